This is an optimization exercise on Yosys and OpenROAD, whose aim is small area, not a production implementation. Where RTL was checked, it was by simulation tests only, not by an equivalence proof against the original. Order is by start time. A run may have started before the one above it ended, and the first run may already hold edits. Not every run is shown, and edits may drop behaviour that the tests do not exercise. Only the layout flow was run in runs 2 to 6 and 10; the RTL was not checked for function there.

### design.v
`timescale 1ns / 1ps
module input_2_fp32 #(
    parameter DATA_WIDTH = 32,
    parameter ASCENDING = 1
) (
    input clk, rst, i_valid,
    input [DATA_WIDTH-1 : 0] x_0, x_1,
    output reg [DATA_WIDTH-1 : 0] y_0, y_1,
    output reg o_valid
);
wire flag_0, flag_1;
wire [7 : 0] exp_0, exp_1;
wire [22 : 0] frac_0, frac_1;
reg result;
wire exp_0_l_exp_1, exp_0_e_exp_1;
wire frac_0_l_frac_1, frac_0_e_frac_1;
assign {flag_0, exp_0, frac_0} = x_0;
assign {flag_1, exp_1, frac_1} = x_1;
assign exp_0_l_exp_1   = exp_0 < exp_1;
assign exp_0_e_exp_1   = exp_0 == exp_1;
assign frac_0_l_frac_1 = frac_0 < frac_1;
assign frac_0_e_frac_1 = frac_0 == frac_1;
always @(*) begin
    if(!exp_0_e_exp_1)
        result = exp_0_l_exp_1 ? 0: 1;
    else if(!frac_0_e_frac_1)
        result = frac_0_l_frac_1 ? 0: 1;
    else
        result = flag_0 & ~flag_1;   
end
always @(posedge clk or negedge rst) begin
    if (!rst) begin
        y_0 <= 0;
        y_1 <= 0;
        o_valid <= 0;
    end
    else begin
        if (ASCENDING) begin
            if (!result) begin
                y_0 <= x_0;
                y_1 <= x_1;
            end
            else begin
                y_0 <= x_1;
                y_1 <= x_0;
            end
        end
        else begin
            if (result) begin
                y_0 <= x_0;
                y_1 <= x_1;
            end
            else begin
                y_0 <= x_1;
                y_1 <= x_0;
            end
        end
        o_valid <= i_valid;
    end
end
endmodule
`timescale 1ns / 1ps
module bitonic_sorting_recursion_submodule #
(
    parameter LOG_INPUT_NUM = 4,  
    parameter DATA_WIDTH = 32,
    parameter ASCENDING = 1
)
(
    input clk, rst, i_valid,
    input [DATA_WIDTH*(2**LOG_INPUT_NUM)-1 : 0] x,
    output [DATA_WIDTH*(2**LOG_INPUT_NUM)-1 : 0] y,
    output o_valid
);
if (LOG_INPUT_NUM > 1) begin
    wire [DATA_WIDTH*(2**LOG_INPUT_NUM)-1 : 0] stage0_rslt;
    wire stage0_valid;
    genvar i;
    for ( i = 0; i < (2**(LOG_INPUT_NUM-1)); i = i + 1) begin: stage0
        input_2_fp32 #
        (
            .DATA_WIDTH(DATA_WIDTH),
            .ASCENDING(ASCENDING)
        )
        input_2_stage0
        (
            .clk(clk),
            .rst(rst),
            .i_valid(i_valid),
            .x_0(x[DATA_WIDTH*(i+1)-1:DATA_WIDTH*i]),
            .x_1(x[DATA_WIDTH*(i+1+(2**(LOG_INPUT_NUM-1)))-1:DATA_WIDTH*(i+(2**(LOG_INPUT_NUM-1)))]),
            .y_0(stage0_rslt[DATA_WIDTH*(i+1)-1:DATA_WIDTH*i]),
            .y_1(stage0_rslt[DATA_WIDTH*(i+1+(2**(LOG_INPUT_NUM-1)))-1:DATA_WIDTH*(i+(2**(LOG_INPUT_NUM-1)))]),
            .o_valid(stage0_valid)
        );
    end
    bitonic_sorting_recursion_submodule #
    (
        .LOG_INPUT_NUM(LOG_INPUT_NUM-1),
        .DATA_WIDTH(DATA_WIDTH),
        .ASCENDING(ASCENDING)
    )
    inst_stage1_0 
    (
        .clk(clk),
        .rst(rst),
        .i_valid(stage0_valid),
        .x(stage0_rslt[DATA_WIDTH*(2**(LOG_INPUT_NUM-1))-1:0]),
        .y(y[DATA_WIDTH*(2**(LOG_INPUT_NUM-1))-1:0]),
        .o_valid(o_valid)
    );
    bitonic_sorting_recursion_submodule #
    (
        .LOG_INPUT_NUM(LOG_INPUT_NUM-1),
        .DATA_WIDTH(DATA_WIDTH),
        .ASCENDING(ASCENDING)
    )
    inst_stage1_1 
    (
        .clk(clk),
        .rst(rst),
        .i_valid(stage0_valid),
        .x(stage0_rslt[DATA_WIDTH*(2**LOG_INPUT_NUM)-1:DATA_WIDTH*(2**(LOG_INPUT_NUM-1))]),
        .y(y[DATA_WIDTH*(2**LOG_INPUT_NUM)-1:DATA_WIDTH*(2**(LOG_INPUT_NUM-1))]),
        .o_valid()
    );
end else if (LOG_INPUT_NUM == 1) begin
    input_2_fp32 #
    (
        .DATA_WIDTH(DATA_WIDTH),
        .ASCENDING(ASCENDING)
    )
    input_2_stage0_1 
    (
        .clk(clk),
        .rst(rst),
        .i_valid(i_valid),
        .x_0(x[DATA_WIDTH-1:0]),
        .x_1(x[DATA_WIDTH*2-1:DATA_WIDTH]),
        .y_0(y[DATA_WIDTH-1:0]),
        .y_1(y[DATA_WIDTH*2-1:DATA_WIDTH]),
        .o_valid(o_valid)
    );
end
endmodule
`timescale 1ns / 1ps
module bitonic_sorting_recursion #
(
    parameter LOG_INPUT_NUM = 4,  
    parameter DATA_WIDTH = 32,
    parameter ASCENDING = 1
)
(
    input clk, rst, i_valid,
    input [DATA_WIDTH*(2**LOG_INPUT_NUM)-1 : 0] x,
    output [DATA_WIDTH*(2**LOG_INPUT_NUM)-1 : 0] y,
    output o_valid
);
if (LOG_INPUT_NUM > 1) begin
    wire [DATA_WIDTH*(2**LOG_INPUT_NUM)-1 : 0] stage0_rslt;
    wire stage0_valid;
    bitonic_sorting_recursion #
    (
        .LOG_INPUT_NUM(LOG_INPUT_NUM-1),
        .DATA_WIDTH(DATA_WIDTH),
        .ASCENDING(ASCENDING)
    )
    inst_stage0_0 
    (
        .clk(clk),
        .rst(rst),
        .i_valid(i_valid),
        .x(x[DATA_WIDTH*(2**(LOG_INPUT_NUM-1))-1:0]),
        .y(stage0_rslt[DATA_WIDTH*(2**(LOG_INPUT_NUM-1))-1:0]),  
        .o_valid(stage0_valid)
    );
    bitonic_sorting_recursion #
    (
        .LOG_INPUT_NUM(LOG_INPUT_NUM-1),
        .DATA_WIDTH(DATA_WIDTH),
        .ASCENDING(1-ASCENDING)
    )
    inst_stage0_1 
    (
        .clk(clk),
        .rst(rst),
        .i_valid(i_valid),
        .x(x[DATA_WIDTH*(2**LOG_INPUT_NUM)-1:DATA_WIDTH*(2**(LOG_INPUT_NUM-1))]),
        .y(stage0_rslt[DATA_WIDTH*(2**LOG_INPUT_NUM)-1:DATA_WIDTH*(2**(LOG_INPUT_NUM-1))]),  
        .o_valid()
    );
    bitonic_sorting_recursion_submodule #
    (
        .LOG_INPUT_NUM(LOG_INPUT_NUM),
        .DATA_WIDTH(DATA_WIDTH),
        .ASCENDING(ASCENDING)
    )
    inst_stage1 
    (
        .clk(clk),
        .rst(rst),
        .i_valid(stage0_valid),
        .x(stage0_rslt),
        .y(y),
        .o_valid(o_valid)
    );
end else if (LOG_INPUT_NUM == 1) begin
    input_2_fp32 #   
    (
        .DATA_WIDTH(DATA_WIDTH),
        .ASCENDING(ASCENDING)
    )
    input_2_stage0_1 
    (
        .clk(clk),
        .rst(rst),
        .i_valid(i_valid),
        .x_0(x[DATA_WIDTH-1:0]),
        .x_1(x[DATA_WIDTH*2-1:DATA_WIDTH]),
        .y_0(y[DATA_WIDTH-1:0]),
        .y_1(y[DATA_WIDTH*2-1:DATA_WIDTH]),
        .o_valid(o_valid)
    );
end
endmodule
`timescale 1ns / 1ps
module sort16_top (
    input          clk,
    input          rst,
    input          i_valid,
    input  [511:0] x,
    output [511:0] y,
    output         o_valid
);
bitonic_sorting_recursion #
(
    .LOG_INPUT_NUM(4),
    .DATA_WIDTH(32),
    .ASCENDING(1)
)
sorter
(
    .clk(clk),
    .rst(rst),
    .i_valid(i_valid),
    .x(x),
    .y(y),
    .o_valid(o_valid)
);
endmodule
### run.sh
#!/bin/bash
# synth_recipe.tcl (not shown) runs the flow's synth.tcl, then flattens the netlist and writes it again
# the make line also repeats each setting of config.mk as NAME=value (left out here)
make -C /OpenROAD-flow-scripts/flow DESIGN_CONFIG=/design/flow/config.mk WORK_HOME=/design/flow/orfs CLKGATE_MAP_FILE= SYNTH_SCRIPT=/design/flow/synth_recipe.tcl finish
### config.mk
export PLATFORM = sky130hd
export DESIGN_NAME = sort16_top
export DESIGN_NICKNAME = sort16_top
export VERILOG_FILES = /design/flow/design.v
export SDC_FILE = /design/flow/constraint.sdc
export NUM_CORES = 8
export LEC_CHECK = 0
export CAP_MARGIN = 20
export CORE_MARGIN = 2
export CORE_UTILIZATION = 45
export SLEW_MARGIN = 20
### constraint.sdc
create_clock -name core_clock -period 5.0 [get_ports {clk}]
set_input_delay 1.0000 -clock core_clock [delete_from_list [all_inputs] [get_ports {clk}]]
set_output_delay 1.0000 -clock core_clock [all_outputs]
set_load 0.01 [all_outputs]
==> results of run 1 <==
## logic make-up (layout without fill, tap and decap cells)
group,Yosys count,count (layout)
flip-flops,5130,5130
AND/OR/NAND/NOR,4367,4367
multiplexers,3843,3843
AO/OA/AOI/OAI,3471,3471
buffers and inverters,3442,4971
adder cells (fa/ha/maj),2480,2480
other,0,216
## layout by cell type, fill, tap and decap left out, drive strengths merged, types with 27 or more instances in the layout
cell / instances
a2111oi: 54
a211o: 48
a211oi: 108
a21o: 238
a21oi: 985
a221o: 720
a31oi: 40
and2: 384
and3: 81
buf: 331
bufinv: 67
clkbuf: 777
clkdlybuf4s50: 1026
clkinv: 110
clkinvlp: 29
dfrtp: 5130
diode: 216
ha: 2480
inv: 2630
mux2: 3840
nand2: 1908
nand2b: 124
nand3: 187
nand4: 565
nor2: 470
nor2b: 154
nor3: 253
nor4: 67
o2111ai: 76
o211ai: 591
o21a: 27
o21ai: 450
or2: 32
or3: 29
or4: 46
## worst max-delay path by stage
stage	startpoint	endpoint
after floorplan	x[110]	register
after global placement	x[180]	register
after detailed placement	x[180]	register
after CTS	register	register
after global routing	register	register
final	register	register
## cell usage after synthesis (14+ instances only)
cell       instances  area [um^2]
a2111oi_0         54          473
a211o_1           48          420
a211oi_1         102          766
a21o_1           238         1790
a21oi_1          985         4930
a221o_1          720         7210
a31oi_1           40          250
and2_1           383         2400
and3_1            81          507
and4_1            21          184
buf_1             14         52.6
buf_2             66          330
clkbuf_1         759         2850
dfrtp_1         5130       128000
ha_1            2480        31000
inv_1           2591         9730
mux2_2          3720        41900
mux2_4           120         1800
nand2_1         1908         7160
nand2b_1         124          776
nand3_1          187          936
nand3b_1          24          180
nand4_1          565         3530
nor2_1           470         1760
nor2b_1          154          963
nor3_1           253         1270
nor4_1            67          419
o2111ai_1         76          666
o211ai_1         591         4440
o21a_1            27          203
o21ai_0          431         2160
o21ai_1           19         95.1
o21bai_1          18          135
o221ai_1          16          140
o31ai_1           16          120
or2_2             30          188
or3_1             29          181
or4_1             44          330
## what timing repair did
item / in CTS / in global routing
gates resized for setup: 0 / 0
setup buffers: 0 / 0
hold buffers: 1 / 0
hold endpoints to repair: 99 / 0
## metrics by stage
stage           util  hold WS [ps]  worst slack, ps
3_3_place_gp   0.488           334              653
3_5_place_dp   0.488           335              706
2_1_floorplan      -           331             1310
6_report       0.523           325              951
5_1_grt        0.523           302              864
4_1_cts        0.522           265             1050
## final cells by class
cell class              count  area share
clock buffers             777      0.0537
flip-flops and latches   5130       0.423
inverters                2591      0.0320
well taps                7755      0.0320
repair buffers           1358      0.0452
clock inverters           245      0.0113
diodes                    216     0.00178
multi-input cells       14200       0.401
## layer usage
metal / up-vias / GRT usage / routed length, um
li1: 82800 / - / -
met4: 48 / 0.188 / 66800
met5: - / 0 / 302
met1: 94500 / 0.441 / 415000
met2: 6981 / 0.486 / 423000
met3: 1853 / 0.0580 / 66400
==> flow_metrics.env, run 1 <==
export IMPL_core_mm2=0.581
export IMPL_cts_buffer_depth=4
export IMPL_grt_first_pass_wirelength_um=1360000
export IMPL_n_fill_cell=50100
export IMPL_dp_hpwl_um=792000
export IMPL_wl_per_cell_um=30.1
export IMPL_path_class="reg2reg"
export IMPL_synthFlopType="dfrtp_1"
export IMPL_grt_total_usage=0.324
export IMPL_path_cells="ha_1 -> nand4_1 -> nor4_1 -> nand2_1 -> a2111oi_0 -> buf_4 -> o21ai_0 -> o21ai_4 -> buf_12 -> mux2_2"
export IMPL_syn_nets=25700
export IMPL_critPathMaxStageDelay_ps=670
export IMPL_synth_edff_count=0
export IMPL_postRouteAntennaNets=0
export IMPL_setup_violations_final=0
export IMPL_crit_slowest_cell="nor4_1"
export IMPL_ys_warn_count=8
export IMPL_fin_skew_ps=57.2
export IMPL_critPathBufInv=2
export IMPL_routed_wl_um=972000
export IMPL_cts_sinks=5130
export IMPL_ioPinCount=1028
export IMPL_tns_ps=0
export IMPL_nets=26800
export IMPL_cts_buffers=571
export IMPL_grt_pass1_vias=179000
export IMPL_multi_input_area_mm2=0.122
export IMPL_synthCells=22700
export IMPL_required_ps=6000
export IMPL_drv_slew=0
export IMPL_rsz0062_at_grt="false"
export IMPL_root_buffer="clkbuf_16"
export IMPL_min_path_type="in2reg"
export IMPL_die_area_mm2=0.588
export IMPL_io_buffers=1027
export IMPL_yosysSeqAreaShare=0.490
export IMPL_cp_start_kind="register"
export IMPL_holdPathStages=1
export IMPL_crit_family="simple AND/OR/NAND/NOR gates"
export IMPL_hold_start="i_valid"
export IMPL_reg2reg_depth=10
export IMPL_dieHeight_um=767
export IMPL_placed_area_mm2=0.283
export IMPL_die_w_um=767
export IMPL_antenna_found_initial=193
export IMPL_synthAdderAreaFrac=0.118
export IMPL_min_period_over_period=0.810
export IMPL_remaining_drc_errors=0
export IMPL_drt_vias_per_instance=5.78
export IMPL_yosysUniqueCellTypes=67
export IMPL_place_inst=31000
export IMPL_fin_area_mm2=0.304
export IMPL_reg2reg_slack_ps=950
export IMPL_syn_area_mm2=0.262
export IMPL_synth_compound_area_frac=0.0940
export IMPL_drt_iter0_drc=17200
export IMPL_cts_htree_levels=6
export IMPL_clk_pin_slew_ps=60
export IMPL_outcome="finished clean"
export IMPL_cts_tree="built"
export IMPL_grt_overflow=0
export IMPL_cp_num_cells=10
export IMPL_firstDrtPassIters=9
export IMPL_initial_utilization=0.451
export IMPL_postSynthAreaPerCell_um2=11.5
export IMPL_crit_fanout=36
export IMPL_timing_fmax_mhz=247
export IMPL_yosys_area_share_xor_xnor=0
export IMPL_synth_simple_area_share=0.0803
export IMPL_min_period_ps=4050
export IMPL_slew_headroom=0.150
export IMPL_grt_max_degree=191
export IMPL_worstPathArrival_ps=5050
export IMPL_maxCapViolCount=0
export IMPL_insertion_delay_ps=1150
export IMPL_layout_drive_gt1_share=0.218
export IMPL_fin_cells=32200
export IMPL_synthMuxAreaShare=0.167
export IMPL_fp_row_count=280
export IMPL_synth_top_family_by_area="multiplexers"
export IMPL_area_delta_synth_final_pct=15.9
export IMPL_vias=186000
export IMPL_regArea_mm2=0.128
export IMPL_worst_pin_slew_ps=1270
export IMPL_ys_async_sr_fraction=1.00
export IMPL_ys_ff_latch=5130
export IMPL_gp_congestion=1.07
export IMPL_cp_end_kind="register"
export IMPL_hold_viol=0
Power of run 1 is not shown: the default activity estimate is doubtful for this run.
==> run 2, diff against run 1 <==
==> design.v (replaced) <==
`timescale 1ns / 1ps
module cas32 (
    input  [31:0] a, b,
    output [31:0] lo, hi
);
wire [31:0] ka = {a[30:0], a[31]};
wire [31:0] kb = {b[30:0], b[31]};
wire [31:0] g0 = ka & ~kb;
wire [31:0] p0 = ka | ~kb;
wire [15:0] g1, p1; wire [7:0] g2, p2; wire [3:0] g3, p3; wire [1:0] g4, p4;
genvar i;
for (i = 0; i < 16; i = i + 1) begin : l1
    assign g1[i] = g0[2*i+1] | p0[2*i+1] & g0[2*i];
    assign p1[i] = p0[2*i+1] & p0[2*i];
end
for (i = 0; i < 8; i = i + 1) begin : l2
    assign g2[i] = g1[2*i+1] | p1[2*i+1] & g1[2*i];
    assign p2[i] = p1[2*i+1] & p1[2*i];
end
for (i = 0; i < 4; i = i + 1) begin : l3
    assign g3[i] = g2[2*i+1] | p2[2*i+1] & g2[2*i];
    assign p3[i] = p2[2*i+1] & p2[2*i];
end
for (i = 0; i < 2; i = i + 1) begin : l4
    assign g4[i] = g3[2*i+1] | p3[2*i+1] & g3[2*i];
    assign p4[i] = p3[2*i+1] & p3[2*i];
end
wire sw = g4[1] | p4[1] & g4[0];
assign lo = sw ? b : a;
assign hi = sw ? a : b;
endmodule
`timescale 1ns / 1ps
module sort16_top (
    input          clk,
    input          rst,
    input          i_valid,
    input  [511:0] x,
    output [511:0] y,
    output         o_valid
);
reg [3:0] vld;
always @(posedge clk or negedge rst)
    if (!rst) vld <= 0;
    else vld <= {vld[2:0], i_valid};
assign o_valid = vld[3];
wire [31:0] c1_0_13_lo, c1_0_13_hi;
cas32 c1_0_13 (.a(x[31:0]), .b(x[447:416]), .lo(c1_0_13_lo), .hi(c1_0_13_hi));
wire [31:0] c1_1_12_lo, c1_1_12_hi;
cas32 c1_1_12 (.a(x[63:32]), .b(x[415:384]), .lo(c1_1_12_lo), .hi(c1_1_12_hi));
wire [31:0] c1_2_15_lo, c1_2_15_hi;
cas32 c1_2_15 (.a(x[95:64]), .b(x[511:480]), .lo(c1_2_15_lo), .hi(c1_2_15_hi));
wire [31:0] c1_3_14_lo, c1_3_14_hi;
cas32 c1_3_14 (.a(x[127:96]), .b(x[479:448]), .lo(c1_3_14_lo), .hi(c1_3_14_hi));
wire [31:0] c1_4_8_lo, c1_4_8_hi;
cas32 c1_4_8 (.a(x[159:128]), .b(x[287:256]), .lo(c1_4_8_lo), .hi(c1_4_8_hi));
wire [31:0] c1_5_6_lo, c1_5_6_hi;
cas32 c1_5_6 (.a(x[191:160]), .b(x[223:192]), .lo(c1_5_6_lo), .hi(c1_5_6_hi));
wire [31:0] c1_7_11_lo, c1_7_11_hi;
cas32 c1_7_11 (.a(x[255:224]), .b(x[383:352]), .lo(c1_7_11_lo), .hi(c1_7_11_hi));
wire [31:0] c1_9_10_lo, c1_9_10_hi;
cas32 c1_9_10 (.a(x[319:288]), .b(x[351:320]), .lo(c1_9_10_lo), .hi(c1_9_10_hi));
wire [31:0] c2_0_5_lo, c2_0_5_hi;
cas32 c2_0_5 (.a(c1_0_13_lo), .b(c1_5_6_lo), .lo(c2_0_5_lo), .hi(c2_0_5_hi));
wire [31:0] c2_1_7_lo, c2_1_7_hi;
cas32 c2_1_7 (.a(c1_1_12_lo), .b(c1_7_11_lo), .lo(c2_1_7_lo), .hi(c2_1_7_hi));
wire [31:0] c2_2_9_lo, c2_2_9_hi;
cas32 c2_2_9 (.a(c1_2_15_lo), .b(c1_9_10_lo), .lo(c2_2_9_lo), .hi(c2_2_9_hi));
wire [31:0] c2_3_4_lo, c2_3_4_hi;
cas32 c2_3_4 (.a(c1_3_14_lo), .b(c1_4_8_lo), .lo(c2_3_4_lo), .hi(c2_3_4_hi));
wire [31:0] c2_6_13_lo, c2_6_13_hi;
cas32 c2_6_13 (.a(c1_5_6_hi), .b(c1_0_13_hi), .lo(c2_6_13_lo), .hi(c2_6_13_hi));
wire [31:0] c2_8_14_lo, c2_8_14_hi;
cas32 c2_8_14 (.a(c1_4_8_hi), .b(c1_3_14_hi), .lo(c2_8_14_lo), .hi(c2_8_14_hi));
wire [31:0] c2_10_15_lo, c2_10_15_hi;
cas32 c2_10_15 (.a(c1_9_10_hi), .b(c1_2_15_hi), .lo(c2_10_15_lo), .hi(c2_10_15_hi));
wire [31:0] c2_11_12_lo, c2_11_12_hi;
cas32 c2_11_12 (.a(c1_7_11_hi), .b(c1_1_12_hi), .lo(c2_11_12_lo), .hi(c2_11_12_hi));
reg [31:0] r2_0, r2_1, r2_2, r2_3, r2_4, r2_5, r2_6, r2_7, r2_8, r2_9, r2_10, r2_11, r2_12, r2_13, r2_14, r2_15;
always @(posedge clk) begin
    r2_0 <= c2_0_5_lo;
    r2_1 <= c2_1_7_lo;
    r2_2 <= c2_2_9_lo;
    r2_3 <= c2_3_4_lo;
    r2_4 <= c2_3_4_hi;
    r2_5 <= c2_0_5_hi;
    r2_6 <= c2_6_13_lo;
    r2_7 <= c2_1_7_hi;
    r2_8 <= c2_8_14_lo;
    r2_9 <= c2_2_9_hi;
    r2_10 <= c2_10_15_lo;
    r2_11 <= c2_11_12_lo;
    r2_12 <= c2_11_12_hi;
    r2_13 <= c2_6_13_hi;
    r2_14 <= c2_8_14_hi;
    r2_15 <= c2_10_15_hi;
end
wire [31:0] c3_0_1_lo, c3_0_1_hi;
cas32 c3_0_1 (.a(r2_0), .b(r2_1), .lo(c3_0_1_lo), .hi(c3_0_1_hi));
wire [31:0] c3_2_3_lo, c3_2_3_hi;
cas32 c3_2_3 (.a(r2_2), .b(r2_3), .lo(c3_2_3_lo), .hi(c3_2_3_hi));
wire [31:0] c3_4_5_lo, c3_4_5_hi;
cas32 c3_4_5 (.a(r2_4), .b(r2_5), .lo(c3_4_5_lo), .hi(c3_4_5_hi));
wire [31:0] c3_6_8_lo, c3_6_8_hi;
cas32 c3_6_8 (.a(r2_6), .b(r2_8), .lo(c3_6_8_lo), .hi(c3_6_8_hi));
wire [31:0] c3_7_9_lo, c3_7_9_hi;
cas32 c3_7_9 (.a(r2_7), .b(r2_9), .lo(c3_7_9_lo), .hi(c3_7_9_hi));
wire [31:0] c3_10_11_lo, c3_10_11_hi;
cas32 c3_10_11 (.a(r2_10), .b(r2_11), .lo(c3_10_11_lo), .hi(c3_10_11_hi));
wire [31:0] c3_12_13_lo, c3_12_13_hi;
cas32 c3_12_13 (.a(r2_12), .b(r2_13), .lo(c3_12_13_lo), .hi(c3_12_13_hi));
wire [31:0] c3_14_15_lo, c3_14_15_hi;
cas32 c3_14_15 (.a(r2_14), .b(r2_15), .lo(c3_14_15_lo), .hi(c3_14_15_hi));
wire [31:0] c4_0_2_lo, c4_0_2_hi;
cas32 c4_0_2 (.a(c3_0_1_lo), .b(c3_2_3_lo), .lo(c4_0_2_lo), .hi(c4_0_2_hi));
wire [31:0] c4_1_3_lo, c4_1_3_hi;
cas32 c4_1_3 (.a(c3_0_1_hi), .b(c3_2_3_hi), .lo(c4_1_3_lo), .hi(c4_1_3_hi));
wire [31:0] c4_4_10_lo, c4_4_10_hi;
cas32 c4_4_10 (.a(c3_4_5_lo), .b(c3_10_11_lo), .lo(c4_4_10_lo), .hi(c4_4_10_hi));
wire [31:0] c4_5_11_lo, c4_5_11_hi;
cas32 c4_5_11 (.a(c3_4_5_hi), .b(c3_10_11_hi), .lo(c4_5_11_lo), .hi(c4_5_11_hi));
wire [31:0] c4_6_7_lo, c4_6_7_hi;
cas32 c4_6_7 (.a(c3_6_8_lo), .b(c3_7_9_lo), .lo(c4_6_7_lo), .hi(c4_6_7_hi));
wire [31:0] c4_8_9_lo, c4_8_9_hi;
cas32 c4_8_9 (.a(c3_6_8_hi), .b(c3_7_9_hi), .lo(c4_8_9_lo), .hi(c4_8_9_hi));
wire [31:0] c4_12_14_lo, c4_12_14_hi;
cas32 c4_12_14 (.a(c3_12_13_lo), .b(c3_14_15_lo), .lo(c4_12_14_lo), .hi(c4_12_14_hi));
wire [31:0] c4_13_15_lo, c4_13_15_hi;
cas32 c4_13_15 (.a(c3_12_13_hi), .b(c3_14_15_hi), .lo(c4_13_15_lo), .hi(c4_13_15_hi));
reg [31:0] r4_0, r4_1, r4_2, r4_3, r4_4, r4_5, r4_6, r4_7, r4_8, r4_9, r4_10, r4_11, r4_12, r4_13, r4_14, r4_15;
always @(posedge clk) begin
    r4_0 <= c4_0_2_lo;
    r4_1 <= c4_1_3_lo;
    r4_2 <= c4_0_2_hi;
    r4_3 <= c4_1_3_hi;
    r4_4 <= c4_4_10_lo;
    r4_5 <= c4_5_11_lo;
    r4_6 <= c4_6_7_lo;
    r4_7 <= c4_6_7_hi;
    r4_8 <= c4_8_9_lo;
    r4_9 <= c4_8_9_hi;
    r4_10 <= c4_4_10_hi;
    r4_11 <= c4_5_11_hi;
    r4_12 <= c4_12_14_lo;
    r4_13 <= c4_13_15_lo;
    r4_14 <= c4_12_14_hi;
    r4_15 <= c4_13_15_hi;
end
wire [31:0] c5_1_2_lo, c5_1_2_hi;
cas32 c5_1_2 (.a(r4_1), .b(r4_2), .lo(c5_1_2_lo), .hi(c5_1_2_hi));
wire [31:0] c5_3_12_lo, c5_3_12_hi;
cas32 c5_3_12 (.a(r4_3), .b(r4_12), .lo(c5_3_12_lo), .hi(c5_3_12_hi));
wire [31:0] c5_4_6_lo, c5_4_6_hi;
cas32 c5_4_6 (.a(r4_4), .b(r4_6), .lo(c5_4_6_lo), .hi(c5_4_6_hi));
wire [31:0] c5_5_7_lo, c5_5_7_hi;
cas32 c5_5_7 (.a(r4_5), .b(r4_7), .lo(c5_5_7_lo), .hi(c5_5_7_hi));
wire [31:0] c5_8_10_lo, c5_8_10_hi;
cas32 c5_8_10 (.a(r4_8), .b(r4_10), .lo(c5_8_10_lo), .hi(c5_8_10_hi));
wire [31:0] c5_9_11_lo, c5_9_11_hi;
cas32 c5_9_11 (.a(r4_9), .b(r4_11), .lo(c5_9_11_lo), .hi(c5_9_11_hi));
wire [31:0] c5_13_14_lo, c5_13_14_hi;
cas32 c5_13_14 (.a(r4_13), .b(r4_14), .lo(c5_13_14_lo), .hi(c5_13_14_hi));
wire [31:0] c6_1_4_lo, c6_1_4_hi;
cas32 c6_1_4 (.a(c5_1_2_lo), .b(c5_4_6_lo), .lo(c6_1_4_lo), .hi(c6_1_4_hi));
wire [31:0] c6_2_6_lo, c6_2_6_hi;
cas32 c6_2_6 (.a(c5_1_2_hi), .b(c5_4_6_hi), .lo(c6_2_6_lo), .hi(c6_2_6_hi));
wire [31:0] c6_5_8_lo, c6_5_8_hi;
cas32 c6_5_8 (.a(c5_5_7_lo), .b(c5_8_10_lo), .lo(c6_5_8_lo), .hi(c6_5_8_hi));
wire [31:0] c6_7_10_lo, c6_7_10_hi;
cas32 c6_7_10 (.a(c5_5_7_hi), .b(c5_8_10_hi), .lo(c6_7_10_lo), .hi(c6_7_10_hi));
wire [31:0] c6_9_13_lo, c6_9_13_hi;
cas32 c6_9_13 (.a(c5_9_11_lo), .b(c5_13_14_lo), .lo(c6_9_13_lo), .hi(c6_9_13_hi));
wire [31:0] c6_11_14_lo, c6_11_14_hi;
cas32 c6_11_14 (.a(c5_9_11_hi), .b(c5_13_14_hi), .lo(c6_11_14_lo), .hi(c6_11_14_hi));
reg [31:0] r6_0, r6_1, r6_2, r6_3, r6_4, r6_5, r6_6, r6_7, r6_8, r6_9, r6_10, r6_11, r6_12, r6_13, r6_14, r6_15;
always @(posedge clk) begin
    r6_0 <= r4_0;
    r6_1 <= c6_1_4_lo;
    r6_2 <= c6_2_6_lo;
    r6_3 <= c5_3_12_lo;
    r6_4 <= c6_1_4_hi;
    r6_5 <= c6_5_8_lo;
    r6_6 <= c6_2_6_hi;
    r6_7 <= c6_7_10_lo;
    r6_8 <= c6_5_8_hi;
    r6_9 <= c6_9_13_lo;
    r6_10 <= c6_7_10_hi;
    r6_11 <= c6_11_14_lo;
    r6_12 <= c5_3_12_hi;
    r6_13 <= c6_9_13_hi;
    r6_14 <= c6_11_14_hi;
    r6_15 <= r4_15;
end
wire [31:0] c7_2_4_lo, c7_2_4_hi;
cas32 c7_2_4 (.a(r6_2), .b(r6_4), .lo(c7_2_4_lo), .hi(c7_2_4_hi));
wire [31:0] c7_3_6_lo, c7_3_6_hi;
cas32 c7_3_6 (.a(r6_3), .b(r6_6), .lo(c7_3_6_lo), .hi(c7_3_6_hi));
wire [31:0] c7_9_12_lo, c7_9_12_hi;
cas32 c7_9_12 (.a(r6_9), .b(r6_12), .lo(c7_9_12_lo), .hi(c7_9_12_hi));
wire [31:0] c7_11_13_lo, c7_11_13_hi;
cas32 c7_11_13 (.a(r6_11), .b(r6_13), .lo(c7_11_13_lo), .hi(c7_11_13_hi));
wire [31:0] c8_3_5_lo, c8_3_5_hi;
cas32 c8_3_5 (.a(c7_3_6_lo), .b(r6_5), .lo(c8_3_5_lo), .hi(c8_3_5_hi));
wire [31:0] c8_6_8_lo, c8_6_8_hi;
cas32 c8_6_8 (.a(c7_3_6_hi), .b(r6_8), .lo(c8_6_8_lo), .hi(c8_6_8_hi));
wire [31:0] c8_7_9_lo, c8_7_9_hi;
cas32 c8_7_9 (.a(r6_7), .b(c7_9_12_lo), .lo(c8_7_9_lo), .hi(c8_7_9_hi));
wire [31:0] c8_10_12_lo, c8_10_12_hi;
cas32 c8_10_12 (.a(r6_10), .b(c7_9_12_hi), .lo(c8_10_12_lo), .hi(c8_10_12_hi));
reg [31:0] r8_0, r8_1, r8_2, r8_3, r8_4, r8_5, r8_6, r8_7, r8_8, r8_9, r8_10, r8_11, r8_12, r8_13, r8_14, r8_15;
always @(posedge clk) begin
    r8_0 <= r6_0;
    r8_1 <= r6_1;
    r8_2 <= c7_2_4_lo;
    r8_3 <= c8_3_5_lo;
    r8_4 <= c7_2_4_hi;
    r8_5 <= c8_3_5_hi;
    r8_6 <= c8_6_8_lo;
    r8_7 <= c8_7_9_lo;
    r8_8 <= c8_6_8_hi;
    r8_9 <= c8_7_9_hi;
    r8_10 <= c8_10_12_lo;
    r8_11 <= c7_11_13_lo;
    r8_12 <= c8_10_12_hi;
    r8_13 <= c7_11_13_hi;
    r8_14 <= r6_14;
    r8_15 <= r6_15;
end
wire [31:0] c9_3_4_lo, c9_3_4_hi;
cas32 c9_3_4 (.a(r8_3), .b(r8_4), .lo(c9_3_4_lo), .hi(c9_3_4_hi));
wire [31:0] c9_5_6_lo, c9_5_6_hi;
cas32 c9_5_6 (.a(r8_5), .b(r8_6), .lo(c9_5_6_lo), .hi(c9_5_6_hi));
wire [31:0] c9_7_8_lo, c9_7_8_hi;
cas32 c9_7_8 (.a(r8_7), .b(r8_8), .lo(c9_7_8_lo), .hi(c9_7_8_hi));
wire [31:0] c9_9_10_lo, c9_9_10_hi;
cas32 c9_9_10 (.a(r8_9), .b(r8_10), .lo(c9_9_10_lo), .hi(c9_9_10_hi));
wire [31:0] c9_11_12_lo, c9_11_12_hi;
cas32 c9_11_12 (.a(r8_11), .b(r8_12), .lo(c9_11_12_lo), .hi(c9_11_12_hi));
wire [31:0] c10_6_7_lo, c10_6_7_hi;
cas32 c10_6_7 (.a(c9_5_6_hi), .b(c9_7_8_lo), .lo(c10_6_7_lo), .hi(c10_6_7_hi));
wire [31:0] c10_8_9_lo, c10_8_9_hi;
cas32 c10_8_9 (.a(c9_7_8_hi), .b(c9_9_10_lo), .lo(c10_8_9_lo), .hi(c10_8_9_hi));
assign y = {r8_15, r8_14, r8_13, c9_11_12_hi, c9_11_12_lo, c9_9_10_hi, c10_8_9_hi, c10_8_9_lo, c10_6_7_hi, c10_6_7_lo, c9_5_6_lo, c9_3_4_hi, c9_3_4_lo, r8_2, r8_1, r8_0};
endmodule
==> run 2 against run 1 <==
Net effect: the layout now fails its checks (max-capacitance violations, max-slew violations, negative setup slack); global-route usage rose by 15 points; critical path depth grew 14; clock skew grew 110 ps; final cell count decreased by 29%; largest cell class is now multi-input gates; clock-buffer cell count down 502; wire length down 27%; sequential cell count shrank 3078; core utilization rose by 16 points; worst hold slack worse by 86 ps.
==> flow_metrics.env, run 2 <==
export IMPL_outcome="failed layout checks"
export IMPL_violatedChecks="max-capacitance violations, max-slew violations, negative setup slack"
export IMPL_vias=138000
export IMPL_cts_htree_levels=4
export IMPL_root_buffer="clkbuf_16"
export IMPL_netlist_top_cells_count="mux2i_1 (2,446), dfxtp_1 (2,048), inv_1 (1,296)"
export IMPL_cp_end_kind="output pin"
export IMPL_required_ps=4000
export IMPL_nets=19500
export IMPL_maxCapViolCount=1
export IMPL_min_period_over_period=1.32
export IMPL_layout_drive_gt1_share=0.334
export IMPL_firstDrtPassIters=10
export IMPL_fin_skew_ps=164
export IMPL_grt_total_usage=0.471
export IMPL_hold_viol=0
export IMPL_worst_pin_slew_ps=1590
export IMPL_synth_top_cell_area_share=0.334
export IMPL_fin_area_mm2=0.184
export IMPL_ys_top_cells_by_area="dfxtp_1 (33%), mux2i_1 (20%), a21oi_1 (4.3%)"
export IMPL_wl_per_cell_um=31.1
export IMPL_area_delta_synth_final_pct=50.1
export IMPL_synthFlopType="dfxtp_1"
export IMPL_crit_fanout=7
export IMPL_yosysMostFrequentCell="mux2i_1"
export IMPL_synth_top_cell_by_area="dfxtp_1"
export IMPL_dieHeight_um=526
export IMPL_ys_async_sr_fraction=0.00195
export IMPL_postSynthAreaPerCell_um2=8.81
export IMPL_gp_congestion=1.19
export IMPL_hold_start="r6_15[29]"
export IMPL_synth_edff_count=0
export IMPL_cts_hold_fix_buffers=0
export IMPL_setup_violations_final=707
export IMPL_worst_slack_ps=-1600
export IMPL_routed_wl_um=710000
export IMPL_insertion_delay_ps=1000
export IMPL_critPathLaunch="r8_5[6]"
export IMPL_path_cells="nor2b_4 -> maj3_2 -> a211oi_2 -> a2111oi_2 -> nor2_1 -> o41ai_4 -> buf_4 -> buf_6 -> mux2i_2 -> a22oi_1 -> o211ai_1 -> buf_4 -> a2111oi_4 -> o2111ai_1 -> a21oi_1 -> o211ai_1 -> buf_4 -> buf_12 -> buf_12 -> buf_8 -> buf_6 -> mux2i_1 -> buf_4 -> buf_6"
export IMPL_drt_iter0_drc=18200
export IMPL_grt_overflow=0
export IMPL_rr_startpoint="r2_1[17]"
export IMPL_worstPathArrival_ps=5600
export IMPL_fin_cells=22800
export IMPL_ioPinCount=1028
export IMPL_cts_buffer_depth=4
export IMPL_initial_utilization=0.453
export IMPL_placed_area_mm2=0.168
export IMPL_syn_nets=14400
export IMPL_slew_headroom=-0.0628
export IMPL_die_w_um=526
export IMPL_holdPathStages=0
export IMPL_timing_fmax_mhz=152
export IMPL_antenna_found_initial=96
export IMPL_clk_pin_slew_ps=70
export IMPL_cts_sinks=2052
export IMPL_drt_vias_per_instance=6.04
export IMPL_grt_pass1_vias=125000
export IMPL_place_inst=22000
export IMPL_grt_max_degree=70
export IMPL_n_fill_cell=21500
export IMPL_hold_slack_ps=240
export IMPL_rsz0062_at_grt="true"
export IMPL_cp_start_kind="register"
export IMPL_io_buffers=1027
export IMPL_cts_buffers=217
export IMPL_cts_tree="built"
export IMPL_path_class="reg2out"
export IMPL_reg2reg_depth=25
export IMPL_die_area_mm2=0.277
export IMPL_drv_slew=3
export IMPL_crit_slowest_cell="mux2i_2"
export IMPL_yosysSeqAreaShare=0.335
export IMPL_critPathMostFrequentCell="buf_4"
export IMPL_ys_ff_latch=2052
export IMPL_min_path_type="reg2reg"
export IMPL_remaining_drc_errors=0
export IMPL_ys_warn_count=1
export IMPL_layout_common_cells="buf_4 (4,021), mux2i_1 (2,194), dfxtp_1 (1,966), inv_1 (1,283), a21oi_1 (1,004)"
export IMPL_synthCells=13900
export IMPL_grt_first_pass_wirelength_um=932000
export IMPL_syn_area_mm2=0.123
export IMPL_postRouteAntennaNets=0
export IMPL_core_mm2=0.271
export IMPL_post_route_util=0.680
export IMPL_critPathMaxStageDelay_ps=590
export IMPL_yosysUniqueCellTypes=111
export IMPL_fp_row_count=191
export IMPL_mostFrequentLayoutCell="buf_4"
export IMPL_dp_hpwl_um=586000
export IMPL_min_period_ps=6600
## run 2: final cells by class
type	instances	area [um^2]	area share
well taps	3570	4470	0.0242
diodes	52	130	0.000706
clock inverters	121	1620	0.00882
repair buffers	5502	47700	0.259
flip-flops and latches	2052	41200	0.224
inverters	1299	4880	0.0265
clock buffers	275	6010	0.0326
multi-input cells	9949	78200	0.425
## run 2: worst max-delay path: cells and delay by family, from the launching register on
kind | cells | cell delay [ps]
flops | 1 | 370
mux | 2 | 810
fa+ha+maj | 1 | 200
buf+inv | 10 | 1410
compound gates | 9 | 1590
simple gates | 2 | 280
## run 2: path summary, 6_finish.rpt
| path | endpoint | slack [ps] |
|---|---|---|
| max reg2reg | r4_2[8] | -400 |
| min | r8_15[29] | 240 |
| min in group asynchronous | vld[3] | 300 |
| max in group asynchronous | vld[0] | 4520 |
| min reg2reg | r8_15[29] | 240 |
| max | y[235] | -1600 |
## run 2: per-layer routing
metal | routed length, um | vias up | part of all wire | track usage
met5 | 366 | - | 0.00052 | 0
met4 | 76900 | 46 | 0.11 | 0.405
met3 | 75900 | 2523 | 0.11 | 0.110
met2 | 294000 | 8946 | 0.41 | 0.704
met1 | 264000 | 65600 | 0.37 | 0.568
li1 | - | 60900 | - | -
## run 2: per-stage QoR
stage | TNS, ps | worst slack, ps
2_1_floorplan | -27.7 | -3.77
3_3_place_gp | -799120 | -1470
3_5_place_dp | -835630 | -1530
4_1_cts | -531200 | -1610
5_1_grt | -543480 | -1740
6_report | -409330 | -1600
## run 2: kinds of logic after synthesis
group / synth area share
flops: 0.335
compound gates: 0.194
mux: 0.252
buf+inv: 0.0693
simple gates: 0.110
fa+ha+maj: 0.0395
## run 2: timing repair
item	CTS	global route
resized for setup	1138	1329
pin swaps	54	227
setup endpoints to repair	1310	1894
cloned	19	65
endpoints found under the hold margin	0	0
setup buffers	77	236
Power of run 2 is not shown: default switching activity piles up to over one toggle a cycle in this logic, so the estimate is an artifact.
==> run 3, diff against run 2 <==
--- a/design.v
+++ b/design.v
@@ -38,11 +38,11 @@
     output [511:0] y,
     output         o_valid
 );
-reg [3:0] vld;
+reg [2:0] vld;
 always @(posedge clk or negedge rst)
     if (!rst) vld <= 0;
-    else vld <= {vld[2:0], i_valid};
-assign o_valid = vld[3];
+    else vld <= {vld[1:0], i_valid};
+assign o_valid = vld[2];
 wire [31:0] c1_0_13_lo, c1_0_13_hi;
 cas32 c1_0_13 (.a(x[31:0]), .b(x[447:416]), .lo(c1_0_13_lo), .hi(c1_0_13_hi));
 wire [31:0] c1_1_12_lo, c1_1_12_hi;
@@ -126,90 +126,71 @@
 cas32 c4_12_14 (.a(c3_12_13_lo), .b(c3_14_15_lo), .lo(c4_12_14_lo), .hi(c4_12_14_hi));
 wire [31:0] c4_13_15_lo, c4_13_15_hi;
 cas32 c4_13_15 (.a(c3_12_13_hi), .b(c3_14_15_hi), .lo(c4_13_15_lo), .hi(c4_13_15_hi));
-reg [31:0] r4_0, r4_1, r4_2, r4_3, r4_4, r4_5, r4_6, r4_7, r4_8, r4_9, r4_10, r4_11, r4_12, r4_13, r4_14, r4_15;
+wire [31:0] c5_1_2_lo, c5_1_2_hi;
+cas32 c5_1_2 (.a(c4_1_3_lo), .b(c4_0_2_hi), .lo(c5_1_2_lo), .hi(c5_1_2_hi));
+wire [31:0] c5_3_12_lo, c5_3_12_hi;
+cas32 c5_3_12 (.a(c4_1_3_hi), .b(c4_12_14_lo), .lo(c5_3_12_lo), .hi(c5_3_12_hi));
+wire [31:0] c5_4_6_lo, c5_4_6_hi;
+cas32 c5_4_6 (.a(c4_4_10_lo), .b(c4_6_7_lo), .lo(c5_4_6_lo), .hi(c5_4_6_hi));
+wire [31:0] c5_5_7_lo, c5_5_7_hi;
+cas32 c5_5_7 (.a(c4_5_11_lo), .b(c4_6_7_hi), .lo(c5_5_7_lo), .hi(c5_5_7_hi));
+wire [31:0] c5_8_10_lo, c5_8_10_hi;
+cas32 c5_8_10 (.a(c4_8_9_lo), .b(c4_4_10_hi), .lo(c5_8_10_lo), .hi(c5_8_10_hi));
+wire [31:0] c5_9_11_lo, c5_9_11_hi;
+cas32 c5_9_11 (.a(c4_8_9_hi), .b(c4_5_11_hi), .lo(c5_9_11_lo), .hi(c5_9_11_hi));
+wire [31:0] c5_13_14_lo, c5_13_14_hi;
+cas32 c5_13_14 (.a(c4_13_15_lo), .b(c4_12_14_hi), .lo(c5_13_14_lo), .hi(c5_13_14_hi));
+reg [31:0] r5_0, r5_1, r5_2, r5_3, r5_4, r5_5, r5_6, r5_7, r5_8, r5_9, r5_10, r5_11, r5_12, r5_13, r5_14, r5_15;
 always @(posedge clk) begin
-    r4_0 <= c4_0_2_lo;
-    r4_1 <= c4_1_3_lo;
-    r4_2 <= c4_0_2_hi;
-    r4_3 <= c4_1_3_hi;
-    r4_4 <= c4_4_10_lo;
-    r4_5 <= c4_5_11_lo;
-    r4_6 <= c4_6_7_lo;
-    r4_7 <= c4_6_7_hi;
-    r4_8 <= c4_8_9_lo;
-    r4_9 <= c4_8_9_hi;
-    r4_10 <= c4_4_10_hi;
-    r4_11 <= c4_5_11_hi;
-    r4_12 <= c4_12_14_lo;
-    r4_13 <= c4_13_15_lo;
-    r4_14 <= c4_12_14_hi;
-    r4_15 <= c4_13_15_hi;
-end
-wire [31:0] c5_1_2_lo, c5_1_2_hi;
-cas32 c5_1_2 (.a(r4_1), .b(r4_2), .lo(c5_1_2_lo), .hi(c5_1_2_hi));
-wire [31:0] c5_3_12_lo, c5_3_12_hi;
-cas32 c5_3_12 (.a(r4_3), .b(r4_12), .lo(c5_3_12_lo), .hi(c5_3_12_hi));
-wire [31:0] c5_4_6_lo, c5_4_6_hi;
-cas32 c5_4_6 (.a(r4_4), .b(r4_6), .lo(c5_4_6_lo), .hi(c5_4_6_hi));
-wire [31:0] c5_5_7_lo, c5_5_7_hi;
-cas32 c5_5_7 (.a(r4_5), .b(r4_7), .lo(c5_5_7_lo), .hi(c5_5_7_hi));
-wire [31:0] c5_8_10_lo, c5_8_10_hi;
-cas32 c5_8_10 (.a(r4_8), .b(r4_10), .lo(c5_8_10_lo), .hi(c5_8_10_hi));
-wire [31:0] c5_9_11_lo, c5_9_11_hi;
-cas32 c5_9_11 (.a(r4_9), .b(r4_11), .lo(c5_9_11_lo), .hi(c5_9_11_hi));
-wire [31:0] c5_13_14_lo, c5_13_14_hi;
-cas32 c5_13_14 (.a(r4_13), .b(r4_14), .lo(c5_13_14_lo), .hi(c5_13_14_hi));
+    r5_0 <= c4_0_2_lo;
+    r5_1 <= c5_1_2_lo;
+    r5_2 <= c5_1_2_hi;
+    r5_3 <= c5_3_12_lo;
+    r5_4 <= c5_4_6_lo;
+    r5_5 <= c5_5_7_lo;
+    r5_6 <= c5_4_6_hi;
+    r5_7 <= c5_5_7_hi;
+    r5_8 <= c5_8_10_lo;
+    r5_9 <= c5_9_11_lo;
+    r5_10 <= c5_8_10_hi;
+    r5_11 <= c5_9_11_hi;
+    r5_12 <= c5_3_12_hi;
+    r5_13 <= c5_13_14_lo;
+    r5_14 <= c5_13_14_hi;
+    r5_15 <= c4_13_15_hi;
+end
 wire [31:0] c6_1_4_lo, c6_1_4_hi;
-cas32 c6_1_4 (.a(c5_1_2_lo), .b(c5_4_6_lo), .lo(c6_1_4_lo), .hi(c6_1_4_hi));
+cas32 c6_1_4 (.a(r5_1), .b(r5_4), .lo(c6_1_4_lo), .hi(c6_1_4_hi));
 wire [31:0] c6_2_6_lo, c6_2_6_hi;
-cas32 c6_2_6 (.a(c5_1_2_hi), .b(c5_4_6_hi), .lo(c6_2_6_lo), .hi(c6_2_6_hi));
+cas32 c6_2_6 (.a(r5_2), .b(r5_6), .lo(c6_2_6_lo), .hi(c6_2_6_hi));
 wire [31:0] c6_5_8_lo, c6_5_8_hi;
-cas32 c6_5_8 (.a(c5_5_7_lo), .b(c5_8_10_lo), .lo(c6_5_8_lo), .hi(c6_5_8_hi));
+cas32 c6_5_8 (.a(r5_5), .b(r5_8), .lo(c6_5_8_lo), .hi(c6_5_8_hi));
 wire [31:0] c6_7_10_lo, c6_7_10_hi;
-cas32 c6_7_10 (.a(c5_5_7_hi), .b(c5_8_10_hi), .lo(c6_7_10_lo), .hi(c6_7_10_hi));
+cas32 c6_7_10 (.a(r5_7), .b(r5_10), .lo(c6_7_10_lo), .hi(c6_7_10_hi));
 wire [31:0] c6_9_13_lo, c6_9_13_hi;
-cas32 c6_9_13 (.a(c5_9_11_lo), .b(c5_13_14_lo), .lo(c6_9_13_lo), .hi(c6_9_13_hi));
+cas32 c6_9_13 (.a(r5_9), .b(r5_13), .lo(c6_9_13_lo), .hi(c6_9_13_hi));
 wire [31:0] c6_11_14_lo, c6_11_14_hi;
-cas32 c6_11_14 (.a(c5_9_11_hi), .b(c5_13_14_hi), .lo(c6_11_14_lo), .hi(c6_11_14_hi));
-reg [31:0] r6_0, r6_1, r6_2, r6_3, r6_4, r6_5, r6_6, r6_7, r6_8, r6_9, r6_10, r6_11, r6_12, r6_13, r6_14, r6_15;
-always @(posedge clk) begin
-    r6_0 <= r4_0;
-    r6_1 <= c6_1_4_lo;
-    r6_2 <= c6_2_6_lo;
-    r6_3 <= c5_3_12_lo;
-    r6_4 <= c6_1_4_hi;
-    r6_5 <= c6_5_8_lo;
-    r6_6 <= c6_2_6_hi;
-    r6_7 <= c6_7_10_lo;
-    r6_8 <= c6_5_8_hi;
-    r6_9 <= c6_9_13_lo;
-    r6_10 <= c6_7_10_hi;
-    r6_11 <= c6_11_14_lo;
-    r6_12 <= c5_3_12_hi;
-    r6_13 <= c6_9_13_hi;
-    r6_14 <= c6_11_14_hi;
-    r6_15 <= r4_15;
-end
+cas32 c6_11_14 (.a(r5_11), .b(r5_14), .lo(c6_11_14_lo), .hi(c6_11_14_hi));
 wire [31:0] c7_2_4_lo, c7_2_4_hi;
-cas32 c7_2_4 (.a(r6_2), .b(r6_4), .lo(c7_2_4_lo), .hi(c7_2_4_hi));
+cas32 c7_2_4 (.a(c6_2_6_lo), .b(c6_1_4_hi), .lo(c7_2_4_lo), .hi(c7_2_4_hi));
 wire [31:0] c7_3_6_lo, c7_3_6_hi;
-cas32 c7_3_6 (.a(r6_3), .b(r6_6), .lo(c7_3_6_lo), .hi(c7_3_6_hi));
+cas32 c7_3_6 (.a(r5_3), .b(c6_2_6_hi), .lo(c7_3_6_lo), .hi(c7_3_6_hi));
 wire [31:0] c7_9_12_lo, c7_9_12_hi;
-cas32 c7_9_12 (.a(r6_9), .b(r6_12), .lo(c7_9_12_lo), .hi(c7_9_12_hi));
+cas32 c7_9_12 (.a(c6_9_13_lo), .b(r5_12), .lo(c7_9_12_lo), .hi(c7_9_12_hi));
 wire [31:0] c7_11_13_lo, c7_11_13_hi;
-cas32 c7_11_13 (.a(r6_11), .b(r6_13), .lo(c7_11_13_lo), .hi(c7_11_13_hi));
+cas32 c7_11_13 (.a(c6_11_14_lo), .b(c6_9_13_hi), .lo(c7_11_13_lo), .hi(c7_11_13_hi));
 wire [31:0] c8_3_5_lo, c8_3_5_hi;
-cas32 c8_3_5 (.a(c7_3_6_lo), .b(r6_5), .lo(c8_3_5_lo), .hi(c8_3_5_hi));
+cas32 c8_3_5 (.a(c7_3_6_lo), .b(c6_5_8_lo), .lo(c8_3_5_lo), .hi(c8_3_5_hi));
 wire [31:0] c8_6_8_lo, c8_6_8_hi;
-cas32 c8_6_8 (.a(c7_3_6_hi), .b(r6_8), .lo(c8_6_8_lo), .hi(c8_6_8_hi));
+cas32 c8_6_8 (.a(c7_3_6_hi), .b(c6_5_8_hi), .lo(c8_6_8_lo), .hi(c8_6_8_hi));
 wire [31:0] c8_7_9_lo, c8_7_9_hi;
-cas32 c8_7_9 (.a(r6_7), .b(c7_9_12_lo), .lo(c8_7_9_lo), .hi(c8_7_9_hi));
+cas32 c8_7_9 (.a(c6_7_10_lo), .b(c7_9_12_lo), .lo(c8_7_9_lo), .hi(c8_7_9_hi));
 wire [31:0] c8_10_12_lo, c8_10_12_hi;
-cas32 c8_10_12 (.a(r6_10), .b(c7_9_12_hi), .lo(c8_10_12_lo), .hi(c8_10_12_hi));
+cas32 c8_10_12 (.a(c6_7_10_hi), .b(c7_9_12_hi), .lo(c8_10_12_lo), .hi(c8_10_12_hi));
 reg [31:0] r8_0, r8_1, r8_2, r8_3, r8_4, r8_5, r8_6, r8_7, r8_8, r8_9, r8_10, r8_11, r8_12, r8_13, r8_14, r8_15;
 always @(posedge clk) begin
-    r8_0 <= r6_0;
-    r8_1 <= r6_1;
+    r8_0 <= r5_0;
+    r8_1 <= c6_1_4_lo;
     r8_2 <= c7_2_4_lo;
     r8_3 <= c8_3_5_lo;
     r8_4 <= c7_2_4_hi;
@@ -222,8 +203,8 @@
     r8_11 <= c7_11_13_lo;
     r8_12 <= c8_10_12_hi;
     r8_13 <= c7_11_13_hi;
-    r8_14 <= r6_14;
-    r8_15 <= r6_15;
+    r8_14 <= c6_11_14_hi;
+    r8_15 <= r5_15;
 end
 wire [31:0] c9_3_4_lo, c9_3_4_hi;
 cas32 c9_3_4 (.a(r8_3), .b(r8_4), .lo(c9_3_4_lo), .hi(c9_3_4_hi));
--- a/config.mk
+++ b/config.mk
@@ -5,6 +5,7 @@
 export SDC_FILE = /design/flow/constraint.sdc
 export NUM_CORES = 8
 export LEC_CHECK = 0
+export ABC_AREA = 1
 export CAP_MARGIN = 20
 export CORE_MARGIN = 2
 export CORE_UTILIZATION = 45
==> run 3 against run 2 <==
Net effect: the layout fails its checks (negative setup slack); final cell count grew 22%; worst setup slack gained 1100 ps; worst hold slack gained 68 ps; register-to-register slack is essentially flat; clock skew shrank 79 ps; sequential share of layout area shrank 3.0 points; sequential cell count shrank 513; core utilization shrank 5.9 points; synthesized area shrank 5.3%; die area shrank 5.2%; via count grew 11%; first-iteration DRC count grew 17%; critical path type unchanged; highest routed layer unchanged.
==> flow_metrics.env, run 3 <==
export IMPL_yosysUniqueCellTypes=59
export IMPL_setup_violations_final=690
export IMPL_grt_overflow=0
export IMPL_cts_htree_levels=4
export IMPL_critPathLaunch="r8_5[21]"
export IMPL_initial_utilization=0.453
export IMPL_worst_slack_ps=-513
export IMPL_slew_headroom=0.236
export IMPL_cp_start_kind="register"
export IMPL_grt_first_pass_wirelength_um=891000
export IMPL_remaining_drc_errors=0
export IMPL_hold_viol=0
export IMPL_holdPathStages=0
export IMPL_worstPathArrival_ps=4510
export IMPL_dieHeight_um=512
export IMPL_synth_top_cell_area_share=0.274
export IMPL_syn_nets=21800
export IMPL_worst_pin_slew_ps=1130
export IMPL_ys_ff_latch=1539
export IMPL_yosysMostFrequentCell="nand2_1"
export IMPL_syn_area_mm2=0.116
export IMPL_synth_top_cell_by_area="nand2_1"
export IMPL_cts_buffers=161
export IMPL_path_class="reg2out"
export IMPL_nets=24900
export IMPL_ys_warn_count=1
export IMPL_cp_end_kind="output pin"
export IMPL_netlist_top_cells_count="nand2_1 (8,490), inv_1 (2,812), nand3_1 (2,392)"
export IMPL_reg2reg_depth=35
export IMPL_fp_row_count=186
export IMPL_clk_pin_slew_ps=80
export IMPL_core_mm2=0.257
export IMPL_die_w_um=512
export IMPL_timing_fmax_mhz=181
export IMPL_mostFrequentLayoutCell="nand2_1"
export IMPL_pre_cts_slack_ps=-421
export IMPL_antenna_found_initial=50
export IMPL_layout_common_cells="nand2_1 (8,315), inv_1 (2,796), buf_4 (2,442), nand3_1 (2,373), o21ai_0 (1,631)"
export IMPL_synthCells=21300
export IMPL_postSynthAreaPerCell_um2=5.45
export IMPL_synth_edff_count=0
export IMPL_drt_iter0_drc=21300
export IMPL_grt_total_usage=0.463
export IMPL_hold_end="r8_15[6]"
export IMPL_ys_top_cells_by_area="nand2_1 (27%), dfxtp_1 (26%), nand3_1 (10%)"
export IMPL_wl_per_cell_um=23.0
export IMPL_dp_hpwl_um=545000
export IMPL_cts_buffer_depth=3
export IMPL_tns_ps=-135630
export IMPL_reg2reg_slack_ps=-400
export IMPL_root_buffer="clkbuf_16"
export IMPL_drv_slew=0
export IMPL_required_ps=4000
export IMPL_vias=153000
export IMPL_r2r_end="r5_10[25]"
export IMPL_layout_drive_gt1_share=0.163
export IMPL_maxCapViolCount=0
export IMPL_outcome="failed layout checks"
export IMPL_min_period_ps=5510
export IMPL_drt_vias_per_instance=5.50
export IMPL_die_area_mm2=0.263
export IMPL_rr_startpoint="r2_6[30]"
export IMPL_area_delta_synth_final_pct=37.1
export IMPL_min_path_type="reg2reg"
export IMPL_io_buffers=1027
export IMPL_synthFlopType="dfxtp_1"
export IMPL_grt_pass1_vias=131000
export IMPL_cts_sinks=1539
export IMPL_postRouteAntennaNets=0
export IMPL_ioPinCount=1028
export IMPL_rsz0062_at_grt="true"
export IMPL_hold_start="r5_15[6]"
export IMPL_grt_max_degree=122
export IMPL_yosysSeqAreaShare=0.265
export IMPL_ys_async_sr_fraction=0.00195
export IMPL_crit_fanout=13
export IMPL_fin_skew_ps=85.0
export IMPL_violatedChecks="negative setup slack"
export IMPL_cts_tree="built"
export IMPL_insertion_delay_ps=900
export IMPL_gp_congestion=1.12
export IMPL_routed_wl_um=643000
export IMPL_min_period_over_period=1.10
export IMPL_firstDrtPassIters=11
run 3: final cells by class:
class                           instances  area, um^2
Antenna cell                           28        70.1
Clock buffer                          201        4390
Clock inverter                         98        1330
Fill cell                           24600       97500
Inverter                             2894       10900
Multi-Input combinational cell      15900       71900
Sequential cell                      1539       31000
Tap cell                             3384        4230
Timing Repair Buffer                 3848       35700
run 3: worst max-delay path by stage:
stage          cells past startpoint     end  slack (ps)
6_report                          26  y[228]        -510
5_1_grt                           26  y[202]        -690
4_1_cts                           25  y[256]        -580
3_5_place_dp                      20  y[267]        -420
3_3_place_gp                      20  y[267]        -360
2_1_floorplan                     23  y[193]         510
run 3: cell families after synthesis:
| family | synth area share |
|---|---|
| AOI/OAI and AO/OA | 0.166 |
| buffers and inverters | 0.135 |
| DFF | 0.265 |
| and+or+nand+nor | 0.434 |
run 3: metal layers:
metal  GRT usage  part of all wire  up-vias
li1            -                 -    73600
met1       0.562              0.37    68600
met2       0.697              0.41     9273
met3      0.0905              0.11     1965
met4       0.410              0.11       20
met5           0           0.00018        -
run 3: repair_timing:
action                                  in CTS  in global routing
resized for setup                          448                837
buffers inserted                            15                 82
hold endpoints to repair                     0                  0
cloned                                      13                 37
pin swaps                                   18                102
hold buffers                                 0                  0
endpoints found under the setup margin     720                962
run 3: metrics by stage:
stage / util / instances / hold WS (ps) / cell area (um^2)
floorplan: - / 21300 / 310 / 116000
global placement: 0.583 / 27400 / 311 / 150000
detailed placement: 0.583 / 27400 / 312 / 150000
CTS: 0.609 / 27800 / 277 / 157000
global route: 0.621 / 27900 / 331 / 159000
finish: 0.621 / 27900 / 307 / 159000
run 3: critical path: stages, from the launching register on:
cell and delay, ps:
dfxtp_1 360, inv_1 80, nand2_1 70, o221ai_2 110, a21oi_2 200, o2111ai_2 160, o211ai_1 230, a21oi_2 100
nand2_4 160, buf_4 150, clkbuf_16 150, buf_4 130, nand2_1 70, o21ai_2 140, nand2_1 130, nand3b_1 110
o211ai_1 80, a21oi_1 190, nand2_1 90, nand2_2 120, nand2_4 90, buf_6 140, buf_12 130, clkbuf_16 150
nand2_2 70, nand2_2 70, buf_6 120
Power of run 3 is left out for the same reason.
==> run 4, diff against run 3 <==
==> flow/run.sh (new file) <==
#!/bin/bash
# Standard ORFS layout, with two changes: the data pins are placed in bit-slice
# order (flow/io.tcl, run just before pin placement), and ports are buffered with
# the smallest buffer instead of a delay cell.
set -euo pipefail
here=$(pwd)
bash standard.sh \
  "PRE_IO_PLACEMENT_TCL=$here/flow/io.tcl" \
  "BUFFER_PORTS_ARGS=-buffer_cell sky130_fd_sc_hd__buf_1" \
  finish > "$here/standard_flow.log" 2>&1
==> flow/io.tcl (new file) <==
# Bit-slice pin order: inputs on the left edge and outputs on the right edge,
# bit k of all 16 values next to each other.
set xs {}
set ys {}
for {set k 0} {$k < 32} {incr k} {
  for {set i 0} {$i < 16} {incr i} {
    set b [expr {32 * $i + $k}]
    lappend xs "x\[$b\]"
    lappend ys "y\[$b\]"
  }
}
set_io_pin_constraint -pin_names $xs -region left:* -group -order
set_io_pin_constraint -pin_names $ys -region right:* -group -order
==> standard.sh (new file) <==
#!/bin/bash
# synth_recipe.tcl (not shown) runs the flow's synth.tcl, then flattens the netlist and writes it again
# the make line also repeats each setting of config.mk as NAME=value (left out here)
make -C /OpenROAD-flow-scripts/flow DESIGN_CONFIG=/design/flow/config.mk WORK_HOME=/design/flow/orfs CLKGATE_MAP_FILE= SYNTH_SCRIPT=/design/flow/synth_recipe.tcl "${@:-finish}"
removed: run.sh
==> run 4 against run 3 <==
Net effect: the run now fails in I/O pin placement; synthesized cell count unchanged; synthesized area unchanged.
==> flow_metrics.env, run 4 <==
export IMPL_yosysMostFrequentCell="nand2_1"
export IMPL_synthCells=21300
export IMPL_syn_nets=21800
export IMPL_failed_stage="I/O pin placement"
export IMPL_ys_warn_count=1
export IMPL_fp_row_count=186
export IMPL_outcome="aborted with a tool error"
export IMPL_synth_edff_count=0
export IMPL_synth_top_cell_by_area="nand2_1"
export IMPL_dieHeight_um=512
export IMPL_syn_area_mm2=0.116
export IMPL_synth_top_cell_area_share=0.274
export IMPL_toolErrorMsg="[ERROR PPL-0111] 2 constraint(s) does not have available slots for the pins."
export IMPL_initial_utilization=0.453
export IMPL_netlist_top_cells_count="nand2_1 (8,490), inv_1 (2,812), nand3_1 (2,392)"
export IMPL_postSynthAreaPerCell_um2=5.45
export IMPL_die_w_um=512
export IMPL_ys_ff_latch=1539
export IMPL_yosysUniqueCellTypes=59
export IMPL_ys_async_sr_fraction=0.00195
export IMPL_yosysSeqAreaShare=0.265
export IMPL_ys_top_cells_by_area="nand2_1 (27%), dfxtp_1 (26%), nand3_1 (10%)"
export IMPL_synthFlopType="dfxtp_1"
[run 4: cell counts after synthesis]
Identical to the previous run, type by type.
[run 4: kinds of logic after synthesis]
kind of cell,count (synthesis),synth area share
AND/OR/NAND/NOR,12400,0.434
buffers and inverters,3887,0.135
AO/OA/AOI/OAI,3477,0.166
flip-flops,1539,0.265
==> run 5, diff against run 4 <==
==> design.v (replaced) <==
`timescale 1ns / 1ps
module cas32 (
    input  [31:0] a, b,
    output [31:0] lo, hi
);
wire [31:0] ka = {a[30:0], a[31]};
wire [31:0] kb = {b[30:0], b[31]};
wire [31:0] g0 = ka & ~kb;
wire [31:0] p0 = ka | ~kb;
wire [15:0] g1, p1; wire [7:0] g2, p2; wire [3:0] g3, p3; wire [1:0] g4, p4;
genvar i;
for (i = 0; i < 16; i = i + 1) begin : l1
    assign g1[i] = g0[2*i+1] | p0[2*i+1] & g0[2*i];
    assign p1[i] = p0[2*i+1] & p0[2*i];
end
for (i = 0; i < 8; i = i + 1) begin : l2
    assign g2[i] = g1[2*i+1] | p1[2*i+1] & g1[2*i];
    assign p2[i] = p1[2*i+1] & p1[2*i];
end
for (i = 0; i < 4; i = i + 1) begin : l3
    assign g3[i] = g2[2*i+1] | p2[2*i+1] & g2[2*i];
    assign p3[i] = p2[2*i+1] & p2[2*i];
end
for (i = 0; i < 2; i = i + 1) begin : l4
    assign g4[i] = g3[2*i+1] | p3[2*i+1] & g3[2*i];
    assign p4[i] = p3[2*i+1] & p3[2*i];
end
wire sw = g4[1] | p4[1] & g4[0];
assign lo = sw ? b : a;
assign hi = sw ? a : b;
endmodule
`timescale 1ns / 1ps
module sort16_top (
    input          clk,
    input          rst,
    input          i_valid,
    input  [511:0] x,
    output [511:0] y,
    output         o_valid
);
reg [2:0] vld;
always @(posedge clk or negedge rst)
    if (!rst) vld <= 0;
    else vld <= {vld[1:0], i_valid};
assign o_valid = vld[2];
wire [31:0] c1_0_13_lo, c1_0_13_hi;
cas32 c1_0_13 (.a(x[31:0]), .b(x[447:416]), .lo(c1_0_13_lo), .hi(c1_0_13_hi));
wire [31:0] c1_1_12_lo, c1_1_12_hi;
cas32 c1_1_12 (.a(x[63:32]), .b(x[415:384]), .lo(c1_1_12_lo), .hi(c1_1_12_hi));
wire [31:0] c1_2_15_lo, c1_2_15_hi;
cas32 c1_2_15 (.a(x[95:64]), .b(x[511:480]), .lo(c1_2_15_lo), .hi(c1_2_15_hi));
wire [31:0] c1_3_14_lo, c1_3_14_hi;
cas32 c1_3_14 (.a(x[127:96]), .b(x[479:448]), .lo(c1_3_14_lo), .hi(c1_3_14_hi));
wire [31:0] c1_4_8_lo, c1_4_8_hi;
cas32 c1_4_8 (.a(x[159:128]), .b(x[287:256]), .lo(c1_4_8_lo), .hi(c1_4_8_hi));
wire [31:0] c1_5_6_lo, c1_5_6_hi;
cas32 c1_5_6 (.a(x[191:160]), .b(x[223:192]), .lo(c1_5_6_lo), .hi(c1_5_6_hi));
wire [31:0] c1_7_11_lo, c1_7_11_hi;
cas32 c1_7_11 (.a(x[255:224]), .b(x[383:352]), .lo(c1_7_11_lo), .hi(c1_7_11_hi));
wire [31:0] c1_9_10_lo, c1_9_10_hi;
cas32 c1_9_10 (.a(x[319:288]), .b(x[351:320]), .lo(c1_9_10_lo), .hi(c1_9_10_hi));
wire [31:0] c2_0_5_lo, c2_0_5_hi;
cas32 c2_0_5 (.a(c1_0_13_lo), .b(c1_5_6_lo), .lo(c2_0_5_lo), .hi(c2_0_5_hi));
wire [31:0] c2_1_7_lo, c2_1_7_hi;
cas32 c2_1_7 (.a(c1_1_12_lo), .b(c1_7_11_lo), .lo(c2_1_7_lo), .hi(c2_1_7_hi));
wire [31:0] c2_2_9_lo, c2_2_9_hi;
cas32 c2_2_9 (.a(c1_2_15_lo), .b(c1_9_10_lo), .lo(c2_2_9_lo), .hi(c2_2_9_hi));
wire [31:0] c2_3_4_lo, c2_3_4_hi;
cas32 c2_3_4 (.a(c1_3_14_lo), .b(c1_4_8_lo), .lo(c2_3_4_lo), .hi(c2_3_4_hi));
wire [31:0] c2_6_13_lo, c2_6_13_hi;
cas32 c2_6_13 (.a(c1_5_6_hi), .b(c1_0_13_hi), .lo(c2_6_13_lo), .hi(c2_6_13_hi));
wire [31:0] c2_8_14_lo, c2_8_14_hi;
cas32 c2_8_14 (.a(c1_4_8_hi), .b(c1_3_14_hi), .lo(c2_8_14_lo), .hi(c2_8_14_hi));
wire [31:0] c2_10_15_lo, c2_10_15_hi;
cas32 c2_10_15 (.a(c1_9_10_hi), .b(c1_2_15_hi), .lo(c2_10_15_lo), .hi(c2_10_15_hi));
wire [31:0] c2_11_12_lo, c2_11_12_hi;
cas32 c2_11_12 (.a(c1_7_11_hi), .b(c1_1_12_hi), .lo(c2_11_12_lo), .hi(c2_11_12_hi));
wire [31:0] c3_0_1_lo, c3_0_1_hi;
cas32 c3_0_1 (.a(c2_0_5_lo), .b(c2_1_7_lo), .lo(c3_0_1_lo), .hi(c3_0_1_hi));
wire [31:0] c3_2_3_lo, c3_2_3_hi;
cas32 c3_2_3 (.a(c2_2_9_lo), .b(c2_3_4_lo), .lo(c3_2_3_lo), .hi(c3_2_3_hi));
wire [31:0] c3_4_5_lo, c3_4_5_hi;
cas32 c3_4_5 (.a(c2_3_4_hi), .b(c2_0_5_hi), .lo(c3_4_5_lo), .hi(c3_4_5_hi));
wire [31:0] c3_6_8_lo, c3_6_8_hi;
cas32 c3_6_8 (.a(c2_6_13_lo), .b(c2_8_14_lo), .lo(c3_6_8_lo), .hi(c3_6_8_hi));
wire [31:0] c3_7_9_lo, c3_7_9_hi;
cas32 c3_7_9 (.a(c2_1_7_hi), .b(c2_2_9_hi), .lo(c3_7_9_lo), .hi(c3_7_9_hi));
wire [31:0] c3_10_11_lo, c3_10_11_hi;
cas32 c3_10_11 (.a(c2_10_15_lo), .b(c2_11_12_lo), .lo(c3_10_11_lo), .hi(c3_10_11_hi));
wire [31:0] c3_12_13_lo, c3_12_13_hi;
cas32 c3_12_13 (.a(c2_11_12_hi), .b(c2_6_13_hi), .lo(c3_12_13_lo), .hi(c3_12_13_hi));
wire [31:0] c3_14_15_lo, c3_14_15_hi;
cas32 c3_14_15 (.a(c2_8_14_hi), .b(c2_10_15_hi), .lo(c3_14_15_lo), .hi(c3_14_15_hi));
reg [31:0] r3_0, r3_1, r3_2, r3_3, r3_4, r3_5, r3_6, r3_7, r3_8, r3_9, r3_10, r3_11, r3_12, r3_13, r3_14, r3_15;
always @(posedge clk) begin
    r3_0 <= c3_0_1_lo;
    r3_1 <= c3_0_1_hi;
    r3_2 <= c3_2_3_lo;
    r3_3 <= c3_2_3_hi;
    r3_4 <= c3_4_5_lo;
    r3_5 <= c3_4_5_hi;
    r3_6 <= c3_6_8_lo;
    r3_7 <= c3_7_9_lo;
    r3_8 <= c3_6_8_hi;
    r3_9 <= c3_7_9_hi;
    r3_10 <= c3_10_11_lo;
    r3_11 <= c3_10_11_hi;
    r3_12 <= c3_12_13_lo;
    r3_13 <= c3_12_13_hi;
    r3_14 <= c3_14_15_lo;
    r3_15 <= c3_14_15_hi;
end
wire [31:0] c4_0_2_lo, c4_0_2_hi;
cas32 c4_0_2 (.a(r3_0), .b(r3_2), .lo(c4_0_2_lo), .hi(c4_0_2_hi));
wire [31:0] c4_1_3_lo, c4_1_3_hi;
cas32 c4_1_3 (.a(r3_1), .b(r3_3), .lo(c4_1_3_lo), .hi(c4_1_3_hi));
wire [31:0] c4_4_10_lo, c4_4_10_hi;
cas32 c4_4_10 (.a(r3_4), .b(r3_10), .lo(c4_4_10_lo), .hi(c4_4_10_hi));
wire [31:0] c4_5_11_lo, c4_5_11_hi;
cas32 c4_5_11 (.a(r3_5), .b(r3_11), .lo(c4_5_11_lo), .hi(c4_5_11_hi));
wire [31:0] c4_6_7_lo, c4_6_7_hi;
cas32 c4_6_7 (.a(r3_6), .b(r3_7), .lo(c4_6_7_lo), .hi(c4_6_7_hi));
wire [31:0] c4_8_9_lo, c4_8_9_hi;
cas32 c4_8_9 (.a(r3_8), .b(r3_9), .lo(c4_8_9_lo), .hi(c4_8_9_hi));
wire [31:0] c4_12_14_lo, c4_12_14_hi;
cas32 c4_12_14 (.a(r3_12), .b(r3_14), .lo(c4_12_14_lo), .hi(c4_12_14_hi));
wire [31:0] c4_13_15_lo, c4_13_15_hi;
cas32 c4_13_15 (.a(r3_13), .b(r3_15), .lo(c4_13_15_lo), .hi(c4_13_15_hi));
wire [31:0] c5_1_2_lo, c5_1_2_hi;
cas32 c5_1_2 (.a(c4_1_3_lo), .b(c4_0_2_hi), .lo(c5_1_2_lo), .hi(c5_1_2_hi));
wire [31:0] c5_3_12_lo, c5_3_12_hi;
cas32 c5_3_12 (.a(c4_1_3_hi), .b(c4_12_14_lo), .lo(c5_3_12_lo), .hi(c5_3_12_hi));
wire [31:0] c5_4_6_lo, c5_4_6_hi;
cas32 c5_4_6 (.a(c4_4_10_lo), .b(c4_6_7_lo), .lo(c5_4_6_lo), .hi(c5_4_6_hi));
wire [31:0] c5_5_7_lo, c5_5_7_hi;
cas32 c5_5_7 (.a(c4_5_11_lo), .b(c4_6_7_hi), .lo(c5_5_7_lo), .hi(c5_5_7_hi));
wire [31:0] c5_8_10_lo, c5_8_10_hi;
cas32 c5_8_10 (.a(c4_8_9_lo), .b(c4_4_10_hi), .lo(c5_8_10_lo), .hi(c5_8_10_hi));
wire [31:0] c5_9_11_lo, c5_9_11_hi;
cas32 c5_9_11 (.a(c4_8_9_hi), .b(c4_5_11_hi), .lo(c5_9_11_lo), .hi(c5_9_11_hi));
wire [31:0] c5_13_14_lo, c5_13_14_hi;
cas32 c5_13_14 (.a(c4_13_15_lo), .b(c4_12_14_hi), .lo(c5_13_14_lo), .hi(c5_13_14_hi));
wire [31:0] c6_1_4_lo, c6_1_4_hi;
cas32 c6_1_4 (.a(c5_1_2_lo), .b(c5_4_6_lo), .lo(c6_1_4_lo), .hi(c6_1_4_hi));
wire [31:0] c6_2_6_lo, c6_2_6_hi;
cas32 c6_2_6 (.a(c5_1_2_hi), .b(c5_4_6_hi), .lo(c6_2_6_lo), .hi(c6_2_6_hi));
wire [31:0] c6_5_8_lo, c6_5_8_hi;
cas32 c6_5_8 (.a(c5_5_7_lo), .b(c5_8_10_lo), .lo(c6_5_8_lo), .hi(c6_5_8_hi));
wire [31:0] c6_7_10_lo, c6_7_10_hi;
cas32 c6_7_10 (.a(c5_5_7_hi), .b(c5_8_10_hi), .lo(c6_7_10_lo), .hi(c6_7_10_hi));
wire [31:0] c6_9_13_lo, c6_9_13_hi;
cas32 c6_9_13 (.a(c5_9_11_lo), .b(c5_13_14_lo), .lo(c6_9_13_lo), .hi(c6_9_13_hi));
wire [31:0] c6_11_14_lo, c6_11_14_hi;
cas32 c6_11_14 (.a(c5_9_11_hi), .b(c5_13_14_hi), .lo(c6_11_14_lo), .hi(c6_11_14_hi));
reg [31:0] r6_0, r6_1, r6_2, r6_3, r6_4, r6_5, r6_6, r6_7, r6_8, r6_9, r6_10, r6_11, r6_12, r6_13, r6_14, r6_15;
always @(posedge clk) begin
    r6_0 <= c4_0_2_lo;
    r6_1 <= c6_1_4_lo;
    r6_2 <= c6_2_6_lo;
    r6_3 <= c5_3_12_lo;
    r6_4 <= c6_1_4_hi;
    r6_5 <= c6_5_8_lo;
    r6_6 <= c6_2_6_hi;
    r6_7 <= c6_7_10_lo;
    r6_8 <= c6_5_8_hi;
    r6_9 <= c6_9_13_lo;
    r6_10 <= c6_7_10_hi;
    r6_11 <= c6_11_14_lo;
    r6_12 <= c5_3_12_hi;
    r6_13 <= c6_9_13_hi;
    r6_14 <= c6_11_14_hi;
    r6_15 <= c4_13_15_hi;
end
wire [31:0] c7_2_4_lo, c7_2_4_hi;
cas32 c7_2_4 (.a(r6_2), .b(r6_4), .lo(c7_2_4_lo), .hi(c7_2_4_hi));
wire [31:0] c7_3_6_lo, c7_3_6_hi;
cas32 c7_3_6 (.a(r6_3), .b(r6_6), .lo(c7_3_6_lo), .hi(c7_3_6_hi));
wire [31:0] c7_9_12_lo, c7_9_12_hi;
cas32 c7_9_12 (.a(r6_9), .b(r6_12), .lo(c7_9_12_lo), .hi(c7_9_12_hi));
wire [31:0] c7_11_13_lo, c7_11_13_hi;
cas32 c7_11_13 (.a(r6_11), .b(r6_13), .lo(c7_11_13_lo), .hi(c7_11_13_hi));
wire [31:0] c8_3_5_lo, c8_3_5_hi;
cas32 c8_3_5 (.a(c7_3_6_lo), .b(r6_5), .lo(c8_3_5_lo), .hi(c8_3_5_hi));
wire [31:0] c8_6_8_lo, c8_6_8_hi;
cas32 c8_6_8 (.a(c7_3_6_hi), .b(r6_8), .lo(c8_6_8_lo), .hi(c8_6_8_hi));
wire [31:0] c8_7_9_lo, c8_7_9_hi;
cas32 c8_7_9 (.a(r6_7), .b(c7_9_12_lo), .lo(c8_7_9_lo), .hi(c8_7_9_hi));
wire [31:0] c8_10_12_lo, c8_10_12_hi;
cas32 c8_10_12 (.a(r6_10), .b(c7_9_12_hi), .lo(c8_10_12_lo), .hi(c8_10_12_hi));
wire [31:0] c9_3_4_lo, c9_3_4_hi;
cas32 c9_3_4 (.a(c8_3_5_lo), .b(c7_2_4_hi), .lo(c9_3_4_lo), .hi(c9_3_4_hi));
wire [31:0] c9_5_6_lo, c9_5_6_hi;
cas32 c9_5_6 (.a(c8_3_5_hi), .b(c8_6_8_lo), .lo(c9_5_6_lo), .hi(c9_5_6_hi));
wire [31:0] c9_7_8_lo, c9_7_8_hi;
cas32 c9_7_8 (.a(c8_7_9_lo), .b(c8_6_8_hi), .lo(c9_7_8_lo), .hi(c9_7_8_hi));
wire [31:0] c9_9_10_lo, c9_9_10_hi;
cas32 c9_9_10 (.a(c8_7_9_hi), .b(c8_10_12_lo), .lo(c9_9_10_lo), .hi(c9_9_10_hi));
wire [31:0] c9_11_12_lo, c9_11_12_hi;
cas32 c9_11_12 (.a(c7_11_13_lo), .b(c8_10_12_hi), .lo(c9_11_12_lo), .hi(c9_11_12_hi));
reg [31:0] r9_0, r9_1, r9_2, r9_3, r9_4, r9_5, r9_6, r9_7, r9_8, r9_9, r9_10, r9_11, r9_12, r9_13, r9_14, r9_15;
always @(posedge clk) begin
    r9_0 <= r6_0;
    r9_1 <= r6_1;
    r9_2 <= c7_2_4_lo;
    r9_3 <= c9_3_4_lo;
    r9_4 <= c9_3_4_hi;
    r9_5 <= c9_5_6_lo;
    r9_6 <= c9_5_6_hi;
    r9_7 <= c9_7_8_lo;
    r9_8 <= c9_7_8_hi;
    r9_9 <= c9_9_10_lo;
    r9_10 <= c9_9_10_hi;
    r9_11 <= c9_11_12_lo;
    r9_12 <= c9_11_12_hi;
    r9_13 <= c7_11_13_hi;
    r9_14 <= r6_14;
    r9_15 <= r6_15;
end
wire [31:0] c10_6_7_lo, c10_6_7_hi;
cas32 c10_6_7 (.a(r9_6), .b(r9_7), .lo(c10_6_7_lo), .hi(c10_6_7_hi));
wire [31:0] c10_8_9_lo, c10_8_9_hi;
cas32 c10_8_9 (.a(r9_8), .b(r9_9), .lo(c10_8_9_lo), .hi(c10_8_9_hi));
assign y = {r9_15, r9_14, r9_13, r9_12, r9_11, r9_10, c10_8_9_hi, c10_8_9_lo, c10_6_7_hi, c10_6_7_lo, r9_5, r9_4, r9_3, r9_2, r9_1, r9_0};
endmodule
--- a/flow/run.sh
+++ b/flow/run.sh
@@ -6,5 +6,6 @@
 here=$(pwd)
 bash standard.sh \
   "PRE_IO_PLACEMENT_TCL=$here/flow/io.tcl" \
+  "PLACE_PINS_ARGS=-min_distance 1 -min_distance_in_tracks" \
   "BUFFER_PORTS_ARGS=-buffer_cell sky130_fd_sc_hd__buf_1" \
   finish > "$here/standard_flow.log" 2>&1
--- a/config.mk
+++ b/config.mk
@@ -9,4 +9,5 @@
 export CAP_MARGIN = 20
 export CORE_MARGIN = 2
 export CORE_UTILIZATION = 45
+export GPL_TIMING_DRIVEN = 0
 export SLEW_MARGIN = 20
==> run 5 against run 4 <==
Net effect: the run fails in global routing; synthesized cell count grew 5.5%; synthesized area grew 3.4%.
==> flow_metrics.env, run 5 <==
export IMPL_dp_hpwl_um=754000
export IMPL_yosysMostFrequentCell="nand2_1"
export IMPL_initial_utilization=0.453
export IMPL_outcome="aborted with a tool error"
export IMPL_grt_overflow=2637
export IMPL_yosysSeqAreaShare=0.256
export IMPL_grt_max_degree=18
export IMPL_syn_nets=23000
export IMPL_postSynthAreaPerCell_um2=5.34
export IMPL_failed_stage="global routing"
export IMPL_root_buffer="clkbuf_16"
export IMPL_grt_first_pass_wirelength_um=1560000
export IMPL_cts_sinks=1539
export IMPL_cts_htree_levels=4
export IMPL_synth_compound_area_frac=0.137
export IMPL_synthFlopType="dfxtp_1"
export IMPL_toolErrorMsg="[ERROR GRT-0116] Global routing finished with congestion. Check the congestion regions in the DRC Viewer."
export IMPL_yosysUniqueCellTypes=52
export IMPL_synth_top_cell_area_share=0.303
export IMPL_yosys_area_share_xor_xnor=0
export IMPL_synth_edff_count=0
export IMPL_synth_simple_area_share=0.467
export IMPL_cts_buffers=156
export IMPL_fp_row_count=189
export IMPL_synth_top_family_by_area="simple AND/OR/NAND/NOR gates"
export IMPL_synthAdderAreaFrac=0
export IMPL_grt_pass1_vias=166000
export IMPL_die_w_um=521
export IMPL_ys_top_cells_by_area="nand2_1 (30%), dfxtp_1 (26%), nand3_1 (9.6%)"
export IMPL_syn_area_mm2=0.120
export IMPL_io_buffers=1027
export IMPL_ioPinCount=1028
export IMPL_cts_buffer_depth=4
export IMPL_netlist_top_cells_count="nand2_1 (9,705), inv_1 (2,809), nand3_1 (2,316)"
export IMPL_gp_congestion=1.48
export IMPL_synthCells=22500
export IMPL_ys_async_sr_fraction=0.00195
export IMPL_dieHeight_um=521
export IMPL_ys_ff_latch=1539
export IMPL_grt_total_usage=0.779
export IMPL_synth_top_cell_by_area="nand2_1"
export IMPL_ys_warn_count=1
export IMPL_synthMuxAreaShare=0
-- run 5: changes by cell type after synthesis, moves of 76 or more --
cell and delta:
clkbuf_1 -332, nor2_1 +339, nand2_1 +1215, o22ai_1 -138
o21ai_1 +582, a21oi_1 -229, nand3_1 -76, buf_2 +269
buf_4 +78, o21a_1 -105, o21ai_0 -300
-- run 5: how the worst min path moves through the flow --
stage	to	slack, ps	depth (start not counted)
after global placement	r9_0[31]	310	0
after floorplan	r9_0[0]	310	0
after detailed placement	r9_0[20]	310	0
after CTS	vld[0]	230	1
-- run 5: logic make-up after synthesis --
group                  count (synthesis)
flip-flops                          1539
buffers and inverters               3959
AO/OA/AOI/OAI                       3099
AND/OR/NAND/NOR                    13900
-- run 5: layer usage --
metal / global-route usage / GRT overflow
met5: 0.204 / 0
met4: 0.710 / 882
met3: 0.656 / 12
met2: 0.915 / 1738
met1: 0.817 / 5
-- run 5: what timing repair did --
action	in CTS
endpoints found under the setup margin	1404
hold buffers	1
endpoints found under the hold margin	3
gates resized for setup	1655
buffers inserted	63
pin swaps	46
cloned	3
-- run 5: through the flow --
step / cell area (um^2) / instances / TNS (ps) / worst slack (ps) / utilization
after CTS: 141000 / 27500 / -205730 / -374 / 0.530
after detailed placement: 130000 / 27200 / -2104650 / -3660 / 0.490
after global placement: 128000 / 27100 / -2629280 / -5120 / 0.484
after floorplan: 120000 / 22500 / 0 / 511 / -
==> run 6, diff against run 5 <==
==> run.sh (new file) <==
#!/bin/bash
# synth_recipe.tcl (not shown) runs the flow's synth.tcl, then flattens the netlist and writes it again
# the make line also repeats each setting of config.mk as NAME=value (left out here)
make -C /OpenROAD-flow-scripts/flow DESIGN_CONFIG=/design/flow/config.mk WORK_HOME=/design/flow/orfs CLKGATE_MAP_FILE= SYNTH_SCRIPT=/design/flow/synth_recipe.tcl finish
--- a/config.mk
+++ b/config.mk
@@ -8,6 +8,7 @@
 export ABC_AREA = 1
 export CAP_MARGIN = 20
 export CORE_MARGIN = 2
-export CORE_UTILIZATION = 45
+export CORE_UTILIZATION = 60
 export GPL_TIMING_DRIVEN = 0
+export PLACE_DENSITY = 0.75
 export SLEW_MARGIN = 20
removed: flow/run.sh
removed: flow/io.tcl
removed: standard.sh
==> run 6 against run 5 <==
Net effect: the flow again stops in global routing; synthesized area unchanged; synthesized cell count is the same.
==> flow_metrics.env, run 6 <==
export IMPL_ys_ff_latch=1539
export IMPL_root_buffer="clkbuf_16"
export IMPL_grt_total_usage=0.706
export IMPL_synthCells=22500
export IMPL_syn_area_mm2=0.120
export IMPL_ys_top_cells_by_area="nand2_1 (30%), dfxtp_1 (26%), nand3_1 (9.6%)"
export IMPL_synthFlopType="dfxtp_1"
export IMPL_ys_async_sr_fraction=0.00195
export IMPL_initial_utilization=0.603
export IMPL_ys_warn_count=1
export IMPL_cts_htree_levels=4
export IMPL_yosysSeqAreaShare=0.256
export IMPL_cts_buffer_depth=3
export IMPL_worstEndpointType="register input"
export IMPL_syn_nets=23000
export IMPL_synth_edff_count=0
export IMPL_outcome="aborted with a tool error"
export IMPL_synth_top_cell_by_area="nand2_1"
export IMPL_postSynthAreaPerCell_um2=5.34
export IMPL_postGrtWorstEndpoint="r9_8[6]$_DFF_P_/D"
export IMPL_ioPinCount=1028
export IMPL_cts_buffers=151
export IMPL_io_buffers=1027
export IMPL_yosysUniqueCellTypes=52
export IMPL_die_w_um=452
export IMPL_failed_stage="global routing"
export IMPL_grt_overflow=13
export IMPL_dieHeight_um=452
export IMPL_cts_sinks=1539
export IMPL_gp_congestion=1.35
export IMPL_fp_row_count=164
export IMPL_dp_hpwl_um=531000
export IMPL_toolErrorMsg="[ERROR GRT-0232] Routing congestion too high. Check the congestion heatmap in the GUI."
export IMPL_grt_max_degree=18
export IMPL_yosysMostFrequentCell="nand2_1"
export IMPL_netlist_top_cells_count="nand2_1 (9,705), inv_1 (2,809), nand3_1 (2,316)"
export IMPL_synth_top_cell_area_share=0.303
[run 6: cell counts after synthesis]
Identical to the previous run, type by type.
[run 6: repair_timing]
| action | in CTS |
|---|---|
| resized for setup | 1305 |
| pin swaps | 24 |
| setup buffers | 27 |
| endpoints found under the hold margin | 0 |
| setup endpoints to repair | 1400 |
| hold buffers | 0 |
[run 6: layer usage]
| layer | global-route usage | GRT overflow |
|---|---|---|
| met1 | 0.715 | 0 |
| met2 | 0.890 | 8 |
| met3 | 0.515 | 1 |
| met4 | 0.702 | 4 |
| met5 | 0.225 | 0 |
[run 6: metrics by stage]
| step | TNS (ps) | hold slack [ps] | setup WS (ps) | std cells | instance area (um^2) |
|---|---|---|---|---|---|
| after floorplan | 0 | 310 | 511 | 22500 | 120000 |
| after global placement | -1310450 | 311 | -2670 | 26200 | 134000 |
| after detailed placement | -1279740 | 312 | -2440 | 26200 | 134000 |
| after CTS | -171350 | 315 | -290 | 26500 | 143000 |
[run 6: worst min path at each step]
| stage | end | start |
|---|---|---|
| 3_5_place_dp | r9_15[13] | r6_15[13] |
| 4_1_cts | r9_0[15] | r6_0[15] |
| 2_1_floorplan | r9_0[0] | r6_0[0] |
| 3_3_place_gp | r9_1[0] | r6_1[0] |
[run 6: cell families after synthesis]
| kind of cell | Yosys count | share of synthesized area |
|---|---|---|
| and+or+nand+nor | 13900 | 0.467 |
| buffers and inverters | 3959 | 0.140 |
| AOI/OAI and AO/OA | 3099 | 0.137 |
| DFF | 1539 | 0.256 |
==> run 7, diff against run 6 <==
==> design.v (replaced) <==
`timescale 1ns / 1ps
module cas32 (
    input  [31:0] a, b,
    output [31:0] lo, hi
);
wire [31:0] ka = {a[30:0], a[31]};
wire [31:0] kb = {b[30:0], b[31]};
wire [31:0] g0 = ka & ~kb;
wire [31:0] p0 = ka | ~kb;
wire [15:0] g1, p1; wire [7:0] g2, p2; wire [3:0] g3, p3; wire [1:0] g4, p4;
genvar i;
for (i = 0; i < 16; i = i + 1) begin : l1
    assign g1[i] = g0[2*i+1] | p0[2*i+1] & g0[2*i];
    assign p1[i] = p0[2*i+1] & p0[2*i];
end
for (i = 0; i < 8; i = i + 1) begin : l2
    assign g2[i] = g1[2*i+1] | p1[2*i+1] & g1[2*i];
    assign p2[i] = p1[2*i+1] & p1[2*i];
end
for (i = 0; i < 4; i = i + 1) begin : l3
    assign g3[i] = g2[2*i+1] | p2[2*i+1] & g2[2*i];
    assign p3[i] = p2[2*i+1] & p2[2*i];
end
for (i = 0; i < 2; i = i + 1) begin : l4
    assign g4[i] = g3[2*i+1] | p3[2*i+1] & g3[2*i];
    assign p4[i] = p3[2*i+1] & p3[2*i];
end
wire sw = g4[1] | p4[1] & g4[0];
assign lo = sw ? b : a;
assign hi = sw ? a : b;
endmodule
`timescale 1ns / 1ps
module sort16_top (
    input          clk,
    input          rst,
    input          i_valid,
    input  [511:0] x,
    output [511:0] y,
    output         o_valid
);
reg [4:0] vld;
always @(posedge clk or negedge rst)
    if (!rst) vld <= 0;
    else vld <= {vld[3:0], i_valid};
assign o_valid = vld[4];
wire [31:0] c1_0_13_lo, c1_0_13_hi;
cas32 c1_0_13 (.a(x[31:0]), .b(x[447:416]), .lo(c1_0_13_lo), .hi(c1_0_13_hi));
wire [31:0] c1_1_12_lo, c1_1_12_hi;
cas32 c1_1_12 (.a(x[63:32]), .b(x[415:384]), .lo(c1_1_12_lo), .hi(c1_1_12_hi));
wire [31:0] c1_2_15_lo, c1_2_15_hi;
cas32 c1_2_15 (.a(x[95:64]), .b(x[511:480]), .lo(c1_2_15_lo), .hi(c1_2_15_hi));
wire [31:0] c1_3_14_lo, c1_3_14_hi;
cas32 c1_3_14 (.a(x[127:96]), .b(x[479:448]), .lo(c1_3_14_lo), .hi(c1_3_14_hi));
wire [31:0] c1_4_8_lo, c1_4_8_hi;
cas32 c1_4_8 (.a(x[159:128]), .b(x[287:256]), .lo(c1_4_8_lo), .hi(c1_4_8_hi));
wire [31:0] c1_5_6_lo, c1_5_6_hi;
cas32 c1_5_6 (.a(x[191:160]), .b(x[223:192]), .lo(c1_5_6_lo), .hi(c1_5_6_hi));
wire [31:0] c1_7_11_lo, c1_7_11_hi;
cas32 c1_7_11 (.a(x[255:224]), .b(x[383:352]), .lo(c1_7_11_lo), .hi(c1_7_11_hi));
wire [31:0] c1_9_10_lo, c1_9_10_hi;
cas32 c1_9_10 (.a(x[319:288]), .b(x[351:320]), .lo(c1_9_10_lo), .hi(c1_9_10_hi));
wire [31:0] c2_0_5_lo, c2_0_5_hi;
cas32 c2_0_5 (.a(c1_0_13_lo), .b(c1_5_6_lo), .lo(c2_0_5_lo), .hi(c2_0_5_hi));
wire [31:0] c2_1_7_lo, c2_1_7_hi;
cas32 c2_1_7 (.a(c1_1_12_lo), .b(c1_7_11_lo), .lo(c2_1_7_lo), .hi(c2_1_7_hi));
wire [31:0] c2_2_9_lo, c2_2_9_hi;
cas32 c2_2_9 (.a(c1_2_15_lo), .b(c1_9_10_lo), .lo(c2_2_9_lo), .hi(c2_2_9_hi));
wire [31:0] c2_3_4_lo, c2_3_4_hi;
cas32 c2_3_4 (.a(c1_3_14_lo), .b(c1_4_8_lo), .lo(c2_3_4_lo), .hi(c2_3_4_hi));
wire [31:0] c2_6_13_lo, c2_6_13_hi;
cas32 c2_6_13 (.a(c1_5_6_hi), .b(c1_0_13_hi), .lo(c2_6_13_lo), .hi(c2_6_13_hi));
wire [31:0] c2_8_14_lo, c2_8_14_hi;
cas32 c2_8_14 (.a(c1_4_8_hi), .b(c1_3_14_hi), .lo(c2_8_14_lo), .hi(c2_8_14_hi));
wire [31:0] c2_10_15_lo, c2_10_15_hi;
cas32 c2_10_15 (.a(c1_9_10_hi), .b(c1_2_15_hi), .lo(c2_10_15_lo), .hi(c2_10_15_hi));
wire [31:0] c2_11_12_lo, c2_11_12_hi;
cas32 c2_11_12 (.a(c1_7_11_hi), .b(c1_1_12_hi), .lo(c2_11_12_lo), .hi(c2_11_12_hi));
reg [31:0] r2_0, r2_1, r2_2, r2_3, r2_4, r2_5, r2_6, r2_7, r2_8, r2_9, r2_10, r2_11, r2_12, r2_13, r2_14, r2_15;
always @(posedge clk) begin
    r2_0 <= c2_0_5_lo;
    r2_1 <= c2_1_7_lo;
    r2_2 <= c2_2_9_lo;
    r2_3 <= c2_3_4_lo;
    r2_4 <= c2_3_4_hi;
    r2_5 <= c2_0_5_hi;
    r2_6 <= c2_6_13_lo;
    r2_7 <= c2_1_7_hi;
    r2_8 <= c2_8_14_lo;
    r2_9 <= c2_2_9_hi;
    r2_10 <= c2_10_15_lo;
    r2_11 <= c2_11_12_lo;
    r2_12 <= c2_11_12_hi;
    r2_13 <= c2_6_13_hi;
    r2_14 <= c2_8_14_hi;
    r2_15 <= c2_10_15_hi;
end
wire [31:0] c3_0_1_lo, c3_0_1_hi;
cas32 c3_0_1 (.a(r2_0), .b(r2_1), .lo(c3_0_1_lo), .hi(c3_0_1_hi));
wire [31:0] c3_2_3_lo, c3_2_3_hi;
cas32 c3_2_3 (.a(r2_2), .b(r2_3), .lo(c3_2_3_lo), .hi(c3_2_3_hi));
wire [31:0] c3_4_5_lo, c3_4_5_hi;
cas32 c3_4_5 (.a(r2_4), .b(r2_5), .lo(c3_4_5_lo), .hi(c3_4_5_hi));
wire [31:0] c3_6_8_lo, c3_6_8_hi;
cas32 c3_6_8 (.a(r2_6), .b(r2_8), .lo(c3_6_8_lo), .hi(c3_6_8_hi));
wire [31:0] c3_7_9_lo, c3_7_9_hi;
cas32 c3_7_9 (.a(r2_7), .b(r2_9), .lo(c3_7_9_lo), .hi(c3_7_9_hi));
wire [31:0] c3_10_11_lo, c3_10_11_hi;
cas32 c3_10_11 (.a(r2_10), .b(r2_11), .lo(c3_10_11_lo), .hi(c3_10_11_hi));
wire [31:0] c3_12_13_lo, c3_12_13_hi;
cas32 c3_12_13 (.a(r2_12), .b(r2_13), .lo(c3_12_13_lo), .hi(c3_12_13_hi));
wire [31:0] c3_14_15_lo, c3_14_15_hi;
cas32 c3_14_15 (.a(r2_14), .b(r2_15), .lo(c3_14_15_lo), .hi(c3_14_15_hi));
wire [31:0] c4_0_2_lo, c4_0_2_hi;
cas32 c4_0_2 (.a(c3_0_1_lo), .b(c3_2_3_lo), .lo(c4_0_2_lo), .hi(c4_0_2_hi));
wire [31:0] c4_1_3_lo, c4_1_3_hi;
cas32 c4_1_3 (.a(c3_0_1_hi), .b(c3_2_3_hi), .lo(c4_1_3_lo), .hi(c4_1_3_hi));
wire [31:0] c4_4_10_lo, c4_4_10_hi;
cas32 c4_4_10 (.a(c3_4_5_lo), .b(c3_10_11_lo), .lo(c4_4_10_lo), .hi(c4_4_10_hi));
wire [31:0] c4_5_11_lo, c4_5_11_hi;
cas32 c4_5_11 (.a(c3_4_5_hi), .b(c3_10_11_hi), .lo(c4_5_11_lo), .hi(c4_5_11_hi));
wire [31:0] c4_6_7_lo, c4_6_7_hi;
cas32 c4_6_7 (.a(c3_6_8_lo), .b(c3_7_9_lo), .lo(c4_6_7_lo), .hi(c4_6_7_hi));
wire [31:0] c4_8_9_lo, c4_8_9_hi;
cas32 c4_8_9 (.a(c3_6_8_hi), .b(c3_7_9_hi), .lo(c4_8_9_lo), .hi(c4_8_9_hi));
wire [31:0] c4_12_14_lo, c4_12_14_hi;
cas32 c4_12_14 (.a(c3_12_13_lo), .b(c3_14_15_lo), .lo(c4_12_14_lo), .hi(c4_12_14_hi));
wire [31:0] c4_13_15_lo, c4_13_15_hi;
cas32 c4_13_15 (.a(c3_12_13_hi), .b(c3_14_15_hi), .lo(c4_13_15_lo), .hi(c4_13_15_hi));
reg [31:0] r4_0, r4_1, r4_2, r4_3, r4_4, r4_5, r4_6, r4_7, r4_8, r4_9, r4_10, r4_11, r4_12, r4_13, r4_14, r4_15;
always @(posedge clk) begin
    r4_0 <= c4_0_2_lo;
    r4_1 <= c4_1_3_lo;
    r4_2 <= c4_0_2_hi;
    r4_3 <= c4_1_3_hi;
    r4_4 <= c4_4_10_lo;
    r4_5 <= c4_5_11_lo;
    r4_6 <= c4_6_7_lo;
    r4_7 <= c4_6_7_hi;
    r4_8 <= c4_8_9_lo;
    r4_9 <= c4_8_9_hi;
    r4_10 <= c4_4_10_hi;
    r4_11 <= c4_5_11_hi;
    r4_12 <= c4_12_14_lo;
    r4_13 <= c4_13_15_lo;
    r4_14 <= c4_12_14_hi;
    r4_15 <= c4_13_15_hi;
end
wire [31:0] c5_1_2_lo, c5_1_2_hi;
cas32 c5_1_2 (.a(r4_1), .b(r4_2), .lo(c5_1_2_lo), .hi(c5_1_2_hi));
wire [31:0] c5_3_12_lo, c5_3_12_hi;
cas32 c5_3_12 (.a(r4_3), .b(r4_12), .lo(c5_3_12_lo), .hi(c5_3_12_hi));
wire [31:0] c5_4_6_lo, c5_4_6_hi;
cas32 c5_4_6 (.a(r4_4), .b(r4_6), .lo(c5_4_6_lo), .hi(c5_4_6_hi));
wire [31:0] c5_5_7_lo, c5_5_7_hi;
cas32 c5_5_7 (.a(r4_5), .b(r4_7), .lo(c5_5_7_lo), .hi(c5_5_7_hi));
wire [31:0] c5_8_10_lo, c5_8_10_hi;
cas32 c5_8_10 (.a(r4_8), .b(r4_10), .lo(c5_8_10_lo), .hi(c5_8_10_hi));
wire [31:0] c5_9_11_lo, c5_9_11_hi;
cas32 c5_9_11 (.a(r4_9), .b(r4_11), .lo(c5_9_11_lo), .hi(c5_9_11_hi));
wire [31:0] c5_13_14_lo, c5_13_14_hi;
cas32 c5_13_14 (.a(r4_13), .b(r4_14), .lo(c5_13_14_lo), .hi(c5_13_14_hi));
wire [31:0] c6_1_4_lo, c6_1_4_hi;
cas32 c6_1_4 (.a(c5_1_2_lo), .b(c5_4_6_lo), .lo(c6_1_4_lo), .hi(c6_1_4_hi));
wire [31:0] c6_2_6_lo, c6_2_6_hi;
cas32 c6_2_6 (.a(c5_1_2_hi), .b(c5_4_6_hi), .lo(c6_2_6_lo), .hi(c6_2_6_hi));
wire [31:0] c6_5_8_lo, c6_5_8_hi;
cas32 c6_5_8 (.a(c5_5_7_lo), .b(c5_8_10_lo), .lo(c6_5_8_lo), .hi(c6_5_8_hi));
wire [31:0] c6_7_10_lo, c6_7_10_hi;
cas32 c6_7_10 (.a(c5_5_7_hi), .b(c5_8_10_hi), .lo(c6_7_10_lo), .hi(c6_7_10_hi));
wire [31:0] c6_9_13_lo, c6_9_13_hi;
cas32 c6_9_13 (.a(c5_9_11_lo), .b(c5_13_14_lo), .lo(c6_9_13_lo), .hi(c6_9_13_hi));
wire [31:0] c6_11_14_lo, c6_11_14_hi;
cas32 c6_11_14 (.a(c5_9_11_hi), .b(c5_13_14_hi), .lo(c6_11_14_lo), .hi(c6_11_14_hi));
reg [31:0] r6_0, r6_1, r6_2, r6_3, r6_4, r6_5, r6_6, r6_7, r6_8, r6_9, r6_10, r6_11, r6_12, r6_13, r6_14, r6_15;
always @(posedge clk) begin
    r6_0 <= r4_0;
    r6_1 <= c6_1_4_lo;
    r6_2 <= c6_2_6_lo;
    r6_3 <= c5_3_12_lo;
    r6_4 <= c6_1_4_hi;
    r6_5 <= c6_5_8_lo;
    r6_6 <= c6_2_6_hi;
    r6_7 <= c6_7_10_lo;
    r6_8 <= c6_5_8_hi;
    r6_9 <= c6_9_13_lo;
    r6_10 <= c6_7_10_hi;
    r6_11 <= c6_11_14_lo;
    r6_12 <= c5_3_12_hi;
    r6_13 <= c6_9_13_hi;
    r6_14 <= c6_11_14_hi;
    r6_15 <= r4_15;
end
wire [31:0] c7_2_4_lo, c7_2_4_hi;
cas32 c7_2_4 (.a(r6_2), .b(r6_4), .lo(c7_2_4_lo), .hi(c7_2_4_hi));
wire [31:0] c7_3_6_lo, c7_3_6_hi;
cas32 c7_3_6 (.a(r6_3), .b(r6_6), .lo(c7_3_6_lo), .hi(c7_3_6_hi));
wire [31:0] c7_9_12_lo, c7_9_12_hi;
cas32 c7_9_12 (.a(r6_9), .b(r6_12), .lo(c7_9_12_lo), .hi(c7_9_12_hi));
wire [31:0] c7_11_13_lo, c7_11_13_hi;
cas32 c7_11_13 (.a(r6_11), .b(r6_13), .lo(c7_11_13_lo), .hi(c7_11_13_hi));
wire [31:0] c8_3_5_lo, c8_3_5_hi;
cas32 c8_3_5 (.a(c7_3_6_lo), .b(r6_5), .lo(c8_3_5_lo), .hi(c8_3_5_hi));
wire [31:0] c8_6_8_lo, c8_6_8_hi;
cas32 c8_6_8 (.a(c7_3_6_hi), .b(r6_8), .lo(c8_6_8_lo), .hi(c8_6_8_hi));
wire [31:0] c8_7_9_lo, c8_7_9_hi;
cas32 c8_7_9 (.a(r6_7), .b(c7_9_12_lo), .lo(c8_7_9_lo), .hi(c8_7_9_hi));
wire [31:0] c8_10_12_lo, c8_10_12_hi;
cas32 c8_10_12 (.a(r6_10), .b(c7_9_12_hi), .lo(c8_10_12_lo), .hi(c8_10_12_hi));
reg [31:0] r8_0, r8_1, r8_2, r8_3, r8_4, r8_5, r8_6, r8_7, r8_8, r8_9, r8_10, r8_11, r8_12, r8_13, r8_14, r8_15;
always @(posedge clk) begin
    r8_0 <= r6_0;
    r8_1 <= r6_1;
    r8_2 <= c7_2_4_lo;
    r8_3 <= c8_3_5_lo;
    r8_4 <= c7_2_4_hi;
    r8_5 <= c8_3_5_hi;
    r8_6 <= c8_6_8_lo;
    r8_7 <= c8_7_9_lo;
    r8_8 <= c8_6_8_hi;
    r8_9 <= c8_7_9_hi;
    r8_10 <= c8_10_12_lo;
    r8_11 <= c7_11_13_lo;
    r8_12 <= c8_10_12_hi;
    r8_13 <= c7_11_13_hi;
    r8_14 <= r6_14;
    r8_15 <= r6_15;
end
wire [31:0] c9_3_4_lo, c9_3_4_hi;
cas32 c9_3_4 (.a(r8_3), .b(r8_4), .lo(c9_3_4_lo), .hi(c9_3_4_hi));
wire [31:0] c9_5_6_lo, c9_5_6_hi;
cas32 c9_5_6 (.a(r8_5), .b(r8_6), .lo(c9_5_6_lo), .hi(c9_5_6_hi));
wire [31:0] c9_7_8_lo, c9_7_8_hi;
cas32 c9_7_8 (.a(r8_7), .b(r8_8), .lo(c9_7_8_lo), .hi(c9_7_8_hi));
wire [31:0] c9_9_10_lo, c9_9_10_hi;
cas32 c9_9_10 (.a(r8_9), .b(r8_10), .lo(c9_9_10_lo), .hi(c9_9_10_hi));
wire [31:0] c9_11_12_lo, c9_11_12_hi;
cas32 c9_11_12 (.a(r8_11), .b(r8_12), .lo(c9_11_12_lo), .hi(c9_11_12_hi));
wire [31:0] c10_6_7_lo, c10_6_7_hi;
cas32 c10_6_7 (.a(c9_5_6_hi), .b(c9_7_8_lo), .lo(c10_6_7_lo), .hi(c10_6_7_hi));
wire [31:0] c10_8_9_lo, c10_8_9_hi;
cas32 c10_8_9 (.a(c9_7_8_hi), .b(c9_9_10_lo), .lo(c10_8_9_lo), .hi(c10_8_9_hi));
reg [31:0] r10_0, r10_1, r10_2, r10_3, r10_4, r10_5, r10_6, r10_7, r10_8, r10_9, r10_10, r10_11, r10_12, r10_13, r10_14, r10_15;
always @(posedge clk) begin
    r10_0 <= r8_0;
    r10_1 <= r8_1;
    r10_2 <= r8_2;
    r10_3 <= c9_3_4_lo;
    r10_4 <= c9_3_4_hi;
    r10_5 <= c9_5_6_lo;
    r10_6 <= c10_6_7_lo;
    r10_7 <= c10_6_7_hi;
    r10_8 <= c10_8_9_lo;
    r10_9 <= c10_8_9_hi;
    r10_10 <= c9_9_10_hi;
    r10_11 <= c9_11_12_lo;
    r10_12 <= c9_11_12_hi;
    r10_13 <= r8_13;
    r10_14 <= r8_14;
    r10_15 <= r8_15;
end
assign y = {r10_15, r10_14, r10_13, r10_12, r10_11, r10_10, r10_9, r10_8, r10_7, r10_6, r10_5, r10_4, r10_3, r10_2, r10_1, r10_0};
endmodule
==> run 7 against run 6 <==
Net effect: now fails the layout checks on max-capacitance violations, max-slew violations, negative setup slack; synthesized cell count increased by 5.8%; synthesized area increased by 18%.
==> flow_metrics.env, run 7 <==
export IMPL_cp_end_kind="register"
export IMPL_initial_utilization=0.604
export IMPL_min_period_over_period=1.05
export IMPL_yosysUniqueCellTypes=49
export IMPL_fp_row_count=178
export IMPL_area_delta_synth_final_pct=16.0
export IMPL_gp_congestion=1.24
export IMPL_crit_fanout=10
export IMPL_grt_overflow=0
export IMPL_cts_htree_levels=4
export IMPL_mostFrequentLayoutCell="nand2_1"
export IMPL_synthCells=23800
export IMPL_remaining_drc_errors=0
export IMPL_firstDrtPassIters=14
export IMPL_grt_use_met2=0.758
export IMPL_cts_hold_fix_buffers=0
export IMPL_root_buffer="clkbuf_16"
export IMPL_grt_pass1_vias=148000
export IMPL_fin_area_mm2=0.165
export IMPL_busiest_layer="met2"
export IMPL_yosysSeqAreaShare=0.361
export IMPL_ys_warn_count=1
export IMPL_min_path_type="reg2reg"
export IMPL_cp_start_kind="input pin"
export IMPL_ys_top_cells_by_area="dfxtp_1 (36%), nand2_1 (26%), nand3_1 (10%)"
export IMPL_synth_top_cell_area_share=0.361
export IMPL_rr_startpoint="r2_9[25]"
export IMPL_slew_headroom=-0.0588
export IMPL_cts_setup_buffers=0
export IMPL_outcome="failed layout checks"
export IMPL_grt_first_pass_wirelength_um=974000
export IMPL_grt_total_usage=0.543
export IMPL_postSynthAreaPerCell_um2=5.97
export IMPL_syn_area_mm2=0.142
export IMPL_cts_tree="built"
export IMPL_maxCapViolCount=3
export IMPL_hold_viol=0
export IMPL_insertion_delay_ps=940
export IMPL_netlist_top_cells_count="nand2_1 (9,948), nand3_1 (2,952), inv_1 (2,816)"
export IMPL_worst_pin_slew_ps=1570
export IMPL_grt_use_met1=0.626
export IMPL_syn_nets=24300
export IMPL_antenna_found_initial=123
export IMPL_worstPathArrival_ps=5820
export IMPL_timing_fmax_mhz=190
export IMPL_ioPinCount=1028
export IMPL_fin_skew_ps=95.7
export IMPL_synthFlopType="dfxtp_1"
export IMPL_cts_buffer_depth=3
export IMPL_wl_per_cell_um=23.9
export IMPL_setup_violations_final=24
export IMPL_synth_top_cell_by_area="dfxtp_1"
export IMPL_drv_slew=4
export IMPL_pre_cts_slack_ps=-671
export IMPL_placed_area_mm2=0.156
export IMPL_routed_wl_um=682000
export IMPL_hold_start="r4_0[20]"
export IMPL_yosysMostFrequentCell="nand2_1"
export IMPL_postRouteAntennaNets=0
export IMPL_path_class="in2reg"
export IMPL_ys_async_sr_fraction=0.00195
export IMPL_drt_vias_per_instance=5.97
export IMPL_required_ps=5570
export IMPL_clk_pin_slew_ps=70
export IMPL_core_mm2=0.235
export IMPL_min_period_ps=5250
export IMPL_dp_hpwl_um=548000
export IMPL_ys_ff_latch=2565
export IMPL_fin_cells=28500
export IMPL_layout_drive_gt1_share=0.0625
export IMPL_drt_iter0_drc=30300
export IMPL_nets=25600
export IMPL_worst_slack_ps=-252
export IMPL_grt_max_degree=21
export IMPL_layout_common_cells="nand2_1 (9,935), nand3_1 (2,952), inv_1 (2,816), dfxtp_1 (2,560), nor2_1 (1,449)"
export IMPL_dieHeight_um=491
export IMPL_post_route_util=0.701
export IMPL_violatedChecks="max-capacitance violations, max-slew violations, negative setup slack"
export IMPL_cts_buffers=233
export IMPL_cts_sinks=2565
export IMPL_critPathLaunch="x[341]"
export IMPL_die_w_um=491
export IMPL_grt_use_met3=0.220
export IMPL_place_inst=28000
export IMPL_die_area_mm2=0.241
export IMPL_vias=170000
export IMPL_io_buffers=1027
export IMPL_synth_edff_count=0
run 7: logic make-up (layout without fill, tap and decap cells):
logic type / after synthesis / in the layout / synth area share
buf+inv: 3974 / 5451 / 0.120
simple gates: 14600 / 14600 / 0.419
flops: 2565 / 2565 / 0.361
other cells: 0 / 81 / 0
compound gates: 2631 / 2631 / 0.0999
run 7: per-stage QoR:
stage	setup TNS, ps	hold slack, ps
2_1_floorplan	0	310
3_3_place_gp	-73780	310
3_5_place_dp	-61120	312
4_1_cts	0	232
5_1_grt	-90.8	259
6_report	-1300	254
run 7: area by class of cell:
cell class / count / area [um^2]
Sequential cell: 2565 / 51400
Clock buffer: 306 / 6490
Clock inverter: 129 / 1730
Multi-Input combinational cell: 17300 / 73700
Buffer: 1053 / 6120
Inverter: 2921 / 11000
Antenna cell: 81 / 203
Tap cell: 3150 / 3940
Fill cell: 20500 / 70500
Timing Repair Buffer: 1042 / 10400
run 7: per-layer routing:
layer  part of all wire  wire (um)  up-vias
li1                   -          -    76800
met5            0.00092        625        -
met2               0.38     261000    15000
met1               0.33     224000    74200
met3               0.16     112000     4106
met4               0.12      85200       64
run 7: path summary, 6_finish.rpt:
check	endpoint	slack [ps]	cells past startpoint
max reg2reg	r4_6[7]	-120	23
min in group asynchronous	vld[4]	260	1
max	r2_15[3]	-250	24
min	r6_0[20]	250	0
min reg2reg	r6_0[20]	250	0
max in group asynchronous	vld[2]	4550	1
run 7: repair_timing:
action / in CTS / in global routing
endpoints found under the hold margin: 0 / 0
gates resized for setup: 0 / 28
endpoints found under the setup margin: 0 / 154
run 7: worst max-delay path, stage by stage:
cell and delay, ps:
clkdlybuf4s50_1 840, inv_1 140, o211ai_1 320, nor2_1 100, nand2_1 110, nand2_1 130, a21oi_4 330, nand2_1 140
buf_4 190, buf_4 200, o21ai_0 580, nand2_1 100, nand2_1 100, nand2_1 50, nand2_1 50, nand2_1 40
nand2_1 60, nand2_1 60, nand2_1 130, nand2_1 110, buf_4 190, buf_2 190, nand3_1 90, nand2_1 530
Power of run 7 is left out for the same reason.
==> run 8, diff against run 7 <==
--- a/config.mk
+++ b/config.mk
@@ -8,7 +8,5 @@
 export ABC_AREA = 1
 export CAP_MARGIN = 20
 export CORE_MARGIN = 2
-export CORE_UTILIZATION = 60
-export GPL_TIMING_DRIVEN = 0
-export PLACE_DENSITY = 0.75
+export CORE_UTILIZATION = 45
 export SLEW_MARGIN = 20
==> run 8 against run 7 <==
Net effect: now clean on timing, DRC and antenna; first-iteration DRC count decreased by 31%; synthesized cell count unchanged; non-clock buffer count is 46 lower; design area grew 3.9%; worst hold slack gained 28 ps; sequential share of layout area down 1.2 points; sequential cell count unchanged; via count down 7.2%; worst setup slack better by 670 ps.
==> flow_metrics.env, run 8 <==
export IMPL_drv_slew=0
export IMPL_grt_first_pass_wirelength_um=969000
export IMPL_ioPinCount=1028
export IMPL_grt_pass1_vias=136000
export IMPL_reg2reg_slack_ps=420
export IMPL_vias=158000
export IMPL_grt_max_degree=129
export IMPL_crit_path_end="r4_4[8]"
export IMPL_path_class="reg2reg"
export IMPL_hold_viol=0
export IMPL_clk_pin_slew_ps=60
export IMPL_antenna_found_initial=83
export IMPL_ys_async_sr_fraction=0.00195
export IMPL_cts_buffer_depth=4
export IMPL_layout_common_cells="nand2_1 (9,905), nand3_1 (2,952), inv_1 (2,816), dfxtp_1 (2,560), o21ai_0 (1,491)"
export IMPL_synth_top_cell_area_share=0.361
export IMPL_synthFlopType="dfxtp_1"
export IMPL_netlist_top_cells_count="nand2_1 (9,948), nand3_1 (2,952), inv_1 (2,816)"
export IMPL_crit_fanout=58
export IMPL_cts_sinks=2565
export IMPL_area_delta_synth_final_pct=20.5
export IMPL_layout_drive_gt1_share=0.0717
export IMPL_cts_setup_buffers=0
export IMPL_cp_end_kind="register"
export IMPL_regArea_mm2=0.0514
export IMPL_gp_congestion=1.12
export IMPL_cts_htree_levels=5
export IMPL_die_w_um=566
export IMPL_min_period_over_period=0.916
export IMPL_hold_slack_ps=282
export IMPL_post_route_util=0.544
export IMPL_min_path_type="in2async"
export IMPL_synthCells=23800
export IMPL_cts_buffers=272
export IMPL_fin_skew_ps=87.2
export IMPL_n_fill_cell=31500
export IMPL_postSynthAreaPerCell_um2=5.97
export IMPL_drt_iter0_drc=21000
export IMPL_nets=25600
export IMPL_slew_headroom=0.270
export IMPL_cts_tree="built"
export IMPL_insertion_delay_ps=950
export IMPL_wl_per_cell_um=23.6
export IMPL_syn_nets=24300
export IMPL_timing_fmax_mhz=218
export IMPL_syn_area_mm2=0.142
export IMPL_ys_warn_count=1
export IMPL_firstDrtPassIters=9
export IMPL_cp_start_kind="register"
export IMPL_routed_wl_um=697000
export IMPL_yosysSeqAreaShare=0.361
export IMPL_die_area_mm2=0.320
export IMPL_postRouteAntennaNets=0
export IMPL_worst_pin_slew_ps=1080
export IMPL_worstPathArrival_ps=5300
export IMPL_maxCapViolCount=0
export IMPL_initial_utilization=0.452
export IMPL_outcome="finished clean"
export IMPL_multi_input_area_mm2=0.0741
export IMPL_synth_top_cell_by_area="dfxtp_1"
export IMPL_grt_total_usage=0.417
export IMPL_tns_ps=0
export IMPL_cts_hold_fix_buffers=0
export IMPL_drt_vias_per_instance=5.36
export IMPL_mostFrequentLayoutCell="nand2_1"
export IMPL_ys_top_cells_by_area="dfxtp_1 (36%), nand2_1 (26%), nand3_1 (10%)"
export IMPL_rr_startpoint="r2_11[17]"
export IMPL_remaining_drc_errors=0
export IMPL_yosysMostFrequentCell="nand2_1"
export IMPL_required_ps=5720
export IMPL_reg2reg_depth=24
export IMPL_fp_row_count=206
export IMPL_r2r_end="r4_4[8]"
export IMPL_yosysUniqueCellTypes=49
export IMPL_ys_ff_latch=2565
export IMPL_grt_overflow=0
export IMPL_dieHeight_um=566
export IMPL_root_buffer="clkbuf_16"
export IMPL_core_mm2=0.315
export IMPL_setup_violations_final=0
export IMPL_rsz0062_at_grt="false"
export IMPL_synth_edff_count=0
export IMPL_min_period_ps=4580
export IMPL_cts_resized=0
export IMPL_io_buffers=1027
export IMPL_dp_hpwl_um=590000
export IMPL_critPathLaunch="r2_11[17]"
run 8: cell counts after synthesis:
No cell type changed its count.
run 8: cell type report:
type,count,share of cell area
Multi-Input combinational cell,17300,0.432
Sequential cell,2565,0.300
Timing Repair Buffer,2049,0.117
Inverter,2921,0.0640
Clock buffer,360,0.0443
Tap cell,4160,0.0304
Clock inverter,133,0.0113
Antenna cell,42,0.000614
run 8: kinds of logic after synthesis:
family / count (synthesis) / synth area share
buffers and inverters: 3974 / 0.120
AND/OR/NAND/NOR: 14600 / 0.419
flip-flops: 2565 / 0.361
AO/OA/AOI/OAI: 2631 / 0.0999
run 8: worst min path at each step:
stage                         from  depth (start not counted)         to
after detailed placement  r8_2[16]                          0  r10_2[16]
after global routing           rst                          1     vld[4]
after floorplan            r8_0[0]                          0   r10_0[0]
after CTS                      rst                          1     vld[4]
final                          rst                          1     vld[4]
after global placement     r6_0[0]                          0    r8_0[0]
run 8: worst max-delay path, stage by stage (launching register included):
cell	delay, ps
dfxtp_1	340
buf_4	240
inv_1	120
o21ai_1	390
inv_1	140
nand2_1	90
nand2_1	50
nand2_1	50
nand2_1	60
a21oi_1	350
nand2_2	160
buf_12	230
buf_4	200
o21ai_0	420
buf_4	290
nand2_1	90
a21oi_1	150
nand2_1	80
nand2_1	50
nand2_1	80
a21oi_4	190
nand2_2	120
buf_4	200
nand2_1	70
nand2_1	150
run 8: metal layers:
metal | vias up | GRT usage | wire [um]
met5 | - | 0 | 172
met4 | 26 | 0.325 | 65300
met3 | 1591 | 0.0756 | 64800
met2 | 8079 | 0.624 | 290000
met1 | 71500 | 0.529 | 277000
li1 | 76700 | - | -
run 8: per-stage QoR:
| step | worst slack [ps] | area [um^2] | cells |
|---|---|---|---|
| after detailed placement | 91.2 | 162000 | 29000 |
| final | 418 | 171000 | 29500 |
| after floorplan | 1590 | 142000 | 23800 |
| after global routing | 22.4 | 171000 | 29500 |
| after CTS | 568 | 171000 | 29500 |
| after global placement | 94.2 | 162000 | 29000 |
Power of run 8 is left out for the same reason.
==> run 9, diff against run 8 <==
==> flow/run.sh (new file) <==
#!/bin/bash
# Standard ORFS layout (standard.sh), except that ports are buffered with
# the smallest plain buffer instead of a delay cell.
set -euo pipefail
here=$(pwd)
bash standard.sh \
  "BUFFER_PORTS_ARGS=-buffer_cell sky130_fd_sc_hd__buf_1" \
  finish > "$here/standard_flow.log" 2>&1
==> standard.sh (new file) <==
#!/bin/bash
# synth_recipe.tcl (not shown) runs the flow's synth.tcl, then flattens the netlist and writes it again
# the make line also repeats each setting of config.mk as NAME=value (left out here)
make -C /OpenROAD-flow-scripts/flow DESIGN_CONFIG=/design/flow/config.mk WORK_HOME=/design/flow/orfs CLKGATE_MAP_FILE= SYNTH_SCRIPT=/design/flow/synth_recipe.tcl "${@:-finish}"
--- a/config.mk
+++ b/config.mk
@@ -9,4 +9,5 @@
 export CAP_MARGIN = 20
 export CORE_MARGIN = 2
 export CORE_UTILIZATION = 45
+export CTS_BUF_LIST = sky130_fd_sc_hd__clkbuf_8
 export SLEW_MARGIN = 20
removed: run.sh
==> run 9 against run 8 <==
Net effect: synthesized area unchanged; clock-buffer cell count up 142; still clean on timing, DRC and antenna; first-iteration DRC count down 0.21%; maximum frequency down 4.0%; critical path type unchanged.
==> flow_metrics.env, run 9 <==
export IMPL_ys_warn_count=1
export IMPL_wl_per_cell_um=23.2
export IMPL_cts_buffer_depth=4
export IMPL_layout_drive_gt1_share=0.0700
export IMPL_multi_input_area_mm2=0.0741
export IMPL_required_ps=5960
export IMPL_initial_utilization=0.452
export IMPL_die_area_mm2=0.320
export IMPL_grt_pass1_vias=135000
export IMPL_tns_ps=0
export IMPL_cts_htree_levels=5
export IMPL_rr_startpoint="r2_1[28]"
export IMPL_critPathBufInv=4
export IMPL_crit_family="simple AND/OR/NAND/NOR gates"
export IMPL_core_mm2=0.315
export IMPL_drt_iter0_drc=20900
export IMPL_ys_async_sr_fraction=0.00195
export IMPL_drt_vias_per_instance=5.31
export IMPL_ioPinCount=1028
export IMPL_netlist_top_cells_count="nand2_1 (9,948), nand3_1 (2,952), inv_1 (2,816)"
export IMPL_worst_pin_slew_ps=1210
export IMPL_insertion_delay_ps=1160
export IMPL_syn_area_mm2=0.142
export IMPL_cts_setup_buffers=0
export IMPL_dieHeight_um=566
export IMPL_timing_fmax_mhz=209
export IMPL_dp_hpwl_um=578000
export IMPL_drv_slew=0
export IMPL_crit_fanout=64
export IMPL_worstPathArrival_ps=5740
export IMPL_rsz0062_at_grt="false"
export IMPL_critPathMostFrequentCell="nand2_1"
export IMPL_n_fill_cell=32900
export IMPL_path_cells="inv_1 -> o211ai_1 -> a21oi_1 -> nor2_1 -> nand2_1 -> a21oi_2 -> nand2_2 -> buf_4 -> o21ai_0 -> inv_1 -> nand2_1 -> nand2_1 -> nor2_1 -> nand2_1 -> nand2_1 -> nand2_1 -> nand2_1 -> nand2_2 -> nand2_1 -> buf_12 -> nand2_1 -> nand2_1"
export IMPL_synth_top_cell_by_area="dfxtp_1"
export IMPL_antenna_found_initial=97
export IMPL_layout_common_cells="nand2_1 (9,904), nand3_1 (2,952), inv_1 (2,911), dfxtp_1 (2,560), o21ai_0 (1,495)"
export IMPL_yosysMostFrequentCell="nand2_1"
export IMPL_cp_num_cells=22
export IMPL_synthAdderAreaFrac=0
export IMPL_fin_skew_ps=93.0
export IMPL_path_class="reg2reg"
export IMPL_vias=157000
export IMPL_min_period_over_period=0.955
export IMPL_ys_ff_latch=2565
export IMPL_synthFlopType="dfxtp_1"
export IMPL_nets=25500
export IMPL_synth_top_family_by_area="simple AND/OR/NAND/NOR gates"
export IMPL_hold_viol=0
export IMPL_remaining_drc_errors=0
export IMPL_gp_congestion=1.14
export IMPL_yosys_area_share_xor_xnor=0
export IMPL_synth_edff_count=0
export IMPL_synthCells=23800
export IMPL_mostFrequentLayoutCell="nand2_1"
export IMPL_synth_top_cell_area_share=0.361
export IMPL_r2r_end="r4_3[6]"
export IMPL_cts_tree="built"
export IMPL_grt_overflow=0
export IMPL_reg2reg_depth=22
export IMPL_synth_simple_area_share=0.419
export IMPL_root_buffer="clkbuf_8"
export IMPL_area_delta_synth_final_pct=13.9
export IMPL_synth_compound_area_frac=0.0999
export IMPL_grt_first_pass_wirelength_um=954000
export IMPL_outcome="finished clean"
export IMPL_clk_pin_slew_ps=60
export IMPL_postRouteAntennaNets=0
export IMPL_cp_start_kind="register"
export IMPL_grt_total_usage=0.410
export IMPL_cts_sinks=2565
export IMPL_min_period_ps=4770
export IMPL_postSynthAreaPerCell_um2=5.97
export IMPL_min_path_type="in2async"
export IMPL_die_w_um=566
export IMPL_slew_headroom=0.184
export IMPL_grt_max_degree=129
export IMPL_cp_end_kind="register"
export IMPL_reg2reg_slack_ps=230
export IMPL_critPathMaxStageDelay_ps=840
export IMPL_yosysSeqAreaShare=0.361
export IMPL_routed_wl_um=686000
export IMPL_crit_slowest_cell="o21ai_0"
export IMPL_maxCapViolCount=0
export IMPL_firstDrtPassIters=7
export IMPL_yosysUniqueCellTypes=49
export IMPL_setup_violations_final=0
export IMPL_fp_row_count=206
export IMPL_regArea_mm2=0.0514
export IMPL_crit_path_end="r4_3[6]"
export IMPL_io_buffers=1027
export IMPL_cts_buffers=410
export IMPL_ys_top_cells_by_area="dfxtp_1 (36%), nand2_1 (26%), nand3_1 (10%)"
export IMPL_syn_nets=24300
export IMPL_synthMuxAreaShare=0
export IMPL_critPathLaunch="r2_1[28]"
## run 9: area by class of cell
| class | instances | share of cell area |
|---|---|---|
| clock inverter | 246 | 0.0130 |
| inverter | 2921 | 0.0677 |
| tap | 4160 | 0.0321 |
| antenna | 62 | 0.000958 |
| sequential | 2565 | 0.317 |
| multi-input combinational | 17300 | 0.458 |
| timing repair buffer | 1802 | 0.0687 |
| clock buffer | 502 | 0.0427 |
## run 9: how the worst min path moves through the flow
stage                     cells past startpoint     start  slack, ps         to
after global placement                        0  r6_1[21]        310   r8_1[21]
final                                         2       rst        250     vld[2]
after CTS                                     2       rst        150     vld[2]
after floorplan                               0   r8_0[0]        310   r10_0[0]
after detailed placement                      0  r8_13[7]        310  r10_13[7]
after global routing                          2       rst        230     vld[3]
## run 9: repair_timing
| action | 4_1_cts | 5_1_grt |
|---|---|---|
| endpoints found under the hold margin | 6 | 0 |
| hold buffers | 2 | 0 |
| gates resized for setup | 0 | 0 |
## run 9: cell families after synthesis
family | after synthesis
AOI/OAI and AO/OA | 2631
DFF | 2565
buffers and inverters | 3974
and+or+nand+nor | 14600
## run 9: stage by stage
step / util / cell area [um^2] / instances / hold slack (ps) / setup WS, ps
finish: 0.515 / 162000 / 29500 / 253 / 226
global route: 0.514 / 162000 / 29500 / 233 / 104
CTS: 0.514 / 162000 / 29500 / 153 / 547
detailed placement: 0.485 / 153000 / 28700 / 312 / 183
global placement: 0.485 / 153000 / 28700 / 310 / 167
floorplan: - / 142000 / 23800 / 310 / 1590
## run 9: layer usage
layer | share of wire | track usage | vias to the layer above
li1 | - | - | 76600
met5 | 0.00036 | 0 | -
met4 | 0.089 | 0.306 | 40
met1 | 0.40 | 0.526 | 70500
met3 | 0.094 | 0.0759 | 1549
met2 | 0.41 | 0.611 | 8054
Power of run 9 is left out for the same reason.
==> run 10, diff against run 9 <==
==> design.v (replaced) <==
`timescale 1ns / 1ps
module cas32 (
    input  [31:0] a, b,
    output [31:0] lo, hi
);
wire [31:0] ka = {a[30:0], a[31]};
wire [31:0] kb = {b[30:0], b[31]};
wire [31:0] g0 = ka & ~kb;
wire [31:0] p0 = ka | ~kb;
wire [15:0] g1, p1; wire [7:0] g2, p2; wire [3:0] g3, p3; wire [1:0] g4, p4;
genvar i;
for (i = 0; i < 16; i = i + 1) begin : l1
    assign g1[i] = g0[2*i+1] | p0[2*i+1] & g0[2*i];
    assign p1[i] = p0[2*i+1] & p0[2*i];
end
for (i = 0; i < 8; i = i + 1) begin : l2
    assign g2[i] = g1[2*i+1] | p1[2*i+1] & g1[2*i];
    assign p2[i] = p1[2*i+1] & p1[2*i];
end
for (i = 0; i < 4; i = i + 1) begin : l3
    assign g3[i] = g2[2*i+1] | p2[2*i+1] & g2[2*i];
    assign p3[i] = p2[2*i+1] & p2[2*i];
end
for (i = 0; i < 2; i = i + 1) begin : l4
    assign g4[i] = g3[2*i+1] | p3[2*i+1] & g3[2*i];
    assign p4[i] = p3[2*i+1] & p3[2*i];
end
wire sw = g4[1] | p4[1] & g4[0];
assign lo = sw ? b : a;
assign hi = sw ? a : b;
endmodule
`timescale 1ns / 1ps
module sort16_top (
    input          clk,
    input          rst,
    input          i_valid,
    input  [511:0] x,
    output [511:0] y,
    output         o_valid
);
reg [3:0] vld;
always @(posedge clk or negedge rst)
    if (!rst) vld <= 0;
    else vld <= {vld[2:0], i_valid};
assign o_valid = vld[3];
wire [31:0] c1_0_1_lo, c1_0_1_hi;
cas32 c1_0_1 (.a(x[31:0]), .b(x[63:32]), .lo(c1_0_1_lo), .hi(c1_0_1_hi));
wire [31:0] c1_2_3_lo, c1_2_3_hi;
cas32 c1_2_3 (.a(x[95:64]), .b(x[127:96]), .lo(c1_2_3_lo), .hi(c1_2_3_hi));
wire [31:0] c1_4_5_lo, c1_4_5_hi;
cas32 c1_4_5 (.a(x[159:128]), .b(x[191:160]), .lo(c1_4_5_lo), .hi(c1_4_5_hi));
wire [31:0] c1_6_7_lo, c1_6_7_hi;
cas32 c1_6_7 (.a(x[223:192]), .b(x[255:224]), .lo(c1_6_7_lo), .hi(c1_6_7_hi));
wire [31:0] c1_8_9_lo, c1_8_9_hi;
cas32 c1_8_9 (.a(x[287:256]), .b(x[319:288]), .lo(c1_8_9_lo), .hi(c1_8_9_hi));
wire [31:0] c1_10_11_lo, c1_10_11_hi;
cas32 c1_10_11 (.a(x[351:320]), .b(x[383:352]), .lo(c1_10_11_lo), .hi(c1_10_11_hi));
wire [31:0] c1_12_13_lo, c1_12_13_hi;
cas32 c1_12_13 (.a(x[415:384]), .b(x[447:416]), .lo(c1_12_13_lo), .hi(c1_12_13_hi));
wire [31:0] c1_14_15_lo, c1_14_15_hi;
cas32 c1_14_15 (.a(x[479:448]), .b(x[511:480]), .lo(c1_14_15_lo), .hi(c1_14_15_hi));
wire [31:0] c2_0_2_lo, c2_0_2_hi;
cas32 c2_0_2 (.a(c1_0_1_lo), .b(c1_2_3_lo), .lo(c2_0_2_lo), .hi(c2_0_2_hi));
wire [31:0] c2_1_3_lo, c2_1_3_hi;
cas32 c2_1_3 (.a(c1_0_1_hi), .b(c1_2_3_hi), .lo(c2_1_3_lo), .hi(c2_1_3_hi));
wire [31:0] c2_4_6_lo, c2_4_6_hi;
cas32 c2_4_6 (.a(c1_4_5_lo), .b(c1_6_7_lo), .lo(c2_4_6_lo), .hi(c2_4_6_hi));
wire [31:0] c2_5_7_lo, c2_5_7_hi;
cas32 c2_5_7 (.a(c1_4_5_hi), .b(c1_6_7_hi), .lo(c2_5_7_lo), .hi(c2_5_7_hi));
wire [31:0] c2_8_10_lo, c2_8_10_hi;
cas32 c2_8_10 (.a(c1_8_9_lo), .b(c1_10_11_lo), .lo(c2_8_10_lo), .hi(c2_8_10_hi));
wire [31:0] c2_9_11_lo, c2_9_11_hi;
cas32 c2_9_11 (.a(c1_8_9_hi), .b(c1_10_11_hi), .lo(c2_9_11_lo), .hi(c2_9_11_hi));
wire [31:0] c2_12_14_lo, c2_12_14_hi;
cas32 c2_12_14 (.a(c1_12_13_lo), .b(c1_14_15_lo), .lo(c2_12_14_lo), .hi(c2_12_14_hi));
wire [31:0] c2_13_15_lo, c2_13_15_hi;
cas32 c2_13_15 (.a(c1_12_13_hi), .b(c1_14_15_hi), .lo(c2_13_15_lo), .hi(c2_13_15_hi));
reg [31:0] r2_0, r2_1, r2_2, r2_3, r2_4, r2_5, r2_6, r2_7, r2_8, r2_9, r2_10, r2_11, r2_12, r2_13, r2_14, r2_15;
always @(posedge clk) begin
    r2_0 <= c2_0_2_lo;
    r2_1 <= c2_1_3_lo;
    r2_2 <= c2_0_2_hi;
    r2_3 <= c2_1_3_hi;
    r2_4 <= c2_4_6_lo;
    r2_5 <= c2_5_7_lo;
    r2_6 <= c2_4_6_hi;
    r2_7 <= c2_5_7_hi;
    r2_8 <= c2_8_10_lo;
    r2_9 <= c2_9_11_lo;
    r2_10 <= c2_8_10_hi;
    r2_11 <= c2_9_11_hi;
    r2_12 <= c2_12_14_lo;
    r2_13 <= c2_13_15_lo;
    r2_14 <= c2_12_14_hi;
    r2_15 <= c2_13_15_hi;
end
wire [31:0] c3_0_4_lo, c3_0_4_hi;
cas32 c3_0_4 (.a(r2_0), .b(r2_4), .lo(c3_0_4_lo), .hi(c3_0_4_hi));
wire [31:0] c3_1_5_lo, c3_1_5_hi;
cas32 c3_1_5 (.a(r2_1), .b(r2_5), .lo(c3_1_5_lo), .hi(c3_1_5_hi));
wire [31:0] c3_2_6_lo, c3_2_6_hi;
cas32 c3_2_6 (.a(r2_2), .b(r2_6), .lo(c3_2_6_lo), .hi(c3_2_6_hi));
wire [31:0] c3_3_7_lo, c3_3_7_hi;
cas32 c3_3_7 (.a(r2_3), .b(r2_7), .lo(c3_3_7_lo), .hi(c3_3_7_hi));
wire [31:0] c3_8_12_lo, c3_8_12_hi;
cas32 c3_8_12 (.a(r2_8), .b(r2_12), .lo(c3_8_12_lo), .hi(c3_8_12_hi));
wire [31:0] c3_9_13_lo, c3_9_13_hi;
cas32 c3_9_13 (.a(r2_9), .b(r2_13), .lo(c3_9_13_lo), .hi(c3_9_13_hi));
wire [31:0] c3_10_14_lo, c3_10_14_hi;
cas32 c3_10_14 (.a(r2_10), .b(r2_14), .lo(c3_10_14_lo), .hi(c3_10_14_hi));
wire [31:0] c3_11_15_lo, c3_11_15_hi;
cas32 c3_11_15 (.a(r2_11), .b(r2_15), .lo(c3_11_15_lo), .hi(c3_11_15_hi));
wire [31:0] c4_0_8_lo, c4_0_8_hi;
cas32 c4_0_8 (.a(c3_0_4_lo), .b(c3_8_12_lo), .lo(c4_0_8_lo), .hi(c4_0_8_hi));
wire [31:0] c4_1_12_lo, c4_1_12_hi;
cas32 c4_1_12 (.a(c3_1_5_lo), .b(c3_8_12_hi), .lo(c4_1_12_lo), .hi(c4_1_12_hi));
wire [31:0] c4_2_10_lo, c4_2_10_hi;
cas32 c4_2_10 (.a(c3_2_6_lo), .b(c3_10_14_lo), .lo(c4_2_10_lo), .hi(c4_2_10_hi));
wire [31:0] c4_3_14_lo, c4_3_14_hi;
cas32 c4_3_14 (.a(c3_3_7_lo), .b(c3_10_14_hi), .lo(c4_3_14_lo), .hi(c4_3_14_hi));
wire [31:0] c4_4_9_lo, c4_4_9_hi;
cas32 c4_4_9 (.a(c3_0_4_hi), .b(c3_9_13_lo), .lo(c4_4_9_lo), .hi(c4_4_9_hi));
wire [31:0] c4_5_13_lo, c4_5_13_hi;
cas32 c4_5_13 (.a(c3_1_5_hi), .b(c3_9_13_hi), .lo(c4_5_13_lo), .hi(c4_5_13_hi));
wire [31:0] c4_6_11_lo, c4_6_11_hi;
cas32 c4_6_11 (.a(c3_2_6_hi), .b(c3_11_15_lo), .lo(c4_6_11_lo), .hi(c4_6_11_hi));
wire [31:0] c4_7_15_lo, c4_7_15_hi;
cas32 c4_7_15 (.a(c3_3_7_hi), .b(c3_11_15_hi), .lo(c4_7_15_lo), .hi(c4_7_15_hi));
reg [31:0] r4_0, r4_1, r4_2, r4_3, r4_4, r4_5, r4_6, r4_7, r4_8, r4_9, r4_10, r4_11, r4_12, r4_13, r4_14, r4_15;
always @(posedge clk) begin
    r4_0 <= c4_0_8_lo;
    r4_1 <= c4_1_12_lo;
    r4_2 <= c4_2_10_lo;
    r4_3 <= c4_3_14_lo;
    r4_4 <= c4_4_9_lo;
    r4_5 <= c4_5_13_lo;
    r4_6 <= c4_6_11_lo;
    r4_7 <= c4_7_15_lo;
    r4_8 <= c4_0_8_hi;
    r4_9 <= c4_4_9_hi;
    r4_10 <= c4_2_10_hi;
    r4_11 <= c4_6_11_hi;
    r4_12 <= c4_1_12_hi;
    r4_13 <= c4_5_13_hi;
    r4_14 <= c4_3_14_hi;
    r4_15 <= c4_7_15_hi;
end
wire [31:0] c5_1_8_lo, c5_1_8_hi;
cas32 c5_1_8 (.a(r4_1), .b(r4_8), .lo(c5_1_8_lo), .hi(c5_1_8_hi));
wire [31:0] c5_2_4_lo, c5_2_4_hi;
cas32 c5_2_4 (.a(r4_2), .b(r4_4), .lo(c5_2_4_lo), .hi(c5_2_4_hi));
wire [31:0] c5_3_12_lo, c5_3_12_hi;
cas32 c5_3_12 (.a(r4_3), .b(r4_12), .lo(c5_3_12_lo), .hi(c5_3_12_hi));
wire [31:0] c5_5_9_lo, c5_5_9_hi;
cas32 c5_5_9 (.a(r4_5), .b(r4_9), .lo(c5_5_9_lo), .hi(c5_5_9_hi));
wire [31:0] c5_6_10_lo, c5_6_10_hi;
cas32 c5_6_10 (.a(r4_6), .b(r4_10), .lo(c5_6_10_lo), .hi(c5_6_10_hi));
wire [31:0] c5_7_14_lo, c5_7_14_hi;
cas32 c5_7_14 (.a(r4_7), .b(r4_14), .lo(c5_7_14_lo), .hi(c5_7_14_hi));
wire [31:0] c5_11_13_lo, c5_11_13_hi;
cas32 c5_11_13 (.a(r4_11), .b(r4_13), .lo(c5_11_13_lo), .hi(c5_11_13_hi));
wire [31:0] c6_3_10_lo, c6_3_10_hi;
cas32 c6_3_10 (.a(c5_3_12_lo), .b(c5_6_10_hi), .lo(c6_3_10_lo), .hi(c6_3_10_hi));
wire [31:0] c6_4_8_lo, c6_4_8_hi;
cas32 c6_4_8 (.a(c5_2_4_hi), .b(c5_1_8_hi), .lo(c6_4_8_lo), .hi(c6_4_8_hi));
wire [31:0] c6_5_12_lo, c6_5_12_hi;
cas32 c6_5_12 (.a(c5_5_9_lo), .b(c5_3_12_hi), .lo(c6_5_12_lo), .hi(c6_5_12_hi));
wire [31:0] c6_6_9_lo, c6_6_9_hi;
cas32 c6_6_9 (.a(c5_6_10_lo), .b(c5_5_9_hi), .lo(c6_6_9_lo), .hi(c6_6_9_hi));
wire [31:0] c6_7_11_lo, c6_7_11_hi;
cas32 c6_7_11 (.a(c5_7_14_lo), .b(c5_11_13_lo), .lo(c6_7_11_lo), .hi(c6_7_11_hi));
reg [31:0] r6_0, r6_1, r6_2, r6_3, r6_4, r6_5, r6_6, r6_7, r6_8, r6_9, r6_10, r6_11, r6_12, r6_13, r6_14, r6_15;
always @(posedge clk) begin
    r6_0 <= r4_0;
    r6_1 <= c5_1_8_lo;
    r6_2 <= c5_2_4_lo;
    r6_3 <= c6_3_10_lo;
    r6_4 <= c6_4_8_lo;
    r6_5 <= c6_5_12_lo;
    r6_6 <= c6_6_9_lo;
    r6_7 <= c6_7_11_lo;
    r6_8 <= c6_4_8_hi;
    r6_9 <= c6_6_9_hi;
    r6_10 <= c6_3_10_hi;
    r6_11 <= c6_7_11_hi;
    r6_12 <= c6_5_12_hi;
    r6_13 <= c5_11_13_hi;
    r6_14 <= c5_7_14_hi;
    r6_15 <= r4_15;
end
wire [31:0] c7_2_4_lo, c7_2_4_hi;
cas32 c7_2_4 (.a(r6_2), .b(r6_4), .lo(c7_2_4_lo), .hi(c7_2_4_hi));
wire [31:0] c7_3_5_lo, c7_3_5_hi;
cas32 c7_3_5 (.a(r6_3), .b(r6_5), .lo(c7_3_5_lo), .hi(c7_3_5_hi));
wire [31:0] c7_6_8_lo, c7_6_8_hi;
cas32 c7_6_8 (.a(r6_6), .b(r6_8), .lo(c7_6_8_lo), .hi(c7_6_8_hi));
wire [31:0] c7_7_9_lo, c7_7_9_hi;
cas32 c7_7_9 (.a(r6_7), .b(r6_9), .lo(c7_7_9_lo), .hi(c7_7_9_hi));
wire [31:0] c7_10_12_lo, c7_10_12_hi;
cas32 c7_10_12 (.a(r6_10), .b(r6_12), .lo(c7_10_12_lo), .hi(c7_10_12_hi));
wire [31:0] c7_11_13_lo, c7_11_13_hi;
cas32 c7_11_13 (.a(r6_11), .b(r6_13), .lo(c7_11_13_lo), .hi(c7_11_13_hi));
wire [31:0] c8_1_4_lo, c8_1_4_hi;
cas32 c8_1_4 (.a(r6_1), .b(c7_2_4_hi), .lo(c8_1_4_lo), .hi(c8_1_4_hi));
wire [31:0] c8_3_6_lo, c8_3_6_hi;
cas32 c8_3_6 (.a(c7_3_5_lo), .b(c7_6_8_lo), .lo(c8_3_6_lo), .hi(c8_3_6_hi));
wire [31:0] c8_5_8_lo, c8_5_8_hi;
cas32 c8_5_8 (.a(c7_3_5_hi), .b(c7_6_8_hi), .lo(c8_5_8_lo), .hi(c8_5_8_hi));
wire [31:0] c8_7_10_lo, c8_7_10_hi;
cas32 c8_7_10 (.a(c7_7_9_lo), .b(c7_10_12_lo), .lo(c8_7_10_lo), .hi(c8_7_10_hi));
wire [31:0] c8_9_12_lo, c8_9_12_hi;
cas32 c8_9_12 (.a(c7_7_9_hi), .b(c7_10_12_hi), .lo(c8_9_12_lo), .hi(c8_9_12_hi));
wire [31:0] c8_11_14_lo, c8_11_14_hi;
cas32 c8_11_14 (.a(c7_11_13_lo), .b(r6_14), .lo(c8_11_14_lo), .hi(c8_11_14_hi));
reg [31:0] r8_0, r8_1, r8_2, r8_3, r8_4, r8_5, r8_6, r8_7, r8_8, r8_9, r8_10, r8_11, r8_12, r8_13, r8_14, r8_15;
always @(posedge clk) begin
    r8_0 <= r6_0;
    r8_1 <= c8_1_4_lo;
    r8_2 <= c7_2_4_lo;
    r8_3 <= c8_3_6_lo;
    r8_4 <= c8_1_4_hi;
    r8_5 <= c8_5_8_lo;
    r8_6 <= c8_3_6_hi;
    r8_7 <= c8_7_10_lo;
    r8_8 <= c8_5_8_hi;
    r8_9 <= c8_9_12_lo;
    r8_10 <= c8_7_10_hi;
    r8_11 <= c8_11_14_lo;
    r8_12 <= c8_9_12_hi;
    r8_13 <= c7_11_13_hi;
    r8_14 <= c8_11_14_hi;
    r8_15 <= r6_15;
end
wire [31:0] c9_1_2_lo, c9_1_2_hi;
cas32 c9_1_2 (.a(r8_1), .b(r8_2), .lo(c9_1_2_lo), .hi(c9_1_2_hi));
wire [31:0] c9_3_4_lo, c9_3_4_hi;
cas32 c9_3_4 (.a(r8_3), .b(r8_4), .lo(c9_3_4_lo), .hi(c9_3_4_hi));
wire [31:0] c9_5_6_lo, c9_5_6_hi;
cas32 c9_5_6 (.a(r8_5), .b(r8_6), .lo(c9_5_6_lo), .hi(c9_5_6_hi));
wire [31:0] c9_7_8_lo, c9_7_8_hi;
cas32 c9_7_8 (.a(r8_7), .b(r8_8), .lo(c9_7_8_lo), .hi(c9_7_8_hi));
wire [31:0] c9_9_10_lo, c9_9_10_hi;
cas32 c9_9_10 (.a(r8_9), .b(r8_10), .lo(c9_9_10_lo), .hi(c9_9_10_hi));
wire [31:0] c9_11_12_lo, c9_11_12_hi;
cas32 c9_11_12 (.a(r8_11), .b(r8_12), .lo(c9_11_12_lo), .hi(c9_11_12_hi));
wire [31:0] c9_13_14_lo, c9_13_14_hi;
cas32 c9_13_14 (.a(r8_13), .b(r8_14), .lo(c9_13_14_lo), .hi(c9_13_14_hi));
assign y = {r8_15, c9_13_14_hi, c9_13_14_lo, c9_11_12_hi, c9_11_12_lo, c9_9_10_hi, c9_9_10_lo, c9_7_8_hi, c9_7_8_lo, c9_5_6_hi, c9_5_6_lo, c9_3_4_hi, c9_3_4_lo, c9_1_2_hi, c9_1_2_lo, r8_0};
endmodule
==> run 10 against run 9 <==
Net effect: clock skew is 37 ps higher; non-clock buffer count fell by 219; die area shrank 4.8%; sequential cell count is 513 lower; largest cell class unchanged; first-iteration DRC count decreased by 5.7%; wire length decreased by 0.87%; critical path depth is 12 lower; worst setup slack worse by 55 ps.
==> flow_metrics.env, run 10 <==
export IMPL_io_buffers=1027
export IMPL_synth_simple_area_share=0.453
export IMPL_top_layer_used="met5"
export IMPL_core_mm2=0.300
export IMPL_ys_top_cells_by_area="dfxtp_1 (30%), nand2_1 (28%), nand3_1 (12%)"
export IMPL_syn_nets=24700
export IMPL_die_area_mm2=0.305
export IMPL_gp_congestion=1.11
export IMPL_cts_sinks=2052
export IMPL_ys_async_sr_fraction=0.00195
export IMPL_grt_first_pass_wirelength_um=941000
export IMPL_route_met3_wl_um=61400
export IMPL_synth_edff_count=0
export IMPL_r2r_end="r4_3[8]"
export IMPL_worst_pin_slew_ps=1300
export IMPL_synthCells=24200
export IMPL_grt_max_degree=114
export IMPL_synth_compound_area_frac=0.113
export IMPL_pre_cts_slack_ps=213
export IMPL_hold_slack_ps=253
export IMPL_nets=25600
export IMPL_rr_startpoint="r2_14[20]"
export IMPL_min_period_ps=4830
export IMPL_hold_viol=0
export IMPL_drt_vias_per_instance=5.41
export IMPL_yosysMostFrequentCell="nand2_1"
export IMPL_insertion_delay_ps=1120
export IMPL_layout_common_cells="nand2_1 (10,200), inv_1 (3,140), nand3_1 (3,126), dfxtp_1 (2,048), o21ai_0 (1,668)"
export IMPL_synth_top_cell_by_area="dfxtp_1"
export IMPL_yosys_area_share_xor_xnor=0
export IMPL_vias=158000
export IMPL_drt_iter0_drc=19700
export IMPL_ys_warn_count=1
export IMPL_syn_area_mm2=0.135
export IMPL_multi_input_area_mm2=0.0771
export IMPL_grt_pass1_vias=134000
export IMPL_grt_total_usage=0.423
export IMPL_synthAdderAreaFrac=0
export IMPL_min_period_over_period=0.966
export IMPL_synthMuxAreaShare=0
export IMPL_m1WireLength_um=273000
export IMPL_cp_end_kind="output pin"
export IMPL_reg2reg_depth=21
export IMPL_crit_fanout=21
export IMPL_dr_wl_met2_um=287000
export IMPL_firstDrtPassIters=9
export IMPL_worst_slack_ps=171
export IMPL_min_path_type="in2async"
export IMPL_critPathMaxStageDelay_ps=410
export IMPL_synth_top_cell_area_share=0.303
export IMPL_timing_fmax_mhz=207
export IMPL_die_w_um=552
export IMPL_fp_row_count=201
export IMPL_path_class="reg2out"
export IMPL_cp_start_kind="register"
export IMPL_root_buffer="clkbuf_8"
export IMPL_worstPathArrival_ps=3830
export IMPL_cts_buffers=342
export IMPL_clk_pin_slew_ps=60
export IMPL_drv_slew=0
export IMPL_path_cells="inv_1 -> o221ai_1 -> a21oi_1 -> a221oi_1 -> o211ai_1 -> a21oi_2 -> nand2_8 -> buf_4 -> o21ai_0 -> buf_1"
export IMPL_dp_hpwl_um=574000
export IMPL_outcome="finished clean"
export IMPL_required_ps=4000
export IMPL_grt_overflow=0
export IMPL_yosysUniqueCellTypes=52
export IMPL_yosysSeqAreaShare=0.304
export IMPL_crit_slowest_cell="a21oi_2"
export IMPL_n_fill_cell=32100
export IMPL_cts_buffer_depth=4
export IMPL_layout_drive_gt1_share=0.0547
export IMPL_fin_area_mm2=0.152
export IMPL_fin_skew_ps=130
export IMPL_ioPinCount=1028
export IMPL_postSynthAreaPerCell_um2=5.59
export IMPL_routed_wl_um=680000
export IMPL_synthFlopType="dfxtp_1"
export IMPL_netlist_top_cells_count="nand2_1 (10,200), nand3_1 (3,128), inv_1 (3,067)"
export IMPL_antenna_found_initial=56
export IMPL_initial_utilization=0.452
export IMPL_dieHeight_um=552
export IMPL_placed_area_mm2=0.144
export IMPL_mostFrequentLayoutCell="nand2_1"
export IMPL_synth_top_family_by_area="simple AND/OR/NAND/NOR gates"
export IMPL_slew_headroom=0.127
export IMPL_setup_violations_final=0
export IMPL_postRouteAntennaNets=0
export IMPL_cts_tree="built"
export IMPL_regArea_mm2=0.0411
export IMPL_wl_per_cell_um=23.2
export IMPL_area_delta_synth_final_pct=12.2
export IMPL_maxCapViolCount=0
export IMPL_cts_htree_levels=5
export IMPL_reg2reg_slack_ps=210
export IMPL_remaining_drc_errors=0
export IMPL_ys_ff_latch=2052
==> run 10: cell count changes after synthesis, sizes merged, moves of 18 or more <==
cell    previous run  this run
dfxtp           2560      2048
o21a              48        30
o21ai           1926      2035
o22ai            172       219
nand3           2953      3128
clkbuf           185       284
inv             2917      3128
nand2          10008     10300
a21oi            343       364
buf              868       830
==> run 10: how the worst max path moves through the flow <==
stage | from | end | slack (ps)
finish | r8_4[30] | y[129] | 170
global route | r8_6[22] | y[161] | -100
CTS | r8_11[30] | y[415] | 9
detailed placement | x[57] | r2_3[30] | 210
global placement | x[57] | r2_3[26] | 250
floorplan | x[158] | r2_7[27] | 1600
==> run 10: through the flow <==
step | utilization | instances | setup TNS (ps)
floorplan | - | 24200 | 0
global placement | 0.480 | 28600 | 0
detailed placement | 0.480 | 28600 | 0
CTS | 0.506 | 29300 | 0
global route | 0.507 | 29300 | -2540
finish | 0.507 | 29300 | 0
==> run 10: kinds of logic (layout without fill, tap and decap cells) <==
logic type             count (synthesis)  in the layout
buffers and inverters               4244           5333
other                                  0             30
AND/OR/NAND/NOR                    15100          15100
flip-flops                          2052           2052
AO/OA/AOI/OAI                       2838           2838
==> run 10: final cells by class <==
class | count | area share
Multi-Input combinational cell | 17900 | 0.508
Sequential cell | 2052 | 0.271
Inverter | 3130 | 0.0774
Timing Repair Buffer | 1583 | 0.0603
Clock buffer | 418 | 0.0379
Tap cell | 3958 | 0.0326
Clock inverter | 202 | 0.0125
Antenna cell | 30 | 0.000495
==> run 10: what timing repair did <==
item	4_1_cts	5_1_grt
hold buffers	2	0
endpoints found under the hold margin	5	0
setup endpoints to repair	142	207
pin swaps	0	5
buffers inserted	0	3
resized for setup	6	18
cloned	0	5
==> run 10: routing by layer <==
layer,vias to the layer above,track usage
met1,71800,0.538
li1,77300,-
met5,-,0
met3,1447,0.0746
met2,7836,0.644
met4,10,0.307
==> run 10: worst max-delay path, delay by kind of cell (launching register included) <==
kind / cells / cell delay, ps
buf+inv: 3 / 550
compound gates: 6 / 1610
simple gates: 1 / 190
flops: 1 / 350
Power of run 10 is left out for the same reason.
==> run 11, diff against run 10 <==
==> design.v (replaced) <==
`timescale 1ns / 1ps
module cas32 #(
    parameter IN_INV = 0,
    parameter OUT_INV = 0
) (
    input  [31:0] a, b,
    output [31:0] lo, hi
);
wire [31:0] x = IN_INV ? b : a;
wire [31:0] y = IN_INV ? a : b;
wire [31:0] kx = {x[30:0], x[31]};
wire [31:0] ky = {y[30:0], y[31]};
wire [31:0] g0 = kx & ~ky;
wire [31:0] p0 = kx | ~ky;
wire [15:0] g1, p1; wire [7:0] g2, p2; wire [3:0] g3, p3; wire [1:0] g4, p4;
genvar i;
for (i = 0; i < 16; i = i + 1) begin : l1
    assign g1[i] = g0[2*i+1] | p0[2*i+1] & g0[2*i];
    assign p1[i] = p0[2*i+1] & p0[2*i];
end
for (i = 0; i < 8; i = i + 1) begin : l2
    assign g2[i] = g1[2*i+1] | p1[2*i+1] & g1[2*i];
    assign p2[i] = p1[2*i+1] & p1[2*i];
end
for (i = 0; i < 4; i = i + 1) begin : l3
    assign g3[i] = g2[2*i+1] | p2[2*i+1] & g2[2*i];
    assign p3[i] = p2[2*i+1] & p2[2*i];
end
for (i = 0; i < 2; i = i + 1) begin : l4
    assign g4[i] = g3[2*i+1] | p3[2*i+1] & g3[2*i];
    assign p4[i] = p3[2*i+1] & p3[2*i];
end
wire sw = g4[1] | p4[1] & g4[0];
wire [31:0] lo_m = sw ? b : a;
wire [31:0] hi_m = sw ? a : b;
assign lo = (IN_INV != OUT_INV) ? ~lo_m : lo_m;
assign hi = (IN_INV != OUT_INV) ? ~hi_m : hi_m;
endmodule
`timescale 1ns / 1ps
module sort16_top (
    input          clk,
    input          rst,
    input          i_valid,
    input  [511:0] x,
    output [511:0] y,
    output         o_valid
);
reg [3:0] vld;
always @(posedge clk or negedge rst)
    if (!rst) vld <= 0;
    else vld <= {vld[2:0], i_valid};
assign o_valid = vld[3];
wire [31:0] c1_0_1_lo, c1_0_1_hi;
cas32 #(.IN_INV(0), .OUT_INV(1)) c1_0_1 (.a(x[31:0]), .b(x[63:32]), .lo(c1_0_1_lo), .hi(c1_0_1_hi));
wire [31:0] c1_2_3_lo, c1_2_3_hi;
cas32 #(.IN_INV(0), .OUT_INV(1)) c1_2_3 (.a(x[95:64]), .b(x[127:96]), .lo(c1_2_3_lo), .hi(c1_2_3_hi));
wire [31:0] c1_4_5_lo, c1_4_5_hi;
cas32 #(.IN_INV(0), .OUT_INV(1)) c1_4_5 (.a(x[159:128]), .b(x[191:160]), .lo(c1_4_5_lo), .hi(c1_4_5_hi));
wire [31:0] c1_6_7_lo, c1_6_7_hi;
cas32 #(.IN_INV(0), .OUT_INV(1)) c1_6_7 (.a(x[223:192]), .b(x[255:224]), .lo(c1_6_7_lo), .hi(c1_6_7_hi));
wire [31:0] c1_8_9_lo, c1_8_9_hi;
cas32 #(.IN_INV(0), .OUT_INV(1)) c1_8_9 (.a(x[287:256]), .b(x[319:288]), .lo(c1_8_9_lo), .hi(c1_8_9_hi));
wire [31:0] c1_10_11_lo, c1_10_11_hi;
cas32 #(.IN_INV(0), .OUT_INV(1)) c1_10_11 (.a(x[351:320]), .b(x[383:352]), .lo(c1_10_11_lo), .hi(c1_10_11_hi));
wire [31:0] c1_12_13_lo, c1_12_13_hi;
cas32 #(.IN_INV(0), .OUT_INV(1)) c1_12_13 (.a(x[415:384]), .b(x[447:416]), .lo(c1_12_13_lo), .hi(c1_12_13_hi));
wire [31:0] c1_14_15_lo, c1_14_15_hi;
cas32 #(.IN_INV(0), .OUT_INV(1)) c1_14_15 (.a(x[479:448]), .b(x[511:480]), .lo(c1_14_15_lo), .hi(c1_14_15_hi));
wire [31:0] c2_0_2_lo, c2_0_2_hi;
cas32 #(.IN_INV(1), .OUT_INV(0)) c2_0_2 (.a(c1_0_1_lo), .b(c1_2_3_lo), .lo(c2_0_2_lo), .hi(c2_0_2_hi));
wire [31:0] c2_1_3_lo, c2_1_3_hi;
cas32 #(.IN_INV(1), .OUT_INV(0)) c2_1_3 (.a(c1_0_1_hi), .b(c1_2_3_hi), .lo(c2_1_3_lo), .hi(c2_1_3_hi));
wire [31:0] c2_4_6_lo, c2_4_6_hi;
cas32 #(.IN_INV(1), .OUT_INV(0)) c2_4_6 (.a(c1_4_5_lo), .b(c1_6_7_lo), .lo(c2_4_6_lo), .hi(c2_4_6_hi));
wire [31:0] c2_5_7_lo, c2_5_7_hi;
cas32 #(.IN_INV(1), .OUT_INV(0)) c2_5_7 (.a(c1_4_5_hi), .b(c1_6_7_hi), .lo(c2_5_7_lo), .hi(c2_5_7_hi));
wire [31:0] c2_8_10_lo, c2_8_10_hi;
cas32 #(.IN_INV(1), .OUT_INV(0)) c2_8_10 (.a(c1_8_9_lo), .b(c1_10_11_lo), .lo(c2_8_10_lo), .hi(c2_8_10_hi));
wire [31:0] c2_9_11_lo, c2_9_11_hi;
cas32 #(.IN_INV(1), .OUT_INV(0)) c2_9_11 (.a(c1_8_9_hi), .b(c1_10_11_hi), .lo(c2_9_11_lo), .hi(c2_9_11_hi));
wire [31:0] c2_12_14_lo, c2_12_14_hi;
cas32 #(.IN_INV(1), .OUT_INV(0)) c2_12_14 (.a(c1_12_13_lo), .b(c1_14_15_lo), .lo(c2_12_14_lo), .hi(c2_12_14_hi));
wire [31:0] c2_13_15_lo, c2_13_15_hi;
cas32 #(.IN_INV(1), .OUT_INV(0)) c2_13_15 (.a(c1_12_13_hi), .b(c1_14_15_hi), .lo(c2_13_15_lo), .hi(c2_13_15_hi));
reg [31:0] r2_0, r2_1, r2_2, r2_3, r2_4, r2_5, r2_6, r2_7, r2_8, r2_9, r2_10, r2_11, r2_12, r2_13, r2_14, r2_15;
always @(posedge clk) begin
    r2_0 <= c2_0_2_lo;
    r2_1 <= c2_1_3_lo;
    r2_2 <= c2_0_2_hi;
    r2_3 <= c2_1_3_hi;
    r2_4 <= c2_4_6_lo;
    r2_5 <= c2_5_7_lo;
    r2_6 <= c2_4_6_hi;
    r2_7 <= c2_5_7_hi;
    r2_8 <= c2_8_10_lo;
    r2_9 <= c2_9_11_lo;
    r2_10 <= c2_8_10_hi;
    r2_11 <= c2_9_11_hi;
    r2_12 <= c2_12_14_lo;
    r2_13 <= c2_13_15_lo;
    r2_14 <= c2_12_14_hi;
    r2_15 <= c2_13_15_hi;
end
wire [31:0] c3_0_4_lo, c3_0_4_hi;
cas32 #(.IN_INV(0), .OUT_INV(1)) c3_0_4 (.a(r2_0), .b(r2_4), .lo(c3_0_4_lo), .hi(c3_0_4_hi));
wire [31:0] c3_1_5_lo, c3_1_5_hi;
cas32 #(.IN_INV(0), .OUT_INV(1)) c3_1_5 (.a(r2_1), .b(r2_5), .lo(c3_1_5_lo), .hi(c3_1_5_hi));
wire [31:0] c3_2_6_lo, c3_2_6_hi;
cas32 #(.IN_INV(0), .OUT_INV(1)) c3_2_6 (.a(r2_2), .b(r2_6), .lo(c3_2_6_lo), .hi(c3_2_6_hi));
wire [31:0] c3_3_7_lo, c3_3_7_hi;
cas32 #(.IN_INV(0), .OUT_INV(1)) c3_3_7 (.a(r2_3), .b(r2_7), .lo(c3_3_7_lo), .hi(c3_3_7_hi));
wire [31:0] c3_8_12_lo, c3_8_12_hi;
cas32 #(.IN_INV(0), .OUT_INV(1)) c3_8_12 (.a(r2_8), .b(r2_12), .lo(c3_8_12_lo), .hi(c3_8_12_hi));
wire [31:0] c3_9_13_lo, c3_9_13_hi;
cas32 #(.IN_INV(0), .OUT_INV(1)) c3_9_13 (.a(r2_9), .b(r2_13), .lo(c3_9_13_lo), .hi(c3_9_13_hi));
wire [31:0] c3_10_14_lo, c3_10_14_hi;
cas32 #(.IN_INV(0), .OUT_INV(1)) c3_10_14 (.a(r2_10), .b(r2_14), .lo(c3_10_14_lo), .hi(c3_10_14_hi));
wire [31:0] c3_11_15_lo, c3_11_15_hi;
cas32 #(.IN_INV(0), .OUT_INV(1)) c3_11_15 (.a(r2_11), .b(r2_15), .lo(c3_11_15_lo), .hi(c3_11_15_hi));
wire [31:0] c4_0_8_lo, c4_0_8_hi;
cas32 #(.IN_INV(1), .OUT_INV(0)) c4_0_8 (.a(c3_0_4_lo), .b(c3_8_12_lo), .lo(c4_0_8_lo), .hi(c4_0_8_hi));
wire [31:0] c4_1_12_lo, c4_1_12_hi;
cas32 #(.IN_INV(1), .OUT_INV(0)) c4_1_12 (.a(c3_1_5_lo), .b(c3_8_12_hi), .lo(c4_1_12_lo), .hi(c4_1_12_hi));
wire [31:0] c4_2_10_lo, c4_2_10_hi;
cas32 #(.IN_INV(1), .OUT_INV(0)) c4_2_10 (.a(c3_2_6_lo), .b(c3_10_14_lo), .lo(c4_2_10_lo), .hi(c4_2_10_hi));
wire [31:0] c4_3_14_lo, c4_3_14_hi;
cas32 #(.IN_INV(1), .OUT_INV(0)) c4_3_14 (.a(c3_3_7_lo), .b(c3_10_14_hi), .lo(c4_3_14_lo), .hi(c4_3_14_hi));
wire [31:0] c4_4_9_lo, c4_4_9_hi;
cas32 #(.IN_INV(1), .OUT_INV(0)) c4_4_9 (.a(c3_0_4_hi), .b(c3_9_13_lo), .lo(c4_4_9_lo), .hi(c4_4_9_hi));
wire [31:0] c4_5_13_lo, c4_5_13_hi;
cas32 #(.IN_INV(1), .OUT_INV(0)) c4_5_13 (.a(c3_1_5_hi), .b(c3_9_13_hi), .lo(c4_5_13_lo), .hi(c4_5_13_hi));
wire [31:0] c4_6_11_lo, c4_6_11_hi;
cas32 #(.IN_INV(1), .OUT_INV(0)) c4_6_11 (.a(c3_2_6_hi), .b(c3_11_15_lo), .lo(c4_6_11_lo), .hi(c4_6_11_hi));
wire [31:0] c4_7_15_lo, c4_7_15_hi;
cas32 #(.IN_INV(1), .OUT_INV(0)) c4_7_15 (.a(c3_3_7_hi), .b(c3_11_15_hi), .lo(c4_7_15_lo), .hi(c4_7_15_hi));
reg [31:0] r4_0, r4_1, r4_2, r4_3, r4_4, r4_5, r4_6, r4_7, r4_8, r4_9, r4_10, r4_11, r4_12, r4_13, r4_14, r4_15;
always @(posedge clk) begin
    r4_0 <= c4_0_8_lo;
    r4_1 <= c4_1_12_lo;
    r4_2 <= c4_2_10_lo;
    r4_3 <= c4_3_14_lo;
    r4_4 <= c4_4_9_lo;
    r4_5 <= c4_5_13_lo;
    r4_6 <= c4_6_11_lo;
    r4_7 <= c4_7_15_lo;
    r4_8 <= c4_0_8_hi;
    r4_9 <= c4_4_9_hi;
    r4_10 <= c4_2_10_hi;
    r4_11 <= c4_6_11_hi;
    r4_12 <= c4_1_12_hi;
    r4_13 <= c4_5_13_hi;
    r4_14 <= c4_3_14_hi;
    r4_15 <= c4_7_15_hi;
end
wire [31:0] c5_1_8_lo, c5_1_8_hi;
cas32 #(.IN_INV(0), .OUT_INV(1)) c5_1_8 (.a(r4_1), .b(r4_8), .lo(c5_1_8_lo), .hi(c5_1_8_hi));
wire [31:0] c5_2_4_lo, c5_2_4_hi;
cas32 #(.IN_INV(0), .OUT_INV(1)) c5_2_4 (.a(r4_2), .b(r4_4), .lo(c5_2_4_lo), .hi(c5_2_4_hi));
wire [31:0] c5_3_9_lo, c5_3_9_hi;
cas32 #(.IN_INV(0), .OUT_INV(1)) c5_3_9 (.a(r4_3), .b(r4_9), .lo(c5_3_9_lo), .hi(c5_3_9_hi));
wire [31:0] c5_5_10_lo, c5_5_10_hi;
cas32 #(.IN_INV(0), .OUT_INV(1)) c5_5_10 (.a(r4_5), .b(r4_10), .lo(c5_5_10_lo), .hi(c5_5_10_hi));
wire [31:0] c5_6_12_lo, c5_6_12_hi;
cas32 #(.IN_INV(0), .OUT_INV(1)) c5_6_12 (.a(r4_6), .b(r4_12), .lo(c5_6_12_lo), .hi(c5_6_12_hi));
wire [31:0] c5_7_14_lo, c5_7_14_hi;
cas32 #(.IN_INV(0), .OUT_INV(1)) c5_7_14 (.a(r4_7), .b(r4_14), .lo(c5_7_14_lo), .hi(c5_7_14_hi));
wire [31:0] c5_11_13_lo, c5_11_13_hi;
cas32 #(.IN_INV(0), .OUT_INV(1)) c5_11_13 (.a(r4_11), .b(r4_13), .lo(c5_11_13_lo), .hi(c5_11_13_hi));
wire [31:0] c6_1_2_lo, c6_1_2_hi;
cas32 #(.IN_INV(1), .OUT_INV(0)) c6_1_2 (.a(c5_1_8_lo), .b(c5_2_4_lo), .lo(c6_1_2_lo), .hi(c6_1_2_hi));
wire [31:0] c6_3_10_lo, c6_3_10_hi;
cas32 #(.IN_INV(1), .OUT_INV(0)) c6_3_10 (.a(c5_3_9_lo), .b(c5_5_10_hi), .lo(c6_3_10_lo), .hi(c6_3_10_hi));
wire [31:0] c6_4_8_lo, c6_4_8_hi;
cas32 #(.IN_INV(1), .OUT_INV(0)) c6_4_8 (.a(c5_2_4_hi), .b(c5_1_8_hi), .lo(c6_4_8_lo), .hi(c6_4_8_hi));
wire [31:0] c6_5_12_lo, c6_5_12_hi;
cas32 #(.IN_INV(1), .OUT_INV(0)) c6_5_12 (.a(c5_5_10_lo), .b(c5_6_12_hi), .lo(c6_5_12_lo), .hi(c6_5_12_hi));
wire [31:0] c6_6_9_lo, c6_6_9_hi;
cas32 #(.IN_INV(1), .OUT_INV(0)) c6_6_9 (.a(c5_6_12_lo), .b(c5_3_9_hi), .lo(c6_6_9_lo), .hi(c6_6_9_hi));
wire [31:0] c6_7_11_lo, c6_7_11_hi;
cas32 #(.IN_INV(1), .OUT_INV(0)) c6_7_11 (.a(c5_7_14_lo), .b(c5_11_13_lo), .lo(c6_7_11_lo), .hi(c6_7_11_hi));
wire [31:0] c6_13_14_lo, c6_13_14_hi;
cas32 #(.IN_INV(1), .OUT_INV(0)) c6_13_14 (.a(c5_11_13_hi), .b(c5_7_14_hi), .lo(c6_13_14_lo), .hi(c6_13_14_hi));
reg [31:0] r6_0, r6_1, r6_2, r6_3, r6_4, r6_5, r6_6, r6_7, r6_8, r6_9, r6_10, r6_11, r6_12, r6_13, r6_14, r6_15;
always @(posedge clk) begin
    r6_0 <= r4_0;
    r6_1 <= c6_1_2_lo;
    r6_2 <= c6_1_2_hi;
    r6_3 <= c6_3_10_lo;
    r6_4 <= c6_4_8_lo;
    r6_5 <= c6_5_12_lo;
    r6_6 <= c6_6_9_lo;
    r6_7 <= c6_7_11_lo;
    r6_8 <= c6_4_8_hi;
    r6_9 <= c6_6_9_hi;
    r6_10 <= c6_3_10_hi;
    r6_11 <= c6_7_11_hi;
    r6_12 <= c6_5_12_hi;
    r6_13 <= c6_13_14_lo;
    r6_14 <= c6_13_14_hi;
    r6_15 <= r4_15;
end
wire [31:0] c7_2_4_lo, c7_2_4_hi;
cas32 #(.IN_INV(0), .OUT_INV(0)) c7_2_4 (.a(r6_2), .b(r6_4), .lo(c7_2_4_lo), .hi(c7_2_4_hi));
wire [31:0] c7_3_8_lo, c7_3_8_hi;
cas32 #(.IN_INV(0), .OUT_INV(1)) c7_3_8 (.a(r6_3), .b(r6_8), .lo(c7_3_8_lo), .hi(c7_3_8_hi));
wire [31:0] c7_5_6_lo, c7_5_6_hi;
cas32 #(.IN_INV(0), .OUT_INV(1)) c7_5_6 (.a(r6_5), .b(r6_6), .lo(c7_5_6_lo), .hi(c7_5_6_hi));
wire [31:0] c7_7_12_lo, c7_7_12_hi;
cas32 #(.IN_INV(0), .OUT_INV(1)) c7_7_12 (.a(r6_7), .b(r6_12), .lo(c7_7_12_lo), .hi(c7_7_12_hi));
wire [31:0] c7_9_10_lo, c7_9_10_hi;
cas32 #(.IN_INV(0), .OUT_INV(1)) c7_9_10 (.a(r6_9), .b(r6_10), .lo(c7_9_10_lo), .hi(c7_9_10_hi));
wire [31:0] c7_11_13_lo, c7_11_13_hi;
cas32 #(.IN_INV(0), .OUT_INV(0)) c7_11_13 (.a(r6_11), .b(r6_13), .lo(c7_11_13_lo), .hi(c7_11_13_hi));
wire [31:0] c8_3_5_lo, c8_3_5_hi;
cas32 #(.IN_INV(1), .OUT_INV(0)) c8_3_5 (.a(c7_3_8_lo), .b(c7_5_6_lo), .lo(c8_3_5_lo), .hi(c8_3_5_hi));
wire [31:0] c8_6_8_lo, c8_6_8_hi;
cas32 #(.IN_INV(1), .OUT_INV(0)) c8_6_8 (.a(c7_5_6_hi), .b(c7_3_8_hi), .lo(c8_6_8_lo), .hi(c8_6_8_hi));
wire [31:0] c8_7_9_lo, c8_7_9_hi;
cas32 #(.IN_INV(1), .OUT_INV(0)) c8_7_9 (.a(c7_7_12_lo), .b(c7_9_10_lo), .lo(c8_7_9_lo), .hi(c8_7_9_hi));
wire [31:0] c8_10_12_lo, c8_10_12_hi;
cas32 #(.IN_INV(1), .OUT_INV(0)) c8_10_12 (.a(c7_9_10_hi), .b(c7_7_12_hi), .lo(c8_10_12_lo), .hi(c8_10_12_hi));
reg [31:0] r8_0, r8_1, r8_2, r8_3, r8_4, r8_5, r8_6, r8_7, r8_8, r8_9, r8_10, r8_11, r8_12, r8_13, r8_14, r8_15;
always @(posedge clk) begin
    r8_0 <= r6_0;
    r8_1 <= r6_1;
    r8_2 <= c7_2_4_lo;
    r8_3 <= c8_3_5_lo;
    r8_4 <= c7_2_4_hi;
    r8_5 <= c8_3_5_hi;
    r8_6 <= c8_6_8_lo;
    r8_7 <= c8_7_9_lo;
    r8_8 <= c8_6_8_hi;
    r8_9 <= c8_7_9_hi;
    r8_10 <= c8_10_12_lo;
    r8_11 <= c7_11_13_lo;
    r8_12 <= c8_10_12_hi;
    r8_13 <= c7_11_13_hi;
    r8_14 <= r6_14;
    r8_15 <= r6_15;
end
wire [31:0] c9_3_4_lo, c9_3_4_hi;
cas32 #(.IN_INV(0), .OUT_INV(0)) c9_3_4 (.a(r8_3), .b(r8_4), .lo(c9_3_4_lo), .hi(c9_3_4_hi));
wire [31:0] c9_5_6_lo, c9_5_6_hi;
cas32 #(.IN_INV(0), .OUT_INV(0)) c9_5_6 (.a(r8_5), .b(r8_6), .lo(c9_5_6_lo), .hi(c9_5_6_hi));
wire [31:0] c9_7_8_lo, c9_7_8_hi;
cas32 #(.IN_INV(0), .OUT_INV(0)) c9_7_8 (.a(r8_7), .b(r8_8), .lo(c9_7_8_lo), .hi(c9_7_8_hi));
wire [31:0] c9_9_10_lo, c9_9_10_hi;
cas32 #(.IN_INV(0), .OUT_INV(0)) c9_9_10 (.a(r8_9), .b(r8_10), .lo(c9_9_10_lo), .hi(c9_9_10_hi));
wire [31:0] c9_11_12_lo, c9_11_12_hi;
cas32 #(.IN_INV(0), .OUT_INV(0)) c9_11_12 (.a(r8_11), .b(r8_12), .lo(c9_11_12_lo), .hi(c9_11_12_hi));
assign y = {r8_15, r8_14, r8_13, c9_11_12_hi, c9_11_12_lo, c9_9_10_hi, c9_9_10_lo, c9_7_8_hi, c9_7_8_lo, c9_5_6_hi, c9_5_6_lo, c9_3_4_hi, c9_3_4_lo, r8_2, r8_1, r8_0};
endmodule
==> flow/run.sh (replaced) <==
#!/bin/bash
# The standard ORFS layout (standard.sh) with two changes:
#  - synthesis uses flow/synth.tcl (the standard flow's script plus multiplexer pre-mapping),
#  - ports are buffered with the smallest plain buffer instead of a delay cell.
set -euo pipefail
here=$(pwd)
bash standard.sh \
  "SYNTH_SCRIPT=$here/flow/synth.tcl" \
  "BUFFER_PORTS_ARGS=-buffer_cell sky130_fd_sc_hd__buf_1" \
  finish > "$here/standard_flow.log" 2>&1
==> flow/mux2_map.v (new file) <==
module \$_MUX_ (A, B, S, Y);
  input A, B, S;
  output Y;
  sky130_fd_sc_hd__mux2_1 _TECHMAP_REPLACE_ (.A0(A), .A1(B), .S(S), .X(Y));
endmodule
==> flow/nmux32_map.v (new file) <==
module nmux32(A, B, S, Y);
  input [31:0] A, B;
  input S;
  output [31:0] Y;
  genvar i;
  generate for (i = 0; i < 32; i = i + 1) begin : m
    sky130_fd_sc_hd__mux2i_1 u (.A0(A[i]), .A1(B[i]), .S(S), .Y(Y[i]));
  end endgenerate
endmodule
==> flow/nmux32_pat.v (new file) <==
module nmux32(A, B, S, Y);
  input [31:0] A, B;
  input S;
  output [31:0] Y;
  assign Y = ~(S ? B : A);
endmodule
==> flow/synth.tcl (new file) <==
# The standard flow's synthesis script (synth_recipe.tcl) with one addition: the data
# multiplexers are mapped to 2:1 multiplexer cells before ABC maps the rest.
# A 32-bit multiplexer whose output is inverted becomes 32 mux2i cells (the RTL
# arranges for most compare-and-swap outputs to be inverted); the remaining
# 2:1 multiplexers become mux2 cells. Registers are untouched.
set flow_dir [file dirname [file normalize [info script]]]
proc synth {args} {
  global flow_dir
  if {[lsearch -exact $args "fine:"] >= 0} {
    yosys extract -map $flow_dir/nmux32_pat.v
    yosys techmap -map $flow_dir/nmux32_map.v
  }
  yosys synth -nofsm -noshare {*}$args
}
proc abc {args} {
  global flow_dir
  yosys techmap -map $flow_dir/mux2_map.v
  yosys abc {*}$args
}
source $::env(SCRIPTS_DIR)/synth.tcl
# left out here: clear keep_hierarchy, flatten, clean up, hide names made inside functions, write 1_2_yosys.v
--- a/config.mk
+++ b/config.mk
@@ -9,5 +9,7 @@
 export CAP_MARGIN = 20
 export CORE_MARGIN = 2
 export CORE_UTILIZATION = 45
-export CTS_BUF_LIST = sky130_fd_sc_hd__clkbuf_8
+export CTS_BUF_LIST = sky130_fd_sc_hd__clkbuf_16
+export CTS_CLUSTER_DIAMETER = 100
+export CTS_CLUSTER_SIZE = 25
 export SLEW_MARGIN = 20
==> run 11 against run 10 <==
Net effect: highest routed layer unchanged; still clean; critical path depth increased by 3; critical path type unchanged; core utilization grew 2.5 points; maximum frequency about the same.
==> flow_metrics.env, run 11 <==
export IMPL_critPathMostFrequentCell="nand2_1"
export IMPL_hold_slack_ps=279
export IMPL_synthCells=14800
export IMPL_grt_first_pass_wirelength_um=665000
export IMPL_die_w_um=517
export IMPL_gp_congestion=1.06
export IMPL_hold_viol=0
export IMPL_grt_overflow=0
export IMPL_path_cells="inv_1 -> nand2_1 -> nand3_1 -> a21oi_1 -> nand2_1 -> nand2_1 -> nand2_1 -> nand2_2 -> nand2_1 -> nand2_2 -> buf_4 -> mux2_1 -> buf_1"
export IMPL_insertion_delay_ps=830
export IMPL_maxCapViolCount=0
export IMPL_remaining_drc_errors=0
export IMPL_synthFlopType="dfxtp_1"
export IMPL_initial_utilization=0.452
export IMPL_rsz0062_at_grt="false"
export IMPL_yosysSeqAreaShare=0.347
export IMPL_min_period_ps=4830
export IMPL_synth_edff_count=0
export IMPL_firstDrtPassIters=7
export IMPL_wl_per_cell_um=23.3
export IMPL_ys_top_cells_by_area="dfxtp_1 (35%), mux2i_1 (29%), nand2_1 (9.9%)"
export IMPL_slew_headroom=0.232
export IMPL_drt_vias_per_instance=5.33
export IMPL_fp_row_count=188
export IMPL_nets=17500
export IMPL_syn_area_mm2=0.118
export IMPL_drt_iter0_drc=11900
export IMPL_crit_slowest_cell="dfxtp_1"
export IMPL_mostFrequentLayoutCell="mux2i_1"
export IMPL_cts_buffers=108
export IMPL_path_class="reg2out"
export IMPL_required_ps=4000
export IMPL_yosysUniqueCellTypes=28
export IMPL_timing_fmax_mhz=207
export IMPL_die_area_mm2=0.267
export IMPL_cts_buffer_depth=3
export IMPL_ys_ff_latch=2052
export IMPL_dieHeight_um=517
export IMPL_yosysMostFrequentCell="mux2i_1"
export IMPL_synth_top_cell_area_share=0.346
export IMPL_min_path_type="in2reg"
export IMPL_antenna_found_initial=78
export IMPL_grt_max_degree=65
export IMPL_cp_start_kind="register"
export IMPL_cp_end_kind="output pin"
export IMPL_root_buffer="clkbuf_16"
export IMPL_grt_total_usage=0.344
export IMPL_grt_pass1_vias=95100
export IMPL_cts_tree="built"
export IMPL_cts_setup_buffers=0
export IMPL_io_buffers=1027
export IMPL_routed_wl_um=480000
export IMPL_core_mm2=0.262
export IMPL_dp_hpwl_um=416000
export IMPL_area_delta_synth_final_pct=17.8
export IMPL_min_period_over_period=0.967
export IMPL_worst_pin_slew_ps=1150
export IMPL_ioPinCount=1028
export IMPL_layout_drive_gt1_share=0.0869
export IMPL_placed_area_mm2=0.136
export IMPL_postSynthAreaPerCell_um2=7.98
export IMPL_syn_nets=15300
export IMPL_fin_skew_ps=38.7
export IMPL_outcome="finished clean"
export IMPL_cts_sinks=2052
export IMPL_critPathMaxStageDelay_ps=600
export IMPL_fin_area_mm2=0.139
export IMPL_synth_top_cell_by_area="dfxtp_1"
export IMPL_ys_warn_count=1
export IMPL_ys_async_sr_fraction=0.00195
export IMPL_setup_violations_final=0
export IMPL_clk_pin_slew_ps=100
export IMPL_postRouteAntennaNets=0
export IMPL_layout_common_cells="mux2i_1 (3,454), nand2_1 (3,065), inv_1 (2,252), dfxtp_1 (2,048), nor2_1 (1,218)"
export IMPL_n_fill_cell=25600
export IMPL_crit_fanout=16
export IMPL_drv_slew=0
export IMPL_netlist_top_cells_count="mux2i_1 (3,456), nand2_1 (3,126), inv_1 (2,247)"
export IMPL_worstPathArrival_ps=3830
export IMPL_cts_htree_levels=3
export IMPL_vias=110000
## run 11: metal layers
metal / wire length (um) / vias up / global-route usage / part of all wire
li1: - / 53500 / - / -
met1: 227000 / 51600 / 0.512 / 0.47
met2: 198000 / 4128 / 0.509 / 0.41
met3: 38200 / 482 / 0.0431 / 0.080
met4: 17100 / 22 / 0.111 / 0.036
met5: 142 / - / 0 / 0.00030
## run 11: repair_timing
action                                  CTS  global route
endpoints found under the setup margin   16            66
cloned                                    0             0
hold buffers                              1             0
endpoints found under the hold margin     4             0
gates resized for setup                   1             4
## run 11: kinds of logic after synthesis
group / after synthesis / share of synthesized area
and+or+nand+nor: 5164 / 0.178
DFF: 2052 / 0.347
AOI/OAI and AO/OA: 1443 / 0.0683
buffers and inverters: 2268 / 0.0719
muxes: 3904 / 0.335
## run 11: through the flow
stage	util	setup slack [ps]	cells	TNS (ps)
2_1_floorplan	-	272	14800	0
4_1_cts	0.532	61.4	20600	0
3_5_place_dp	0.519	-320	20400	-36360
3_3_place_gp	0.519	-303	20400	-33130
6_report	0.532	167	20600	0
5_1_grt	0.532	50.6	20600	0
## run 11: cell type report
type                    count  area [um^2]  area share
diodes                     38         95.1    0.000682
clock buffers             111         2780      0.0199
clock inverters            49          679     0.00487
inverters                2268         8510      0.0610
multi-input cells       10500        69300       0.497
flip-flops and latches   2052        41100       0.295
well taps                3515         4400      0.0315
repair buffers           2063        12600      0.0907
## run 11: final timing paths
path / from / end / slack (ps) / cells past startpoint
max reg2reg: r2_7[0] / r4_7[4] / 210 / 25
min in group asynchronous: rst / vld[0] / 530 / 2
max: r8_11[5] / y[391] / 170 / 13
min reg2reg: r6_14[25] / r8_14[25] / 320 / 0
min: i_valid / vld[0] / 280 / 1
max in group asynchronous: rst / vld[2] / 4260 / 2
## run 11: critical path, delay by kind of cell, from the launching register on
kind | cells | cell delay (ps)
AND/OR/NAND/NOR | 8 | 1150
buffers and inverters | 3 | 620
flip-flops | 1 | 600
multiplexers | 1 | 440
AO/OA/AOI/OAI | 1 | 120
Power of run 11 is left out for the same reason.
==> run 12, diff against run 11 <==
==> flow/run.sh (replaced) <==
#!/bin/bash
# The standard ORFS layout (standard.sh) with three changes:
#  - synthesis uses flow/synth.tcl (the standard flow's script plus multiplexer pre-mapping),
#  - before the first global placement, flow/slice_place.tcl fixes the data pins
#    and pipeline registers in a bit-slice floorplan,
#  - ports are buffered with the smallest plain buffer instead of a delay cell.
set -euo pipefail
here=$(pwd)
export SLICE_CUTS="2 4 6 8"
export SLICE_FRACS="0.24 0.5 0.74 0.92"
bash standard.sh \
  "SYNTH_SCRIPT=$here/flow/synth.tcl" \
  "PRE_GLOBAL_PLACE_SKIP_IO_TCL=$here/flow/slice_place.tcl" \
  "BUFFER_PORTS_ARGS=-buffer_cell sky130_fd_sc_hd__buf_1" \
  finish > "$here/standard_flow.log" 2>&1
==> flow/mux32_pat.v (new file) <==
module mux32(A, B, S, Y);
  input [31:0] A, B;
  input S;
  output [31:0] Y;
  assign Y = S ? B : A;
endmodule
==> flow/oai_map.v (new file) <==
// Y = ~(S ? B : A) = ~((~S | B) & (S | A)): one o22ai per bit; ~S is left to ABC
module nmux32(A, B, S, Y);
  input [31:0] A, B;
  input S;
  output [31:0] Y;
  wire sn;
  assign sn = ~S;
  genvar i;
  generate for (i = 0; i < 32; i = i + 1) begin : m
    sky130_fd_sc_hd__o22ai_1 u (.A1(sn), .A2(B[i]), .B1(S), .B2(A[i]), .Y(Y[i]));
  end endgenerate
endmodule
// Y = S ? B : A = (~S | B) & (S | A): one o22a per bit; ~S is left to ABC
module mux32(A, B, S, Y);
  input [31:0] A, B;
  input S;
  output [31:0] Y;
  wire sn;
  assign sn = ~S;
  genvar i;
  generate for (i = 0; i < 32; i = i + 1) begin : m
    sky130_fd_sc_hd__o22a_1 u (.A1(sn), .A2(B[i]), .B1(S), .B2(A[i]), .X(Y[i]));
  end endgenerate
endmodule
==> flow/slice_place.tcl (new file) <==
# Bit-slice floorplan: pins of data bit k of every value sit together on the left
# (x) and right (y) edges; the pipeline registers of bit k sit in the same
# horizontal band, in one column per register stage.  Everything else is left
# to global placement.
set block [ord::get_db_block]
set dbu [$block getDefUnits]
set core [$block getCoreArea]
set cx0 [$core xMin]; set cy0 [$core yMin]; set cx1 [$core xMax]; set cy1 [$core yMax]
set die [$block getDieArea]
set dx1 [$die xMax]; set dy1 [$die yMax]
set H [expr {$cy1 - $cy0}]; set W [expr {$cx1 - $cx0}]
set nb 32
# band of value bit b: ordered by key bit (key bit 0 is the sign bit 31)
proc band_of {b} { return [expr {($b + 1) % 32}] }
# ---- pins
foreach side {x y} {
  for {set b 0} {$b < 32} {incr b} {
    set j [band_of $b]
    for {set i 0} {$i < 16} {incr i} {
      set yy [expr {($cy0 + ($j + ($i + 0.5) / 16.0) * $H / $nb) / double($dbu)}]
      set xx [expr {$side eq "x" ? 0.0 : $dx1 / double($dbu)}]
      place_pin -pin_name "$side\[[expr {32 * $i + $b}]\]" -layer met3 -location [list $xx $yy] -pin_size {0.8 0.3} -force_to_die_boundary
    }
  }
}
# ---- rows and occupancy
set rows {}
foreach row [$block getRows] {
  set o [$row getOrigin]
  set site [$row getSite]
  lappend rows [list [lindex $o 0] [lindex $o 1] [$site getWidth] [$row getSiteCount]]
}
set rows [lsort -integer -index 1 $rows]
set rowh [expr {[lindex $rows 1 1] - [lindex $rows 0 1]}]
set sw [lindex $rows 0 2]
array unset ::slice_occ
array set ::slice_occ {}
foreach inst [$block getInsts] {
  if {[$inst isFixed]} {
    set bb [$inst getBBox]
    set r [expr {([$bb yMin] - [lindex $rows 0 1]) / $rowh}]
    for {set s [expr {([$bb xMin] - [lindex $rows 0 0]) / $sw}]} {$s < ([$bb xMax] - [lindex $rows 0 0] + $sw - 1) / $sw} {incr s} { set ::slice_occ($r,$s) 1 }
  }
}
proc find_slot {r s0 n} {
  upvar #0 slice_occ occ
  for {set d 0} {$d < 400} {incr d} {
    foreach s [list [expr {$s0 + $d}] [expr {$s0 - $d}]] {
      set ok 1
      for {set k 0} {$k < $n} {incr k} { if {[info exists occ($r,[expr {$s + $k}])]} { set ok 0; break } }
      if {$ok && $s >= 0} { for {set k 0} {$k < $n} {incr k} { set occ($r,[expr {$s + $k}]) 1 }; return $s }
    }
  }
  error "no slot"
}
# ---- register columns
set cuts $::env(SLICE_CUTS)
set fracs $::env(SLICE_FRACS)
set nreg 0
foreach inst [$block getInsts] {
  set nm [$inst getName]
  if {![regexp {^r(\d+)_(\d+)\\?\[(\d+)\\?\]} $nm -> c w b]} continue
  set ci [lsearch -exact $cuts $c]
  set f [lindex $fracs $ci]
  set j [band_of $b]
  set m [$inst getMaster]
  set n [expr {[$m getWidth] / $sw}]
  # 16 registers of a band: 4 rows x 4 columns around the column centre
  set rb [expr {int((($j + 0.5) * $H / $nb) / $rowh) - 2}]
  set r [expr {$rb + ($w / 4)}]
  if {$r < 0} {set r 0}
  if {$r >= [llength $rows]} {set r [expr {[llength $rows] - 1}]}
  set xc [expr {$cx0 + $f * $W}]
  set s0 [expr {int(($xc - [lindex $rows 0 0]) / $sw) + ($w % 4 - 2) * ($n + 1)}]
  set s [find_slot $r $s0 $n]
  set row [lindex $rows $r]
  $inst setOrient [expr {$r % 2 ? "MX" : "R0"}]
  $inst setLocation [expr {[lindex $row 0] + $s * $sw}] [lindex $row 1]
  set bb [$inst getBBox]
  if {[$bb yMin] != [lindex $row 1] || [$bb xMin] != [lindex $row 0] + $s * $sw} { error "slice_place: bad bbox for $nm" }
  $inst setPlacementStatus FIRM
  incr nreg
}
puts "slice_place: placed $nreg registers"
==> flow/synth.tcl (replaced) <==
# The standard flow's synthesis script (synth_recipe.tcl) with one addition before Yosys's
# fine-grained synthesis: the 32-bit data multiplexers of the compare-and-swap
# cells are mapped to cells directly. A 32-bit multiplexer whose output is
# inverted becomes 32 o22ai cells (the RTL arranges for most compare-and-swap
# outputs to be inverted), a plain one 32 o22a cells; the inverted select
# is left to ABC, which maps the rest as usual. Registers are untouched.
set flow_dir [file dirname [file normalize [info script]]]
proc synth {args} {
  global flow_dir
  if {[lsearch -exact $args "fine:"] >= 0} {
    yosys extract -map $flow_dir/nmux32_pat.v
    yosys extract -map $flow_dir/mux32_pat.v
    yosys techmap -map $flow_dir/oai_map.v
  }
  yosys synth -nofsm -noshare {*}$args
}
source $::env(SCRIPTS_DIR)/synth.tcl
# left out here: clear keep_hierarchy, flatten, clean up, hide names made inside functions, write 1_2_yosys.v
removed: flow/mux2_map.v
removed: flow/nmux32_map.v
==> run 12 against run 11 <==
Net effect: now fails the layout checks on antenna violations; critical path depth increased by 5; maximum frequency increased by 0.98%; non-clock buffer count decreased by 716; via count increased by 15%; global-route usage increased by 5.7 points; worst hold slack got worse by 220 ps; synthesized cell count increased by 4.9%; worst setup slack improved by 47 ps; synthesized area decreased by 10%; final cell count decreased by 2.0%; die area decreased by 10%.
==> flow_metrics.env, run 12 <==
export IMPL_min_period_ps=4790
export IMPL_syn_nets=16100
export IMPL_slew_headroom=0.489
export IMPL_ys_top_cells_by_area="dfxtp_1 (39%), o22ai_1 (22%), nand2_1 (14%)"
export IMPL_cts_resized=0
export IMPL_cts_htree_levels=3
export IMPL_core_mm2=0.235
export IMPL_cts_sinks=2052
export IMPL_drt_vias_per_instance=6.24
export IMPL_remaining_drc_errors=0
export IMPL_postSynthAreaPerCell_um2=6.83
export IMPL_ys_warn_count=1
export IMPL_grt_overflow=0
export IMPL_min_period_over_period=0.957
export IMPL_syn_area_mm2=0.106
export IMPL_nets=17500
export IMPL_fin_area_mm2=0.122
export IMPL_yosysSeqAreaShare=0.386
export IMPL_ys_async_sr_fraction=0.00195
export IMPL_synth_top_cell_by_area="dfxtp_1"
export IMPL_synth_edff_count=0
export IMPL_grt_pass1_vias=108000
export IMPL_synth_top_cell_area_share=0.386
export IMPL_synthFlopType="dfxtp_1"
export IMPL_root_buffer="clkbuf_16"
export IMPL_clk_pin_slew_ps=90
export IMPL_outcome="failed layout checks"
export IMPL_worstPathArrival_ps=5370
export IMPL_maxCapViolCount=0
export IMPL_drv_slew=0
export IMPL_io_buffers=1027
export IMPL_dieHeight_um=490
export IMPL_synthCells=15600
export IMPL_cts_buffers=98
export IMPL_cts_buffer_depth=3
export IMPL_setup_violations_final=0
export IMPL_die_w_um=490
export IMPL_layout_drive_gt1_share=0.0411
export IMPL_cts_tree="built"
export IMPL_firstDrtPassIters=10
export IMPL_placed_area_mm2=0.119
export IMPL_grt_total_usage=0.401
export IMPL_required_ps=5580
export IMPL_yosysMostFrequentCell="nand2_1"
export IMPL_dp_hpwl_um=439000
export IMPL_postRouteAntennaNets=1
export IMPL_timing_fmax_mhz=209
export IMPL_gp_congestion=1.07
export IMPL_initial_utilization=0.452
export IMPL_fp_row_count=178
export IMPL_ys_ff_latch=2052
export IMPL_cts_hold_fix_buffers=0
export IMPL_fin_skew_ps=32.5
export IMPL_mostFrequentLayoutCell="nand2_1"
export IMPL_violatedChecks="antenna violations"
export IMPL_cts_setup_buffers=0
export IMPL_grt_use_met2=0.535
export IMPL_grt_use_met1=0.629
export IMPL_worst_pin_slew_ps=764
export IMPL_layout_common_cells="nand2_1 (3,831), o22ai_1 (3,714), inv_1 (2,453), dfxtp_1 (2,048), nor2_1 (1,258)"
export IMPL_rsz0062_at_grt="false"
export IMPL_crit_fanout=64
export IMPL_busiest_layer="met1"
export IMPL_die_area_mm2=0.240
export IMPL_routed_wl_um=513000
export IMPL_min_path_type="in2async"
export IMPL_yosysUniqueCellTypes=24
export IMPL_cp_end_kind="register"
export IMPL_antenna_found_initial=43
export IMPL_hold_viol=0
export IMPL_netlist_top_cells_count="nand2_1 (3,892), o22ai_1 (3,714), inv_1 (2,452)"
export IMPL_grt_use_met3=0.0932
export IMPL_cp_start_kind="register"
export IMPL_ioPinCount=4
export IMPL_vias=126000
export IMPL_insertion_delay_ps=750
export IMPL_grt_max_degree=65
export IMPL_drt_iter0_drc=20400
export IMPL_wl_per_cell_um=25.4
export IMPL_area_delta_synth_final_pct=14.4
export IMPL_grt_first_pass_wirelength_um=718000
export IMPL_path_class="reg2reg"
[run 12: cell count changes after synthesis, sizes merged, moves of 54 or more]
| cell | before | now |
|---|---|---|
| or2 | 67 | 202 |
| mux2 | 448 | 0 |
| a21oi | 238 | 412 |
| nand4 | 7 | 61 |
| o22ai | 295 | 3714 |
| o22a | 0 | 448 |
| mux2i | 3456 | 0 |
| nand2 | 3169 | 3899 |
| nand3 | 501 | 259 |
| o211ai | 108 | 10 |
| inv | 2268 | 2452 |
[run 12: final cells by class]
class / count / area (um^2)
Fill cell: 24000 / 114000
Clock inverter: 13 / 210
Multi-Input combinational cell: 11100 / 56900
Sequential cell: 2052 / 41100
Timing Repair Buffer: 1347 / 7720
Tap cell: 3150 / 3940
Antenna cell: 19 / 47.5
Clock buffer: 103 / 2580
Inverter: 2452 / 9200
[run 12: final timing paths]
path	startpoint	to	slack [ps]	depth (start not counted)
setup reg to reg	r4_8[29]	r6_2[11]	210	18
min in group core_clock	i_valid	vld[0]	340	1
setup / recovery	r4_8[29]	r6_2[11]	210	18
hold reg to reg	vld[2]	vld[3]	360	0
max in group asynchronous	rst	vld[1]	4760	1
hold / removal	rst	vld[3]	60	1
[run 12: cells by family after synthesis]
logic type / Yosys count / synth area share
buffers and inverters: 2452 / 0.0865
DFF: 2052 / 0.386
and+or+nand+nor: 5739 / 0.214
AOI/OAI and AO/OA: 5317 / 0.313
[run 12: critical path: stages, from the launching register on]
cell     delay (ps)
dfxtp_1         400
inv_1            70
o21ai_1         210
nor2_1          130
a21oi_1         420
nand2_1         190
a21oi_4         560
buf_4           500
o22ai_1         240
nand2_1         130
nand3_1         100
a21oi_1         140
nand2_1          80
nand2_1         110
nand2_1          70
nand2_1         210
a21oi_4          70
buf_4           330
o22ai_1         560
[run 12: stage by stage]
step / setup WS [ps] / std cells / utilization / TNS [ps] / hold slack, ps
after global routing: 15.5 / 20200 / 0.517 / 0 / 68.3
after detailed placement: -81.5 / 20100 / 0.505 / -2500 / 335
final: 214 / 20200 / 0.517 / 0 / 55.8
after global placement: -78.7 / 20100 / 0.505 / -1950 / 332
after CTS: 294 / 20200 / 0.517 / 0 / 20.0
after floorplan: 47.9 / 15600 / - / 0 / 310
[run 12: per-layer routing]
| metal | part of all wire | wire, um | up-vias |
|---|---|---|---|
| met5 | 0.00037 | 188 | - |
| met4 | 0.029 | 14800 | 26 |
| met3 | 0.16 | 79700 | 617 |
| met2 | 0.37 | 191000 | 9052 |
| met1 | 0.44 | 228000 | 58900 |
| li1 | - | - | 57500 |
Power of run 12 is left out for the same reason.
==> run 13, diff against run 12 <==
==> flow/oai_map.v (replaced) <==
// Y = ~(S ? B : A) = ~((~S | B) & (S | A)): one o22ai per bit, one inverter for ~S
module nmux32(A, B, S, Y);
  input [31:0] A, B;
  input S;
  output [31:0] Y;
  wire sn;
  sky130_fd_sc_hd__inv_1 si (.A(S), .Y(sn));
  genvar i;
  generate for (i = 0; i < 32; i = i + 1) begin : m
    sky130_fd_sc_hd__o22ai_1 u (.A1(sn), .A2(B[i]), .B1(S), .B2(A[i]), .Y(Y[i]));
  end endgenerate
endmodule
// Y = S ? B : A = (~S | B) & (S | A): one o22a per bit
module mux32(A, B, S, Y);
  input [31:0] A, B;
  input S;
  output [31:0] Y;
  wire sn;
  sky130_fd_sc_hd__inv_1 si (.A(S), .Y(sn));
  genvar i;
  generate for (i = 0; i < 32; i = i + 1) begin : m
    sky130_fd_sc_hd__o22a_1 u (.A1(sn), .A2(B[i]), .B1(S), .B2(A[i]), .X(Y[i]));
  end endgenerate
endmodule
--- a/flow/synth.tcl
+++ b/flow/synth.tcl
@@ -2,8 +2,8 @@
 # fine-grained synthesis: the 32-bit data multiplexers of the compare-and-swap
 # cells are mapped to cells directly. A 32-bit multiplexer whose output is
 # inverted becomes 32 o22ai cells (the RTL arranges for most compare-and-swap
-# outputs to be inverted), a plain one 32 o22a cells; the inverted select
-# is left to ABC, which maps the rest as usual. Registers are untouched.
+# outputs to be inverted), a plain one 32 o22a cells, each with one inverter
+# for the select. ABC maps the rest as usual. Registers are untouched.
 set flow_dir [file dirname [file normalize [info script]]]
 proc synth {args} {
   global flow_dir
==> run 13 against run 12 <==
Net effect: now clean on timing, DRC and antenna; core utilization up 0.34 points; first-iteration DRC count up 6.1%; clock skew up 4.1 ps; global-route usage up 3.0 points; worst hold slack worse by 13 ps; highest routed layer unchanged.
==> flow_metrics.env, run 13 <==
export IMPL_outcome="finished clean"
export IMPL_ys_async_sr_fraction=0.00195
export IMPL_cts_buffer_depth=3
export IMPL_synth_top_cell_by_area="dfxtp_1"
export IMPL_nets=18000
export IMPL_syn_area_mm2=0.107
export IMPL_crit_slowest_cell="inv_1"
export IMPL_cts_buffers=97
export IMPL_timing_fmax_mhz=205
export IMPL_crit_family="compound AO/OA/AOI/OAI gates"
export IMPL_cts_resized=0
export IMPL_dieHeight_um=492
export IMPL_hold_viol=0
export IMPL_wl_per_cell_um=27.0
export IMPL_fp_row_count=179
export IMPL_antenna_found_initial=32
export IMPL_remaining_drc_errors=0
export IMPL_cts_tree="built"
export IMPL_firstDrtPassIters=13
export IMPL_synth_edff_count=0
export IMPL_drv_slew=0
export IMPL_setup_violations_final=0
export IMPL_vias=130000
export IMPL_min_period_over_period=0.975
export IMPL_n_fill_cell=24400
export IMPL_required_ps=5600
export IMPL_ys_warn_count=1
export IMPL_layout_common_cells="nand2_1 (3,715), o22ai_1 (3,663), inv_1 (2,386), dfxtp_1 (2,048), nor2_1 (1,455)"
export IMPL_ys_top_cells_by_area="dfxtp_1 (38%), o22ai_1 (21%), nand2_1 (13%)"
export IMPL_worstPathArrival_ps=5470
export IMPL_synth_top_cell_area_share=0.382
export IMPL_drt_iter0_drc=21700
export IMPL_grt_pass1_vias=114000
export IMPL_gp_congestion=1.10
export IMPL_mostFrequentLayoutCell="nand2_1"
export IMPL_path_class="reg2reg"
export IMPL_cts_setup_buffers=0
export IMPL_cts_sinks=2052
export IMPL_yosysUniqueCellTypes=26
export IMPL_cp_end_kind="register"
export IMPL_root_buffer="clkbuf_16"
export IMPL_worst_pin_slew_ps=870
export IMPL_cp_start_kind="register"
export IMPL_routed_wl_um=557000
export IMPL_ys_ff_latch=2052
export IMPL_hold_slack_ps=42.7
export IMPL_slew_headroom=0.420
export IMPL_cts_hold_fix_buffers=0
export IMPL_maxCapViolCount=0
export IMPL_clk_pin_slew_ps=90
export IMPL_critPathBufInv=3
export IMPL_synthFlopType="dfxtp_1"
export IMPL_grt_total_usage=0.431
export IMPL_crit_fanout=42
export IMPL_synthCells=15700
export IMPL_postSynthAreaPerCell_um2=6.83
export IMPL_grt_first_pass_wirelength_um=769000
export IMPL_tns_ps=0
export IMPL_ioPinCount=4
export IMPL_core_mm2=0.238
export IMPL_postRouteAntennaNets=0
export IMPL_cts_htree_levels=3
export IMPL_area_delta_synth_final_pct=15.3
export IMPL_insertion_delay_ps=780
export IMPL_rsz0062_at_grt="false"
export IMPL_critPathMaxStageDelay_ps=550
export IMPL_die_area_mm2=0.243
export IMPL_path_cells="nand2_1 -> nand3_1 -> a21oi_1 -> nor2_1 -> nand2_1 -> a21oi_1 -> nand2_2 -> inv_1 -> buf_12 -> o22ai_1 -> nand2_1 -> nand3_1 -> a21oi_1 -> o211ai_1 -> nor2_1 -> nand2_1 -> nand2_2 -> buf_4 -> o22ai_1"
export IMPL_grt_max_degree=67
export IMPL_grt_overflow=0
export IMPL_io_buffers=1027
export IMPL_drt_vias_per_instance=6.32
export IMPL_dp_hpwl_um=478000
export IMPL_min_period_ps=4880
export IMPL_fin_skew_ps=36.6
export IMPL_yosysSeqAreaShare=0.383
export IMPL_netlist_top_cells_count="nand2_1 (3,776), o22ai_1 (3,663), inv_1 (2,395)"
export IMPL_syn_nets=16200
export IMPL_critPathMostFrequentCell="nand2_1"
export IMPL_min_path_type="in2async"
export IMPL_initial_utilization=0.452
export IMPL_layout_drive_gt1_share=0.0702
export IMPL_yosysMostFrequentCell="nand2_1"
export IMPL_die_w_um=492
[run 13: cell types whose count changed in the layout (fill, tap and decap cells not counted), sizes merged, moves of 43 or more]
cell    change
a21oi      -91
buf       +290
o22ai      -51
o211ai     +51
nand3      +71
nor3       +43
nor2      +285
o21ai     -117
nand4      -61
inv        -57
[run 13: worst reg2reg max path, stage by stage (launching register included)]
cell and delay, ps:
dfxtp_1 480, nand2_1 120, nand3_1 150, a21oi_1 60, nor2_1 220, nand2_1 200, a21oi_1 400, nand2_2 140
inv_1 550, buf_12 240, o22ai_1 240, nand2_1 170, nand3_1 110, a21oi_1 330, o211ai_1 240, nor2_1 140
nand2_1 80, nand2_2 130, buf_4 430, o22ai_1 270
[run 13: per-stage QoR]
stage                     instances   util  setup slack, ps  cell area, um^2
after detailed placement      20500  0.509             -160           121000
final                         20600  0.521              123           124000
after floorplan               15700      -             -233           108000
after global placement        20500  0.509             -159           121000
after CTS                     20600  0.521              316           124000
after global routing          20600  0.521             64.2           124000
[run 13: worst paths after layout]
path,startpoint,end,slack (ps),cells after the start
setup / recovery,r4_8[30],r6_2[31],120,19
hold / removal,rst,vld[3],40,1
setup reg to reg,r4_8[30],r6_2[31],120,19
hold reg to reg,vld[0],vld[1],350,0
max in group asynchronous,rst,vld[0],4780,1
min in group core_clock,vld[0],vld[1],350,0
[run 13: metal layers]
| layer | routed length (um) | global-route usage | share of wire |
|---|---|---|---|
| met3 | 79900 | 0.0868 | 0.14 |
| met4 | 23300 | 0.153 | 0.042 |
| met1 | 235000 | 0.639 | 0.42 |
| met2 | 219000 | 0.611 | 0.39 |
| met5 | 70 | 0 | 0.00013 |
[run 13: kinds of logic (layout without fill, tap and decap cells)]
group / after synthesis / after routing / synth area share
compound gates: 5109 / 5109 / 0.301
other cells: 0 / 8 / 0
flops: 2052 / 2052 / 0.383
simple gates: 6107 / 6107 / 0.231
buf+inv: 2440 / 4190 / 0.0853
[run 13: area by class of cell]
cell class | instances | area [um^2] | share of cell area
Multi-Input combinational cell | 11200 | 57300 | 0.463
Sequential cell | 2052 | 41100 | 0.332
Timing Repair Buffer | 1637 | 9400 | 0.0759
Inverter | 2440 | 9190 | 0.0743
Tap cell | 3167 | 3960 | 0.0320
Clock buffer | 103 | 2580 | 0.0208
Clock inverter | 10 | 208 | 0.00168
Antenna cell | 8 | 20.0 | 0.000162
Power of run 13 is left out for the same reason.
==> run 14, diff against run 13 <==
==> flow/run.sh (replaced) <==
#!/bin/bash
# The standard ORFS layout (standard.sh) with three changes:
#  - synthesis uses flow/synth.tcl (the standard flow's script plus multiplexer pre-mapping),
#  - before the first global placement, flow/slice_place.tcl fixes the data pins
#    and pipeline registers in a bit-slice floorplan (flow/slice_unfix.tcl
#    releases the registers again after global placement),
#  - ports are buffered with the smallest plain buffer instead of a delay cell.
set -euo pipefail
here=$(pwd)
export SLICE_CUTS="2 4 6 8"
export SLICE_FRACS="0.24 0.5 0.74 0.92"
bash standard.sh \
  "SYNTH_SCRIPT=$here/flow/synth.tcl" \
  "PRE_GLOBAL_PLACE_SKIP_IO_TCL=$here/flow/slice_place.tcl" \
  "POST_GLOBAL_PLACE_TCL=$here/flow/slice_unfix.tcl" \
  "BUFFER_PORTS_ARGS=-buffer_cell sky130_fd_sc_hd__buf_1" \
  finish > "$here/standard_flow.log" 2>&1
==> flow/oai_map.v (replaced) <==
// Y = ~(S ? B : A) = ~((~S | B) & (S | A)): one o22ai per bit; ~S is left to ABC
module nmux32(A, B, S, Y);
  input [31:0] A, B;
  input S;
  output [31:0] Y;
  wire sn;
  assign sn = ~S;
  genvar i;
  generate for (i = 0; i < 32; i = i + 1) begin : m
    sky130_fd_sc_hd__o22ai_1 u (.A1(sn), .A2(B[i]), .B1(S), .B2(A[i]), .Y(Y[i]));
  end endgenerate
endmodule
// Y = S ? B : A = (~S | B) & (S | A): one o22a per bit; ~S is left to ABC
module mux32(A, B, S, Y);
  input [31:0] A, B;
  input S;
  output [31:0] Y;
  wire sn;
  assign sn = ~S;
  genvar i;
  generate for (i = 0; i < 32; i = i + 1) begin : m
    sky130_fd_sc_hd__o22a_1 u (.A1(sn), .A2(B[i]), .B1(S), .B2(A[i]), .X(Y[i]));
  end endgenerate
endmodule
==> flow/slice_unfix.tcl (new file) <==
# After global placement, release the pipeline registers that slice_place.tcl
# fixed, so that detailed placement, timing repair and antenna repair (diode
# insertion) may move them a little like any other cell.
set n 0
foreach inst [[ord::get_db_block] getInsts] {
  if {[$inst getPlacementStatus] eq "FIRM" && [regexp {^r\d+_\d+} [$inst getName]]} {
    $inst setPlacementStatus PLACED
    incr n
  }
}
puts "slice_unfix: released $n registers"
--- a/flow/synth.tcl
+++ b/flow/synth.tcl
@@ -2,8 +2,8 @@
 # fine-grained synthesis: the 32-bit data multiplexers of the compare-and-swap
 # cells are mapped to cells directly. A 32-bit multiplexer whose output is
 # inverted becomes 32 o22ai cells (the RTL arranges for most compare-and-swap
-# outputs to be inverted), a plain one 32 o22a cells, each with one inverter
-# for the select. ABC maps the rest as usual. Registers are untouched.
+# outputs to be inverted), a plain one 32 o22a cells; the inverted select
+# is left to ABC, which maps the rest as usual. Registers are untouched.
 set flow_dir [file dirname [file normalize [info script]]]
 proc synth {args} {
   global flow_dir
==> run 14 against run 13 <==
Net effect: sequential cell count did not move; die area decreased by 0.94%; clock-buffer cell count down 2; core utilization is 0.39 points lower; worst hold slack got worse by 1.6 ps; non-clock buffer count fell by 290; highest routed layer unchanged.
==> flow_metrics.env, run 14 <==
export IMPL_outcome="finished clean"
export IMPL_remaining_drc_errors=0
export IMPL_maxCapViolCount=0
export IMPL_routed_wl_um=508000
export IMPL_ys_warn_count=1
export IMPL_timing_fmax_mhz=211
export IMPL_synth_top_cell_by_area="dfxtp_1"
export IMPL_yosysMostFrequentCell="nand2_1"
export IMPL_min_path_type="in2async"
export IMPL_cp_start_kind="register"
export IMPL_ioPinCount=4
export IMPL_cts_tree="built"
export IMPL_dp_hpwl_um=433000
export IMPL_path_class="reg2reg"
export IMPL_core_mm2=0.235
export IMPL_layout_drive_gt1_share=0.0409
export IMPL_cts_buffers=96
export IMPL_synth_edff_count=0
export IMPL_dieHeight_um=490
export IMPL_insertion_delay_ps=770
export IMPL_cts_sinks=2052
export IMPL_synth_top_cell_area_share=0.386
export IMPL_place_inst=20100
export IMPL_die_w_um=490
export IMPL_min_period_ps=4740
export IMPL_syn_nets=16100
export IMPL_cts_buffer_depth=3
export IMPL_yosysUniqueCellTypes=24
export IMPL_cts_htree_levels=3
export IMPL_cts_setup_buffers=0
export IMPL_antenna_found_initial=55
export IMPL_slew_headroom=0.486
export IMPL_synthCells=15600
export IMPL_postRouteAntennaNets=0
export IMPL_cts_hold_fix_buffers=0
export IMPL_firstDrtPassIters=7
export IMPL_setup_violations_final=0
export IMPL_yosysSeqAreaShare=0.386
export IMPL_hold_viol=0
export IMPL_reg2reg_slack_ps=260
export IMPL_area_delta_synth_final_pct=14.3
export IMPL_required_ps=5620
export IMPL_postSynthAreaPerCell_um2=6.83
export IMPL_io_buffers=1027
export IMPL_ys_top_cells_by_area="dfxtp_1 (39%), o22ai_1 (22%), nand2_1 (14%)"
export IMPL_syn_area_mm2=0.106
export IMPL_layout_common_cells="nand2_1 (3,831), o22ai_1 (3,714), inv_1 (2,454), dfxtp_1 (2,048), nor2_1 (1,258)"
export IMPL_drt_vias_per_instance=6.21
export IMPL_ys_async_sr_fraction=0.00195
export IMPL_die_area_mm2=0.240
export IMPL_clk_pin_slew_ps=100
export IMPL_fp_row_count=178
export IMPL_r2r_end="r6_5[31]"
export IMPL_drt_iter0_drc=20200
export IMPL_rr_startpoint="r4_12[14]"
export IMPL_nets=17500
export IMPL_vias=125000
export IMPL_min_period_over_period=0.949
export IMPL_cts_resized=0
export IMPL_synthFlopType="dfxtp_1"
export IMPL_worstPathArrival_ps=5360
export IMPL_grt_overflow=0
export IMPL_grt_first_pass_wirelength_um=711000
export IMPL_initial_utilization=0.452
export IMPL_crit_fanout=64
export IMPL_grt_pass1_vias=107000
export IMPL_root_buffer="clkbuf_16"
export IMPL_cp_end_kind="register"
export IMPL_rsz0062_at_grt="false"
export IMPL_worst_pin_slew_ps=770
export IMPL_fin_cells=20200
export IMPL_fin_skew_ps=34.9
export IMPL_grt_max_degree=65
export IMPL_drv_slew=0
export IMPL_netlist_top_cells_count="nand2_1 (3,892), o22ai_1 (3,714), inv_1 (2,452)"
export IMPL_reg2reg_depth=17
export IMPL_wl_per_cell_um=25.2
export IMPL_hold_slack_ps=41.0
export IMPL_grt_total_usage=0.397
export IMPL_ys_ff_latch=2052
export IMPL_mostFrequentLayoutCell="nand2_1"
## run 14: cell types whose count changed after synthesis, moves of 51 or more
| cell | before | now |
|---|---|---|
| nand2_2 | 127 | 7 |
| inv_1 | 2395 | 2452 |
| nand2_1 | 3776 | 3892 |
| o21ai_0 | 452 | 566 |
| nor2_2 | 140 | 52 |
| nand3_1 | 330 | 259 |
| o22ai_1 | 3663 | 3714 |
| nor2_1 | 1455 | 1258 |
| nand4_1 | 0 | 61 |
| o211ai_1 | 61 | 0 |
| a21oi_1 | 299 | 402 |
## run 14: worst max-delay path, stage by stage, from the launching register on
cell and delay (ps):
dfxtp_1 510, nand2_1 160, a31oi_1 260, nand3_1 170, nor2_1 110, nand2_1 330, a21oi_4 640, buf_4 500
o22ai_1 230, inv_1 100, nand2_1 100, a31oi_1 220, nand3_1 150, nor2_1 110, nand2_1 230, a21oi_4 230
buf_12 290, o22ai_1 180
## run 14: worst max-delay path by stage
stage / start / to / depth (start not counted)
6_report: r4_12[14] / r6_5[31] / 17
5_1_grt: r4_8[29] / r6_1[29] / 18
4_1_cts: r8_9[31] / y[289] / 15
3_5_place_dp: x[350] / r2_10[31] / 24
3_3_place_gp: x[350] / r2_8[31] / 24
2_1_floorplan: r6_12[13] / r8_10[0] / 17
## run 14: area by class of cell
| class | instances | area, um^2 |
|---|---|---|
| Clock buffer | 101 | 2530 |
| Inverter | 2452 | 9200 |
| Multi-Input combinational cell | 11100 | 56900 |
| Antenna cell | 12 | 30.0 |
| Sequential cell | 2052 | 41100 |
| Tap cell | 3150 | 3940 |
| Clock inverter | 13 | 176 |
| Fill cell | 23500 | 114000 |
| Timing Repair Buffer | 1347 | 7720 |
## run 14: per-layer routing
metal	vias to the layer above	share of wire	GRT usage	wire, um
met1	58200	0.45	0.632	230000
met2	8949	0.37	0.523	187000
met4	26	0.030	0.106	15200
met5	-	0.00034	0	175
li1	57500	-	-	-
met3	666	0.15	0.0837	75300
## run 14: cells by family after synthesis
kind of cell           count (synthesis)  share of synthesized area
buffers and inverters               2452                     0.0865
AO/OA/AOI/OAI                       5317                      0.313
flip-flops                          2052                      0.386
AND/OR/NAND/NOR                     5739                      0.214
## run 14: through the flow
stage / setup TNS, ps / cell area [um^2] / util / setup slack [ps]
4_1_cts: 0 / 122000 / 0.517 / 291
3_5_place_dp: -580 / 119000 / 0.505 / -50.6
6_report: 0 / 122000 / 0.517 / 257
5_1_grt: 0 / 122000 / 0.517 / 26.0
2_1_floorplan: 0 / 107000 / - / 47.9
3_3_place_gp: -1950 / 119000 / 0.505 / -78.7
Power of run 14 is left out for the same reason.
==> run 15, diff against run 14 <==
--- a/config.mk
+++ b/config.mk
@@ -11,5 +11,5 @@
 export CORE_UTILIZATION = 45
 export CTS_BUF_LIST = sky130_fd_sc_hd__clkbuf_16
 export CTS_CLUSTER_DIAMETER = 100
-export CTS_CLUSTER_SIZE = 25
+export CTS_CLUSTER_SIZE = 30
 export SLEW_MARGIN = 20
==> run 15 against run 14 <==
Net effect: core utilization fell by 0.18 points; critical path type unchanged; first-iteration DRC count fell by 2.3%; largest cell class unchanged; still clean on timing, DRC and antenna; die area did not move; global-route usage fell by 0.10 points; highest routed layer unchanged; worst setup slack improved by 50 ps; synthesized area did not move.
==> flow_metrics.env, run 15 <==
export IMPL_postSynthAreaPerCell_um2=6.83
export IMPL_slew_headroom=0.478
export IMPL_min_period_ps=4690
export IMPL_fin_skew_ps=29.9
export IMPL_critPathBufInv=3
export IMPL_cts_buffer_depth=3
export IMPL_netlist_top_cells_count="nand2_1 (3,892), o22ai_1 (3,714), inv_1 (2,452)"
export IMPL_antenna_found_initial=52
export IMPL_core_mm2=0.235
export IMPL_nets=17500
export IMPL_drt_iter0_drc=19800
export IMPL_cts_sinks=2052
export IMPL_syn_nets=16100
export IMPL_min_path_type="in2async"
export IMPL_grt_total_usage=0.396
export IMPL_fin_cells=20200
export IMPL_critPathLaunch="r4_12[14]"
export IMPL_remaining_drc_errors=0
export IMPL_maxCapViolCount=0
export IMPL_vias=125000
export IMPL_io_buffers=1027
export IMPL_worst_pin_slew_ps=782
export IMPL_crit_slowest_cell="a21oi_4"
export IMPL_ys_async_sr_fraction=0.00195
export IMPL_grt_first_pass_wirelength_um=709000
export IMPL_cp_end_kind="register"
export IMPL_path_class="reg2reg"
export IMPL_timing_fmax_mhz=213
export IMPL_yosysSeqAreaShare=0.386
export IMPL_reg2reg_depth=19
export IMPL_ys_top_cells_by_area="dfxtp_1 (39%), o22ai_1 (22%), nand2_1 (14%)"
export IMPL_synth_top_cell_area_share=0.386
export IMPL_yosysMostFrequentCell="nand2_1"
export IMPL_rr_startpoint="r4_12[14]"
export IMPL_min_period_over_period=0.939
export IMPL_die_w_um=490
export IMPL_cp_start_kind="register"
export IMPL_cts_setup_buffers=0
export IMPL_ys_warn_count=1
export IMPL_layout_common_cells="nand2_1 (3,831), o22ai_1 (3,714), inv_1 (2,455), dfxtp_1 (2,048), nor2_1 (1,258)"
export IMPL_setup_violations_final=0
export IMPL_rsz0062_at_grt="false"
export IMPL_layout_drive_gt1_share=0.0401
export IMPL_cts_resized=0
export IMPL_synth_edff_count=0
export IMPL_wl_per_cell_um=25.1
export IMPL_drv_slew=0
export IMPL_critPathMaxStageDelay_ps=630
export IMPL_worstPathArrival_ps=5290
export IMPL_outcome="finished clean"
export IMPL_cts_buffers=81
export IMPL_grt_pass1_vias=106000
export IMPL_synth_top_cell_by_area="dfxtp_1"
export IMPL_dp_hpwl_um=433000
export IMPL_grt_max_degree=65
export IMPL_cts_tree="built"
export IMPL_mostFrequentLayoutCell="nand2_1"
export IMPL_ys_ff_latch=2052
export IMPL_syn_area_mm2=0.106
export IMPL_root_buffer="clkbuf_16"
export IMPL_insertion_delay_ps=750
export IMPL_synthCells=15600
export IMPL_die_area_mm2=0.240
export IMPL_crit_fanout=64
export IMPL_cp_num_cells=19
export IMPL_required_ps=5590
export IMPL_firstDrtPassIters=7
export IMPL_cts_htree_levels=3
export IMPL_hold_viol=0
export IMPL_ioPinCount=4
export IMPL_synthFlopType="dfxtp_1"
export IMPL_routed_wl_um=506000
export IMPL_fin_area_mm2=0.121
export IMPL_grt_overflow=0
export IMPL_fp_row_count=178
export IMPL_initial_utilization=0.452
export IMPL_drt_vias_per_instance=6.19
export IMPL_path_cells="nand2_1 -> a31oi_1 -> nand3_1 -> nor2_1 -> nand2_1 -> a21oi_4 -> buf_4 -> o22ai_1 -> inv_1 -> nor2_1 -> o21ai_0 -> nand2_1 -> nand2_1 -> nand2_1 -> nand2_1 -> nand2_1 -> a21oi_4 -> buf_12 -> o22ai_1"
export IMPL_place_inst=20100
export IMPL_placed_area_mm2=0.119
export IMPL_postRouteAntennaNets=0
export IMPL_clk_pin_slew_ps=110
export IMPL_crit_family="compound AO/OA/AOI/OAI gates"
export IMPL_area_delta_synth_final_pct=13.9
export IMPL_critPathMostFrequentCell="nand2_1"
export IMPL_cts_hold_fix_buffers=0
export IMPL_yosysUniqueCellTypes=24
export IMPL_dieHeight_um=490
-- run 15: cell counts after synthesis --
No cell type changed its count.
-- run 15: worst paths after layout --
kind | endpoint | slack (ps)
min in group core_clock | vld[0] | 350
hold / removal | vld[0] | 60
setup / recovery | r6_5[31] | 310
hold reg to reg | vld[3] | 360
max in group asynchronous | vld[3] | 4760
setup reg to reg | r6_5[31] | 310
-- run 15: per-layer routing --
metal	vias up	track usage	part of all wire
li1	57400	-	-
met1	58100	0.629	0.45
met2	8814	0.520	0.37
met3	595	0.0873	0.15
met4	20	0.107	0.029
met5	-	0	0.00027
-- run 15: cell type report --
class / instances / area (um^2)
Fill cell: 23600 / 114000
Multi-Input combinational cell: 11100 / 56900
Sequential cell: 2052 / 41100
Inverter: 2452 / 9200
Timing Repair Buffer: 1347 / 7720
Tap cell: 3150 / 3940
Clock buffer: 83 / 2080
Clock inverter: 17 / 194
Antenna cell: 13 / 32.5
-- run 15: kinds of logic after synthesis --
group                  Yosys count  share of synthesized area
AOI/OAI and AO/OA             5317                      0.313
DFF                           2052                      0.386
and+or+nand+nor               5739                      0.214
buffers and inverters         2452                     0.0865
-- run 15: metrics by stage --
step | setup TNS (ps) | hold WS, ps | util | setup slack [ps]
floorplan | 0 | 310 | - | 47.9
global placement | -1950 | 332 | 0.505 | -78.7
detailed placement | -580 | 335 | 0.505 | -50.6
CTS | 0 | 21.2 | 0.515 | 294
global route | 0 | 56.7 | 0.515 | 19.7
finish | 0 | 61.6 | 0.515 | 307
Power of run 15 is left out for the same reason.

[afterwards: timing with drivers on the ports]
No port has a modelled driver above. Below, the same layouts with a new extraction and two added sets of constraints.
Step 1 (the two cells are an assumption about what drives the block):
set clk [get_ports {clk}]
set_driving_cell -lib_cell sky130_fd_sc_hd__clkbuf_16 $clk
set_driving_cell -lib_cell sky130_fd_sc_hd__buf_2 [delete_from_list [all_inputs] $clk]
Step 2 times the ports against the registers' clock, not the clock port: input delays grow and output delays shrink by t, the midpoint of the rising clock arrivals with the driver on.
a / b / c = ideal ports / drivers / drivers and shift; a / b = the first two.
run	t (ns)	setup WS [ns]	worst hold slack (ns)	slew at the worst register clock pin (ns)	worst slew at a driven data input, ns
run 1	1.262	0.951 / 0.951 / 0.581	0.325 / 0.206 / 0.340	0.07 / 0.07	0.07
run 2	1.020	-1.600 / -1.713 / -1.072	0.240 / 0.210 / 0.240	0.08 / 0.08	0.28
run 3	0.968	-0.513 / -0.621 / -0.425	0.307 / 0.240 / 0.307	0.10 / 0.10	0.34
run 7	1.008	-0.252 / -0.178 / -1.187	0.254 / 0.206 / 0.254	0.09 / 0.09	0.21
run 8	1.032	0.418 / 0.418 / -0.111	0.282 / 0.176 / 0.284	0.08 / 0.08	0.20
run 9	1.242	0.226 / 0.226 / -0.225	0.253 / 0.150 / 0.288	0.08 / 0.08	0.25
run 10	1.183	0.171 / 0.050 / 0.069	0.253 / 0.159 / 0.265	0.08 / 0.08	0.25
run 11	0.910	0.167 / 0.071 / -0.472	0.279 / 0.204 / 0.321	0.11 / 0.11	0.22
run 12	0.819	0.214 / 0.214 / -0.154	0.056 / -0.002 / 0.356	0.10 / 0.10	0.10
run 13	0.850	0.123 / 0.123 / -0.524	0.043 / -0.027 / 0.353	0.10 / 0.10	0.16
run 14	0.828	0.257 / 0.197 / -0.208	0.041 / -0.014 / 0.357	0.11 / 0.11	0.09
run 15	0.809	0.307 / 0.249 / -0.161	0.062 / 0.006 / 0.359	0.12 / 0.12	0.09
For run 7, which loses most, drivers alone change the setup slack by +0.074 ns; drivers and shift together by -0.935 ns.
